What follows belongs to an exercise in optimizing a design on an open flow for small area and a short achievable clock period; a production flow would make more cautious choices. Where RTL was checked, it was by simulation tests only, not by an equivalence proof against the original. Runs are listed by start time; runs that overlapped did not see each other's results, and the first one shown may already differ from the original design. Not every run is shown, and edits may drop behaviour that the tests do not exercise. Function not checked in runs 2 to 5, 7, 8 and 16: the RTL went through the layout flow alone. Power and IR drop assume default switching activity.

===== flow/run.sh =====
#!/bin/bash
# synth_recipe.tcl (not shown) runs the flow's synth.tcl, then flattens the netlist and writes it again
# the make line also repeats each setting of config.mk as NAME=value (left out here)
make -C /OpenROAD-flow-scripts/flow DESIGN_CONFIG=/design/flow/config.mk WORK_HOME=/design/flow/orfs CLKGATE_MAP_FILE= SYNTH_SCRIPT=/design/flow/synth_recipe.tcl finish

===== flow/config.mk =====
export PLATFORM = sky130hd
export DESIGN_NAME = CS
export DESIGN_NICKNAME = CS
export VERILOG_FILES = /design/flow/design.v
export SDC_FILE = /design/flow/constraint.sdc
export NUM_CORES = 4
export LEC_CHECK = 0
export CAP_MARGIN = 20
export CORE_MARGIN = 2
export CORE_UTILIZATION = 40
export SLEW_MARGIN = 20

===== flow/constraint.sdc =====
create_clock -name core_clock -period 16.0 [get_ports {clk}]
set_input_delay 3.2000 -clock core_clock [delete_from_list [all_inputs] [get_ports {clk}]]
set_output_delay 3.2000 -clock core_clock [all_outputs]
set_load 0.01 [all_outputs]

===== flow/design.v =====
`timescale 1ns/10ps
module CS(Y, X, reset, clk);
input clk, reset; 
input [7:0] X;
output [9:0] Y;
wire [7:0] X1, X2, X3, X4, X5, X6, X7, X8, X9;
wire [11:0] Sum_nxt, X1_9, X2_9, X3_9, X4_9, X5_9, X6_9, X7_9, X8_9, X9_9;
wire [11:0] After_Compare_to_Sum_X1_9, After_Compare_to_Sum_X2_9, After_Compare_to_Sum_X3_9, After_Compare_to_Sum_X4_9;
wire [11:0] After_Compare_to_Sum_X5_9, After_Compare_to_Sum_X6_9, After_Compare_to_Sum_X7_9, After_Compare_to_Sum_X8_9, After_Compare_to_Sum_X9_9;
wire [11:0] Compare_Reuslt_1, Compare_Reuslt_2, Compare_Reuslt_3, Compare_Reuslt_4, Compare_Reuslt_5, Compare_Reuslt_6, Compare_Reuslt_7;
wire [11:0] X_Appr_9;
wire Y_valid;
reg [11:0] Sum;
reg [7:0] X1_reg, X2_reg, X3_reg, X4_reg, X5_reg, X6_reg, X7_reg, X8_reg, X9_reg;
assign X1 = X1_reg;
assign X2 = X2_reg;
assign X3 = X3_reg;
assign X4 = X4_reg;
assign X5 = X5_reg;
assign X6 = X6_reg;
assign X7 = X7_reg;
assign X8 = X8_reg;
assign X9 = X9_reg;
assign Sum_nxt = Sum - X9 + X;
assign X1_9 = (X1<<3) + X1;
assign X2_9 = (X2<<3) + X2;
assign X3_9 = (X3<<3) + X3;
assign X4_9 = (X4<<3) + X4;
assign X5_9 = (X5<<3) + X5;
assign X6_9 = (X6<<3) + X6;
assign X7_9 = (X7<<3) + X7;
assign X8_9 = (X8<<3) + X8;
assign X9_9 = (X9<<3) + X9;
assign After_Compare_to_Sum_X1_9 = (Sum >= X1_9) ? X1_9 : 12'd0;
assign After_Compare_to_Sum_X2_9 = (Sum >= X2_9) ? X2_9 : 12'd0;
assign After_Compare_to_Sum_X3_9 = (Sum >= X3_9) ? X3_9 : 12'd0;
assign After_Compare_to_Sum_X4_9 = (Sum >= X4_9) ? X4_9 : 12'd0;
assign After_Compare_to_Sum_X5_9 = (Sum >= X5_9) ? X5_9 : 12'd0;
assign After_Compare_to_Sum_X6_9 = (Sum >= X6_9) ? X6_9 : 12'd0;
assign After_Compare_to_Sum_X7_9 = (Sum >= X7_9) ? X7_9 : 12'd0;
assign After_Compare_to_Sum_X8_9 = (Sum >= X8_9) ? X8_9 : 12'd0;
assign After_Compare_to_Sum_X9_9 = (Sum >= X9_9) ? X9_9 : 12'd0;
assign Compare_Reuslt_1 = (After_Compare_to_Sum_X1_9 >= After_Compare_to_Sum_X2_9) ? After_Compare_to_Sum_X1_9 : After_Compare_to_Sum_X2_9;
assign Compare_Reuslt_2 = (After_Compare_to_Sum_X3_9 >= After_Compare_to_Sum_X4_9) ? After_Compare_to_Sum_X3_9 : After_Compare_to_Sum_X4_9;
assign Compare_Reuslt_3 = (After_Compare_to_Sum_X5_9 >= After_Compare_to_Sum_X6_9) ? After_Compare_to_Sum_X5_9 : After_Compare_to_Sum_X6_9;
assign Compare_Reuslt_4 = (After_Compare_to_Sum_X7_9 >= After_Compare_to_Sum_X8_9) ? After_Compare_to_Sum_X7_9 : After_Compare_to_Sum_X8_9;
assign Compare_Reuslt_5 = (Compare_Reuslt_1 >= Compare_Reuslt_2) ? Compare_Reuslt_1 : Compare_Reuslt_2;
assign Compare_Reuslt_6 = (Compare_Reuslt_3 >= Compare_Reuslt_4) ? Compare_Reuslt_3 : Compare_Reuslt_4;
assign Compare_Reuslt_7 = (Compare_Reuslt_5 >= Compare_Reuslt_6) ? Compare_Reuslt_5 : Compare_Reuslt_6;
assign X_Appr_9 = (Compare_Reuslt_7 >= After_Compare_to_Sum_X9_9) ? Compare_Reuslt_7 : After_Compare_to_Sum_X9_9;
wire [12:0] Y_full;
assign Y_full = {1'b0, X_Appr_9} + {1'b0, Sum};
assign Y = Y_full[12:3];
always @(posedge clk) begin
    if (reset) begin
        Sum <= 0;
        X1_reg <= 0;
        X2_reg <= 0;
        X3_reg <= 0;
        X4_reg <= 0;
        X5_reg <= 0;
        X6_reg <= 0;
        X7_reg <= 0;
        X8_reg <= 0;
        X9_reg <= 0;
    end
    else begin
        Sum <= Sum_nxt;
        X1_reg <= X;
        X2_reg <= X1_reg;
        X3_reg <= X2_reg;
        X4_reg <= X3_reg;
        X5_reg <= X4_reg;
        X6_reg <= X5_reg;
        X7_reg <= X6_reg;
        X8_reg <= X7_reg;
        X9_reg <= X8_reg;
    end
end
endmodule

==> results of run 1 <==
## worst max-delay path: cells and delay by family (launching register included)
family,cells,cell delay [ns]
AOI/OAI and AO/OA,25,4.72
and+or+nand+nor,17,2.93
adders and majority gates,9,2.50
buffers and inverters,4,0.57
muxes,2,0.48
DFF,1,0.36
xor gates and xnor gates,1,0.22
## worst min-delay path by stage
stage	start	end	cells after the start
floorplan	X4_reg[0]	X5_reg[0]	2
global placement	X2_reg[3]	X3_reg[3]	1
detailed placement	X2_reg[3]	X3_reg[3]	1
CTS	X2_reg[3]	X3_reg[3]	1
global route	X6_reg[3]	X7_reg[3]	1
finish	X2_reg[3]	X3_reg[3]	1
## cell usage after synthesis, drive strengths merged, types with 3 or more instances
library cell	number	area [um^2]
a211o	5	43.79
a211oi	20	160.2
a21boi	4	30.03
a21o	65	488.0
a21oi	74	374.1
a221oi	3	26.28
a311oi	5	50.04
a31oi	8	50.05
and2	7	43.79
and3	5	31.28
and4	3	26.28
buf	13	56.31
clkbuf	27	102.6
dfxtp	84	1682
fa	17	340.3
ha	266	3328
inv	167	626.9
mux2	11	123.9
mux2i	29	290.3
nand2	89	334.1
nand2b	35	219.0
nand3	28	145.1
nand3b	3	22.52
nand4	17	106.4
nand4b	3	26.28
nor2	145	544.3
nor2b	58	362.9
nor3	26	130.1
nor3b	10	75.07
o2111ai	11	96.34
o211a	3	30.03
o211ai	7	52.55
o21a	23	172.7
o21ai	59	299.0
o21bai	8	60.06
o22ai	4	25.02
o31a	4	35.03
o31ai	17	127.6
or2	4	25.03
or3	10	62.56
xnor2	37	324.1
xor2	30	262.8
## timing repair
action / in CTS / in global routing
pin swaps: 2 / 20
hold buffers: 0 / 0
endpoints found under the setup margin: 6 / 10
buffers inserted: 3 / 14
gates resized for setup: 8 / 62
gates cloned: 1 / 1
## per-stage QoR
step                      TNS (ns)  instance area [um^2]  setup WS [ns]  hold slack [ns]
after floorplan                  0                 11710        0.04689           0.4530
after global placement           0                 12600         0.1230           0.5024
after detailed placement   -0.1196                 12600       -0.06693           0.5080
after CTS                        0                 12960        0.01320           0.5181
after global routing       -0.3241                 13310        -0.1126           0.5269
final                            0                 13310         0.6235           0.5099
## final cells by class
| class | instances | area share (%) |
|---|---|---|
| tap | 384 | 3.610 |
| timing repair buffer | 82 | 5.415 |
| multi-input combinational | 1182 | 71.42 |
| sequential | 84 | 12.70 |
| clock buffer | 10 | 1.796 |
| inverter | 167 | 4.710 |
| clock inverter | 6 | 0.3478 |
## placed cells by master (no fill, tap or decap), types with 8 or more instances in the layout
master and instances:
a211oi_1 14, a21o_1 65, a21oi_1 70, buf_4 54
clkbuf_16 11, clkdlybuf4s50_1 13, dfxtp_1 77, fa_1 17
ha_1 262, inv_1 167, mux2_2 11, mux2i_1 22
nand2_1 88, nand2b_1 35, nand3_1 27, nand4_1 17
nor2_1 142, nor2b_1 58, nor3_1 25, nor3b_1 9
o2111ai_1 10, o21a_1 23, o21ai_0 47, o21ai_1 9
o21bai_1 8, o31ai_1 17, or3_1 10, xnor2_1 36
xor2_1 29
## cells by family after synthesis
group | after synthesis | share of synthesized area, %
AND/OR/NAND/NOR | 451 | 19.15
flip-flops | 84 | 14.36
buffers and inverters | 207 | 6.709
adder cells (fa/ha/maj) | 284 | 31.41
multiplexers | 40 | 3.536
XOR/XNOR | 68 | 5.203
AO/OA/AOI/OAI | 339 | 19.64
## metal layers
layer / track usage, % / vias up
met4: 9.236 / 0
met2: 35.86 / 266
met3: 3.111 / 55
met5: 0 / -
met1: 29.66 / 4925
li1: - / 5314
==> results.yml, run 1 <==
run_status:
  outcome: "timing/DRC/antenna clean"
finish:
  final_util_pct: 46.24
  regArea_mm2: 0.001690
  fin_cells: 1915
  multi_input_area_mm2: 0.009505
  largest_register_ffs: 12
  fillers: 2772
  layout.nets: 1819
  antenna_cells: 0
  area_growth_pct: 13.64
  largest_register: "Sum"
  drive_above_1_share_pct: 9.798
clock_network:
  clk_path_buf_depth: 2
  clk_latency_ns: 0.37
  root_buffer: "clkbuf_16"
  cts.sinks: 84
  htree_num_levels: 3
  path_clk_slew_ns: 0.08
  cts-buffers-inserted: 9
  cts_tree: "built"
placement:
  dp.cells: 1880
  numPortBuffers: 19
  routabilityCongestion: 0.9338
  place_hpwl_mm: 26.80
yosys:
  ys_types: 72
  ys_ff_latch: 84
  async_reset_ff_share_pct: 0
  yosysSeqAreaShare_pct: 14.36
  postSynthAreaPerCell_um2: 7.951
  synth_cells: 1473
  synth_ff_type: "dfxtp_1"
  synth-edff-count: 0
  yosys_warnings: 1
  syn_area_mm2: 0.01171
  syn_nets: 1766
setup_path:
  reg2reg_slack_ns: 12.22
  setup.worst_path.start: "X5_reg[3]"
  cp-end-kind: "output port"
  critPathLaunchType: "flop"
  r2r_cells: 16
  crit_slowest_cell: "or4_1"
  crit_top_cell: "o21ai_1"
  critPathArrivalTime_ns: 12.18
  critPathKind: "flop to output port"
  cp.required_ns: 12.80
  worst_r2r_endpoint: "Sum[10]"
  worstReg2RegStart: "Sum[2]"
  critical_path.max_fanout: 8
  critPathCapture: "Y[8]"
  max_stage_delay_ns: 0.50
floorplanning:
  core_area_mm2: 0.02878
  initial_core_util_pct: 40.69
  die_w_um: 175.1
  die_height_um: 175.1
  die_area_mm2: 0.03066
  fp-row-count: 62
  num_io_pins: 20
hold_path:
  hold_class: "flop to flop"
sta:
  slew_headroom_pct: 35.34
  layout_min_cycle_time_ns: 15.38
  clock_skew_ns: 0.01555
  finalSetupViolations: 0
  final.period_utilization_pct: 96.10
  max_freq_ghz: 0.06503
  worst_slew_pin_slew_ns: 0.9699
  finalHoldViolations: 0
  maxSlewViolCount: 0
global_routing:
  grt_pass1_vias: 10130
  antenna_found_initial: 0
  grt_use_total_pct: 22.22
  grt_overflow: 0
  grt_pass1_wl_mm: 53.40
  grt_max_degree: 85
drt:
  wl_met2_mm: 15.38
  top_layer: "met4"
  wl_per_cell_um: 17.83
  vias: 10560
  drt-pass1-iter-count: 5
  drc_errors: 0
  wl_mm: 34.15
  wl_met1_mm: 15.94
  first_iter_violations: 661
  routed_via_density: 5.514
  drtAntennaViolNets: 0
  wl_met3_mm: 1.655
flow_run:
  drv_cap: 0
Power of run 1 is left out: the tool's default activity adds up to more than one toggle a clock period on the data nets, which glitch-free logic cannot reach.
==> run 2, diff against run 1 <==
==> flow/design.v (replaced) <==
`timescale 1ns/10ps
module CS(Y, X, reset, clk);
input clk, reset;
input [7:0] X;
output [9:0] Y;
reg [7:0] w [1:9];      
reg [7:0] M;            
reg [3:0] R;            
reg [35:0] g;           
function integer idx;   
    input integer i, j;
    idx = (i - 1) * 9 - (i * (i - 1)) / 2 + (j - i) - 1;
endfunction
function [8:0] divmod9;
    input [7:0] v;
    reg [4:0] q;
    reg [7:0] r;
    begin
        q = v / 9;
        r = v - q * 9;
        divmod9 = {q, r[3:0]};
    end
endfunction
wire [4:0] qx, q9;
wire [3:0] rx, r9;
assign {qx, rx} = divmod9(X);
assign {q9, r9} = divmod9(w[9]);
wire signed [5:0] t = $signed({2'b0, R}) + $signed({2'b0, rx}) - $signed({2'b0, r9});
wire t_neg = t[5];
wire t_big = !t[5] && (t >= 6'sd9);
wire [3:0] R_nxt = t_neg ? t[3:0] + 4'd9 : t_big ? t[3:0] - 4'd9 : t[3:0];
wire [7:0] M_nxt = M - {3'd0, q9} + {3'd0, qx} + {{7{t_neg}}, t_neg | t_big};
reg [35:0] G;           
reg [8:0] q, sel;
reg [7:0] A;
integer i, j;
always @* begin
    G = g;
    for (j = 2; j <= 9; j = j + 1) G[idx(1, j)] = (w[1] >= w[j]);
    for (i = 1; i <= 9; i = i + 1) q[i-1] = (w[i] <= M);
    for (i = 1; i <= 9; i = i + 1) begin
        sel[i-1] = q[i-1];
        for (j = 1; j <= 9; j = j + 1)
            if (j < i) sel[i-1] = sel[i-1] & (~q[j-1] | ~G[idx(j, i)]);
            else if (j > i) sel[i-1] = sel[i-1] & (~q[j-1] | G[idx(i, j)]);
    end
    A = 8'd0;
    for (i = 1; i <= 9; i = i + 1) A = A | (w[i] & {8{sel[i-1]}});
end
wire [11:0] S = {M, 3'd0} + {4'd0, M} + {8'd0, R};
wire [12:0] YS = {1'b0, S} + {2'b0, A, 3'd0} + {5'd0, A};
assign Y = YS[12:3];
always @(posedge clk) begin
    if (reset) begin
        M <= 8'd0;
        R <= 4'd0;
        for (i = 1; i <= 9; i = i + 1) w[i] <= 8'd0;
    end else begin
        M <= M_nxt;
        R <= R_nxt;
        w[1] <= X;
        for (i = 2; i <= 9; i = i + 1) w[i] <= w[i-1];
    end
    for (i = 1; i <= 7; i = i + 1)
        for (j = i + 1; j <= 8; j = j + 1)
            g[idx(i + 1, j + 1)] <= G[idx(i, j)];
end
endmodule
==> flow/flow/run.sh (new file) <==
#!/bin/bash
# Own layout flow: the standard ORFS flow (standard.sh), with
#  - synthesis mapped by an area-oriented ABC script (flow/abc.script) and
#    without extracting full/half-adder cells,
#  - a setup margin so that repair_timing aims below the clock period.
# Each step's full output goes to its own log file in this folder.
set -uo pipefail
SYNTH_VARS="ABC_AREA=1 ADDER_MAP_FILE= ABC_CLOCK_PERIOD_IN_PS=5000"
LAYOUT_VARS="SETUP_SLACK_MARGIN=6"
rm -rf myscripts
cp -r "$FLOW_HOME/scripts" myscripts
cp flow/abc.script myscripts/abc_area.script
bash standard.sh SCRIPTS_DIR="$PWD/myscripts" $SYNTH_VARS synth > synth.log 2>&1 || exit 1
bash standard.sh $LAYOUT_VARS finish > layout.log 2>&1 || exit 1
==> flow/flow/abc.script (new file) <==
strash
dch
map -a
topo
stime -c
buffer -c
upsize -c
dnsize -c
==> flow/standard.sh (new file) <==
#!/bin/bash
# synth_recipe.tcl (not shown) runs the flow's synth.tcl, then flattens the netlist and writes it again
# the make line also repeats each setting of config.mk as NAME=value (left out here)
make -C /OpenROAD-flow-scripts/flow DESIGN_CONFIG=/design/flow/config.mk WORK_HOME=/design/flow/orfs CLKGATE_MAP_FILE= SYNTH_SCRIPT=/design/flow/synth_recipe.tcl "${@:-finish}"
removed: flow/run.sh
==> run 2 against run 1 <==
Still clean on timing, DRC and antenna. Hold slack worse by 0.16 ns. Via count fell by 13%. Clock skew grew 0.0013 ns. Die area is 29% lower. Setup slack improved by 5.6 ns. Global-route usage grew 2.6 points. Critical path type unchanged.
==> results.yml, run 2 <==
run_status:
  outcome: "timing/DRC/antenna clean"
placement:
  post_dp_cell_area_mm2: 0.008651
  numPortBuffers: 19
  dp.cells: 1563
  place_hpwl_mm: 20.38
  routabilityCongestion: 0.9308
  dp_slack_ns: 5.025
clock_network:
  cts_tree: "built"
  htree_num_levels: 3
  clk_path_buf_depth: 2
  clk_latency_ns: 0.38
  cts-buffers-inserted: 9
  path_clk_slew_ns: 0.09
  root_buffer: "clkbuf_16"
  ctsHoldBuffers: 0
  cts.sinks: 112
finish:
  drive_above_1_share_pct: 16.86
  fin_cells: 1622
  final_util_pct: 48.83
  largest_register: "w"
  antenna_cells: 0
  final_cell_area_mm2: 0.009879
  layout.nets: 1357
  fillers: 2056
  largest_register_ffs: 72
  reg_top3: "w (72), g (28), M (8)"
  area_growth_pct: 20.09
  final_cell_mix: "nor2_1, inv_1, nand2_1, dfxtp_1, a21oi_1"
  layout_commonest_cell: "nor2_1"
setup_path:
  critPathArrivalTime_ns: 6.57
  cp.required_ns: 12.80
  cp-end-kind: "output port"
  setup.worst_path.start: "M[7]"
  critPathKind: "flop to output port"
  max_stage_delay_ns: 0.56
  crit_top_cell: "buf_4"
  r2r_cells: 60
  reg2reg_slack_ns: 8.66
  worstReg2RegStart: "w[9][7]"
  critPathLaunchType: "flop"
  critical_path.max_fanout: 12
  worst_r2r_endpoint: "M[7]"
  crit_slowest_cell: "clkdlybuf4s50_1"
  critPathCapture: "Y[4]"
sta:
  final.period_utilization_pct: 61.06
  slew_headroom_pct: 37.09
  layout_min_cycle_time_ns: 9.770
  finalWorstSetupSlack_ns: 6.230
  finalHoldViolations: 0
  maxSlewViolCount: 0
  tns_ns: 0
  worst_slew_pin_slew_ns: 0.9437
  rsz0062_at_grt: "true"
  holdWs_ns: 0.3525
  max_freq_ghz: 0.1024
  finalSetupViolations: 0
  clock_skew_ns: 0.01680
yosys:
  ys_ff_latch: 112
  syn_area_mm2: 0.008227
  synth_ff_type: "dfxtp_1"
  synthTopCellsByCount: "nor2_1, inv_1, nand2_1"
  yosysSeqAreaShare_pct: 27.25
  syn_nets: 1316
  synth_cells: 1306
  synth-edff-count: 0
  yosysTopAreaCell: "dfxtp_1"
  synthTopCellsByArea: "dfxtp_1, nor2_1, inv_1"
  ys_types: 61
  postSynthAreaPerCell_um2: 6.299
  yosys_warnings: 2
  async_reset_ff_share_pct: 0
  synth.most_common_cell: "nor2_1"
  yosys.area.top_type_share_pct: 27.25
pwr:
  ir_drop_v: 0.0001434
  p_leak_nw: 4.280
  finalPower_mw: 2.121
  power.density_mw_per_mm2: 214.6
floorplanning:
  num_io_pins: 20
  die_w_um: 147.4
  die_height_um: 147.4
  core_area_mm2: 0.02023
  fp-row-count: 52
  die_area_mm2: 0.02173
  initial_core_util_pct: 40.66
drt:
  top_layer: "met4"
  drtAntennaViolNets: 0
  wl_met2_mm: 12.39
  routed_via_density: 5.641
  wl_per_cell_um: 17.00
  wl_met1_mm: 12.27
  first_iter_violations: 1041
  drt-pass1-iter-count: 6
  drc_errors: 0
  wl_mm: 27.58
  wl_met3_mm: 1.950
  vias: 9149
flow_run:
  drv_cap: 0
global_routing:
  grt_pass1_wl_mm: 43.17
  grt_max_degree: 85
  grt_pass1_vias: 8369
  grt_overflow: 0
  grt_use_total_pct: 24.84
  antenna_found_initial: 0
hold_path:
  hold_class: "flop to flop"
## run 2: worst min path at each step
| stage | start | endpoint | slack [ns] | depth (start not counted) |
|---|---|---|---|---|
| after global placement | g[18] | g[24] | 0.33 | 0 |
| after detailed placement | g[18] | g[24] | 0.34 | 0 |
| after floorplan | g[18] | g[24] | 0.33 | 0 |
| after global routing | g[33] | g[35] | 0.37 | 0 |
| final | g[18] | g[24] | 0.35 | 0 |
| after CTS | g[18] | g[24] | 0.35 | 0 |
## run 2: metal layers
metal | track usage [%] | vias up
li1 | - | 4422
met1 | 34.99 | 4201
met2 | 38.64 | 446
met3 | 2.901 | 80
met4 | 10.29 | 0
met5 | 0 | -
## run 2: timing repair
item / 4_1_cts / 5_1_grt
hold endpoints to repair: 0 / 0
pin swaps: 5 / 39
endpoints found under the setup margin: 12 / 14
setup buffers: 19 / 24
gates resized for setup: 33 / 101
## run 2: cell type report
class,count,area (um^2),share of cell area [%]
Tap cell,270,337.8,3.419
Multi-Input combinational cell,958,5559,56.27
Inverter,197,767.0,7.763
Sequential cell,112,2262,22.90
Clock inverter,5,85.08,0.8612
Timing Repair Buffer,69,615.6,6.231
Clock buffer,11,252.7,2.558
## run 2: logic make-up (layout without fill, tap and decap cells)
kind of cell / after synthesis / in the layout / synth area share (%)
mux: 1 / 1 / 0.1217
buf+inv: 236 / 282 / 10.86
xor+xnor: 67 / 67 / 7.407
compound gates: 304 / 304 / 24.26
flops: 112 / 112 / 27.25
simple gates: 584 / 584 / 29.86
fa+ha+maj: 2 / 2 / 0.2434
## run 2: critical path: cells and delay by family, from the launching register on
| family | cells | cell delay, ns |
|---|---|---|
| buf+inv | 9 | 1.98 |
| flops | 1 | 0.32 |
| xor+xnor | 4 | 0.85 |
| compound gates | 5 | 1.07 |
| simple gates | 13 | 1.96 |
## run 2: power by group
part / internal (mW) / switching (mW) / total, mW
Clock: 0.147 / 0.113 / 0.261
Sequential: 0.308 / 0.0483 / 0.356
Combinational: 0.599 / 0.905 / 1.50
Total: 1.05 / 1.07 / 2.12
==> run 3, diff against run 2 <==
--- a/flow/design.v
+++ b/flow/design.v
@@ -5,4 +5,5 @@
 output [9:0] Y;
 reg [7:0] w [1:9];      
+reg [9:1] v;            
 reg [7:0] M;            
 reg [3:0] R;            
@@ -22,8 +23,9 @@
     end
 endfunction
+wire [7:0] x9 = v[9] ? w[9] : 8'd0;
 wire [4:0] qx, q9;
 wire [3:0] rx, r9;
 assign {qx, rx} = divmod9(X);
-assign {q9, r9} = divmod9(w[9]);
+assign {q9, r9} = divmod9(x9);
 wire signed [5:0] t = $signed({2'b0, R}) + $signed({2'b0, rx}) - $signed({2'b0, r9});
 wire t_neg = t[5];
@@ -38,5 +40,5 @@
     G = g;
     for (j = 2; j <= 9; j = j + 1) G[idx(1, j)] = (w[1] >= w[j]);
-    for (i = 1; i <= 9; i = i + 1) q[i-1] = (w[i] <= M);
+    for (i = 1; i <= 9; i = i + 1) q[i-1] = v[i] & (w[i] <= M);
     for (i = 1; i <= 9; i = i + 1) begin
         sel[i-1] = q[i-1];
@@ -48,18 +50,19 @@
     for (i = 1; i <= 9; i = i + 1) A = A | (w[i] & {8{sel[i-1]}});
 end
-wire [11:0] S = {M, 3'd0} + {4'd0, M} + {8'd0, R};
-wire [12:0] YS = {1'b0, S} + {2'b0, A, 3'd0} + {5'd0, A};
-assign Y = YS[12:3];
+wire [8:0] U = {1'b0, M} + {1'b0, A};
+wire [9:0] T = {1'b0, U} + {6'd0, R};
+assign Y = {1'b0, U} + {3'd0, T[9:3]};
 always @(posedge clk) begin
     if (reset) begin
         M <= 8'd0;
         R <= 4'd0;
-        for (i = 1; i <= 9; i = i + 1) w[i] <= 8'd0;
+        v <= 9'd0;
     end else begin
         M <= M_nxt;
         R <= R_nxt;
-        w[1] <= X;
-        for (i = 2; i <= 9; i = i + 1) w[i] <= w[i-1];
+        v <= {v[8:1], 1'b1};
     end
+    w[1] <= X;
+    for (i = 2; i <= 9; i = i + 1) w[i] <= w[i-1];
     for (i = 1; i <= 7; i = i + 1)
         for (j = i + 1; j <= 8; j = j + 1)
==> flow/flow/abc.script (replaced) <==
&get -n
&st
&dch
&nf
&st
&syn2
&if -g -K 6
&synch2
&nf
&st
&syn2
&if -g -K 6
&synch2
&nf
&st
&syn2
&if -g -K 6
&synch2
&nf
&st
&syn2
&if -g -K 6
&synch2
&nf
&st
&syn2
&if -g -K 6
&synch2
&nf
&put
buffer -c
topo
stime -c
upsize -c
dnsize -c
==> run 3 against run 2 <==
Combinational power shrank 19%. Critical path depth down 9. Die area is 20% higher. Sequential power increased by 19%. Flip-flop and latch count up 9. Utilization decreased by 0.10 points. First-iteration DRC count increased by 11%. Maximum frequency fell by 3.9%. Sequential share of layout area shrank 2.0 points. Total power down 3.4%. Largest cell class unchanged. Highest routed layer unchanged.
==> results.yml, run 3 <==
run_status:
  outcome: "timing/DRC/antenna clean"
clock_network:
  root_buffer: "clkbuf_16"
  cts-buffers-inserted: 17
  path_clk_slew_ns: 0.06
  ctsHoldBuffers: 0
  htree_num_levels: 4
  clk_latency_ns: 0.44
  cts.sinks: 121
  clk_path_buf_depth: 2
  cts_tree: "built"
yosys:
  postSynthAreaPerCell_um2: 8.222
  ys_ff_latch: 121
  yosys.area.top_type_share_pct: 24.43
  ys_types: 120
  synth-edff-count: 0
  synth_cells: 1206
  syn_area_mm2: 0.009916
  synth_ff_type: "dfxtp_1"
  syn_nets: 1216
  yosysTopAreaCell: "dfxtp_1"
  yosys_warnings: 2
  synthTopCellsByArea: "dfxtp_1, xnor2_1, nor2b_1"
  yosysSeqAreaShare_pct: 24.43
  synth.most_common_cell: "dfxtp_1"
  async_reset_ff_share_pct: 0
  synthTopCellsByCount: "dfxtp_1, nor2_1, xnor2_1"
setup_path:
  reg2reg_slack_ns: 9.30
  critPathLaunchType: "flop"
  worst_r2r_endpoint: "M[7]"
  critical_path.max_fanout: 18
  critPathArrivalTime_ns: 6.96
  r2r_cells: 21
  critPathKind: "flop to output port"
  cp.required_ns: 12.80
  cp-end-kind: "output port"
  worstReg2RegStart: "w[9][4]"
drt:
  drc_errors: 0
  vias: 10130
  wl_per_cell_um: 22.94
  drtAntennaViolNets: 0
  first_iter_violations: 1156
  drt-pass1-iter-count: 8
  wl_mm: 35.90
  routed_via_density: 6.472
hold_path:
  holdPathStages: 0
  hold_path_end: "g[31]"
  hold_class: "flop to flop"
  min_from: "g[27]"
placement:
  routabilityCongestion: 0.9652
  place_hpwl_mm: 25.24
  dp_slack_ns: 5.283
  numPortBuffers: 19
global_routing:
  grt_use_total_pct: 26.47
  grt_pass1_vias: 9323
  grt_max_degree: 27
  grt_overflow: 0
  antenna_found_initial: 0
  grt_pass1_wl_mm: 53.92
floorplanning:
  initial_core_util_pct: 40.77
  die_w_um: 161.4
  die_area_mm2: 0.02606
  die_height_um: 161.4
  num_io_pins: 20
  fp-row-count: 57
  core_area_mm2: 0.02432
sta:
  finalWorstSetupSlack_ns: 5.838
  maxSlewViolCount: 0
  rsz0062_at_grt: "true"
  tns_ns: 0
  finalSetupViolations: 0
  final.period_utilization_pct: 63.52
  worst_slew_pin_slew_ns: 1.036
  slew_headroom_pct: 30.73
  max_freq_ghz: 0.09840
  clock_skew_ns: 0.01569
  layout_min_cycle_time_ns: 10.16
  finalHoldViolations: 0
finish:
  layout_commonest_cell: "dfxtp_1"
  final_cell_mix: "dfxtp_1, nor2_1, nand2_1, xnor2_1, nor2b_1"
  largest_register_ffs: 72
  antenna_cells: 0
  layout.nets: 1238
  reg_top3: "w (72), g (28), v (9)"
  fillers: 2297
  area_growth_pct: 19.50
  largest_register: "w"
  drive_above_1_share_pct: 18.45
pwr:
  power.density_mw_per_mm2: 172.8
  p_leak_nw: 4.179
  ir_drop_v: 0.0001069
flow_run:
  drv_cap: 0
## run 3: report_power, final
part           switching (mW)  total, mW  internal, mW  leakage, nW
sequential             0.0827      0.423         0.340         1.02
combinational           0.670       1.22         0.546         2.86
clock                   0.160      0.409         0.249        0.292
## run 3: timing repair
| item | in CTS | in global routing |
|---|---|---|
| pin swaps | 14 | 29 |
| endpoints found under the setup margin | 8 | 7 |
| setup buffers | 23 | 17 |
| cloned | 1 | 1 |
| gates resized for setup | 94 | 65 |
| hold endpoints to repair | 0 | 0 |
## run 3: how the worst max path moves through the flow
stage,startpoint,endpoint,slack [ns]
2_1_floorplan,M[1],Y[7],7.22
3_3_place_gp,M[3],Y[7],5.35
3_5_place_dp,M[3],Y[7],5.28
4_1_cts,M[7],Y[7],5.93
5_1_grt,M[2],Y[7],5.71
6_report,M[2],Y[7],5.84
## run 3: per-layer routing
metal,global-route usage (%),vias up,routed length (um)
met3,4.186,120,3134
met4,10.02,0,1425
met1,35.47,4815,15070
met5,0,-,0
li1,-,4613,-
met2,42.81,581,16260
## run 3: layout make-up
cell class	instances	area [um^2]	share of cell area (%)
multi-input combinational	956	7468	63.03
timing repair buffer	66	584.3	4.931
sequential	121	2477	20.91
timing repair inverter	1	7.507	0.06336
clock buffer	18	429.2	3.622
inverter	65	289.0	2.439
clock inverter	14	187.7	1.584
tap	324	405.4	3.421
## run 3: metrics by stage
step	power [mW]	hold slack [ns]	std cells	util, %	area [um^2]
2_1_floorplan	1.210	0.3258	1206	-	9916
3_3_place_gp	1.470	0.3635	1491	42.07	10230
3_5_place_dp	1.471	0.3614	1491	42.07	10230
4_1_cts	1.959	0.3699	1547	46.92	11410
5_1_grt	2.163	0.3756	1565	48.72	11850
6_report	2.048	0.3696	1565	48.72	11850
## run 3: kinds of logic after synthesis
logic type,Yosys count,synth area share (%)
xor+xnor,93,9.047
mux,10,1.148
flops,121,24.43
buf+inv,129,5.766
fa+ha+maj,37,3.760
simple gates,409,23.09
compound gates,407,32.76
## run 3: worst max-delay path: stages (launching register included)
cell and delay (ns):
dfxtp_4 0.41, or2b_1 0.23, o2111ai_2 0.19, a2111o_1 0.48, and2_2 0.28, a221o_1 0.37, nor4_4 0.53, a222oi_1 0.16
and4bb_4 0.28, a221oi_2 0.36, a41oi_4 0.08, a31oi_4 0.43, and4b_1 0.31, nor3_4 0.08, or3_4 0.44, and2_4 0.17
o21a_1 0.23, a211oi_2 0.30, nor2_1 0.15, a211oi_1 0.24, o22ai_1 0.11, a31oi_1 0.14, clkdlybuf4s50_1 0.55
==> run 4, diff against run 3 <==
==> flow/flow/abc.script (replaced) <==
strash
dch
map -a
topo
stime -c
buffer -c
upsize -c
dnsize -c
==> run 4 against run 3 <==
Clock skew fell by 0.0077 ns. Area after synthesis fell by 25%. Wire length fell by 30%. Utilization rose by 3.9 points. Flip-flop and latch count did not move. Count of clock-buffer cells in the layout did not move. Register-to-register slack got worse by 1.2 ns. Total power rose by 3.3%. Synthesized cell count fell by 10%. Clock power fell by 7.6%. Maximum frequency rose by 2.9%. Critical path type unchanged. Largest cell class unchanged.
==> results.yml, run 4 <==
drt:
  first_iter_violations: 793
  wl_met1_mm: 10.66
  wl_met2_mm: 11.69
  wl_mm: 25.15
  drt-pass1-iter-count: 8
  routed_via_density: 5.682
  drtAntennaViolNets: 0
  vias: 7989
  top_layer: "met4"
  drc_errors: 0
  wl_per_cell_um: 17.89
  wl_met3_mm: 1.961
yosys:
  synth_cells: 1084
  ys_types: 57
  synth_adder_area_share_pct: 0.9758
  synthMuxAreaShare_pct: 0.1346
  ys_ff_latch: 121
  yosysSeqAreaShare_pct: 32.57
  synth_compound_area_share_pct: 27.25
  yosys.area_share.xor_xnor_pct: 5.855
  synthTopCellsByCount: "nor2_1, inv_1, nand2_1"
  yosys.area.top_type_share_pct: 32.57
  synth_ff_type: "dfxtp_1"
  yosys_warnings: 2
  synthTopCellsByArea: "dfxtp_1, nor2_1, inv_1"
  synth.most_common_cell: "nor2_1"
  synth_top_family_by_area: "compound AO/OA/AOI/OAI gates"
  yosys.area_share.simple_pct: 21.48
  synth-edff-count: 0
  async_reset_ff_share_pct: 0
  yosysTopAreaCell: "dfxtp_1"
  syn_area_mm2: 0.007437
  postSynthAreaPerCell_um2: 6.861
  syn_nets: 1094
sta:
  layout_min_cycle_time_ns: 9.876
  rsz0062_at_grt: "true"
  maxSlewViolCount: 0
  final.period_utilization_pct: 61.73
  slew_headroom_pct: 25.11
  clock_skew_ns: 0.007989
  finalSetupViolations: 0
  finalHoldViolations: 0
  tns_ns: 0
  finalWorstSetupSlack_ns: 6.124
  worst_slew_pin_slew_ns: 1.095
  max_freq_ghz: 0.1013
setup_path:
  max_stage_delay_ns: 0.41
  crit_slowest_cell: "dfxtp_2"
  r2r_cells: 67
  worstReg2RegStart: "w[9][7]"
  worst_r2r_endpoint: "M[7]"
  critPathKind: "flop to output port"
  cp.required_ns: 12.80
  cp-end-kind: "output port"
  reg2reg_slack_ns: 8.13
  critPathArrivalTime_ns: 6.68
  critPathLaunchType: "flop"
  critical_path.max_fanout: 9
finish:
  layout.nets: 1174
  final_cell_mix: "inv_1, nor2_1, nand2_1, dfxtp_1, a21oi_1"
  fillers: 1771
  drive_above_1_share_pct: 27.19
  antenna_cells: 0
  multi_input_area_mm2: 0.004743
  largest_register: "w"
  area_growth_pct: 28.03
  regArea_mm2: 0.002450
  layout_commonest_cell: "inv_1"
  reg_top3: "w (72), g (28), v (9)"
  largest_register_ffs: 72
pwr:
  pwr-share-comb_pct: 62.9
  power.density_mw_per_mm2: 222.2
  p_clk_share_pct: 17.9
  seq_power_share_pct: 19.2
  p_sw_share_pct: 46.88
  p_leak_nw: 4.245
  ir_drop_v: 0.0003449
  power_switching_mw: 0.9919
  p_int_mw: 1.124
clock_network:
  clk_latency_ns: 0.42
  path_clk_slew_ns: 0.06
  htree_num_levels: 4
  root_buffer: "clkbuf_16"
  cts_tree: "built"
  ctsHoldBuffers: 0
  cts.sinks: 121
  clk_path_buf_depth: 2
  cts-buffers-inserted: 17
global_routing:
  grt_use_total_pct: 24.87
  grt_max_degree: 22
  grt_overflow: 0
  antenna_found_initial: 0
  grt_pass1_wl_mm: 38.34
  grt_pass1_vias: 7245
floorplanning:
  fp-row-count: 49
  initial_core_util_pct: 41.12
  die_w_um: 140.4
  die_area_mm2: 0.01970
  num_io_pins: 20
  core_area_mm2: 0.01809
  die_height_um: 140.4
hold_path:
  hold_class: "flop to flop"
  hold_path_end: "w[5][6]"
  holdPathStages: 0
  min_from: "w[4][6]"
flow_run:
  drv_cap: 0
run_status:
  outcome: "timing/DRC/antenna clean"
placement:
  dp_slack_ns: 4.844
  routabilityCongestion: 0.9275
  numPortBuffers: 19
  place_hpwl_mm: 17.74
-- run 4: how the worst max path moves through the flow --
stage / startpoint / end / slack, ns / depth (start not counted)
floorplan: X[6] / M[7] / 6.39 / 65
global placement: X[5] / M[7] / 4.90 / 66
detailed placement: X[5] / M[7] / 4.84 / 66
CTS: w[1][1] / Y[8] / 5.92 / 45
global route: w[1][1] / Y[7] / 5.78 / 50
finish: M[5] / Y[7] / 6.12 / 37
-- run 4: cells by family after synthesis --
kind of cell    after synthesis
simple gates                375
buf+inv                     232
compound gates              300
flops                       121
mux                           1
xor+xnor                     48
fa+ha+maj                     7
-- run 4: what timing repair did --
| item | 4_1_cts | 5_1_grt |
|---|---|---|
| endpoints found under the hold margin | 0 | 0 |
| pin swaps | 22 | 58 |
| buffers inserted | 39 | 26 |
| setup endpoints to repair | 14 | 12 |
| resized for setup | 89 | 122 |
-- run 4: final cells by class --
cell class / count / share of cell area [%]
Inverter: 208 / 8.476
Clock inverter: 14 / 1.445
Sequential cell: 121 / 25.73
Multi-Input combinational cell: 731 / 49.82
Clock buffer: 18 / 4.612
Tap cell: 229 / 3.009
Timing Repair Buffer: 85 / 6.912
-- run 4: power by group through the flow --
stage / Sequential [mW] / Combinational (mW) / Clock, mW
5_1_grt: 0.410 / 1.46 / 0.394
3_5_place_dp: 0.404 / 1.09 / 0
3_3_place_gp: 0.404 / 1.09 / 0
2_1_floorplan: 0.363 / 0.850 / 0
4_1_cts: 0.402 / 1.18 / 0.381
6_report: 0.406 / 1.33 / 0.378
-- run 4: worst max-delay path: cells and delay by family, from the launching register on --
| family | cells | cell delay, ns |
|---|---|---|
| compound gates | 8 | 2.03 |
| xor+xnor | 2 | 0.34 |
| fa+ha+maj | 1 | 0.33 |
| buf+inv | 11 | 1.27 |
| flops | 1 | 0.41 |
| simple gates | 15 | 1.87 |
-- run 4: per-layer routing --
layer / up-vias / GRT usage [%]
li1: 3844 / -
met1: 3714 / 32.71
met2: 360 / 40.48
met3: 71 / 4.957
met4: 0 / 9.197
met5: - / 0
-- run 4: metrics by stage --
stage	total power, mW	std cells	area [um^2]	utilization (%)	hold WS [ns]
after floorplan	1.213	1084	7437	-	0.3290
after global placement	1.498	1309	7830	43.29	0.3356
after detailed placement	1.496	1309	7830	43.29	0.3357
after CTS	1.963	1380	8972	49.61	0.3438
after global routing	2.269	1406	9522	52.65	0.3538
final	2.116	1406	9522	52.65	0.3454
==> run 5, diff against run 4 <==
==> flow/design.v (replaced) <==
`timescale 1ns/10ps
module CS(Y, X, reset, clk);
input clk, reset;
input [7:0] X;
output [9:0] Y;
reg [7:0] w [1:9];      
reg [9:1] v;            
reg [7:0] M;            
reg [3:0] R;            
reg [9:1] q;            
reg [35:0] g;           
function integer idx;   
    input integer i, j;
    idx = (i - 1) * 9 - (i * (i - 1)) / 2 + (j - i) - 1;
endfunction
function signed [4:0] mod9t;
    input [7:0] v;
    mod9t = $signed({3'b0, v[7:6]}) - $signed({2'b0, v[5:3]}) + $signed({2'b0, v[2:0]});
endfunction
function [4:0] mod9p;
    input [7:0] v;
    mod9p = {v[7:6], 3'b0} - {3'b0, v[7:6]} + {2'b0, v[5:3]};
endfunction
wire [7:0] x9 = v[9] ? w[9] : 8'd0;
wire signed [4:0] t9 = mod9t(x9);
wire [4:0] p9 = mod9p(x9);
wire t9_neg = t9 < 0;
wire t9_big = t9 > 5'sd8;
wire [4:0] q9 = p9 - {4'd0, t9_neg} + {4'd0, t9_big};                   
wire signed [5:0] r9 = t9 + (t9_neg ? 6'sd9 : t9_big ? -6'sd9 : 6'sd0);  
wire [7:0] B = M - {3'd0, q9};
wire signed [5:0] E = $signed({2'b0, R}) - r9;                          
wire signed [4:0] tx = mod9t(X);
wire [4:0] px = mod9p(X);
wire signed [5:0] z = E + tx;                                           
wire signed [2:0] k = (z < -6'sd9) ? -3'sd2 : (z < 6'sd0) ? -3'sd1 :
                      (z < 6'sd9) ? 3'sd0 : (z < 6'sd18) ? 3'sd1 : 3'sd2;
wire [5:0] Rz = z - (k == -3'sd2 ? -6'sd18 : k == -3'sd1 ? -6'sd9 : k == 3'sd1 ? 6'sd9 : k == 3'sd2 ? 6'sd18 : 6'sd0);
wire [7:0] M_nxt = B + {3'd0, px} + {{5{k[2]}}, k};
wire [3:0] R_nxt = Rz[3:0];
wire [9:1] v_nxt = reset ? 9'd0 : {v[8:1], 1'b1};
wire [7:0] M_new = reset ? 8'd0 : M_nxt;
wire [7:0] wn [1:9];    
assign wn[1] = X;
genvar gi;
generate
    for (gi = 2; gi <= 9; gi = gi + 1) begin : shift
        assign wn[gi] = w[gi-1];
    end
endgenerate
wire [9:1] q_nxt;
wire [35:0] g_nxt;
genvar gj;
generate
    for (gi = 1; gi <= 9; gi = gi + 1) begin : qual
        assign q_nxt[gi] = v_nxt[gi] & (wn[gi] <= M_new);
    end
    for (gj = 2; gj <= 9; gj = gj + 1) begin : order_new
        assign g_nxt[idx(1, gj)] = (X >= w[gj-1]);
    end
    for (gi = 1; gi <= 7; gi = gi + 1) begin : order_old
        for (gj = gi + 1; gj <= 8; gj = gj + 1) begin : pair
            assign g_nxt[idx(gi + 1, gj + 1)] = g[idx(gi, gj)];
        end
    end
endgenerate
integer k2;
always @(posedge clk) begin
    if (reset) begin
        M <= 8'd0;
        R <= 4'd0;
    end else begin
        M <= M_nxt;
        R <= R_nxt;
    end
    v <= v_nxt;
    q <= q_nxt;
    g <= g_nxt;
    for (k2 = 1; k2 <= 9; k2 = k2 + 1) w[k2] <= wn[k2];
end
reg [9:1] sel;
integer m, n;
reg [7:0] A;
always @* begin
    for (m = 1; m <= 9; m = m + 1) begin
        sel[m] = q[m];
        for (n = 1; n <= 9; n = n + 1)
            if (n < m) sel[m] = sel[m] & (~q[n] | ~g[idx(n, m)]);
            else if (n > m) sel[m] = sel[m] & (~q[n] | g[idx(m, n)]);
    end
    A = 8'd0;
    for (m = 1; m <= 9; m = m + 1) A = A | (w[m] & {8{sel[m]}});
end
wire [11:0] S = {1'b0, M, 3'd0} + {4'd0, M} + {8'd0, R};
wire [12:0] YS = {1'b0, S} + {2'b0, A, 3'd0} + {5'd0, A};
assign Y = YS[12:3];
endmodule
--- a/flow/flow/run.sh
+++ b/flow/flow/run.sh
@@ -6,6 +6,6 @@
 # Each step's full output goes to its own log file in this folder.
 set -uo pipefail
-SYNTH_VARS="ABC_AREA=1 ADDER_MAP_FILE= ABC_CLOCK_PERIOD_IN_PS=5000"
-LAYOUT_VARS="SETUP_SLACK_MARGIN=6"
+SYNTH_VARS="ABC_AREA=1 ADDER_MAP_FILE= ABC_CLOCK_PERIOD_IN_PS=5000 SYNTH_OPERATIONS_ARGS=-noabc"
+LAYOUT_VARS="SETUP_SLACK_MARGIN=8"
 rm -rf myscripts
 cp -r "$FLOW_HOME/scripts" myscripts
==> run 5 against run 4 <==
Cell count grew 8.3%. Utilization shrank 2.7 points. Die area grew 8.8%. Final area rose by 5.1%. Flip-flop and latch count increased by 17. Non-clock buffer count down 12. Area after synthesis is 9.1% higher. Via count shrank 0.55%. Count of clock-buffer cells in the layout down 1. Critical path depth decreased by 1.
==> results.yml, run 5 <==
global_routing:
  grt_pass1_wl_mm: 37.91
  grt_max_degree: 20
  antenna_found_initial: 0
  grt_use_total_pct: 22.38
  grt_overflow: 0
  grt_pass1_vias: 7421
finish:
  largest_register: "w"
  fillers: 2016
  antenna_cells: 0
  final_cell_mix: "nor2_1, nand2_1, inv_1, dfxtp_1, a21oi_1"
  reg_top3: "w (72), g (36)"
  largest_register_ffs: 72
  layout.nets: 1250
  layout_commonest_cell: "nor2_1"
  area_growth_pct: 23.32
  drive_above_1_share_pct: 21.79
setup_path:
  crit_slowest_cell: "dfxtp_2"
  worst_r2r_endpoint: "q[2]"
  path_buf_inv: 5
  critPathKind: "flop to output port"
  critPathCapture: "Y[7]"
  worstReg2RegStart: "v[9]"
  setup.worst_path.start: "q[7]"
  cp.required_ns: 12.80
  cp.depth: 36
  critPathLaunchType: "flop"
  reg2reg_slack_ns: 9.21
  cp-end-kind: "output port"
  r2r_cells: 55
  critPathArrivalTime_ns: 5.30
  max_stage_delay_ns: 0.35
  critical_path.max_fanout: 7
  crit_family: "compound AO/OA/AOI/OAI gates"
yosys:
  yosysSeqAreaShare_pct: 34.06
  yosys.area.top_type_share_pct: 34.06
  synth.most_common_cell: "nor2_1"
  synth_ff_type: "dfxtp_1"
  yosys_warnings: 2
  synthTopCellsByArea: "dfxtp_1, nor2_1, nand2_1"
  ys_types: 63
  async_reset_ff_share_pct: 0
  syn_area_mm2: 0.008112
  synth_cells: 1166
  syn_nets: 1176
  synthTopCellsByCount: "nor2_1, nand2_1, inv_1"
  synth-edff-count: 0
  postSynthAreaPerCell_um2: 6.957
  ys_ff_latch: 138
  yosysTopAreaCell: "dfxtp_1"
sta:
  worst_slew_pin_slew_ns: 0.7755
  max_freq_ghz: 0.1177
  rsz0062_at_grt: "true"
  finalSetupViolations: 0
  finalHoldViolations: 0
  tns_ns: 0
  final.period_utilization_pct: 53.11
  layout_min_cycle_time_ns: 8.498
  slew_headroom_pct: 46.96
  maxSlewViolCount: 0
  clock_skew_ns: 0.005630
hold_path:
  hold_class: "flop to flop"
floorplanning:
  initial_core_util_pct: 40.48
  num_io_pins: 20
  die_height_um: 146.4
  die_area_mm2: 0.02143
  fp-row-count: 52
  core_area_mm2: 0.02004
  die_w_um: 146.4
drt:
  routed_via_density: 5.217
  first_iter_violations: 556
  drt-pass1-iter-count: 5
  wl_per_cell_um: 15.90
  vias: 7945
  drc_errors: 0
  wl_mm: 24.22
  drtAntennaViolNets: 0
placement:
  routabilityCongestion: 0.9105
  numPortBuffers: 19
  place_hpwl_mm: 17.88
flow_run:
  drv_cap: 0
clock_network:
  cts_tree: "built"
  ctsHoldBuffers: 0
  cts.sinks: 138
  htree_num_levels: 4
  cts-buffers-inserted: 17
  path_clk_slew_ns: 0.06
  root_buffer: "clkbuf_16"
  clk_path_buf_depth: 2
  clk_latency_ns: 0.43
run_status:
  outcome: "timing/DRC/antenna clean"
-- run 5: changes by cell type after synthesis, sizes merged, moves of 5 or more --
cell,delta
dfxtp,+17
nand3,+8
clkbuf,-9
a31oi,+6
o21a,+7
and2,+5
inv,-18
or2,+6
a2111oi,-8
nor2,+26
nand2,+49
-- run 5: area by class of cell --
| class | instances | area [um^2] | share of cell area, % |
|---|---|---|---|
| multi-input combinational | 815 | 4928 | 49.27 |
| sequential | 138 | 2784 | 27.83 |
| inverter | 194 | 783.3 | 7.830 |
| timing repair buffer | 73 | 596.8 | 5.966 |
| clock buffer | 17 | 425.4 | 4.253 |
| tap | 270 | 337.8 | 3.377 |
| clock inverter | 15 | 140.1 | 1.401 |
| timing repair inverter | 1 | 7.507 | 0.07505 |
-- run 5: kinds of logic after synthesis --
| logic type | share of synthesized area, % |
|---|---|
| buffers and inverters | 10.44 |
| adder cells (fa/ha/maj) | 0.4936 |
| AND/OR/NAND/NOR | 25.10 |
| flip-flops | 34.06 |
| XOR/XNOR | 5.599 |
| AO/OA/AOI/OAI | 24.31 |
-- run 5: metrics by stage --
step | hold WS (ns) | setup slack, ns | util, % | area, um^2 | instances
2_1_floorplan | 0.3308 | 8.003 | - | 8160 | 1166
3_3_place_gp | 0.3330 | 6.758 | 42.88 | 8593 | 1438
3_5_place_dp | 0.3349 | 6.576 | 42.88 | 8593 | 1438
4_1_cts | 0.3497 | 7.495 | 47.86 | 9592 | 1500
5_1_grt | 0.3618 | 7.188 | 49.92 | 10000 | 1523
6_report | 0.3508 | 7.502 | 49.92 | 10000 | 1523
-- run 5: worst min-delay path by stage --
stage | slack [ns] | endpoint | cells after the start | startpoint
6_report | 0.35 | w[4][4] | 0 | w[3][4]
4_1_cts | 0.35 | w[4][4] | 0 | w[3][4]
2_1_floorplan | 0.33 | g[14] | 0 | g[6]
3_5_place_dp | 0.33 | w[4][4] | 0 | w[3][4]
3_3_place_gp | 0.33 | w[4][4] | 0 | w[3][4]
5_1_grt | 0.36 | w[8][6] | 0 | w[7][6]
-- run 5: per-layer routing --
layer  part of all wire [%]  vias to the layer above  global-route usage, %
li1                       -                     4039                      -
met3                    4.6                       36                  3.750
met2                     48                      187                  37.59
met1                     46                     3683                  29.90
met4                    1.6                        0                  5.971
met5                      0                        -                      0
-- run 5: timing repair --
action / 4_1_cts / 5_1_grt
hold endpoints to repair: 0 / 0
setup buffers: 30 / 22
gates cloned: 0 / 1
pin swaps: 29 / 35
endpoints found under the setup margin: 23 / 20
resized for setup: 106 / 64
Power of run 5 is not shown: the default activity estimate is doubtful for this run.
==> run 6, diff against run 5 <==
--- a/flow/design.v
+++ b/flow/design.v
@@ -14,7 +14,7 @@
     idx = (i - 1) * 9 - (i * (i - 1)) / 2 + (j - i) - 1;
 endfunction
-function signed [4:0] mod9t;
+function [4:0] mod9t;
     input [7:0] v;
-    mod9t = $signed({3'b0, v[7:6]}) - $signed({2'b0, v[5:3]}) + $signed({2'b0, v[2:0]});
+    mod9t = {3'b0, v[7:6]} + {2'b0, v[2:0]} + {2'b0, ~v[5:3]};
 endfunction
 function [4:0] mod9p;
@@ -23,19 +23,18 @@
 endfunction
 wire [7:0] x9 = v[9] ? w[9] : 8'd0;
-wire signed [4:0] t9 = mod9t(x9);
+wire [4:0] t9 = mod9t(x9);
 wire [4:0] p9 = mod9p(x9);
-wire t9_neg = t9 < 0;
-wire t9_big = t9 > 5'sd8;
-wire [4:0] q9 = p9 - {4'd0, t9_neg} + {4'd0, t9_big};                   
-wire signed [5:0] r9 = t9 + (t9_neg ? 6'sd9 : t9_big ? -6'sd9 : 6'sd0);  
-wire [7:0] B = M - {3'd0, q9};
-wire signed [5:0] E = $signed({2'b0, R}) - r9;                          
-wire signed [4:0] tx = mod9t(X);
+wire t9_lo = t9 < 5'd7;                       
+wire t9_hi = t9 > 5'd15;                      
+wire [4:0] r9 = t9_lo ? t9 + 5'd2 : t9_hi ? t9 - 5'd16 : t9 - 5'd7;    
+wire [7:0] B = M - {3'd0, p9} - {7'd0, t9_hi} + {7'd0, t9_lo} - 8'd2;  
+wire [3:0] E = 4'd8 - r9[3:0];
+wire [4:0] tx = mod9t(X);
 wire [4:0] px = mod9p(X);
-wire signed [5:0] z = E + tx;                                           
-wire signed [2:0] k = (z < -6'sd9) ? -3'sd2 : (z < 6'sd0) ? -3'sd1 :
-                      (z < 6'sd9) ? 3'sd0 : (z < 6'sd18) ? 3'sd1 : 3'sd2;
-wire [5:0] Rz = z - (k == -3'sd2 ? -6'sd18 : k == -3'sd1 ? -6'sd9 : k == 3'sd1 ? 6'sd9 : k == 3'sd2 ? 6'sd18 : 6'sd0);
-wire [7:0] M_nxt = B + {3'd0, px} + {{5{k[2]}}, k};
+wire [5:0] z = {2'b0, R} + {2'b0, E} + {1'b0, tx};
+wire [2:0] kp = (z < 6'd6) ? 3'd0 : (z < 6'd15) ? 3'd1 : (z < 6'd24) ? 3'd2 :
+                (z < 6'd33) ? 3'd3 : 3'd4;
+wire [5:0] Rz = z + 6'd3 - {kp, 3'b0} - {3'b0, kp};
+wire [7:0] M_nxt = B + {3'd0, px} + {5'd0, kp};
 wire [3:0] R_nxt = Rz[3:0];
 wire [9:1] v_nxt = reset ? 9'd0 : {v[8:1], 1'b1};
==> flow/flow/abc.script (replaced) <==
strash
dch
map -a
topo
stime -c
==> run 6 against run 5 <==
Still clean on timing, DRC and antenna. Hold slack better by 0.0059 ns. Cell count is 2.5% lower. First-iteration DRC count is 27% higher. Wire length is 8.8% higher. Count of clock-buffer cells in the layout is 6 higher. Register-to-register slack worse by 0.62 ns. Synthesized cell count is 4.2% lower. Critical path depth is 1 higher. Maximum frequency is 5.3% higher. Clock skew is 0.0040 ns higher. Sequential share of layout area is 0.78 points lower. Area after synthesis is 5.7% lower. Largest cell class unchanged.
==> results.yml, run 6 <==
sta:
  layout_min_cycle_time_ns: 8.070
  rsz0062_at_grt: "true"
  finalHoldViolations: 0
  clock_skew_ns: 0.009650
  worst_slew_pin_slew_ns: 0.8978
  max_freq_ghz: 0.1239
  maxSlewViolCount: 0
  final.period_utilization_pct: 50.43
  tns_ns: 0
  slew_headroom_pct: 39.95
  finalSetupViolations: 0
setup_path:
  critPathArrivalTime_ns: 4.87
  critPathKind: "flop to output port"
  max_stage_delay_ns: 0.37
  cp.required_ns: 12.80
  cp-end-kind: "output port"
  crit_slowest_cell: "dfxtp_4"
  critPathLaunchType: "flop"
  critical_path.max_fanout: 6
  crit_top_cell: "nand2_1"
finish:
  multi_input_area_mm2: 0.004916
  area_growth_pct: 35.22
  drive_above_1_share_pct: 26.22
  fillers: 1766
  final_util_pct: 55.13
  largest_register: "w"
  antenna_cells: 0
  fin_cells: 1485
  layout.nets: 1248
  largest_register_ffs: 72
  regArea_mm2: 0.002799
  final_cell_mix: "nor2_1, nand2_1, clkinv_1, dfxtp_1, buf_4"
  reg_top3: "w (72), g (36)"
  layout_commonest_cell: "nor2_1"
clock_network:
  htree_num_levels: 4
  ctsHoldBuffers: 0
  clk_path_buf_depth: 2
  root_buffer: "clkbuf_16"
  path_clk_slew_ns: 0.06
  cts.sinks: 138
  cts_tree: "built"
  cts-buffers-inserted: 17
  clk_latency_ns: 0.43
floorplanning:
  num_io_pins: 20
  die_height_um: 142.3
  core_area_mm2: 0.01877
  initial_core_util_pct: 40.77
  fp-row-count: 50
  die_area_mm2: 0.02025
  die_w_um: 142.3
hold_path:
  hold_class: "flop to flop"
yosys:
  synth-edff-count: 0
  yosysSeqAreaShare_pct: 36.10
  synth_cells: 1117
  postSynthAreaPerCell_um2: 6.851
  synthTopCellsByArea: "dfxtp_1, nor2_1, clkinv_1"
  synth_ff_type: "dfxtp_1"
  synth.most_common_cell: "nor2_1"
  ys_types: 34
  async_reset_ff_share_pct: 0
  syn_area_mm2: 0.007652
  synth_top_family_by_area: "compound AO/OA/AOI/OAI gates"
  yosysTopAreaCell: "dfxtp_1"
  synth_adder_area_share_pct: 0.7848
  synthMuxAreaShare_pct: 0
  yosys_warnings: 2
  yosys.area.top_type_share_pct: 36.10
  syn_nets: 1127
  yosys.area_share.xor_xnor_pct: 5.379
  synth_compound_area_share_pct: 24.43
  yosys.area_share.simple_pct: 23.50
  ys_ff_latch: 138
  synthTopCellsByCount: "nor2_1, clkinv_1, nand2_1"
run_status:
  outcome: "timing/DRC/antenna clean"
drt:
  first_iter_violations: 705
  drt-pass1-iter-count: 6
  wl_per_cell_um: 17.74
  wl_mm: 26.34
  routed_via_density: 5.539
  drtAntennaViolNets: 0
  drc_errors: 0
  vias: 8226
global_routing:
  grt_overflow: 0
  grt_max_degree: 20
  grt_pass1_wl_mm: 40.06
  grt_use_total_pct: 25.58
  grt_pass1_vias: 7480
  antenna_found_initial: 0
pwr:
  power.density_mw_per_mm2: 226.4
  p_clk_share_pct: 17.8
  p_int_mw: 1.253
  power_switching_mw: 1.090
  p_sw_share_pct: 46.53
  seq_power_share_pct: 18.6
  ir_drop_v: 0.0001519
  p_leak_nw: 4.154
  pwr-share-comb_pct: 63.6
placement:
  routabilityCongestion: 0.9503
  numPortBuffers: 19
  place_hpwl_mm: 17.72
  dp.cells: 1376
flow_run:
  drv_cap: 0
run 6: changes by cell type after synthesis, sizes merged, moves of 6 or more:
cell    before  now
a211oi       2    8
a21oi       78   53
a221oi      17   27
buf          6    0
clkbuf      13    0
clkinv       7  200
inv        187    0
nand2      186  174
nand3       20   28
nor2       221  207
o21a         8    1
o221ai      20   38
o22ai       64   50
xnor2       13    6
run 6: logic make-up (layout without fill, tap and decap cells):
logic type                 Yosys count  count (layout)
buffers and inverters              200             332
xor gates and xnor gates            47              47
adders and majority gates            6               6
DFF                                138             138
AOI/OAI and AO/OA                  279             281
and+or+nand+nor                    447             447
run 6: layout make-up:
| type | count | area share [%] |
|---|---|---|
| Timing Repair Buffer | 98 | 8.102 |
| Clock inverter | 9 | 1.306 |
| Tap cell | 234 | 2.830 |
| Sequential cell | 138 | 27.05 |
| Clock buffer | 23 | 4.716 |
| Timing Repair inverter | 2 | 0.1572 |
| Inverter | 200 | 8.331 |
| Multi-Input combinational cell | 781 | 47.51 |
run 6: power by group through the flow:
stage | logic [mW] | clock network [mW] | registers (mW)
6_report | 1.49 | 0.418 | 0.436
5_1_grt | 1.63 | 0.435 | 0.440
4_1_cts | 1.35 | 0.418 | 0.431
3_5_place_dp | 1.15 | 0 | 0.436
3_3_place_gp | 1.14 | 0 | 0.437
2_1_floorplan | 0.833 | 0 | 0.417
run 6: path summary, 6_finish.rpt:
| path | start | endpoint | slack (ns) | depth (start not counted) |
|---|---|---|---|---|
| max | q[6] | Y[8] | 7.93 | 37 |
| min | w[7][4] | w[8][4] | 0.36 | 0 |
| max reg2reg | v[9] | q[6] | 8.59 | 57 |
| min reg2reg | w[7][4] | w[8][4] | 0.36 | 0 |
run 6: through the flow:
stage / area [um^2] / hold WS (ns) / setup WS (ns) / power [mW]
2_1_floorplan: 7656 / 0.3380 / 8.053 / 1.250
3_3_place_gp: 8184 / 0.3399 / 6.425 / 1.577
3_5_place_dp: 8184 / 0.3444 / 6.263 / 1.583
4_1_cts: 9673 / 0.3548 / 7.842 / 2.204
5_1_grt: 10350 / 0.3623 / 7.625 / 2.505
6_report: 10350 / 0.3566 / 7.930 / 2.343
run 6: metal layers:
metal | routed length [um] | GRT usage [%]
met5 | 0 | 0
met4 | 938 | 11.15
met3 | 1626 | 5.619
met2 | 12120 | 40.66
met1 | 11650 | 33.48
run 6: what timing repair did:
item | CTS | global route
endpoints found under the setup margin | 25 | 22
buffers inserted | 46 | 26
cloned | 3 | 2
pin swaps | 41 | 51
resized for setup | 178 | 141
run 6: critical path: cells and delay by family (launching register included):
family,cells,cell delay (ns)
compound gates,7,0.77
buf+inv,8,0.89
flops,1,0.37
simple gates,22,2.38
==> run 7, diff against run 6 <==
--- a/flow/design.v
+++ b/flow/design.v
@@ -8,5 +8,5 @@
 reg [7:0] M;            
 reg [3:0] R;            
-reg [9:1] q;            
+reg [9:1] sel;          
 reg [35:0] g;           
 function integer idx;   
@@ -48,6 +48,7 @@
     end
 endgenerate
-wire [9:1] q_nxt;
-wire [35:0] g_nxt;
+wire [9:1] q_nxt;       
+wire [35:0] g_nxt;      
+wire [9:1] sel_nxt;
 genvar gj;
 generate
@@ -63,4 +64,17 @@
         end
     end
+    for (gi = 1; gi <= 9; gi = gi + 1) begin : pick
+        wire [9:1] ok;
+        for (gj = 1; gj <= 9; gj = gj + 1) begin : other
+            if (gj < gi) begin : older
+                assign ok[gj] = ~q_nxt[gj] | ~g_nxt[idx(gj, gi)];
+            end else if (gj > gi) begin : newer
+                assign ok[gj] = ~q_nxt[gj] | g_nxt[idx(gi, gj)];
+            end else begin : self
+                assign ok[gj] = q_nxt[gj];
+            end
+        end
+        assign sel_nxt[gi] = &ok;
+    end
 endgenerate
 integer k2;
@@ -74,18 +88,11 @@
     end
     v <= v_nxt;
-    q <= q_nxt;
+    sel <= sel_nxt;
     g <= g_nxt;
     for (k2 = 1; k2 <= 9; k2 = k2 + 1) w[k2] <= wn[k2];
 end
-reg [9:1] sel;
-integer m, n;
 reg [7:0] A;
+integer m;
 always @* begin
-    for (m = 1; m <= 9; m = m + 1) begin
-        sel[m] = q[m];
-        for (n = 1; n <= 9; n = n + 1)
-            if (n < m) sel[m] = sel[m] & (~q[n] | ~g[idx(n, m)]);
-            else if (n > m) sel[m] = sel[m] & (~q[n] | g[idx(m, n)]);
-    end
     A = 8'd0;
     for (m = 1; m <= 9; m = m + 1) A = A | (w[m] & {8{sel[m]}});
--- a/flow/flow/run.sh
+++ b/flow/flow/run.sh
@@ -7,5 +7,5 @@
 set -uo pipefail
 SYNTH_VARS="ABC_AREA=1 ADDER_MAP_FILE= ABC_CLOCK_PERIOD_IN_PS=5000 SYNTH_OPERATIONS_ARGS=-noabc"
-LAYOUT_VARS="SETUP_SLACK_MARGIN=8"
+LAYOUT_VARS="SETUP_SLACK_MARGIN=8.5"
 rm -rf myscripts
 cp -r "$FLOW_HOME/scripts" myscripts
==> flow/flow/abc.script (replaced) <==
strash
dch
map -a
topo
stime -c
buffer -c
upsize -c
dnsize -c
==> run 7 against run 6 <==
Critical path type is now input port to flop. Highest routed layer unchanged. Cell count increased by 3.1%. Area after synthesis is 2.5% higher. Global-route usage shrank 1.2 points. Count of clock-buffer cells in the layout fell by 4. Still clean on timing, DRC and antenna.
==> results.yml, run 7 <==
clock_network:
  root_buffer: "clkbuf_16"
  ctsHoldBuffers: 0
  cts-buffers-inserted: 17
  cts.sinks: 130
  path_clk_slew_ns: 0.06
  clk_path_buf_depth: 2
  clk_latency_ns: 0.43
  cts_tree: "built"
  htree_num_levels: 4
placement:
  post_dp_cell_area_mm2: 0.008280
  dp_slack_ns: 6.606
  routabilityCongestion: 0.8981
  numPortBuffers: 19
  place_hpwl_mm: 17.18
  dp.cells: 1407
yosys:
  syn_area_mm2: 0.007844
  synth_cells: 1145
  synthTopCellsByArea: "dfxtp_1, nor2_1, nand2_1"
  ys_ff_latch: 130
  ys_types: 56
  synth-edff-count: 0
  synth_ff_type: "dfxtp_1"
  yosysSeqAreaShare_pct: 33.18
  postSynthAreaPerCell_um2: 6.850
  yosys_warnings: 2
  synth.most_common_cell: "nor2_1"
  async_reset_ff_share_pct: 0
  synthTopCellsByCount: "nor2_1, nand2_1, inv_1"
  yosysTopAreaCell: "dfxtp_1"
  yosys.area.top_type_share_pct: 33.18
  syn_nets: 1155
setup_path:
  worstReg2RegStart: "w[9][7]"
  worst_r2r_endpoint: "sel[3]"
  reg2reg_slack_ns: 8.52
  max_stage_delay_ns: 0.32
  critPathArrivalTime_ns: 8.10
  cp.required_ns: 16.31
  setup.worst_path.start: "X[0]"
  critPathCapture: "sel[3]"
  cp-end-kind: "flop"
  critPathLaunchType: "input port"
  critPathKind: "input port to flop"
  r2r_cells: 61
  critical_path.max_fanout: 6
  crit_slowest_cell: "or3_1"
floorplanning:
  initial_core_util_pct: 40.57
  die_w_um: 144.0
  core_area_mm2: 0.01933
  num_io_pins: 20
  die_area_mm2: 0.02075
  fp-row-count: 51
  die_height_um: 144.0
sta:
  layout_min_cycle_time_ns: 7.785
  maxSlewViolCount: 0
  worst_slew_pin_slew_ns: 0.6399
  slew_headroom_pct: 57.34
  max_freq_ghz: 0.1284
  tns_ns: 0
  rsz0062_at_grt: "true"
  finalHoldViolations: 0
  finalWorstSetupSlack_ns: 8.215
  clock_skew_ns: 0.008694
  final.period_utilization_pct: 48.66
  finalSetupViolations: 0
drt:
  first_iter_violations: 596
  drtAntennaViolNets: 0
  drc_errors: 0
  vias: 8324
  wl_per_cell_um: 16.85
  routed_via_density: 5.437
  wl_mm: 25.80
  drt-pass1-iter-count: 5
finish:
  layout_commonest_cell: "nor2_1"
  final_cell_area_mm2: 0.01063
  final_cell_mix: "nor2_1, inv_1, nand2_1, dfxtp_1, buf_4"
  largest_register: "w"
  antenna_cells: 0
  largest_register_ffs: 72
  reg_top3: "w (72), g (28)"
  layout.nets: 1264
  area_growth_pct: 35.54
  fin_cells: 1531
  drive_above_1_share_pct: 31.75
  fillers: 1777
hold_path:
  holdPathStages: 0
  hold_class: "flop to flop"
global_routing:
  grt_pass1_vias: 7758
  grt_use_total_pct: 24.41
  grt_overflow: 0
  antenna_found_initial: 0
  grt_pass1_wl_mm: 38.99
  grt_max_degree: 17
run_status:
  outcome: "timing/DRC/antenna clean"
flow_run:
  drv_cap: 0
-- run 7: layout make-up --
cell class              instances  area (um^2)  area share (%)
clock buffers                  19        452.9           4.260
well taps                     265        331.6           3.119
repair buffers                112        958.4           9.015
flip-flops and latches        130         2633           24.76
repair inverters                1        6.256         0.05884
clock inverters                12        132.6           1.248
multi-input cells             809         5330           50.14
inverters                     183        787.0           7.403
-- run 7: stage by stage --
stage	hold slack, ns	util (%)
2_1_floorplan	0.3308	-
3_3_place_gp	0.3329	42.83
3_5_place_dp	0.3367	42.83
4_1_cts	0.3504	51.70
5_1_grt	0.3592	54.99
6_report	0.3514	54.99
-- run 7: layer usage --
metal	vias up	GRT usage (%)	share of wire (%)
met5	-	0	0
met4	0	8.617	2.3
met3	59	3.510	5.3
met2	281	41.98	49
met1	3927	31.26	44
li1	4057	-	-
-- run 7: how the worst min path moves through the flow --
stage | from | end
detailed placement | w[2][6] | w[3][6]
CTS | w[2][6] | w[3][6]
global route | w[2][6] | w[3][6]
finish | w[2][6] | w[3][6]
global placement | w[2][6] | w[3][6]
floorplan | w[2][6] | w[3][6]
-- run 7: cell families (layout without fill, tap and decap cells) --
| logic type | Yosys count | after routing | share of synthesized area, % |
|---|---|---|---|
| flip-flops | 130 | 130 | 33.18 |
| AND/OR/NAND/NOR | 468 | 468 | 26.05 |
| AO/OA/AOI/OAI | 289 | 290 | 24.57 |
| XOR/XNOR | 47 | 47 | 5.439 |
| adder cells (fa/ha/maj) | 4 | 4 | 0.5105 |
| buffers and inverters | 207 | 327 | 10.26 |
-- run 7: repair_timing --
item	in CTS	in global routing
setup buffers	70	21
endpoints found under the setup margin	18	16
pin swaps	79	71
cloned	2	0
resized for setup	214	127
-- run 7: worst max-delay path: cells and delay by family --
family	cells	cell delay (ns)
AOI/OAI and AO/OA	8	1.27
and+or+nand+nor	24	2.63
buffers and inverters	10	0.97
Power of run 7 is not shown: the default activity estimate is doubtful for this run.
==> run 8, diff against run 7 <==
--- a/flow/flow/run.sh
+++ b/flow/flow/run.sh
@@ -7,5 +7,5 @@
 set -uo pipefail
 SYNTH_VARS="ABC_AREA=1 ADDER_MAP_FILE= ABC_CLOCK_PERIOD_IN_PS=5000 SYNTH_OPERATIONS_ARGS=-noabc"
-LAYOUT_VARS="SETUP_SLACK_MARGIN=8.5"
+LAYOUT_VARS="SETUP_SLACK_MARGIN=8.5 CTS_CLUSTER_SIZE=30 CTS_CLUSTER_DIAMETER=100"
 rm -rf myscripts
 cp -r "$FLOW_HOME/scripts" myscripts
==> run 8 against run 7 <==
Utilization did not move. Clock skew did not move. Area after synthesis did not move. Highest routed layer unchanged. Final area did not move. Global-route usage did not move. Cell count did not move. Wire length did not move.
==> results.yml, run 8 <==
run_status:
  outcome: "timing/DRC/antenna clean"
yosys:
  synth_ff_type: "dfxtp_1"
  synth.most_common_cell: "nor2_1"
  synth-edff-count: 0
  postSynthAreaPerCell_um2: 6.850
  synth_cells: 1145
  yosysTopAreaCell: "dfxtp_1"
  ys_ff_latch: 130
  ys_types: 56
  yosys.area.top_type_share_pct: 33.18
  syn_area_mm2: 0.007844
  yosys_warnings: 2
  synthTopCellsByCount: "nor2_1, nand2_1, inv_1"
  yosysSeqAreaShare_pct: 33.18
  synthTopCellsByArea: "dfxtp_1, nor2_1, nand2_1"
  syn_nets: 1155
  async_reset_ff_share_pct: 0
sta:
  final.period_utilization_pct: 48.66
  max_freq_ghz: 0.1284
  rsz0062_at_grt: "true"
  clock_skew_ns: 0.008694
  finalSetupViolations: 0
  maxSlewViolCount: 0
  tns_ns: 0
  worst_slew_pin_slew_ns: 0.6399
  finalHoldViolations: 0
  slew_headroom_pct: 57.34
  layout_min_cycle_time_ns: 7.785
finish:
  layout_commonest_cell: "nor2_1"
  antenna_cells: 0
  drive_above_1_share_pct: 31.75
  largest_register_ffs: 72
  largest_register: "w"
  reg_top3: "w (72), g (28)"
  final_cell_mix: "nor2_1, inv_1, nand2_1, dfxtp_1, buf_4"
  layout.nets: 1264
  area_growth_pct: 35.54
global_routing:
  grt-busiest-layer: "met2"
  met1_usage_pct: 31.26
  grt_use_total_pct: 24.41
  grt_pass1_vias: 7758
  grt_pass1_wl_mm: 38.99
  antenna_found_initial: 0
  grt_max_degree: 17
  grt_overflow: 0
  grtUsageMet3_pct: 3.510
  met2_usage_pct: 41.98
setup_path:
  cp.required_ns: 16.31
  critical_path.max_fanout: 6
  crit_slowest_cell: "or3_1"
  cp-end-kind: "flop"
  critPathLaunchType: "input port"
  critPathArrivalTime_ns: 8.10
  critPathKind: "input port to flop"
  max_stage_delay_ns: 0.32
clock_network:
  cts.sinks: 130
  clk_latency_ns: 0.43
  root_buffer: "clkbuf_16"
  cts_tree: "built"
  htree_num_levels: 4
  path_clk_slew_ns: 0.06
  cts-buffers-inserted: 17
  clk_path_buf_depth: 2
hold_path:
  hold_class: "flop to flop"
floorplanning:
  die_w_um: 144.0
  num_io_pins: 20
  die_height_um: 144.0
  initial_core_util_pct: 40.57
  die_area_mm2: 0.02075
  core_area_mm2: 0.01933
  fp-row-count: 51
flow_run:
  drv_cap: 0
drt:
  wl_per_cell_um: 16.85
  vias: 8324
  first_iter_violations: 596
  drt-pass1-iter-count: 5
  wl_mm: 25.80
  drc_errors: 0
  routed_via_density: 5.437
  drtAntennaViolNets: 0
placement:
  routabilityCongestion: 0.8981
  place_hpwl_mm: 17.18
  numPortBuffers: 19
==> run 8: cell counts in the layout (fill, tap and decap cells not counted) <==
No cell type changed its count.
==> run 8: worst paths after layout <==
path	from	cells past startpoint	slack [ns]	end
min	w[2][6]	0	0.35	w[3][6]
max reg2reg	w[9][7]	61	8.52	sel[3]
min reg2reg	w[2][6]	0	0.35	w[3][6]
max	X[0]	42	8.21	sel[3]
==> run 8: logic make-up after synthesis <==
logic type | share of synthesized area (%)
simple gates | 26.05
xor+xnor | 5.439
compound gates | 24.57
buf+inv | 10.26
fa+ha+maj | 0.5105
flops | 33.18
==> run 8: stage by stage <==
stage	util (%)	hold WS, ns	worst slack [ns]	area (um^2)	cells
after floorplan	-	0.3308	8.544	7861	1145
final	54.99	0.3514	8.215	10630	1531
after global placement	42.83	0.3329	6.770	8280	1407
after global routing	54.99	0.3592	7.933	10630	1531
after CTS	51.70	0.3504	8.311	9996	1510
after detailed placement	42.83	0.3367	6.606	8280	1407
==> run 8: routing by layer <==
layer / part of all wire, % / vias up
li1: - / 4057
met1: 44 / 3927
met2: 49 / 281
met3: 5.3 / 59
met4: 2.3 / 0
met5: 0 / -
==> run 8: cell type report <==
class | instances | area [um^2]
fill | 1777 | 8703
multi-input combinational | 809 | 5330
sequential | 130 | 2633
timing repair buffer | 112 | 958.4
inverter | 183 | 787.0
clock buffer | 19 | 452.9
tap | 265 | 331.6
clock inverter | 12 | 132.6
timing repair inverter | 1 | 6.256
==> run 8: what timing repair did <==
| item | CTS | global route |
|---|---|---|
| pin swaps | 79 | 71 |
| hold buffers | 0 | 0 |
| gates resized for setup | 214 | 127 |
| gates cloned | 2 | 0 |
| buffers inserted | 70 | 21 |
| setup endpoints to repair | 18 | 16 |
==> run 8: critical path, delay by kind of cell <==
| family | cells | cell delay (ns) |
|---|---|---|
| simple gates | 24 | 2.63 |
| buf+inv | 10 | 0.97 |
| compound gates | 8 | 1.27 |
Power of run 8 is not shown: the default activity estimate is doubtful for this run.
==> run 9, diff against run 8 <==
--- a/flow/design.v
+++ b/flow/design.v
@@ -98,6 +98,6 @@
     for (m = 1; m <= 9; m = m + 1) A = A | (w[m] & {8{sel[m]}});
 end
-wire [11:0] S = {1'b0, M, 3'd0} + {4'd0, M} + {8'd0, R};
-wire [12:0] YS = {1'b0, S} + {2'b0, A, 3'd0} + {5'd0, A};
-assign Y = YS[12:3];
+wire [8:0] U = {1'b0, M} + {1'b0, A};
+wire [9:0] T = {1'b0, U} + {6'd0, R};
+assign Y = {1'b0, U} + {3'd0, T[9:3]};
 endmodule
--- a/flow/flow/run.sh
+++ b/flow/flow/run.sh
@@ -7,8 +7,8 @@
 set -uo pipefail
 SYNTH_VARS="ABC_AREA=1 ADDER_MAP_FILE= ABC_CLOCK_PERIOD_IN_PS=5000 SYNTH_OPERATIONS_ARGS=-noabc"
-LAYOUT_VARS="SETUP_SLACK_MARGIN=8.5 CTS_CLUSTER_SIZE=30 CTS_CLUSTER_DIAMETER=100"
+LAYOUT_VARS=(SETUP_SLACK_MARGIN=0 "CTS_ARGS=-sink_clustering_enable -repair_clock_nets -dont_use_dummy_load -sink_clustering_size 30 -sink_clustering_max_diameter 100")
 rm -rf myscripts
 cp -r "$FLOW_HOME/scripts" myscripts
 cp flow/abc.script myscripts/abc_area.script
 bash standard.sh SCRIPTS_DIR="$PWD/myscripts" $SYNTH_VARS synth > synth.log 2>&1 || exit 1
-bash standard.sh $LAYOUT_VARS finish > layout.log 2>&1 || exit 1
+bash standard.sh "${LAYOUT_VARS[@]}" finish > layout.log 2>&1 || exit 1
==> flow/flow/abc.script (replaced) <==
strash
dc2
dch -f
map -a
topo
stime -c
buffer -c
upsize -c
dnsize -c
==> run 9 against run 8 <==
Still clean. Register-to-register slack got worse by 0.52 ns. Final area decreased by 24%. Area after synthesis decreased by 7.0%. Synthesized cell count decreased by 15%. Flip-flop and latch count unchanged. Clock skew increased by 0.015 ns. Sequential share of layout area increased by 7.5 points. First-iteration DRC count decreased by 4.5%. Cell count decreased by 21%. Wire length decreased by 23%. Critical path type unchanged. Highest routed layer unchanged.
==> results.yml, run 9 <==
sta:
  clock_skew_ns: 0.02382
  tns_ns: 0
  rsz0062_at_grt: "false"
  layout_min_cycle_time_ns: 9.391
  maxSlewViolCount: 0
  finalWorstSetupSlack_ns: 6.609
  worst_slew_pin_slew_ns: 1.038
  holdWs_ns: 0.3490
  final.period_utilization_pct: 58.70
  finalSetupViolations: 0
  finalHoldViolations: 0
  max_freq_ghz: 0.1065
  slew_headroom_pct: 29.00
global_routing:
  grt_overflow: 0
  grt_pass1_wl_mm: 31.89
  grt_pass1_vias: 6148
  grt_max_degree: 22
  antenna_found_initial: 0
  grt_use_total_pct: 20.57
yosys:
  synth-edff-count: 0
  yosysTopAreaCell: "dfxtp_1"
  yosys_warnings: 2
  synth.most_common_cell: "nand2_1"
  synth_ff_type: "dfxtp_1"
  postSynthAreaPerCell_um2: 7.502
  async_reset_ff_share_pct: 0
  yosysSeqAreaShare_pct: 35.69
  ys_ff_latch: 130
  syn_nets: 982
  synthTopCellsByCount: "nand2_1, dfxtp_1, inv_1"
  synth_cells: 972
  yosys.area.top_type_share_pct: 35.69
  synthTopCellsByArea: "dfxtp_1, nand2_1, xor2_1"
  syn_area_mm2: 0.007292
  ys_types: 60
drt:
  drc_errors: 0
  wl_per_cell_um: 16.40
  first_iter_violations: 569
  drtAntennaViolNets: 0
  vias: 6647
  drt-pass1-iter-count: 6
  routed_via_density: 5.489
  wl_mm: 19.86
setup_path:
  critical_path.max_fanout: 18
  cp-end-kind: "flop"
  critPathKind: "input port to flop"
  cp.required_ns: 16.29
  critPathArrivalTime_ns: 9.68
  crit_family: "compound AO/OA/AOI/OAI gates"
  crit_top_cell: "xor2_1"
  max_stage_delay_ns: 0.70
  crit_slowest_cell: "clkdlybuf4s50_1"
  path_buf_inv: 6
  critPathLaunchType: "input port"
placement:
  numPortBuffers: 19
  post_dp_cell_area_mm2: 0.007635
  dp.cells: 1194
  place_hpwl_mm: 15.47
  dp_slack_ns: 6.277
  routabilityCongestion: 0.9230
pwr:
  pwr-share-comb_pct: 62.3
  power.density_mw_per_mm2: 230.7
  power_switching_mw: 0.8514
  p_clk_share_pct: 16.3
  finalPower_mw: 1.860
  seq_power_share_pct: 21.4
  p_int_mw: 1.009
  ir_drop_v: 0.0002846
  p_leak_nw: 3.483
  p_sw_share_pct: 45.78
floorplanning:
  fp-row-count: 49
  num_io_pins: 20
  die_height_um: 139.0
  core_area_mm2: 0.01790
  initial_core_util_pct: 40.73
  die_w_um: 139.0
  die_area_mm2: 0.01933
clock_network:
  cts-buffers-inserted: 17
  ctsResizeCount: 0
  htree_num_levels: 4
  root_buffer: "clkbuf_16"
  post-cts-setup-buffers: 0
  cts_tree: "built"
  clk_latency_ns: 0.42
  path_clk_slew_ns: 0.05
  clk_path_buf_depth: 2
  ctsHoldBuffers: 0
  cts.sinks: 130
run_status:
  outcome: "timing/DRC/antenna clean"
finish:
  largest_register: "w"
  largest_register_ffs: 72
  final_cell_mix: "nand2_1, dfxtp_1, inv_1, nor2_1, o21ai_0"
  fin_cells: 1211
  area_growth_pct: 10.55
  antenna_cells: 0
  final_cell_area_mm2: 0.008061
  layout_commonest_cell: "nand2_1"
  reg_top3: "w (72), g (28)"
  layout.nets: 994
  drive_above_1_share_pct: 9.878
  final_util_pct: 45.03
flow_run:
  drv_cap: 0
hold_path:
  hold_class: "flop to flop"
==> run 9: path summary, 6_finish.rpt <==
path / from / end / slack [ns] / cells after the start
max: X[4] / sel[2] / 6.61 / 33
min: w[6][0] / w[7][0] / 0.35 / 0
max reg2reg: v[9] / sel[2] / 8.00 / 58
min reg2reg: w[6][0] / w[7][0] / 0.35 / 0
==> run 9: final cells by class <==
cell class                 instances  area, um^2
tap                              229       286.5
sequential                       130        2603
multi-input combinational        687        4060
fill                            1812        9841
inverter                         127       481.7
clock buffer                      17       425.4
timing repair buffer              21       205.2
==> run 9: cells by family after synthesis <==
kind of cell,Yosys count,share of synthesized area [%]
AOI/OAI and AO/OA,277,26.90
xor gates and xnor gates,63,7.567
adders and majority gates,3,0.4118
buffers and inverters,155,8.647
DFF,130,35.69
and+or+nand+nor,344,20.78
==> run 9: power by group through the flow <==
stage / Clock (mW) / Sequential [mW] / Combinational [mW]
CTS: 0.307 / 0.398 / 1.15
global placement: 0 / 0.405 / 1.14
finish: 0.303 / 0.399 / 1.16
floorplan: 0 / 0.386 / 0.875
global route: 0.319 / 0.402 / 1.29
detailed placement: 0 / 0.404 / 1.15
==> run 9: per-layer routing <==
layer	global-route usage, %	vias up	part of all wire (%)
met4	5.901	0	1.7
met1	28.77	3060	48
li1	-	3360	-
met3	3.488	27	4.8
met5	0	-	0
met2	32.72	200	45
==> run 10, diff against run 9 <==
--- a/flow/flow/run.sh
+++ b/flow/flow/run.sh
@@ -7,5 +7,5 @@
 set -uo pipefail
 SYNTH_VARS="ABC_AREA=1 ADDER_MAP_FILE= ABC_CLOCK_PERIOD_IN_PS=5000 SYNTH_OPERATIONS_ARGS=-noabc"
-LAYOUT_VARS=(SETUP_SLACK_MARGIN=0 "CTS_ARGS=-sink_clustering_enable -repair_clock_nets -dont_use_dummy_load -sink_clustering_size 30 -sink_clustering_max_diameter 100")
+LAYOUT_VARS=(SETUP_SLACK_MARGIN=0)
 rm -rf myscripts
 cp -r "$FLOW_HOME/scripts" myscripts
==> run 10 against run 9 <==
Still clean. Non-clock buffer count stayed put. Utilization is 1.3 points higher. Register-to-register slack hardly changed. Flip-flop and latch count stayed put. Sequential power hardly changed. Wire length is 0.92% higher. Global-route usage is 0.16 points higher. Hold slack hardly changed. Count of clock-buffer cells in the layout is 2 higher. Critical path type unchanged.
==> results.yml, run 10 <==
global_routing:
  grt_pass1_vias: 6174
  grt_overflow: 0
  grt_use_total_pct: 20.73
  antenna_found_initial: 0
  grt_pass1_wl_mm: 32.13
  grt_max_degree: 22
setup_path:
  critical_path.max_fanout: 18
  max_stage_delay_ns: 0.70
  worst_r2r_endpoint: "sel[2]"
  crit_family: "compound AO/OA/AOI/OAI gates"
  cp-end-kind: "flop"
  critPathArrivalTime_ns: 9.71
  crit_top_cell: "xor2_1"
  critPathKind: "input port to flop"
  worstReg2RegStart: "v[9]"
  reg2reg_slack_ns: 8.01
  path_buf_inv: 6
  critPathLaunchType: "input port"
  r2r_cells: 58
  cp.required_ns: 16.30
  crit_slowest_cell: "clkdlybuf4s50_1"
clock_network:
  root_buffer: "clkbuf_16"
  cts-buffers-inserted: 17
  post-cts-setup-buffers: 0
  htree_num_levels: 4
  cts_tree: "built"
  cts.sinks: 130
  clk_latency_ns: 0.42
  clk_path_buf_depth: 2
  path_clk_slew_ns: 0.06
  ctsHoldBuffers: 0
  ctsResizeCount: 0
placement:
  place_hpwl_mm: 15.47
  routabilityCongestion: 0.9230
  post_dp_cell_area_mm2: 0.007635
  numPortBuffers: 19
sta:
  clock_skew_ns: 0.009085
  finalHoldViolations: 0
  rsz0062_at_grt: "false"
  maxSlewViolCount: 0
  finalSetupViolations: 0
  final.period_utilization_pct: 58.80
  tns_ns: 0
  worst_slew_pin_slew_ns: 1.032
  slew_headroom_pct: 29.39
  layout_min_cycle_time_ns: 9.408
  max_freq_ghz: 0.1063
finish:
  layout_commonest_cell: "nand2_1"
  area_growth_pct: 13.81
  largest_register: "w"
  layout.nets: 994
  largest_register_ffs: 72
  reg_top3: "w (72), g (28)"
  final_cell_mix: "nand2_1, dfxtp_1, inv_1, nor2_1, o21ai_0"
  antenna_cells: 0
  drive_above_1_share_pct: 11.03
  final_cell_area_mm2: 0.008299
yosys:
  yosys.area.top_type_share_pct: 35.69
  yosys_warnings: 2
  ys_types: 60
  ys_ff_latch: 130
  synthTopCellsByCount: "nand2_1, dfxtp_1, inv_1"
  synth_ff_type: "dfxtp_1"
  syn_area_mm2: 0.007292
  yosysTopAreaCell: "dfxtp_1"
  yosysSeqAreaShare_pct: 35.69
  syn_nets: 982
  synth_cells: 972
  synth-edff-count: 0
  synthTopCellsByArea: "dfxtp_1, nand2_1, xor2_1"
  postSynthAreaPerCell_um2: 7.502
  async_reset_ff_share_pct: 0
  synth.most_common_cell: "nand2_1"
pwr:
  seq_power_share_pct: 19.9
  p_leak_nw: 3.599
  pwr-share-comb_pct: 58.2
  p_int_mw: 1.118
  p_sw_share_pct: 44.06
  power_switching_mw: 0.8804
  finalPower_mw: 1.998
  power.density_mw_per_mm2: 240.8
  ir_drop_v: 0.0002847
  p_clk_share_pct: 21.9
floorplanning:
  die_area_mm2: 0.01933
  core_area_mm2: 0.01790
  num_io_pins: 20
  die_height_um: 139.0
  die_w_um: 139.0
  fp-row-count: 49
  initial_core_util_pct: 40.73
drt:
  drtAntennaViolNets: 0
  wl_per_cell_um: 16.35
  drt-pass1-iter-count: 5
  first_iter_violations: 562
  vias: 6692
  drc_errors: 0
  routed_via_density: 5.458
  wl_mm: 20.04
hold_path:
  hold_path_end: "w[7][0]"
  min_from: "w[6][0]"
  holdPathStages: 0
  hold_class: "flop to flop"
run_status:
  outcome: "timing/DRC/antenna clean"
flow_run:
  drv_cap: 0
## run 10: cell counts after synthesis
Identical to the previous run, type by type.
## run 10: through the flow
step	utilization (%)	hold slack, ns	setup slack [ns]	std cells
6_report	46.36	0.3491	6.592	1226
5_1_grt	46.36	0.3550	5.903	1226
3_3_place_gp	42.65	0.3352	6.394	1194
3_5_place_dp	42.65	0.3397	6.277	1194
2_1_floorplan	-	0.3308	8.127	972
4_1_cts	46.35	0.3524	6.697	1226
## run 10: logic make-up after synthesis
family / Yosys count / synth area share (%)
adders and majority gates: 3 / 0.4118
AOI/OAI and AO/OA: 277 / 26.90
xor gates and xnor gates: 63 / 7.567
DFF: 130 / 35.69
and+or+nand+nor: 344 / 20.78
buffers and inverters: 155 / 8.647
## run 10: worst max-delay path by stage
stage	start	depth (start not counted)	to	slack [ns]
detailed placement	X[4]	33	sel[2]	6.28
floorplan	X[0]	41	sel[8]	8.13
CTS	X[4]	33	sel[2]	6.70
global placement	X[4]	33	sel[2]	6.39
finish	X[4]	33	sel[2]	6.59
global route	X[4]	31	sel[7]	5.90
## run 10: final cells by class
cell class              instances  area [um^2]
fillers                      1771         9603
inverters                     127        481.7
well taps                     229        286.5
multi-input cells             687         4060
repair buffers                 21        205.2
clock inverters                13        230.2
flip-flops and latches        130         2603
clock buffers                  19        432.9
## run 10: layer usage
metal / vias to the layer above / share of wire [%] / global-route usage [%]
met5: - / 0 / 0
met2: 185 / 45 / 33.00
met3: 31 / 5.3 / 4.454
met4: 0 / 1.7 / 5.688
li1: 3378 / - / -
met1: 3098 / 48 / 28.51
## run 10: power by group through the flow
stage               Sequential [mW]  Combinational (mW)  Clock [mW]
global placement              0.405                1.14           0
CTS                           0.397                1.15       0.441
detailed placement            0.404                1.15           0
global route                  0.402                1.29       0.456
floorplan                     0.386               0.875           0
finish                        0.398                1.16       0.438
==> run 11, diff against run 10 <==
--- a/flow/flow/run.sh
+++ b/flow/flow/run.sh
@@ -7,5 +7,5 @@
 set -uo pipefail
 SYNTH_VARS="ABC_AREA=1 ADDER_MAP_FILE= ABC_CLOCK_PERIOD_IN_PS=5000 SYNTH_OPERATIONS_ARGS=-noabc"
-LAYOUT_VARS=(SETUP_SLACK_MARGIN=0)
+LAYOUT_VARS=(SETUP_SLACK_MARGIN=0 "BUFFER_PORTS_ARGS=-buffer_cell sky130_fd_sc_hd__buf_2" "CTS_ARGS=-sink_clustering_enable -repair_clock_nets -dont_use_dummy_load -sink_clustering_size 30 -sink_clustering_max_diameter 100")
 rm -rf myscripts
 cp -r "$FLOW_HOME/scripts" myscripts
==> run 11 against run 10 <==
Total power shrank 9.5%. Largest cell class unchanged. Setup slack better by 0.50 ns. Area after synthesis unchanged. Global-route usage down 0.23 points. Die area is the same. Largest power group unchanged. Register-to-register slack got worse by 0.08 ns. Clock skew is 0.0056 ns higher. Utilization decreased by 1.8 points. Critical path depth did not move. Cell count shrank 1.1%. Sequential share of layout area up 1.3 points.
==> results.yml, run 11 <==
run_status:
  outcome: "timing/DRC/antenna clean"
setup_path:
  worstReg2RegStart: "v[9]"
  critPathArrivalTime_ns: 9.20
  critical_path.max_fanout: 18
  r2r_cells: 53
  cp.depth: 33
  setup.worst_path.start: "X[4]"
  max_stage_delay_ns: 0.49
  reg2reg_slack_ns: 7.93
  crit_family: "compound AO/OA/AOI/OAI gates"
  cp.required_ns: 16.29
  cp-end-kind: "flop"
  crit_slowest_cell: "clkinv_1"
  crit_top_cell: "xor2_1"
  critPathKind: "input port to flop"
  path_buf_inv: 6
  critPathLaunchType: "input port"
yosys:
  synth_cells: 972
  synth_ff_type: "dfxtp_1"
  yosys.area_share.xor_xnor_pct: 7.567
  yosys.area_share.simple_pct: 20.78
  yosys.area.top_type_share_pct: 35.69
  synthMuxAreaShare_pct: 0
  async_reset_ff_share_pct: 0
  synthTopCellsByCount: "nand2_1, dfxtp_1, inv_1"
  syn_area_mm2: 0.007292
  synthTopCellsByArea: "dfxtp_1, nand2_1, xor2_1"
  yosys_warnings: 2
  synth_top_family_by_area: "compound AO/OA/AOI/OAI gates"
  yosysTopAreaCell: "dfxtp_1"
  postSynthAreaPerCell_um2: 7.502
  synth.most_common_cell: "nand2_1"
  yosysSeqAreaShare_pct: 35.69
  ys_ff_latch: 130
  synth_adder_area_share_pct: 0.4118
  synth-edff-count: 0
  syn_nets: 982
  synth_compound_area_share_pct: 26.90
  ys_types: 60
sta:
  maxSlewViolCount: 0
  layout_min_cycle_time_ns: 8.913
  tns_ns: 0
  final.period_utilization_pct: 55.70
  clock_skew_ns: 0.01466
  max_freq_ghz: 0.1122
  finalSetupViolations: 0
  worst_slew_pin_slew_ns: 1.022
  rsz0062_at_grt: "false"
  holdWs_ns: 0.3511
  slew_headroom_pct: 30.13
  finalHoldViolations: 0
drt:
  wl_per_cell_um: 16.37
  vias: 6639
  drt-pass1-iter-count: 5
  wl_mm: 19.84
  first_iter_violations: 643
  drc_errors: 0
  drtAntennaViolNets: 0
  routed_via_density: 5.478
global_routing:
  grt_use_total_pct: 20.50
  grt_max_degree: 22
  grt_pass1_wl_mm: 31.60
  antenna_found_initial: 0
  grt_pass1_vias: 6164
  grt_overflow: 0
hold_path:
  min_from: "w[6][0]"
  holdPathStages: 0
  hold_class: "flop to flop"
finish:
  layout_commonest_cell: "nand2_1"
  layout.nets: 995
  drive_above_1_share_pct: 11.90
  antenna_cells: 0
  fillers: 1818
  final_util_pct: 44.53
  largest_register_ffs: 72
  final_cell_mix: "nand2_1, dfxtp_1, inv_1, nor2_1, o21ai_0"
  reg_top3: "w (72), g (28)"
  largest_register: "w"
  area_growth_pct: 9.334
clock_network:
  clk_path_buf_depth: 2
  htree_num_levels: 4
  ctsResizeCount: 0
  cts_tree: "built"
  clk_latency_ns: 0.42
  cts.sinks: 130
  path_clk_slew_ns: 0.05
  root_buffer: "clkbuf_16"
  ctsHoldBuffers: 0
  cts-buffers-inserted: 17
  post-cts-setup-buffers: 0
floorplanning:
  die_w_um: 139.0
  fp-row-count: 49
  num_io_pins: 20
  die_area_mm2: 0.01933
  core_area_mm2: 0.01790
  die_height_um: 139.0
  initial_core_util_pct: 40.73
pwr:
  finalPower_mw: 1.809
  p_leak_nw: 3.492
  ir_drop_v: 0.0002218
  power.density_mw_per_mm2: 226.9
placement:
  routabilityCongestion: 0.9077
  place_hpwl_mm: 15.33
  numPortBuffers: 19
flow_run:
  drv_cap: 0
run 11: changes by cell type in the layout (fill, tap and decap cells not counted), sizes merged:
cell           previous run  this run
clkinv                    8         3
clkbuf                   19        17
bufinv                    6         0
clkdlybuf4s50            19         0
buf                       2        22
inv                     126       124
run 11: logic make-up after synthesis:
| group | count (synthesis) |
|---|---|
| flip-flops | 130 |
| adder cells (fa/ha/maj) | 3 |
| AND/OR/NAND/NOR | 344 |
| XOR/XNOR | 63 |
| AO/OA/AOI/OAI | 277 |
| buffers and inverters | 155 |
run 11: per-stage QoR:
step / instance area [um^2] / setup slack [ns] / cells
2_1_floorplan: 7292 / 8.127 / 972
3_3_place_gp: 7547 / 6.929 / 1195
3_5_place_dp: 7547 / 6.816 / 1195
4_1_cts: 7973 / 7.148 / 1212
5_1_grt: 7973 / 6.565 / 1212
6_report: 7973 / 7.088 / 1212
run 11: power breakdown:
| group | internal [mW] | switching [mW] | total, mW |
|---|---|---|---|
| Clock | 0.183 | 0.122 | 0.305 |
| Sequential | 0.362 | 0.0361 | 0.398 |
| Combinational | 0.407 | 0.699 | 1.11 |
run 11: final cells by class:
class	count	area (um^2)	area share, %
repair buffers	22	117.6	1.475
clock buffers	17	425.4	5.336
flip-flops and latches	130	2603	32.64
well taps	229	286.5	3.594
inverters	127	481.7	6.042
multi-input cells	687	4059	50.91
run 11: final timing paths:
| path | end |
|---|---|
| hold / removal | w[7][0] |
| setup reg to reg | sel[4] |
| hold reg to reg | w[7][0] |
| setup / recovery | sel[4] |
run 11: metal layers:
metal  GRT usage, %  vias to the layer above  share of wire [%]
li1               -                     3363                  -
met1          28.02                     3035                 47
met2          33.11                      217                 45
met3          3.453                       24                5.7
met4          6.539                        0                1.5
met5              0                        -                  0
==> run 12, diff against run 11 <==
--- a/flow/flow/run.sh
+++ b/flow/flow/run.sh
@@ -7,5 +7,5 @@
 set -uo pipefail
 SYNTH_VARS="ABC_AREA=1 ADDER_MAP_FILE= ABC_CLOCK_PERIOD_IN_PS=5000 SYNTH_OPERATIONS_ARGS=-noabc"
-LAYOUT_VARS=(SETUP_SLACK_MARGIN=0 "BUFFER_PORTS_ARGS=-buffer_cell sky130_fd_sc_hd__buf_2" "CTS_ARGS=-sink_clustering_enable -repair_clock_nets -dont_use_dummy_load -sink_clustering_size 30 -sink_clustering_max_diameter 100")
+LAYOUT_VARS=(SETUP_SLACK_MARGIN=7.5 "BUFFER_PORTS_ARGS=-buffer_cell sky130_fd_sc_hd__buf_2" "CTS_ARGS=-sink_clustering_enable -repair_clock_nets -dont_use_dummy_load -sink_clustering_size 30 -sink_clustering_max_diameter 100")
 rm -rf myscripts
 cp -r "$FLOW_HOME/scripts" myscripts
==> run 12 against run 11 <==
Setup slack improved by 0.56 ns. Cell count increased by 2.1%. Final area increased by 5.8%. Critical endpoint is now sel[9]. Largest cell class unchanged.
==> results.yml, run 12 <==
sta:
  clock_skew_ns: 0.01577
  final.period_utilization_pct: 52.21
  slew_headroom_pct: 37.38
  worst_slew_pin_slew_ns: 0.9156
  finalWorstSetupSlack_ns: 7.646
  maxSlewViolCount: 0
  tns_ns: 0
  rsz0062_at_grt: "true"
  finalHoldViolations: 0
  layout_min_cycle_time_ns: 8.354
  finalSetupViolations: 0
  max_freq_ghz: 0.1197
floorplanning:
  die_w_um: 139.0
  initial_core_util_pct: 40.73
  die_area_mm2: 0.01933
  num_io_pins: 20
  fp-row-count: 49
  die_height_um: 139.0
  core_area_mm2: 0.01790
yosys:
  synth.most_common_cell: "nand2_1"
  syn_area_mm2: 0.007292
  synth_cells: 972
  synthMuxAreaShare_pct: 0
  yosys_warnings: 2
  synthTopCellsByCount: "nand2_1, dfxtp_1, inv_1"
  synth_ff_type: "dfxtp_1"
  yosys.area_share.simple_pct: 20.78
  yosysTopAreaCell: "dfxtp_1"
  yosys.area.top_type_share_pct: 35.69
  synth_top_family_by_area: "compound AO/OA/AOI/OAI gates"
  ys_types: 60
  synth_compound_area_share_pct: 26.90
  yosys.area_share.xor_xnor_pct: 7.567
  postSynthAreaPerCell_um2: 7.502
  yosysSeqAreaShare_pct: 35.69
  synth-edff-count: 0
  ys_ff_latch: 130
  synthTopCellsByArea: "dfxtp_1, nand2_1, xor2_1"
  syn_nets: 982
  async_reset_ff_share_pct: 0
  synth_adder_area_share_pct: 0.4118
setup_path:
  critPathLaunchType: "input port"
  critPathCapture: "sel[9]"
  worst_r2r_endpoint: "sel[9]"
  r2r_cells: 59
  crit_family: "simple AND/OR/NAND/NOR gates"
  critPathArrivalTime_ns: 8.67
  reg2reg_slack_ns: 7.98
  worstReg2RegStart: "v[9]"
  cp-end-kind: "flop"
  path_buf_inv: 9
  setup.worst_path.start: "X[1]"
  cp.depth: 41
  max_stage_delay_ns: 0.27
  critical_path.max_fanout: 6
  crit_slowest_cell: "a2111oi_2"
  cp.required_ns: 16.31
  critPathKind: "input port to flop"
drt:
  drt-pass1-iter-count: 5
  drtAntennaViolNets: 0
  drc_errors: 0
  vias: 6769
  wl_mm: 20.81
  routed_via_density: 5.468
  first_iter_violations: 713
  wl_per_cell_um: 16.81
clock_network:
  cts-buffers-inserted: 17
  cts_tree: "built"
  root_buffer: "clkbuf_16"
  clk_latency_ns: 0.42
  ctsHoldBuffers: 0
  cts.sinks: 130
  clk_path_buf_depth: 2
  path_clk_slew_ns: 0.05
  htree_num_levels: 4
finish:
  largest_register: "w"
  antenna_cells: 0
  drive_above_1_share_pct: 17.54
  largest_register_ffs: 72
  area_growth_pct: 15.70
  layout_commonest_cell: "nand2_1"
  final_cell_mix: "nand2_1, dfxtp_1, inv_1, nor2_1, o21ai_0"
  reg_top3: "w (72), g (28)"
  fillers: 1770
  layout.nets: 1021
run_status:
  outcome: "timing/DRC/antenna clean"
global_routing:
  grt_pass1_wl_mm: 31.91
  grtUsageMet3_pct: 4.144
  antenna_found_initial: 0
  met1_usage_pct: 28.15
  grt_max_degree: 22
  grt-busiest-layer: "met2"
  grt_overflow: 0
  met2_usage_pct: 33.45
  grt_pass1_vias: 6175
  grt_use_total_pct: 20.76
placement:
  numPortBuffers: 19
  routabilityCongestion: 0.9077
  dp_slack_ns: 6.816
  place_hpwl_mm: 15.33
flow_run:
  drv_cap: 0
hold_path:
  hold_class: "flop to flop"
[run 12: metrics by stage]
stage	utilization [%]	hold WS, ns	std cells	area, um^2
after floorplan	-	0.3308	972	7292
after global placement	42.16	0.3378	1195	7547
after detailed placement	42.16	0.3408	1195	7547
after CTS	44.72	0.3496	1214	8005
after global routing	47.13	0.3607	1238	8437
final	47.13	0.3483	1238	8437
[run 12: layout make-up]
| type | count | area [um^2] | share of cell area (%) |
|---|---|---|---|
| Multi-Input combinational cell | 687 | 4280 | 50.73 |
| Timing Repair Buffer | 47 | 335.3 | 3.974 |
| Clock buffer | 17 | 425.4 | 5.042 |
| Tap cell | 229 | 286.5 | 3.396 |
| Sequential cell | 130 | 2609 | 30.92 |
| Timing Repair inverter | 1 | 5.005 | 0.05932 |
| Inverter | 127 | 495.5 | 5.873 |
[run 12: worst min path at each step]
stage                  from  depth (start not counted)      end
floorplan              g[3]                          0    g[11]
global placement    w[6][0]                          0  w[7][0]
detailed placement  w[6][0]                          0  w[7][0]
CTS                 w[6][0]                          0  w[7][0]
global route           g[3]                          0    g[11]
finish              w[6][0]                          0  w[7][0]
[run 12: repair_timing]
item / CTS / global route
buffers inserted: 2 / 23
endpoints found under the setup margin: 11 / 13
pin swaps: 0 / 24
gates cloned: 0 / 1
hold endpoints to repair: 0 / 0
resized for setup: 6 / 59
[run 12: kinds of logic (layout without fill, tap and decap cells)]
group | after synthesis | after routing
buffers and inverters | 155 | 192
XOR/XNOR | 63 | 63
AO/OA/AOI/OAI | 277 | 277
adder cells (fa/ha/maj) | 3 | 3
flip-flops | 130 | 130
AND/OR/NAND/NOR | 344 | 344
[run 12: routing by layer]
layer	vias up	routed length [um]
met4	0	310
met2	205	9659
met5	-	0
met1	3123	9556
li1	3413	-
met3	28	1282
Power of run 12 is not shown: the default activity estimate is doubtful for this run.
==> run 13, diff against run 12 <==
--- a/flow/flow/run.sh
+++ b/flow/flow/run.sh
@@ -7,5 +7,5 @@
 set -uo pipefail
 SYNTH_VARS="ABC_AREA=1 ADDER_MAP_FILE= ABC_CLOCK_PERIOD_IN_PS=5000 SYNTH_OPERATIONS_ARGS=-noabc"
-LAYOUT_VARS=(SETUP_SLACK_MARGIN=7.5 "BUFFER_PORTS_ARGS=-buffer_cell sky130_fd_sc_hd__buf_2" "CTS_ARGS=-sink_clustering_enable -repair_clock_nets -dont_use_dummy_load -sink_clustering_size 30 -sink_clustering_max_diameter 100")
+LAYOUT_VARS=(SETUP_SLACK_MARGIN=7.5 "BUFFER_PORTS_ARGS=-buffer_cell sky130_fd_sc_hd__buf_2" "CTS_ARGS=-sink_clustering_enable -repair_clock_nets -dont_use_dummy_load -sink_clustering_size 30 -sink_clustering_max_diameter 100 -buf_list sky130_fd_sc_hd__clkbuf_8 -root_buf sky130_fd_sc_hd__clkbuf_16")
 rm -rf myscripts
 cp -r "$FLOW_HOME/scripts" myscripts
==> run 13 against run 12 <==
Die area unchanged. Wire length increased by 0.59%. Flip-flop and latch count unchanged. Clock skew increased by 0.0070 ns. Utilization decreased by 0.18 points. Hold slack improved by 0.0031 ns. Critical path depth increased by 2. Critical path type unchanged. Critical endpoint is now sel[2].
==> results.yml, run 13 <==
run_status:
  outcome: "timing/DRC/antenna clean"
finish:
  drive_above_1_share_pct: 18.88
  largest_register_ffs: 72
  regArea_mm2: 0.002605
  final_cell_area_mm2: 0.008404
  final_cell_mix: "nand2_1, dfxtp_1, inv_1, nor2_1, o21ai_0"
  layout.nets: 1034
  largest_register: "w"
  layout_commonest_cell: "nand2_1"
  fillers: 1772
  antenna_cells: 0
  multi_input_area_mm2: 0.004317
  reg_top3: "w (72), g (28)"
  area_growth_pct: 15.25
global_routing:
  grt_overflow: 0
  grt_pass1_wl_mm: 31.66
  antenna_found_initial: 0
  grt_max_degree: 22
  grt_pass1_vias: 6168
  grt_use_total_pct: 20.64
yosys:
  synth_cells: 972
  synth.most_common_cell: "nand2_1"
  synth_ff_type: "dfxtp_1"
  ys_types: 60
  ys_ff_latch: 130
  yosys.area.top_type_share_pct: 35.69
  synthTopCellsByCount: "nand2_1, dfxtp_1, inv_1"
  synth-edff-count: 0
  async_reset_ff_share_pct: 0
  yosysTopAreaCell: "dfxtp_1"
  yosysSeqAreaShare_pct: 35.69
  synthTopCellsByArea: "dfxtp_1, nand2_1, xor2_1"
  yosys_warnings: 2
  syn_area_mm2: 0.007292
  postSynthAreaPerCell_um2: 7.502
  syn_nets: 982
clock_network:
  root_buffer: "clkbuf_16"
  cts.sinks: 130
  clk_path_buf_depth: 2
  path_clk_slew_ns: 0.06
  cts_tree: "built"
  clk_latency_ns: 0.37
  htree_num_levels: 4
  cts-buffers-inserted: 17
setup_path:
  critPathKind: "input port to flop"
  critPathArrivalTime_ns: 8.60
  crit_family: "simple AND/OR/NAND/NOR gates"
  critical_path.max_fanout: 6
  critPathLaunchType: "input port"
  cp-end-kind: "flop"
  path_buf_inv: 10
  crit_slowest_cell: "a2111oi_2"
  cp.required_ns: 16.24
  max_stage_delay_ns: 0.29
drt:
  first_iter_violations: 659
  vias: 6824
  drt-pass1-iter-count: 5
  wl_per_cell_um: 16.73
  drc_errors: 0
  wl_mm: 20.93
  drtAntennaViolNets: 0
  routed_via_density: 5.455
hold_path:
  hold_class: "flop to flop"
floorplanning:
  die_height_um: 139.0
  initial_core_util_pct: 40.73
  core_area_mm2: 0.01790
  num_io_pins: 20
  fp-row-count: 49
  die_area_mm2: 0.01933
  die_w_um: 139.0
sta:
  rsz0062_at_grt: "true"
  worst_slew_pin_slew_ns: 0.9142
  finalHoldViolations: 0
  tns_ns: 0
  layout_min_cycle_time_ns: 8.358
  finalSetupViolations: 0
  max_freq_ghz: 0.1196
  final.period_utilization_pct: 52.24
  slew_headroom_pct: 37.48
  clock_skew_ns: 0.02281
  maxSlewViolCount: 0
placement:
  place_hpwl_mm: 15.33
  numPortBuffers: 19
  post_dp_cell_area_mm2: 0.007547
  routabilityCongestion: 0.9077
flow_run:
  drv_cap: 0
==> run 13: changes by cell type in the layout (fill, tap and decap cells not counted), moves of 3 or more <==
cell,change
clkbuf_8,+16
buf_4,+12
a22oi_1,-3
o221ai_1,-3
a22oi_2,+3
clkbuf_16,-16
o221ai_2,+3
dfxtp_1,+3
dfxtp_2,-3
==> run 13: worst paths after layout <==
check        cells past startpoint  endpoint  slack, ns  startpoint
max                             43    sel[2]       7.64        X[1]
max reg2reg                     61    sel[2]       8.02        v[9]
min reg2reg                      0   w[7][0]       0.35     w[6][0]
min                              0   w[7][0]       0.35     w[6][0]
==> run 13: kinds of logic (layout without fill, tap and decap cells) <==
family	count (synthesis)	after routing	share of synthesized area, %
xor gates and xnor gates	63	63	7.567
buffers and inverters	155	205	8.647
DFF	130	130	35.69
and+or+nand+nor	344	344	20.78
AOI/OAI and AO/OA	277	277	26.90
adders and majority gates	3	3	0.4118
==> run 13: metrics by stage <==
stage / hold slack [ns] / setup WS, ns / util (%) / cells
after floorplan: 0.3308 / 8.127 / - / 972
after global placement: 0.3378 / 6.929 / 42.16 / 1195
after detailed placement: 0.3408 / 6.816 / 42.16 / 1195
after CTS: 0.3501 / 7.504 / 43.67 / 1214
after global routing: 0.3628 / 7.305 / 46.95 / 1251
final: 0.3514 / 7.642 / 46.95 / 1251
==> run 13: worst register-to-register path, delay by kind of cell, from the launching register on <==
family	cells	cell delay [ns]
flops	1	0.43
compound gates	15	2.05
simple gates	31	3.96
buf+inv	12	0.94
xor+xnor	3	0.44
==> run 13: cell type report <==
class	count	area share (%)
multi-input cells	687	51.36
flip-flops and latches	130	31.00
inverters	127	5.925
repair buffers	60	5.300
well taps	229	3.409
clock buffers	17	2.918
repair inverters	1	0.08933
==> run 13: routing by layer <==
| layer | global-route usage, % | routed length (um) | up-vias |
|---|---|---|---|
| li1 | - | - | 3446 |
| met2 | 33.00 | 9806 | 208 |
| met1 | 28.15 | 9604 | 3140 |
| met4 | 6.114 | 288 | 0 |
| met5 | 0 | 0 | - |
| met3 | 4.316 | 1232 | 30 |
==> run 13: what timing repair did <==
action                     CTS  global route
setup buffers                2            36
resized for setup            4            67
pin swaps                    0            33
hold buffers                 0             0
setup endpoints to repair   11            14
gates cloned                 0             1
hold endpoints to repair     0             0
Power of run 13 is not shown: the default activity estimate is doubtful for this run.
==> run 14, diff against run 13 <==
==> flow/design.v (replaced) <==
`timescale 1ns/10ps
module CS(Y, X, reset, clk);
input clk, reset;
input [7:0] X;
output [9:0] Y;
reg [7:0] w [1:9];      
reg [9:1] v;            
reg [11:0] S;           
reg [9:1] sel;          
reg [35:0] g;           
function integer idx;   
    input integer i, j;
    idx = (i - 1) * 9 - (i * (i - 1)) / 2 + (j - i) - 1;
endfunction
wire [7:0] x9 = v[9] ? w[9] : 8'd0;
wire [11:0] P = S - {4'd0, x9};               
wire [11:0] S_nxt = P + {4'd0, X};
wire [9:1] v_nxt = reset ? 9'd0 : {v[8:1], 1'b1};
wire [7:0] wn [1:9];    
assign wn[1] = X;
genvar gi, gj;
generate
    for (gi = 2; gi <= 9; gi = gi + 1) begin : shift
        assign wn[gi] = w[gi-1];
    end
endgenerate
wire [9:1] q_nxt;       
wire [35:0] g_nxt;      
wire [9:1] sel_nxt;
generate
    assign q_nxt[1] = v_nxt[1] & ({1'b0, X, 3'd0} <= {1'b0, P});
    for (gi = 2; gi <= 9; gi = gi + 1) begin : qual
        wire [11:0] w9x = {1'b0, wn[gi], 3'd0} + {4'd0, wn[gi]};
        assign q_nxt[gi] = v_nxt[gi] & (w9x <= S_nxt);
    end
    for (gj = 2; gj <= 9; gj = gj + 1) begin : order_new
        assign g_nxt[idx(1, gj)] = (X >= w[gj-1]);
    end
    for (gi = 1; gi <= 7; gi = gi + 1) begin : order_old
        for (gj = gi + 1; gj <= 8; gj = gj + 1) begin : pair
            assign g_nxt[idx(gi + 1, gj + 1)] = g[idx(gi, gj)];
        end
    end
    for (gi = 1; gi <= 9; gi = gi + 1) begin : pick
        wire [9:1] ok;
        for (gj = 1; gj <= 9; gj = gj + 1) begin : other
            if (gj < gi) begin : older
                assign ok[gj] = ~q_nxt[gj] | ~g_nxt[idx(gj, gi)];
            end else if (gj > gi) begin : newer
                assign ok[gj] = ~q_nxt[gj] | g_nxt[idx(gi, gj)];
            end else begin : self
                assign ok[gj] = q_nxt[gj];
            end
        end
        assign sel_nxt[gi] = &ok;
    end
endgenerate
integer k2;
always @(posedge clk) begin
    if (reset) S <= 12'd0;
    else S <= S_nxt;
    v <= v_nxt;
    sel <= sel_nxt;
    g <= g_nxt;
    for (k2 = 1; k2 <= 9; k2 = k2 + 1) w[k2] <= wn[k2];
end
reg [7:0] A;
integer m;
always @* begin
    A = 8'd0;
    for (m = 1; m <= 9; m = m + 1) A = A | (w[m] & {8{sel[m]}});
end
wire [12:0] YS = {1'b0, S} + {2'b0, A, 3'd0} + {5'd0, A};
assign Y = YS[12:3];
endmodule
--- a/flow/flow/run.sh
+++ b/flow/flow/run.sh
@@ -6,5 +6,5 @@
 # Each step's full output goes to its own log file in this folder.
 set -uo pipefail
-SYNTH_VARS="ABC_AREA=1 ADDER_MAP_FILE= ABC_CLOCK_PERIOD_IN_PS=5000 SYNTH_OPERATIONS_ARGS=-noabc"
+SYNTH_VARS="ABC_AREA=1 ADDER_MAP_FILE= ABC_CLOCK_PERIOD_IN_PS=5000"
 LAYOUT_VARS=(SETUP_SLACK_MARGIN=7.5 "BUFFER_PORTS_ARGS=-buffer_cell sky130_fd_sc_hd__buf_2" "CTS_ARGS=-sink_clustering_enable -repair_clock_nets -dont_use_dummy_load -sink_clustering_size 30 -sink_clustering_max_diameter 100 -buf_list sky130_fd_sc_hd__clkbuf_8 -root_buf sky130_fd_sc_hd__clkbuf_16")
 rm -rf myscripts
==> run 14 against run 13 <==
Via count increased by 24%. Non-clock buffer count fell by 38. Global-route usage increased by 4.7 points. Utilization decreased by 3.5 points. Still clean on timing, DRC and antenna. Largest cell class unchanged. Critical endpoint is now Y[8]. Maximum frequency grew 9.9%. Flip-flop and latch count stayed put. Critical path depth is 21 lower. Area after synthesis rose by 13%. Hold slack gained 0.011 ns.
==> results.yml, run 14 <==
setup_path:
  max_stage_delay_ns: 0.57
  crit_chain: "a22oi_1, o21ai_0, a2111oi_0, buf_4, nand2_1, nand2_1, xor2_1, inv_1, or2_2, nand2_1, nand2_1, nand2_1, nand2_1, nand2_1, nand2_1, a21oi_1, inv_1, o21ai_0, inv_1, o41ai_1, xor2_1, buf_2"
  critPathArrivalTime_ns: 4.40
  crit_family: "compound AO/OA/AOI/OAI gates"
  path_buf_inv: 5
  cp.required_ns: 12.80
  critPathKind: "flop to output port"
  critPathLaunchType: "flop"
  cp-end-kind: "output port"
  crit_top_cell: "nand2_1"
  critical_path.max_fanout: 8
  crit_slowest_cell: "a2111oi_0"
pwr:
  ir_drop_v: 0.00007711
  power.density_mw_per_mm2: 190.1
  p_int_mw: 0.8233
  p_leak_nw: 3.938
  p_sw_share_pct: 50.60
  power_switching_mw: 0.8434
  seq_power_share_pct: 23.9
  pwr-share-comb_pct: 63.0
  p_clk_share_pct: 13.1
yosys:
  yosys.area_share.simple_pct: 23.29
  synth_compound_area_share_pct: 27.66
  synth_ff_type: "dfxtp_1"
  yosys_warnings: 2
  synth_top_family_by_area: "compound AO/OA/AOI/OAI gates"
  syn_area_mm2: 0.008209
  postSynthAreaPerCell_um2: 6.824
  synth-edff-count: 0
  synthTopCellsByCount: "nand2_1, nor2_1, inv_1"
  yosys.area.top_type_share_pct: 31.70
  yosysSeqAreaShare_pct: 31.70
  ys_ff_latch: 130
  syn_nets: 1213
  synthTopCellsByArea: "dfxtp_1, nand2_1, nor2_1"
  ys_types: 52
  synth_cells: 1203
  synth_adder_area_share_pct: 0.2439
  async_reset_ff_share_pct: 0
  synth.most_common_cell: "nand2_1"
  yosys.area_share.xor_xnor_pct: 7.438
  synthMuxAreaShare_pct: 0
  yosysTopAreaCell: "dfxtp_1"
placement:
  numPortBuffers: 19
  place_hpwl_mm: 21.22
  dp.cells: 1464
  dp_slack_ns: 8.788
  routabilityCongestion: 1.021
drt:
  drc_errors: 0
  vias: 8477
  wl_mm: 26.89
  drtAntennaViolNets: 0
  wl_per_cell_um: 18.16
  drt-pass1-iter-count: 5
  routed_via_density: 5.724
  first_iter_violations: 856
floorplanning:
  core_area_mm2: 0.02017
  die_height_um: 147.3
  die_w_um: 147.3
  num_io_pins: 20
  fp-row-count: 52
  initial_core_util_pct: 40.70
  die_area_mm2: 0.02168
global_routing:
  grt_pass1_vias: 7989
  grt_overflow: 0
  grt_max_degree: 22
  antenna_found_initial: 0
  grt_use_total_pct: 25.36
  grt_pass1_wl_mm: 42.80
sta:
  rsz0062_at_grt: "false"
  final.period_utilization_pct: 47.51
  worst_slew_pin_slew_ns: 1.042
  finalSetupViolations: 0
  finalHoldViolations: 0
  layout_min_cycle_time_ns: 7.602
  slew_headroom_pct: 30.34
  max_freq_ghz: 0.1315
  maxSlewViolCount: 0
  tns_ns: 0
  finalWorstSetupSlack_ns: 8.398
  clock_skew_ns: 0.02061
  holdWs_ns: 0.3620
finish:
  layout_commonest_cell: "nand2_1"
  largest_register: "w"
  layout.nets: 1223
  final_cell_mix: "nand2_1, nor2_1, inv_1, dfxtp_1, o22ai_1"
  area_growth_pct: 6.783
  fin_cells: 1481
  final_util_pct: 43.46
  drive_above_1_share_pct: 9.001
  antenna_cells: 0
  largest_register_ffs: 72
  reg_top3: "w (72), g (28), S (12)"
run_status:
  outcome: "timing/DRC/antenna clean"
clock_network:
  ctsResizeCount: 0
  clk_path_buf_depth: 2
  clk_latency_ns: 0.39
  cts.sinks: 130
  post-cts-setup-buffers: 0
  ctsHoldBuffers: 0
  path_clk_slew_ns: 0.07
  cts_tree: "built"
  cts-buffers-inserted: 17
  root_buffer: "clkbuf_16"
  htree_num_levels: 4
flow_run:
  drv_cap: 0
hold_path:
  hold_class: "flop to flop"
## run 14: logic make-up after synthesis
family | after synthesis
simple gates | 460
flops | 130
xor+xnor | 68
fa+ha+maj | 2
buf+inv | 203
compound gates | 340
## run 14: stage by stage
stage,cell area [um^2],total power [mW]
2_1_floorplan,8209,1.207
3_3_place_gp,8521,1.435
3_5_place_dp,8521,1.441
4_1_cts,8766,1.659
5_1_grt,8766,1.813
6_report,8766,1.667
## run 14: power by group through the flow
stage | registers, mW | logic (mW) | clock network (mW)
4_1_cts | 0.397 | 1.04 | 0.221
5_1_grt | 0.403 | 1.18 | 0.236
2_1_floorplan | 0.385 | 0.822 | 0
6_report | 0.398 | 1.05 | 0.218
3_3_place_gp | 0.405 | 1.03 | 0
3_5_place_dp | 0.405 | 1.04 | 0
## run 14: layout make-up
class | count | area [um^2]
Clock buffer | 17 | 245.2
Fill cell | 2113 | 11400
Inverter | 172 | 648.1
Multi-Input combinational cell | 870 | 4815
Tap cell | 270 | 337.8
Timing Repair Buffer | 22 | 117.6
Sequential cell | 130 | 2603
## run 14: routing by layer
metal,vias up,track usage [%],wire length (um)
met1,3984,33.74,11860
li1,4090,-,-
met4,0,8.462,619
met5,-,0,0
met3,47,4.410,1987
met2,356,41.75,12430
## run 14: worst paths after layout
kind | to | depth (start not counted) | from | slack [ns]
min | w[8][0] | 0 | w[7][0] | 0.36
max reg2reg | sel[4] | 29 | v[9] | 10.89
max | Y[8] | 22 | sel[2] | 8.40
min reg2reg | w[8][0] | 0 | w[7][0] | 0.36
==> run 15, diff against run 14 <==
--- a/flow/flow/run.sh
+++ b/flow/flow/run.sh
@@ -6,5 +6,5 @@
 # Each step's full output goes to its own log file in this folder.
 set -uo pipefail
-SYNTH_VARS="ABC_AREA=1 ADDER_MAP_FILE= ABC_CLOCK_PERIOD_IN_PS=5000"
+SYNTH_VARS="ABC_AREA=1 ADDER_MAP_FILE= ABC_CLOCK_PERIOD_IN_PS=5000 SYNTH_OPERATIONS_ARGS=-noabc"
 LAYOUT_VARS=(SETUP_SLACK_MARGIN=7.5 "BUFFER_PORTS_ARGS=-buffer_cell sky130_fd_sc_hd__buf_2" "CTS_ARGS=-sink_clustering_enable -repair_clock_nets -dont_use_dummy_load -sink_clustering_size 30 -sink_clustering_max_diameter 100 -buf_list sky130_fd_sc_hd__clkbuf_8 -root_buf sky130_fd_sc_hd__clkbuf_16")
 rm -rf myscripts
==> run 15 against run 14 <==
Still clean on timing, DRC and antenna. Sequential power is essentially flat. Setup slack worse by 0.46 ns. First-iteration DRC count fell by 21%. Combinational power fell by 14%. Global-route usage up 0.44 points. Synthesized cell count is 2.2% lower. Total power fell by 9.2%. Wire length is 0.89% higher. Hold slack got worse by 0.0045 ns. Count of clock-buffer cells in the layout unchanged. Cell count shrank 2.1%. Register-to-register slack got worse by 0.29 ns. Largest cell class unchanged.
==> results.yml, run 15 <==
finish:
  largest_register_ffs: 72
  reg_top3: "w (72), g (28), S (12)"
  final_cell_area_mm2: 0.008665
  final_cell_mix: "nand2_1, nor2_1, inv_1, dfxtp_1, o22ai_1"
  final_util_pct: 43.24
  fin_cells: 1450
  antenna_cells: 0
  largest_register: "w"
  drive_above_1_share_pct: 7.881
  layout_commonest_cell: "nand2_1"
  layout.nets: 1192
  area_growth_pct: 6.900
  fillers: 2119
placement:
  post_dp_cell_area_mm2: 0.008418
  routabilityCongestion: 0.9791
  place_hpwl_mm: 21.20
  numPortBuffers: 19
  dp.cells: 1433
yosys:
  syn_area_mm2: 0.008105
  synthTopCellsByArea: "dfxtp_1, nand2_1, nor2_1"
  yosysTopAreaCell: "dfxtp_1"
  yosysSeqAreaShare_pct: 32.11
  yosys_warnings: 2
  synth-edff-count: 0
  ys_ff_latch: 130
  ys_types: 49
  postSynthAreaPerCell_um2: 6.892
  synthTopCellsByCount: "nand2_1, nor2_1, inv_1"
  syn_nets: 1186
  async_reset_ff_share_pct: 0
  synth_ff_type: "dfxtp_1"
  synth_cells: 1176
  yosys.area.top_type_share_pct: 32.11
  synth.most_common_cell: "nand2_1"
clock_network:
  post-cts-setup-buffers: 0
  cts.sinks: 130
  path_clk_slew_ns: 0.08
  ctsHoldBuffers: 0
  clk_path_buf_depth: 2
  htree_num_levels: 4
  root_buffer: "clkbuf_16"
  cts_tree: "built"
  clk_latency_ns: 0.39
  cts-buffers-inserted: 17
  ctsResizeCount: 0
sta:
  slew_headroom_pct: 38.57
  layout_min_cycle_time_ns: 8.060
  max_freq_ghz: 0.1241
  holdWs_ns: 0.3575
  final.period_utilization_pct: 50.38
  rsz0062_at_grt: "false"
  worst_slew_pin_slew_ns: 0.9192
  maxSlewViolCount: 0
  tns_ns: 0
  finalHoldViolations: 0
  finalSetupViolations: 0
  clock_skew_ns: 0.03316
setup_path:
  cp.required_ns: 12.80
  worstReg2RegStart: "v[9]"
  r2r_cells: 33
  cp-end-kind: "output port"
  critical_path.max_fanout: 6
  critPathKind: "flop to output port"
  worst_r2r_endpoint: "sel[7]"
  critPathLaunchType: "flop"
  reg2reg_slack_ns: 10.60
  critPathArrivalTime_ns: 4.86
drt:
  wl_per_cell_um: 18.71
  routed_via_density: 5.669
  vias: 8220
  drc_errors: 0
  drt-pass1-iter-count: 5
  first_iter_violations: 676
  wl_mm: 27.13
  drtAntennaViolNets: 0
global_routing:
  antenna_found_initial: 0
  grt_overflow: 0
  grt_pass1_wl_mm: 42.59
  grt_max_degree: 22
  grt_pass1_vias: 7919
  grt_use_total_pct: 25.81
floorplanning:
  die_height_um: 146.4
  die_w_um: 146.4
  initial_core_util_pct: 40.45
  num_io_pins: 20
  core_area_mm2: 0.02004
  fp-row-count: 52
  die_area_mm2: 0.02142
hold_path:
  hold_path_end: "g[23]"
  holdPathStages: 0
  hold_class: "flop to flop"
  min_from: "g[17]"
pwr:
  power.density_mw_per_mm2: 174.7
  ir_drop_v: 0.00006529
  p_leak_nw: 3.919
flow_run:
  drv_cap: 0
run_status:
  outcome: "timing/DRC/antenna clean"
## run 15: changes by cell type after synthesis, moves of 13 or more
cell / delta
inv_1: -14
xor2_1: +13
o21ai_0: -17
nor2_1: -30
nand2_1: +23
## run 15: worst max-delay path by stage
stage	slack (ns)	cells after the start	startpoint	endpoint
floorplan	9.08	20	sel[8]	Y[9]
global placement	8.34	20	sel[6]	Y[9]
detailed placement	8.29	20	sel[1]	Y[9]
CTS	7.88	20	sel[1]	Y[9]
global route	7.56	22	sel[6]	Y[9]
finish	7.94	22	sel[6]	Y[9]
## run 15: cell type report
type	instances	area (um^2)	share of cell area (%)
clock buffers	17	245.2	2.830
inverters	160	600.6	6.931
multi-input cells	848	4738	54.69
flip-flops and latches	130	2603	30.04
well taps	270	337.8	3.899
repair buffers	25	140.1	1.617
## run 15: cell families after synthesis
logic type | Yosys count | share of synthesized area (%)
compound gates | 322 | 26.43
xor+xnor | 86 | 9.293
fa+ha+maj | 8 | 0.9880
buf+inv | 198 | 9.447
flops | 130 | 32.11
simple gates | 432 | 21.74
## run 15: stage by stage
stage / setup slack (ns) / power [mW]
final: 7.940 / 1.514
after global routing: 7.563 / 1.634
after CTS: 7.879 / 1.505
after detailed placement: 8.288 / 1.291
after global placement: 8.340 / 1.287
after floorplan: 9.081 / 1.072
## run 15: worst max-delay path: stages, from the launching register on
cell	delay, ns
dfxtp_1	0.38
inv_1	0.22
nor2_1	0.06
a21oi_1	0.21
nand4_1	0.11
a211oi_1	0.68
or2_2	0.24
nand2_1	0.07
xor2_1	0.16
maj3_1	0.37
maj3_1	0.38
maj3_1	0.38
nand2_1	0.07
o21ai_1	0.09
nand2_1	0.07
o21ai_1	0.07
and2_1	0.17
nand2_1	0.05
o21ai_1	0.09
nand2_1	0.07
nand2_1	0.07
maj3_1	0.33
buf_2	0.14
## run 15: power breakdown
group	switching (mW)	internal (mW)
clock network	0.116	0.0999
logic	0.585	0.315
registers	0.0423	0.357
total	0.743	0.771
## run 15: metal layers
layer | global-route usage (%) | wire length [um] | vias to the layer above
li1 | - | - | 3990
met1 | 34.64 | 11970 | 3827
met2 | 41.98 | 12470 | 353
met3 | 4.375 | 2061 | 50
met4 | 9.175 | 633 | 0
met5 | 0 | 0 | -
==> run 16, diff against run 15 <==
--- a/flow/design.v
+++ b/flow/design.v
@@ -65,4 +65,22 @@
     for (k2 = 1; k2 <= 9; k2 = k2 + 1) w[k2] <= wn[k2];
 end
+function [9:0] add10;
+    input [9:0] a, b;
+    reg [9:0] gg, pp, g1, p1;
+    integer l, t;
+    begin
+        gg = a & b;
+        pp = a ^ b;
+        for (l = 1; l < 10; l = l * 2) begin
+            g1 = gg;
+            p1 = pp;
+            for (t = l; t < 10; t = t + 1) begin
+                gg[t] = g1[t] | (p1[t] & g1[t-l]);
+                pp[t] = p1[t] & p1[t-l];
+            end
+        end
+        add10 = a ^ b ^ {gg[8:0], 1'b0};
+    end
+endfunction
 reg [7:0] A;
 integer m;
@@ -71,5 +89,11 @@
     for (m = 1; m <= 9; m = m + 1) A = A | (w[m] & {8{sel[m]}});
 end
-wire [12:0] YS = {1'b0, S} + {2'b0, A, 3'd0} + {5'd0, A};
-assign Y = YS[12:3];
+wire [2:0] lg = S[2:0] & A[2:0], lp = S[2:0] ^ A[2:0];
+wire c3 = lg[2] | (lp[2] & lg[1]) | (lp[2] & lp[1] & lg[0]);
+wire [9:0] ya = {1'b0, S[11:3]};
+wire [9:0] yb = {2'b0, A};
+wire [9:0] yc = {5'b0, A[7:3]};
+wire [9:0] cs_s = ya ^ yb ^ yc;
+wire [9:0] cs_c = {(ya[8:0] & yb[8:0]) | (ya[8:0] & yc[8:0]) | (yb[8:0] & yc[8:0]), c3};
+assign Y = add10(cs_s, cs_c);
 endmodule
--- a/flow/flow/run.sh
+++ b/flow/flow/run.sh
@@ -6,6 +6,6 @@
 # Each step's full output goes to its own log file in this folder.
 set -uo pipefail
-SYNTH_VARS="ABC_AREA=1 ADDER_MAP_FILE= ABC_CLOCK_PERIOD_IN_PS=5000 SYNTH_OPERATIONS_ARGS=-noabc"
-LAYOUT_VARS=(SETUP_SLACK_MARGIN=7.5 "BUFFER_PORTS_ARGS=-buffer_cell sky130_fd_sc_hd__buf_2" "CTS_ARGS=-sink_clustering_enable -repair_clock_nets -dont_use_dummy_load -sink_clustering_size 30 -sink_clustering_max_diameter 100 -buf_list sky130_fd_sc_hd__clkbuf_8 -root_buf sky130_fd_sc_hd__clkbuf_16")
+SYNTH_VARS="ABC_AREA=1 ADDER_MAP_FILE= ABC_CLOCK_PERIOD_IN_PS=5000"
+LAYOUT_VARS=(SETUP_SLACK_MARGIN=8.5 "BUFFER_PORTS_ARGS=-buffer_cell sky130_fd_sc_hd__buf_2" "CTS_ARGS=-sink_clustering_enable -repair_clock_nets -dont_use_dummy_load -sink_clustering_size 30 -sink_clustering_max_diameter 100 -buf_list sky130_fd_sc_hd__clkbuf_8 -root_buf sky130_fd_sc_hd__clkbuf_16")
 rm -rf myscripts
 cp -r "$FLOW_HOME/scripts" myscripts
==> run 16 against run 15 <==
Global-route usage fell by 0.72 points. Synthesized cell count rose by 3.4%. Non-clock buffer count fell by 4. Sequential power rose by 1%. Critical path depth fell by 2. Still clean on timing, DRC and antenna. Total power rose by 5.2%.
==> results.yml, run 16 <==
yosys:
  syn_area_mm2: 0.008237
  yosysTopAreaCell: "dfxtp_1"
  synth-edff-count: 0
  yosys.area_share.simple_pct: 23.97
  syn_nets: 1226
  synth_cells: 1216
  synth_ff_type: "dfxtp_1"
  yosys_warnings: 2
  synth_top_family_by_area: "compound AO/OA/AOI/OAI gates"
  synth_adder_area_share_pct: 0.9722
  synth.most_common_cell: "nand2_1"
  yosys.area_share.xor_xnor_pct: 8.173
  yosys.area.top_type_share_pct: 31.60
  postSynthAreaPerCell_um2: 6.774
  ys_ff_latch: 130
  async_reset_ff_share_pct: 0
  synthTopCellsByCount: "nand2_1, nor2_1, inv_1"
  synthTopCellsByArea: "dfxtp_1, nand2_1, nor2_1"
  synthMuxAreaShare_pct: 0
  ys_types: 57
  yosysSeqAreaShare_pct: 31.60
  synth_compound_area_share_pct: 25.84
hold_path:
  holdPathStages: 0
  hold_class: "flop to flop"
global_routing:
  antenna_found_initial: 0
  grt_use_total_pct: 25.09
  grt_overflow: 0
  grt_pass1_vias: 8000
  grt_max_degree: 22
  grt_pass1_wl_mm: 42.49
sta:
  slew_headroom_pct: 58.95
  rsz0062_at_grt: "true"
  maxSlewViolCount: 0
  finalWorstSetupSlack_ns: 8.747
  finalHoldViolations: 0
  final.period_utilization_pct: 45.33
  tns_ns: 0
  layout_min_cycle_time_ns: 7.253
  max_freq_ghz: 0.1379
  finalSetupViolations: 0
  clock_skew_ns: 0.02312
  worst_slew_pin_slew_ns: 0.6080
finish:
  area_growth_pct: 7.185
  reg_top3: "w (72), g (28), S (12)"
  fillers: 2168
  final_util_pct: 43.63
  antenna_cells: 0
  drive_above_1_share_pct: 8.374
  largest_register_ffs: 72
  fin_cells: 1488
  largest_register: "w"
  layout.nets: 1230
  final_cell_mix: "nand2_1, nor2_1, inv_1, dfxtp_1, o22ai_1"
  layout_commonest_cell: "nand2_1"
setup_path:
  cp-end-kind: "output port"
  critPathArrivalTime_ns: 4.05
  crit_slowest_cell: "dfxtp_1"
  r2r_cells: 26
  critPathLaunchType: "flop"
  crit_chain: "a22oi_1, nand2_1, nor3_1, inv_1, xor2_1, or3_1, nand2_1, o21ai_0, nand3_1, nand2_1, nand2_1, nand2_1, maj3_1, a21oi_1, nor2_1, inv_1, o22ai_1, nor2_1, xor2_1, buf_2"
  cp.required_ns: 12.80
  critPathKind: "flop to output port"
  max_stage_delay_ns: 0.45
  critical_path.max_fanout: 8
  crit_top_cell: "nand2_1"
  reg2reg_slack_ns: 11.05
drt:
  wl_mm: 26.94
  drc_errors: 0
  drt-pass1-iter-count: 5
  vias: 8450
  wl_per_cell_um: 18.10
  routed_via_density: 5.679
  drtAntennaViolNets: 0
  first_iter_violations: 844
clock_network:
  cts_tree: "built"
  cts.sinks: 130
  cts-buffers-inserted: 17
  htree_num_levels: 4
  path_clk_slew_ns: 0.07
  clk_path_buf_depth: 2
  ctsHoldBuffers: 0
  clk_latency_ns: 0.38
  root_buffer: "clkbuf_16"
placement:
  dp.cells: 1470
  numPortBuffers: 19
  routabilityCongestion: 0.9563
  place_hpwl_mm: 21.24
  dp_slack_ns: 8.492
pwr:
  p_leak_nw: 3.957
  ir_drop_v: 0.00008216
  power.density_mw_per_mm2: 180.5
  finalPower_mw: 1.593
floorplanning:
  core_area_mm2: 0.02023
  fp-row-count: 52
  die_area_mm2: 0.02175
  num_io_pins: 20
  initial_core_util_pct: 40.71
  die_w_um: 147.5
  die_height_um: 147.5
flow_run:
  drv_cap: 0
run_status:
  outcome: "timing/DRC/antenna clean"
## run 16: changes by cell type after synthesis, sizes merged, moves of 5 or more
| cell | previous run | this run |
|---|---|---|
| inv | 156 | 163 |
| nor2 | 164 | 201 |
| o2111ai | 2 | 10 |
| nand2 | 231 | 226 |
| a21oi | 60 | 49 |
| nand3 | 11 | 21 |
| o22ai | 70 | 75 |
| a221oi | 13 | 3 |
| a211oi | 6 | 1 |
| xnor2 | 22 | 13 |
## run 16: per-layer routing
metal / GRT usage (%) / routed length, um / up-vias
met5: 0 / 0 / -
met1: 32.71 / 11790 / 3968
met2: 42.06 / 12550 / 309
met3: 4.105 / 1845 / 56
met4: 9.038 / 747 / 0
li1: - / - / 4117
## run 16: report_power, final
| group | internal (mW) | leakage, nW | switching (mW) |
|---|---|---|---|
| combinational | 0.335 | 2.74 | 0.642 |
| sequential | 0.357 | 1.09 | 0.0474 |
| clock | 0.0999 | 0.127 | 0.112 |
## run 16: cell type report
type                    instances  area [um^2]  share of cell area [%]
flip-flops and latches        130         2604                   29.49
inverters                     167        636.9                   7.214
multi-input cells             883         4895                   55.44
repair buffers                 21        110.1                   1.247
well taps                     270        337.8                   3.827
clock buffers                  17        245.2                   2.778
## run 16: kinds of logic (layout without fill, tap and decap cells)
kind of cell | Yosys count | after routing
and+or+nand+nor | 478 | 478
buffers and inverters | 203 | 205
adders and majority gates | 8 | 8
xor gates and xnor gates | 76 | 76
DFF | 130 | 130
AOI/OAI and AO/OA | 321 | 321
## run 16: worst paths after layout
kind,endpoint,startpoint
worst min-delay path,g[15],g[8]
worst max register to register,sel[4],v[9]
worst min register to register,g[15],g[8]
worst max-delay path,Y[8],sel[2]
## run 16: worst max-delay path, delay by kind of cell, from the launching register on
family / cells / cell delay (ns)
AOI/OAI and AO/OA: 4 / 0.71
DFF: 1 / 0.45
buffers and inverters: 3 / 0.37
and+or+nand+nor: 10 / 1.44
xor gates and xnor gates: 2 / 0.35
adders and majority gates: 1 / 0.37
## run 16: what timing repair did
| item | CTS | global route |
|---|---|---|
| pin swaps | 0 | 1 |
| resized for setup | 1 | 10 |
| gates cloned | 0 | 0 |
| endpoints found under the setup margin | 1 | 11 |
| setup buffers | 0 | 1 |
## run 16: per-stage QoR
stage	hold WS [ns]	area, um^2
global route	0.3837	8828
floorplan	0.3290	8237
detailed placement	0.3694	8528
finish	0.3747	8828
CTS	0.3734	8775
global placement	0.3715	8528
==> run 17, diff against run 16 <==
--- a/flow/design.v
+++ b/flow/design.v
@@ -65,22 +65,4 @@
     for (k2 = 1; k2 <= 9; k2 = k2 + 1) w[k2] <= wn[k2];
 end
-function [9:0] add10;
-    input [9:0] a, b;
-    reg [9:0] gg, pp, g1, p1;
-    integer l, t;
-    begin
-        gg = a & b;
-        pp = a ^ b;
-        for (l = 1; l < 10; l = l * 2) begin
-            g1 = gg;
-            p1 = pp;
-            for (t = l; t < 10; t = t + 1) begin
-                gg[t] = g1[t] | (p1[t] & g1[t-l]);
-                pp[t] = p1[t] & p1[t-l];
-            end
-        end
-        add10 = a ^ b ^ {gg[8:0], 1'b0};
-    end
-endfunction
 reg [7:0] A;
 integer m;
@@ -89,11 +71,5 @@
     for (m = 1; m <= 9; m = m + 1) A = A | (w[m] & {8{sel[m]}});
 end
-wire [2:0] lg = S[2:0] & A[2:0], lp = S[2:0] ^ A[2:0];
-wire c3 = lg[2] | (lp[2] & lg[1]) | (lp[2] & lp[1] & lg[0]);
-wire [9:0] ya = {1'b0, S[11:3]};
-wire [9:0] yb = {2'b0, A};
-wire [9:0] yc = {5'b0, A[7:3]};
-wire [9:0] cs_s = ya ^ yb ^ yc;
-wire [9:0] cs_c = {(ya[8:0] & yb[8:0]) | (ya[8:0] & yc[8:0]) | (yb[8:0] & yc[8:0]), c3};
-assign Y = add10(cs_s, cs_c);
+wire [12:0] YS = {1'b0, S} + {2'b0, A, 3'd0} + {5'd0, A};
+assign Y = YS[12:3];
 endmodule
==> run 17 against run 16 <==
Still clean. Cell count shrank 0.47%. Utilization grew 0.085 points. Synthesized cell count fell by 1.1%. Setup slack gained 0.21 ns. Count of clock-buffer cells in the layout stayed put. Sequential share of layout area about the same. Flip-flop and latch count did not move. Clock skew fell by 0.0037 ns. Critical endpoint unchanged.
==> results.yml, run 17 <==
run_status:
  outcome: "timing/DRC/antenna clean"
sta:
  slew_headroom_pct: 30.11
  max_freq_ghz: 0.1420
  finalWorstSetupSlack_ns: 8.957
  worst_slew_pin_slew_ns: 1.046
  final.period_utilization_pct: 44.02
  tns_ns: 0
  finalSetupViolations: 0
  finalHoldViolations: 0
  layout_min_cycle_time_ns: 7.043
  maxSlewViolCount: 0
  clock_skew_ns: 0.01943
  rsz0062_at_grt: "false"
finish:
  layout.nets: 1223
  final_cell_area_mm2: 0.008817
  final_cell_mix: "nand2_1, nor2_1, inv_1, dfxtp_1, o22ai_1"
  layout_commonest_cell: "nand2_1"
  area_growth_pct: 7.407
  largest_register_ffs: 72
  largest_register: "w"
  drive_above_1_share_pct: 9.744
  antenna_cells: 0
  reg_top3: "w (72), g (28), S (12)"
setup_path:
  cp.depth: 21
  setup.worst_path.start: "sel[5]"
  crit_family: "simple AND/OR/NAND/NOR gates"
  cp.required_ns: 12.80
  critPathArrivalTime_ns: 3.84
  critical_path.max_fanout: 8
  max_stage_delay_ns: 0.59
  critPathKind: "flop to output port"
  path_buf_inv: 4
  cp-end-kind: "output port"
  critPathLaunchType: "flop"
  crit_top_cell: "nand2_1"
  crit_slowest_cell: "nor4_1"
  reg2reg_slack_ns: 10.91
  worstReg2RegStart: "v[9]"
  critPathCapture: "Y[8]"
  worst_r2r_endpoint: "sel[5]"
  crit_chain: "a22oi_1, o21ai_0, nor4_1, nor2_1, inv_1, nand2_1, xnor2_1, nand2_1, nand2_1, nand2_1, nand2_1, nand2_1, nand2_1, nand2_1, a21oi_1, inv_1, o21ai_1, inv_1, o41ai_2, xor2_1, buf_2"
  r2r_cells: 29
clock_network:
  ctsHoldBuffers: 0
  htree_num_levels: 4
  cts_tree: "built"
  path_clk_slew_ns: 0.07
  clk_path_buf_depth: 2
  clk_latency_ns: 0.38
  ctsResizeCount: 3
  cts.sinks: 130
  post-cts-setup-buffers: 0
  root_buffer: "clkbuf_16"
  cts-buffers-inserted: 17
yosys:
  async_reset_ff_share_pct: 0
  postSynthAreaPerCell_um2: 6.824
  yosysTopAreaCell: "dfxtp_1"
  ys_ff_latch: 130
  synthTopCellsByCount: "nand2_1, nor2_1, inv_1"
  synth_ff_type: "dfxtp_1"
  syn_nets: 1213
  ys_types: 52
  synth.most_common_cell: "nand2_1"
  yosys.area.top_type_share_pct: 31.70
  syn_area_mm2: 0.008209
  synthTopCellsByArea: "dfxtp_1, nand2_1, nor2_1"
  yosys_warnings: 2
  synth_cells: 1203
  yosysSeqAreaShare_pct: 31.70
  synth-edff-count: 0
placement:
  post_dp_cell_area_mm2: 0.008521
  dp_slack_ns: 8.788
  routabilityCongestion: 1.021
  place_hpwl_mm: 21.22
  numPortBuffers: 19
global_routing:
  antenna_found_initial: 0
  grt_use_total_pct: 25.37
  grt_overflow: 0
  grt_pass1_wl_mm: 42.81
  grt_pass1_vias: 7994
  grt_max_degree: 22
floorplanning:
  num_io_pins: 20
  core_area_mm2: 0.02017
  die_height_um: 147.3
  fp-row-count: 52
  die_area_mm2: 0.02168
  die_w_um: 147.3
  initial_core_util_pct: 40.70
drt:
  vias: 8443
  routed_via_density: 5.701
  drtAntennaViolNets: 0
  wl_per_cell_um: 18.13
  drt-pass1-iter-count: 5
  drc_errors: 0
  wl_mm: 26.85
  first_iter_violations: 916
pwr:
  power.density_mw_per_mm2: 189.7
  p_leak_nw: 3.953
  ir_drop_v: 0.00007646
hold_path:
  hold_class: "flop to flop"
  min_from: "w[7][0]"
flow_run:
  drv_cap: 0
## run 17: changes by cell type in the layout (fill, tap and decap cells not counted), moves of 5 or more
cell       before  now
o21ai_1         5   16
xor2_1         62   51
maj3_1          8    2
inv_1         144  155
nor2_2          1    6
o211ai_1       10    2
nor2_1        195  188
a221oi_2        0    9
o2111ai_1      10    4
nand2_1       214  198
## run 17: layout make-up
cell class / instances / area, um^2
Clock buffer: 17 / 245.2
Inverter: 172 / 648.1
Fill cell: 2109 / 11350
Multi-Input combinational cell: 870 / 4866
Tap cell: 270 / 337.8
Timing Repair Buffer: 22 / 117.6
Sequential cell: 130 / 2603
## run 17: stage by stage
step	utilization, %	power [mW]	cells	hold WS [ns]
6_report	43.72	1.673	1481	0.3616
5_1_grt	43.72	1.822	1481	0.3742
4_1_cts	43.48	1.660	1481	0.3622
3_5_place_dp	42.25	1.441	1464	0.3604
3_3_place_gp	42.25	1.435	1464	0.3573
2_1_floorplan	-	1.207	1203	0.3290
## run 17: metal layers
| layer | up-vias | wire (um) | GRT usage, % | share of wire, % |
|---|---|---|---|---|
| met2 | 312 | 12420 | 41.73 | 46 |
| met1 | 3996 | 11900 | 33.58 | 44 |
| met3 | 54 | 1868 | 4.720 | 7.0 |
| met5 | - | 0 | 0 | 0 |
| li1 | 4081 | - | - | - |
| met4 | 0 | 653 | 8.462 | 2.4 |
## run 17: power breakdown
group | switching, mW | total, mW | leakage [nW] | internal (mW)
combinational | 0.686 | 1.06 | 2.74 | 0.370
sequential | 0.0418 | 0.399 | 1.09 | 0.357
clock | 0.118 | 0.218 | 0.127 | 0.100
total | 0.845 | 1.67 | 3.95 | 0.827
## run 17: worst min-delay path by stage
| stage | endpoint | cells after the start |
|---|---|---|
| 2_1_floorplan | w[3][5] | 0 |
| 3_3_place_gp | w[3][0] | 0 |
| 3_5_place_dp | w[3][0] | 0 |
| 4_1_cts | w[8][0] | 0 |
| 5_1_grt | w[3][0] | 0 |
| 6_report | w[8][0] | 0 |
## run 17: worst reg2reg max path: cells and delay by family (launching register included)
| kind | cells | cell delay, ns |
|---|---|---|
| buffers and inverters | 4 | 0.85 |
| XOR/XNOR | 1 | 0.28 |
| flip-flops | 1 | 0.65 |
| AND/OR/NAND/NOR | 15 | 1.63 |
| AO/OA/AOI/OAI | 9 | 1.56 |
## run 17: logic make-up (layout without fill, tap and decap cells)
group	Yosys count	after routing	synth area share (%)
flops	130	130	31.70
compound gates	340	340	27.66
fa+ha+maj	2	2	0.2439
xor+xnor	68	68	7.438
simple gates	460	460	23.29
buf+inv	203	211	9.663
==> run 18, diff against run 17 <==
--- a/flow/flow/run.sh
+++ b/flow/flow/run.sh
@@ -7,5 +7,5 @@
 set -uo pipefail
 SYNTH_VARS="ABC_AREA=1 ADDER_MAP_FILE= ABC_CLOCK_PERIOD_IN_PS=5000"
-LAYOUT_VARS=(SETUP_SLACK_MARGIN=8.5 "BUFFER_PORTS_ARGS=-buffer_cell sky130_fd_sc_hd__buf_2" "CTS_ARGS=-sink_clustering_enable -repair_clock_nets -dont_use_dummy_load -sink_clustering_size 30 -sink_clustering_max_diameter 100 -buf_list sky130_fd_sc_hd__clkbuf_8 -root_buf sky130_fd_sc_hd__clkbuf_16")
+LAYOUT_VARS=(SETUP_SLACK_MARGIN=9.5 "BUFFER_PORTS_ARGS=-buffer_cell sky130_fd_sc_hd__buf_2" "CTS_ARGS=-sink_clustering_enable -repair_clock_nets -dont_use_dummy_load -sink_clustering_size 30 -sink_clustering_max_diameter 100 -buf_list sky130_fd_sc_hd__clkbuf_8 -root_buf sky130_fd_sc_hd__clkbuf_16")
 rm -rf myscripts
 cp -r "$FLOW_HOME/scripts" myscripts
==> run 18 against run 17 <==
Still clean on timing, DRC and antenna. Total power grew 29%. Largest cell class unchanged. Setup slack improved by 0.45 ns. Register-to-register slack improved by 0.08 ns. Utilization rose by 6.2 points. Wire length grew 10%. Highest routed layer unchanged.
==> results.yml, run 18 <==
setup_path:
  worst_r2r_endpoint: "sel[7]"
  r2r_cells: 34
  crit_slowest_cell: "dfxtp_4"
  critPathArrivalTime_ns: 3.39
  critPathLaunchType: "flop"
  max_stage_delay_ns: 0.38
  cp-end-kind: "output port"
  critPathKind: "flop to output port"
  reg2reg_slack_ns: 10.99
  crit_family: "buffers and inverters"
  crit_chain: "a22oi_2, o21ai_2, a2111oi_4, buf_4, buf_6, nor2_4, inv_2, nand2_2, xnor2_1, inv_1, or2_4, nand2_2, nand2_2, a21oi_2, inv_2, o21ai_2, buf_4, buf_6, buf_6, buf_6, xnor2_2, buf_2"
  worstReg2RegStart: "v[9]"
  critical_path.max_fanout: 6
  path_buf_inv: 10
  crit_top_cell: "buf_6"
  cp.required_ns: 12.80
drt:
  wl_mm: 29.57
  first_iter_violations: 766
  routed_via_density: 5.744
  vias: 8990
  drtAntennaViolNets: 0
  drc_errors: 0
  wl_per_cell_um: 18.89
  drt-pass1-iter-count: 5
sta:
  holdWs_ns: 0.3595
  rsz0062_at_grt: "true"
  max_freq_ghz: 0.1518
  worst_slew_pin_slew_ns: 0.5993
  maxSlewViolCount: 0
  tns_ns: 0
  final.period_utilization_pct: 41.18
  slew_headroom_pct: 60.05
  finalHoldViolations: 0
  layout_min_cycle_time_ns: 6.588
  finalSetupViolations: 0
  clock_skew_ns: 0.03376
finish:
  layout.nets: 1307
  fin_cells: 1565
  area_growth_pct: 22.60
  reg_top3: "w (72), g (28), S (12)"
  drive_above_1_share_pct: 24.17
  largest_register: "w"
  antenna_cells: 0
  multi_input_area_mm2: 0.005348
  regArea_mm2: 0.002635
  layout_commonest_cell: "nor2_1"
  final_cell_mix: "nor2_1, nand2_1, inv_1, dfxtp_1, o22ai_1"
  largest_register_ffs: 72
  fillers: 2006
clock_network:
  root_buffer: "clkbuf_16"
  cts-buffers-inserted: 17
  cts.sinks: 130
  cts_tree: "built"
  clk_path_buf_depth: 2
  clk_latency_ns: 0.39
  path_clk_slew_ns: 0.06
  htree_num_levels: 4
floorplanning:
  die_height_um: 147.3
  core_area_mm2: 0.02017
  die_area_mm2: 0.02168
  num_io_pins: 20
  initial_core_util_pct: 40.70
  die_w_um: 147.3
  fp-row-count: 52
hold_path:
  holdPathStages: 0
  min_from: "w[8][0]"
  hold_path_end: "w[9][0]"
  hold_class: "flop to flop"
pwr:
  ir_drop_v: 0.0001005
  power.density_mw_per_mm2: 214.4
  p_leak_nw: 4.453
yosys:
  yosysSeqAreaShare_pct: 31.70
  yosysTopAreaCell: "dfxtp_1"
  syn_area_mm2: 0.008209
  yosys_warnings: 2
  yosys.area.top_type_share_pct: 31.70
  synthTopCellsByArea: "dfxtp_1, nand2_1, nor2_1"
  synth_cells: 1203
  postSynthAreaPerCell_um2: 6.824
  synth-edff-count: 0
  async_reset_ff_share_pct: 0
  syn_nets: 1213
  ys_ff_latch: 130
  synth.most_common_cell: "nand2_1"
  synthTopCellsByCount: "nand2_1, nor2_1, inv_1"
  synth_ff_type: "dfxtp_1"
  ys_types: 52
placement:
  dp.cells: 1463
  place_hpwl_mm: 21.63
  numPortBuffers: 19
  routabilityCongestion: 0.9772
global_routing:
  grt_pass1_wl_mm: 43.78
  grt_use_total_pct: 26.05
  grt_pass1_vias: 8254
  antenna_found_initial: 0
  grt_max_degree: 22
  grt_overflow: 0
flow_run:
  drv_cap: 0
run_status:
  outcome: "timing/DRC/antenna clean"
-- run 18: cell counts after synthesis --
No cell type changed its count.
-- run 18: cells by family (layout without fill, tap and decap cells) --
group / count (synthesis) / count (layout) / synth area share (%)
DFF: 130 / 130 / 31.70
xor gates and xnor gates: 68 / 68 / 7.438
and+or+nand+nor: 460 / 462 / 23.29
buffers and inverters: 203 / 293 / 9.663
AOI/OAI and AO/OA: 340 / 340 / 27.66
adders and majority gates: 2 / 2 / 0.2439
-- run 18: worst register-to-register path, delay by kind of cell (launching register included) --
family	cells	cell delay, ns
compound gates	8	1.15
simple gates	19	2.17
flops	1	0.65
buf+inv	7	0.92
-- run 18: what timing repair did --
| item | CTS | global route |
|---|---|---|
| setup endpoints to repair | 14 | 14 |
| resized for setup | 50 | 137 |
| cloned | 0 | 4 |
| hold buffers | 0 | 0 |
| pin swaps | 16 | 59 |
| setup buffers | 23 | 58 |
-- run 18: worst max-delay path by stage --
stage / start / endpoint / slack, ns / depth (start not counted)
6_report: sel[2] / Y[6] / 9.41 / 22
5_1_grt: sel[9] / Y[6] / 9.21 / 22
4_1_cts: sel[2] / Y[8] / 9.15 / 23
3_5_place_dp: X[1] / sel[5] / 8.84 / 30
3_3_place_gp: sel[2] / Y[8] / 8.65 / 21
2_1_floorplan: X[1] / sel[9] / 9.51 / 33
-- run 18: cell type report --
class | count | area share, %
Inverter | 172 | 6.813
Multi-Input combinational cell | 872 | 53.13
Tap cell | 270 | 3.357
Timing Repair Buffer | 102 | 7.931
Timing Repair inverter | 2 | 0.1492
Clock buffer | 17 | 2.437
Sequential cell | 130 | 26.18
-- run 18: power breakdown --
part | internal (mW) | switching, mW
registers | 0.359 | 0.0445
clock network | 0.0999 | 0.114
logic | 0.653 | 0.887
total | 1.11 | 1.05
-- run 18: layer usage --
metal	track usage [%]	vias up	wire, um
met4	9.760	0	757
li1	-	4264	-
met2	43.57	412	14040
met3	5.776	62	2320
met1	32.89	4252	12450
met5	0	-	0
-- run 18: per-stage QoR --
stage | instance area, um^2 | power [mW] | utilization [%] | worst slack (ns)
6_report | 10060 | 2.158 | 49.90 | 9.412
3_3_place_gp | 8521 | 1.438 | 42.25 | 8.653
5_1_grt | 10060 | 2.311 | 49.90 | 9.214
2_1_floorplan | 8217 | 1.208 | - | 9.508
3_5_place_dp | 8526 | 1.445 | 42.27 | 8.839
4_1_cts | 9129 | 1.774 | 45.26 | 9.152
==> run 19, diff against run 18 <==
--- a/flow/flow/run.sh
+++ b/flow/flow/run.sh
@@ -7,5 +7,5 @@
 set -uo pipefail
 SYNTH_VARS="ABC_AREA=1 ADDER_MAP_FILE= ABC_CLOCK_PERIOD_IN_PS=5000"
-LAYOUT_VARS=(SETUP_SLACK_MARGIN=9.5 "BUFFER_PORTS_ARGS=-buffer_cell sky130_fd_sc_hd__buf_2" "CTS_ARGS=-sink_clustering_enable -repair_clock_nets -dont_use_dummy_load -sink_clustering_size 30 -sink_clustering_max_diameter 100 -buf_list sky130_fd_sc_hd__clkbuf_8 -root_buf sky130_fd_sc_hd__clkbuf_16")
+LAYOUT_VARS=(SETUP_SLACK_MARGIN=8.5 CORE_UTILIZATION=65 PLACE_DENSITY=0.75 GPL_TIMING_DRIVEN=1 "BUFFER_PORTS_ARGS=-buffer_cell sky130_fd_sc_hd__buf_2" "CTS_ARGS=-sink_clustering_enable -repair_clock_nets -dont_use_dummy_load -sink_clustering_size 30 -sink_clustering_max_diameter 100 -buf_list sky130_fd_sc_hd__clkbuf_8 -root_buf sky130_fd_sc_hd__clkbuf_16")
 rm -rf myscripts
 cp -r "$FLOW_HOME/scripts" myscripts
==> run 19 against run 18 <==
Largest power group unchanged. Sequential power shrank 1%. Final area shrank 13%. Critical path depth decreased by 1. Clock skew is 0.015 ns lower. Via count decreased by 4.0%. Global-route usage is 13 points higher. Highest routed layer is now met5.
==> results.yml, run 19 <==
yosys:
  synth_ff_type: "dfxtp_1"
  yosysTopAreaCell: "dfxtp_1"
  ys_ff_latch: 130
  synth.most_common_cell: "nand2_1"
  synthTopCellsByCount: "nand2_1, nor2_1, inv_1"
  syn_area_mm2: 0.008209
  postSynthAreaPerCell_um2: 6.824
  ys_types: 52
  synthTopCellsByArea: "dfxtp_1, nand2_1, nor2_1"
  async_reset_ff_share_pct: 0
  synth-edff-count: 0
  syn_nets: 1213
  yosys.area.top_type_share_pct: 31.70
  yosysSeqAreaShare_pct: 31.70
  synth_cells: 1203
  yosys_warnings: 2
drt:
  routed_via_density: 6.236
  wl_mm: 25.72
  vias: 8631
  drc_errors: 0
  first_iter_violations: 1123
  drt-pass1-iter-count: 8
  wl_per_cell_um: 18.58
  drtAntennaViolNets: 0
clock_network:
  cts_tree: "built"
  ctsHoldBuffers: 0
  root_buffer: "clkbuf_16"
  path_clk_slew_ns: 0.07
  clk_latency_ns: 0.38
  clk_path_buf_depth: 2
  htree_num_levels: 4
  cts-buffers-inserted: 17
  cts.sinks: 130
finish:
  drive_above_1_share_pct: 9.818
  largest_register: "w"
  antenna_cells: 0
  layout.nets: 1224
  area_growth_pct: 6.173
  reg_top3: "w (72), g (28), S (12)"
  final_cell_mix: "nand2_1, nor2_1, inv_1, dfxtp_1, o22ai_1"
  largest_register_ffs: 72
  layout_commonest_cell: "nand2_1"
  fin_cells: 1384
global_routing:
  antenna_found_initial: 1
  grt_pass1_vias: 8146
  grt_max_degree: 22
  grt_overflow: 0
  grt_use_total_pct: 39.38
  grt_pass1_wl_mm: 40.56
placement:
  dp_slack_ns: 8.852
  numPortBuffers: 19
  routabilityCongestion: 0.9931
  dp.cells: 1366
  place_hpwl_mm: 19.96
sta:
  finalWorstSetupSlack_ns: 8.899
  maxSlewViolCount: 0
  layout_min_cycle_time_ns: 7.101
  holdWs_ns: 0.3669
  finalSetupViolations: 0
  tns_ns: 0
  worst_slew_pin_slew_ns: 0.6997
  max_freq_ghz: 0.1408
  slew_headroom_pct: 53.00
  final.period_utilization_pct: 44.38
  clock_skew_ns: 0.01876
  finalHoldViolations: 0
  rsz0062_at_grt: "false"
floorplanning:
  fp-row-count: 41
  num_io_pins: 20
  core_area_mm2: 0.01247
  die_area_mm2: 0.01354
  initial_core_util_pct: 65.85
  die_height_um: 116.4
  die_w_um: 116.4
setup_path:
  critPathLaunchType: "flop"
  cp-end-kind: "output port"
  cp.required_ns: 12.80
  critPathArrivalTime_ns: 3.90
  critical_path.max_fanout: 8
  critPathKind: "flop to output port"
pwr:
  ir_drop_v: 0.00008815
  p_leak_nw: 3.967
  finalPower_mw: 1.685
  power.density_mw_per_mm2: 193.4
flow_run:
  drv_cap: 0
run_status:
  outcome: "timing/DRC/antenna clean"
hold_path:
  hold_class: "flop to flop"
[run 19: final cells by class]
class	instances	area [um^2]
multi-input combinational	870	4880
fill	1134	3750
sequential	130	2603
inverter	172	648.1
clock buffer	17	245.2
tap	172	215.2
timing repair buffer	23	125.1
[run 19: timing repair]
item	4_1_cts	5_1_grt
endpoints found under the setup margin	1	5
resized for setup	1	10
pin swaps	0	2
cloned	0	0
setup buffers	0	1
endpoints found under the hold margin	0	0
[run 19: per-stage QoR]
stage               util [%]  cell area (um^2)
CTS                    69.40              8651
floorplan                  -              8209
detailed placement     67.42              8404
global placement       67.37              8398
global route           69.92              8716
finish                 69.92              8716
[run 19: path summary, 6_finish.rpt]
| check | endpoint | from | slack, ns | cells past startpoint |
|---|---|---|---|---|
| max reg2reg | sel[7] | v[9] | 10.84 | 25 |
| min | w[5][0] | w[4][0] | 0.37 | 0 |
| min reg2reg | w[5][0] | w[4][0] | 0.37 | 0 |
| max | Y[8] | sel[2] | 8.90 | 21 |
[run 19: routing by layer]
metal  routed length, um  GRT usage [%]  vias to the layer above
met4                 993          17.46                        2
li1                    -              -                     4092
met2               11750          64.22                      491
met1               10220          49.82                     3955
met5                  15              0                        -
met3                2743          9.289                       91
[run 19: report_power, final]
part	switching, mW	leakage [nW]	internal, mW	total [mW]
combinational	0.698	2.75	0.375	1.07
clock	0.113	0.127	0.0998	0.213
sequential	0.0414	1.09	0.357	0.399
[run 19: kinds of logic after synthesis]
| group | synth area share (%) |
|---|---|
| flip-flops | 31.70 |
| AND/OR/NAND/NOR | 23.29 |
| adder cells (fa/ha/maj) | 0.2439 |
| AO/OA/AOI/OAI | 27.66 |
| XOR/XNOR | 7.438 |
| buffers and inverters | 9.663 |
[run 19: worst max-delay path, stage by stage (launching register included)]
cell       delay (ns)
dfxtp_1          0.42
a22oi_2          0.28
o21ai_0          0.19
a2111oi_4        0.50
nand2_1          0.13
nand2_1          0.10
xor2_1           0.14
inv_1            0.06
or2_2            0.28
nand2_1          0.06
nand2_1          0.08
nand2_1          0.07
nand2_1          0.07
nand2_1          0.06
nand2_1          0.07
a21oi_1          0.13
inv_1            0.08
o21ai_2          0.15
inv_1            0.09
o41ai_2          0.23
xor2_1           0.17
buf_2            0.15
==> run 20, diff against run 19 <==
--- a/flow/flow/run.sh
+++ b/flow/flow/run.sh
@@ -7,5 +7,5 @@
 set -uo pipefail
 SYNTH_VARS="ABC_AREA=1 ADDER_MAP_FILE= ABC_CLOCK_PERIOD_IN_PS=5000"
-LAYOUT_VARS=(SETUP_SLACK_MARGIN=8.5 CORE_UTILIZATION=65 PLACE_DENSITY=0.75 GPL_TIMING_DRIVEN=1 "BUFFER_PORTS_ARGS=-buffer_cell sky130_fd_sc_hd__buf_2" "CTS_ARGS=-sink_clustering_enable -repair_clock_nets -dont_use_dummy_load -sink_clustering_size 30 -sink_clustering_max_diameter 100 -buf_list sky130_fd_sc_hd__clkbuf_8 -root_buf sky130_fd_sc_hd__clkbuf_16")
+LAYOUT_VARS=(SETUP_SLACK_MARGIN=8.5 CORE_UTILIZATION=65 PLACE_DENSITY=0.75 "BUFFER_PORTS_ARGS=-buffer_cell sky130_fd_sc_hd__buf_2" "CTS_ARGS=-sink_clustering_enable -repair_clock_nets -dont_use_dummy_load -sink_clustering_size 30 -sink_clustering_max_diameter 100 -buf_list sky130_fd_sc_hd__clkbuf_8 -root_buf sky130_fd_sc_hd__clkbuf_16")
 rm -rf myscripts
 cp -r "$FLOW_HOME/scripts" myscripts
==> run 20 against run 19 <==
Utilization did not move. Synthesized cell count did not move. Register-to-register slack barely moved. First-iteration DRC count did not move. Flip-flop and latch count did not move. Hold slack did not move. Maximum frequency did not move. Critical path type unchanged. Largest cell class unchanged.
==> results.yml, run 20 <==
run_status:
  outcome: "timing/DRC/antenna clean"
sta:
  rsz0062_at_grt: "false"
  finalSetupViolations: 0
  finalHoldViolations: 0
  worst_slew_pin_slew_ns: 0.6997
  max_freq_ghz: 0.1408
  clock_skew_ns: 0.01876
  layout_min_cycle_time_ns: 7.101
  slew_headroom_pct: 53.00
  tns_ns: 0
  final.period_utilization_pct: 44.38
  finalWorstSetupSlack_ns: 8.899
  maxSlewViolCount: 0
floorplanning:
  die_w_um: 116.4
  initial_core_util_pct: 65.85
  fp-row-count: 41
  die_height_um: 116.4
  num_io_pins: 20
  core_area_mm2: 0.01247
  die_area_mm2: 0.01354
global_routing:
  antenna_found_initial: 1
  grt_pass1_vias: 8146
  met1_usage_pct: 49.82
  grt-busiest-layer: "met2"
  grtUsageMet3_pct: 9.289
  grt_use_total_pct: 39.38
  grt_overflow: 0
  met2_usage_pct: 64.22
  grt_pass1_wl_mm: 40.56
  grt_max_degree: 22
pwr:
  p_sw_share_pct: 50.60
  p_leak_nw: 3.967
  ir_drop_v: 0.00008815
  p_clk_share_pct: 12.6
  seq_power_share_pct: 23.7
  pwr-share-comb_pct: 63.7
  power_switching_mw: 0.8528
  p_int_mw: 0.8325
  power.density_mw_per_mm2: 193.4
yosys:
  async_reset_ff_share_pct: 0
  yosys_warnings: 2
  syn_area_mm2: 0.008209
  ys_types: 52
  synth-edff-count: 0
  synthTopCellsByArea: "dfxtp_1, nand2_1, nor2_1"
  yosys.area.top_type_share_pct: 31.70
  ys_ff_latch: 130
  synth_ff_type: "dfxtp_1"
  yosysTopAreaCell: "dfxtp_1"
  synth_cells: 1203
  synthTopCellsByCount: "nand2_1, nor2_1, inv_1"
  yosysSeqAreaShare_pct: 31.70
  syn_nets: 1213
  synth.most_common_cell: "nand2_1"
  postSynthAreaPerCell_um2: 6.824
setup_path:
  max_stage_delay_ns: 0.50
  critical_path.max_fanout: 8
  critPathArrivalTime_ns: 3.90
  crit_chain: "a22oi_2, o21ai_0, a2111oi_4, nand2_1, nand2_1, xor2_1, inv_1, or2_2, nand2_1, nand2_1, nand2_1, nand2_1, nand2_1, nand2_1, a21oi_1, inv_1, o21ai_2, inv_1, o41ai_2, xor2_1, buf_2"
  crit_top_cell: "nand2_1"
  critPathKind: "flop to output port"
  crit_slowest_cell: "a2111oi_4"
  critPathLaunchType: "flop"
  cp.required_ns: 12.80
  cp-end-kind: "output port"
finish:
  largest_register: "w"
  layout.nets: 1224
  area_growth_pct: 6.173
  layout_commonest_cell: "nand2_1"
  largest_register_ffs: 72
  reg_top3: "w (72), g (28), S (12)"
  final_cell_mix: "nand2_1, nor2_1, inv_1, dfxtp_1, o22ai_1"
  drive_above_1_share_pct: 9.818
  antenna_cells: 0
placement:
  dp_slack_ns: 8.852
  place_hpwl_mm: 19.96
  numPortBuffers: 19
  routabilityCongestion: 0.9931
drt:
  wl_mm: 25.72
  drc_errors: 0
  drtAntennaViolNets: 0
  drt-pass1-iter-count: 8
  vias: 8631
  first_iter_violations: 1123
  routed_via_density: 6.236
  wl_per_cell_um: 18.58
clock_network:
  cts.sinks: 130
  cts-buffers-inserted: 17
  htree_num_levels: 4
  path_clk_slew_ns: 0.07
  cts_tree: "built"
  root_buffer: "clkbuf_16"
  clk_latency_ns: 0.38
  ctsHoldBuffers: 0
  clk_path_buf_depth: 2
flow_run:
  drv_cap: 0
hold_path:
  hold_class: "flop to flop"
run 20: cell counts in the layout (fill, tap and decap cells not counted):
No cell type changed its count.
run 20: cell type report:
class / count / area, um^2
inverter: 172 / 648.1
clock buffer: 17 / 245.2
sequential: 130 / 2603
tap: 172 / 215.2
fill: 1134 / 3750
multi-input combinational: 870 / 4880
timing repair buffer: 23 / 125.1
run 20: worst paths after layout:
| path | startpoint | to | slack [ns] | depth (start not counted) |
|---|---|---|---|---|
| hold reg to reg | w[4][0] | w[5][0] | 0.37 | 0 |
| setup reg to reg | v[9] | sel[7] | 10.84 | 25 |
| setup / recovery | sel[2] | Y[8] | 8.90 | 21 |
| hold / removal | w[4][0] | w[5][0] | 0.37 | 0 |
run 20: logic make-up after synthesis:
kind of cell             synth area share, %
flip-flops                             31.70
buffers and inverters                  9.663
adder cells (fa/ha/maj)               0.2439
AND/OR/NAND/NOR                        23.29
XOR/XNOR                               7.438
AO/OA/AOI/OAI                          27.66
run 20: power by group through the flow:
stage	combinational (mW)	clock, mW	sequential [mW]
after floorplan	0.822	0	0.385
after global placement	1.01	0	0.403
after detailed placement	1.03	0	0.402
after CTS	1.04	0.213	0.395
after global routing	1.20	0.224	0.401
final	1.07	0.213	0.399
run 20: critical path: cells and delay by family, from the launching register on:
family          cells  cell delay (ns)
compound gates      6             1.48
buf+inv             4             0.38
flops               1             0.42
xor+xnor            2             0.31
simple gates        9             0.92
run 20: timing repair:
item / in CTS / in global routing
gates resized for setup: 1 / 10
pin swaps: 0 / 2
setup buffers: 0 / 1
gates cloned: 0 / 0
endpoints found under the setup margin: 1 / 5
run 20: layer usage:
metal | share of wire, % | vias to the layer above
li1 | - | 4092
met1 | 40 | 3955
met2 | 46 | 491
met3 | 11 | 91
met4 | 3.9 | 2
met5 | 0.058 | -
run 20: stage by stage:
step | util (%) | power (mW) | cells | cell area (um^2) | hold slack (ns)
after global routing | 69.92 | 1.826 | 1384 | 8716 | 0.3706
after CTS | 69.40 | 1.645 | 1383 | 8651 | 0.3657
after global placement | 67.37 | 1.417 | 1366 | 8398 | 0.3551
after detailed placement | 67.42 | 1.432 | 1366 | 8404 | 0.3569
final | 69.92 | 1.685 | 1384 | 8716 | 0.3669
after floorplan | - | 1.207 | 1203 | 8209 | 0.3290
==> run 21, diff against run 20 <==
--- a/flow/flow/run.sh
+++ b/flow/flow/run.sh
@@ -7,5 +7,5 @@
 set -uo pipefail
 SYNTH_VARS="ABC_AREA=1 ADDER_MAP_FILE= ABC_CLOCK_PERIOD_IN_PS=5000"
-LAYOUT_VARS=(SETUP_SLACK_MARGIN=8.5 CORE_UTILIZATION=65 PLACE_DENSITY=0.75 "BUFFER_PORTS_ARGS=-buffer_cell sky130_fd_sc_hd__buf_2" "CTS_ARGS=-sink_clustering_enable -repair_clock_nets -dont_use_dummy_load -sink_clustering_size 30 -sink_clustering_max_diameter 100 -buf_list sky130_fd_sc_hd__clkbuf_8 -root_buf sky130_fd_sc_hd__clkbuf_16")
+LAYOUT_VARS=(SETUP_SLACK_MARGIN=8.5 "BUFFER_PORTS_ARGS=-buffer_cell sky130_fd_sc_hd__buf_2" "CTS_ARGS=-sink_clustering_enable -repair_clock_nets -dont_use_dummy_load -sink_clustering_size 30 -sink_clustering_max_diameter 100 -buf_list sky130_fd_sc_hd__clkbuf_8 -root_buf sky130_fd_sc_hd__clkbuf_16")
 rm -rf myscripts
 cp -r "$FLOW_HOME/scripts" myscripts
==> flow/flow/abc.script (replaced) <==
strash
dc2
dch -f
map -a
topo
stime -c
buffer -c
upsize -c
dnsize -c
strash
dch -f
map -a
topo
stime -c
buffer -c
upsize -c
dnsize -c
==> run 21 against run 20 <==
Count of clock-buffer cells in the layout unchanged. Final area about the same. Die area increased by 58%. Setup slack improved by 0.0031 ns. Critical path type is now input port to flop. Via count decreased by 5.2%. Sequential power about the same. Utilization decreased by 26 points. Clock power about the same.
==> results.yml, run 21 <==
setup_path:
  critical_path.max_fanout: 12
  reg2reg_slack_ns: 10.93
  r2r_cells: 31
  critPathArrivalTime_ns: 7.36
  critPathLaunchType: "input port"
  worstReg2RegStart: "v[9]"
  worst_r2r_endpoint: "sel[2]"
  critPathKind: "input port to flop"
  cp.required_ns: 16.26
  cp-end-kind: "flop"
finish:
  largest_register: "w"
  drive_above_1_share_pct: 8.593
  area_growth_pct: 7.470
  largest_register_ffs: 72
  final_cell_mix: "nor2_1, nand2_1, inv_1, dfxtp_1"
  layout.nets: 1199
  reg_top3: "w (72), g (28), S (12)"
floorplanning:
  die_w_um: 146.4
  die_area_mm2: 0.02142
  die_height_um: 146.4
  num_io_pins: 20
  core_area_mm2: 0.02004
  fp-row-count: 52
  initial_core_util_pct: 40.45
yosys:
  syn_area_mm2: 0.008107
  ys_types: 54
  async_reset_ff_share_pct: 0
  ys_ff_latch: 130
  synth_ff_type: "dfxtp_1"
  synth-edff-count: 0
  yosysTopAreaCell: "dfxtp_1"
  postSynthAreaPerCell_um2: 6.911
  yosys_warnings: 2
  synth.most_common_cell: "nand2_1"
  yosys.area.top_type_share_pct: 32.10
  yosysSeqAreaShare_pct: 32.10
  synth_cells: 1173
  synthTopCellsByCount: "nand2_1, nor2_1, inv_1"
  synthTopCellsByArea: "dfxtp_1, nand2_1, nor2_1"
  syn_nets: 1183
drt:
  drt-pass1-iter-count: 6
  vias: 8181
  wl_mm: 27.13
  drtAntennaViolNets: 0
  routed_via_density: 5.611
  drc_errors: 0
  first_iter_violations: 812
  wl_per_cell_um: 18.61
pwr:
  p_int_mw: 0.7874
  p_sw_share_pct: 48.97
  ir_drop_v: 0.00007138
  p_leak_nw: 3.839
  pwr-share-comb_pct: 60.3
  power.density_mw_per_mm2: 177.1
  seq_power_share_pct: 25.7
  power_switching_mw: 0.7555
  p_clk_share_pct: 14.0
clock_network:
  ctsResizeCount: 0
  clk_latency_ns: 0.38
  cts_tree: "built"
  root_buffer: "clkbuf_16"
  post-cts-setup-buffers: 0
  cts-buffers-inserted: 17
  clk_path_buf_depth: 2
  htree_num_levels: 4
  cts.sinks: 130
  path_clk_slew_ns: 0.08
  ctsHoldBuffers: 0
sta:
  clock_skew_ns: 0.03189
  final.period_utilization_pct: 44.36
  worst_slew_pin_slew_ns: 0.7930
  finalHoldViolations: 0
  slew_headroom_pct: 46.65
  layout_min_cycle_time_ns: 7.097
  finalSetupViolations: 0
  max_freq_ghz: 0.1409
  tns_ns: 0
  maxSlewViolCount: 0
  holdWs_ns: 0.3371
  rsz0062_at_grt: "false"
global_routing:
  grt_max_degree: 22
  grt_pass1_vias: 7777
  grt_use_total_pct: 25.30
  grt_overflow: 0
  grt_pass1_wl_mm: 41.90
  antenna_found_initial: 3
hold_path:
  min_from: "g[5]"
  hold_class: "flop to flop"
  hold_path_end: "g[13]"
  holdPathStages: 0
placement:
  numPortBuffers: 19
  routabilityCongestion: 0.9353
  place_hpwl_mm: 21.47
run_status:
  outcome: "timing/DRC/antenna clean"
flow_run:
  drv_cap: 0
==> run 21: cell count changes after synthesis, moves of 7 or more <==
cell	change
inv_1	-10
clkbuf_1	-9
nor3_1	+7
nand2_1	-10
xor2_1	+8
o21ai_1	-12
a22oi_1	-12
o21ai_0	+9
==> run 21: kinds of logic after synthesis <==
| logic type | Yosys count | synth area share [%] |
|---|---|---|
| compound gates | 318 | 25.59 |
| xor+xnor | 81 | 9.029 |
| fa+ha+maj | 8 | 1.034 |
| buf+inv | 183 | 8.906 |
| flops | 130 | 32.10 |
| simple gates | 453 | 23.34 |
==> run 21: cell type report <==
class / instances / area, um^2
diodes: 1 / 2.502
clock buffers: 17 / 245.2
inverters: 160 / 609.3
repair buffers: 20 / 100.1
multi-input cells: 860 / 4815
fillers: 2171 / 11330
flip-flops and latches: 130 / 2603
well taps: 270 / 337.8
==> run 21: through the flow <==
step           util, %  cells  instance area (um^2)  setup WS [ns]  power [mW]
2_1_floorplan        -   1173                  8107          9.589       1.103
3_3_place_gp     42.02   1439                  8421          8.662       1.305
3_5_place_dp     42.02   1439                  8421          8.533       1.312
4_1_cts          43.24   1456                  8666          8.516       1.524
5_1_grt          43.46   1457                  8710          8.524       1.668
6_report         43.48   1458                  8712          8.903       1.543
==> run 21: worst max path at each step <==
stage	from	endpoint	slack [ns]
after floorplan	X[1]	sel[8]	9.59
after global placement	X[1]	sel[7]	8.66
after detailed placement	X[1]	sel[8]	8.53
after CTS	sel[9]	Y[7]	8.52
after global routing	X[1]	sel[8]	8.52
final	X[1]	sel[8]	8.90
==> run 21: routing by layer <==
metal | vias up | global-route usage, % | wire, um | part of all wire (%)
met5 | - | 0 | 0 | 0
met4 | 0 | 8.981 | 618 | 2.3
met3 | 40 | 4.938 | 2071 | 7.6
met2 | 345 | 41.63 | 12420 | 46
met1 | 3793 | 33.17 | 12020 | 44
li1 | 4003 | - | - | -
==> run 21: worst max-delay path, cell delays in order <==
cell	delay, ns
buf_2	0.23
clkinv_1	0.33
nand2_1	0.19
nand3_1	0.10
nand2_1	0.37
clkinvlp_4	0.33
a211oi_1	0.25
a21oi_1	0.06
a21oi_1	0.13
a21oi_1	0.05
a221oi_1	0.29
o22ai_1	0.15
maj3_1	0.37
o21ai_1	0.09
a21oi_1	0.08
a211oi_2	0.15
o221ai_1	0.20
nand2_1	0.22
nor2_1	0.06
a21oi_1	0.12
o2111ai_1	0.13
a2111oi_2	0.24
==> run 21: power by group through the flow <==
stage / clock (mW) / combinational [mW] / sequential, mW
2_1_floorplan: 0 / 0.718 / 0.385
3_3_place_gp: 0 / 0.901 / 0.403
3_5_place_dp: 0 / 0.909 / 0.402
4_1_cts: 0.217 / 0.913 / 0.395
5_1_grt: 0.229 / 1.04 / 0.399
6_report: 0.216 / 0.931 / 0.397
==> run 22, diff against run 21 <==
==> flow/flow/abc.script (replaced) <==
strash
dc2
dch -f
map -a
topo
==> run 22 against run 21 <==
Highest routed layer unchanged. Flip-flop and latch count unchanged. Still clean on timing, DRC and antenna. Combinational power is 21% higher. Critical path type unchanged. Non-clock buffer count is 24 higher. Clock power about the same. Count of clock-buffer cells in the layout stayed put. Setup slack worse by 0.087 ns. Hold slack better by 0.022 ns. Area after synthesis fell by 2.8%. Critical path depth up 10. Wire length shrank 0.53%. Via count up 4.5%.
==> results.yml, run 22 <==
finish:
  drive_above_1_share_pct: 9.887
  final_cell_mix: "nand2_1, nor2_1, clkinv_1, dfxtp_1, o21ai_0"
  multi_input_area_mm2: 0.004765
  area_growth_pct: 13.18
  final_util_pct: 45.96
  regArea_mm2: 0.002605
  fillers: 2061
  largest_register: "w"
  fin_cells: 1499
  layout.nets: 1246
  largest_register_ffs: 72
  layout_commonest_cell: "nand2_1"
  antenna_cells: 0
  reg_top3: "w (72), g (28), S (12)"
  final_cell_area_mm2: 0.008916
global_routing:
  grt_use_total_pct: 26.55
  grtUsageMet3_pct: 4.305
  grt_overflow: 0
  grt_pass1_wl_mm: 41.97
  grt_pass1_vias: 7958
  grt_max_degree: 22
  antenna_found_initial: 0
  met1_usage_pct: 35.04
  met2_usage_pct: 44.38
  grt-busiest-layer: "met2"
floorplanning:
  die_height_um: 144.3
  fp-row-count: 51
  core_area_mm2: 0.01940
  num_io_pins: 20
  die_w_um: 144.3
  die_area_mm2: 0.02083
  initial_core_util_pct: 40.61
setup_path:
  cp.required_ns: 16.25
  crit_top_cell: "nor2_1"
  critPathKind: "input port to flop"
  critPathLaunchType: "input port"
  max_stage_delay_ns: 0.40
  cp-end-kind: "flop"
  critPathArrivalTime_ns: 7.43
  crit_slowest_cell: "a2111oi_1"
  critical_path.max_fanout: 10
yosys:
  ys_types: 32
  synthMuxAreaShare_pct: 0
  yosys.area.top_type_share_pct: 33.04
  synth_ff_type: "dfxtp_1"
  synth-edff-count: 0
  yosysSeqAreaShare_pct: 33.04
  yosys.area_share.xor_xnor_pct: 7.560
  synth.most_common_cell: "nand2_1"
  synth_cells: 1172
  yosys_warnings: 2
  syn_area_mm2: 0.007878
  synth_adder_area_share_pct: 0.2541
  synthTopCellsByArea: "dfxtp_1, nand2_1, nor2_1"
  syn_nets: 1182
  yosys.area_share.simple_pct: 23.05
  synth_top_family_by_area: "compound AO/OA/AOI/OAI gates"
  synth_compound_area_share_pct: 27.91
  async_reset_ff_share_pct: 0
  ys_ff_latch: 130
  synthTopCellsByCount: "nand2_1, nor2_1, clkinv_1"
  yosysTopAreaCell: "dfxtp_1"
  postSynthAreaPerCell_um2: 6.721
sta:
  final.period_utilization_pct: 44.91
  slew_headroom_pct: 26.99
  tns_ns: 0
  finalSetupViolations: 0
  finalHoldViolations: 0
  rsz0062_at_grt: "true"
  holdWs_ns: 0.3596
  maxSlewViolCount: 0
  layout_min_cycle_time_ns: 7.185
  worst_slew_pin_slew_ns: 1.092
  finalWorstSetupSlack_ns: 8.815
  max_freq_ghz: 0.1392
  clock_skew_ns: 0.03001
clock_network:
  cts.sinks: 130
  path_clk_slew_ns: 0.09
  ctsHoldBuffers: 0
  cts-buffers-inserted: 17
  root_buffer: "clkbuf_16"
  clk_path_buf_depth: 2
  cts_tree: "built"
  clk_latency_ns: 0.38
  htree_num_levels: 4
drt:
  routed_via_density: 5.706
  drc_errors: 0
  first_iter_violations: 779
  wl_mm: 26.99
  vias: 8553
  wl_per_cell_um: 18.00
  drt-pass1-iter-count: 7
  drtAntennaViolNets: 0
pwr:
  power.density_mw_per_mm2: 196.1
  p_int_mw: 0.8963
  p_leak_nw: 3.520
  ir_drop_v: 0.00008576
  power_switching_mw: 0.8519
  seq_power_share_pct: 23.0
  finalPower_mw: 1.748
  p_sw_share_pct: 48.73
  pwr-share-comb_pct: 64.7
  p_clk_share_pct: 12.4
hold_path:
  hold_class: "flop to flop"
placement:
  routabilityCongestion: 0.9566
  post_dp_cell_area_mm2: 0.008322
  place_hpwl_mm: 20.91
  numPortBuffers: 19
  dp_slack_ns: 7.738
  dp.cells: 1458
flow_run:
  drv_cap: 0
run_status:
  outcome: "timing/DRC/antenna clean"
==> run 22: changes by cell type after synthesis, moves of 8 or more <==
| cell | before | now |
|---|---|---|
| clkinv_1 | 5 | 172 |
| clkbuf_1 | 14 | 0 |
| inv_1 | 145 | 0 |
| nand2_2 | 11 | 0 |
| nor2_2 | 8 | 0 |
| a221oi_1 | 4 | 13 |
| nor2_1 | 187 | 196 |
| nand2_1 | 188 | 215 |
| a22oi_1 | 35 | 47 |
| inv_2 | 9 | 0 |
==> run 22: final cells by class <==
cell class              count  area share [%]
clock buffers              17           2.750
inverters                 172           7.592
flip-flops and latches    130           29.22
multi-input cells         870           53.44
well taps                 265           3.719
repair buffers             44           3.228
repair inverters            1         0.05613
==> run 22: power groups by stage <==
stage	clock [mW]	combinational (mW)	sequential, mW
after floorplan	0	0.704	0.389
after global placement	0	0.949	0.406
after detailed placement	0	0.952	0.405
after CTS	0.217	0.964	0.398
after global routing	0.230	1.27	0.405
final	0.216	1.13	0.401
==> run 22: worst paths after layout <==
check,from,end,slack (ns),cells after the start
hold / removal,g[30],g[33],0.36,0
hold reg to reg,g[30],g[33],0.36,0
setup reg to reg,v[9],sel[5],10.25,33
setup / recovery,X[0],sel[5],8.82,32
==> run 22: routing by layer <==
metal	share of wire, %	vias to the layer above
li1	-	4167
met1	44	3990
met2	47	347
met3	7.1	49
met4	2.1	0
met5	0	-
==> run 22: worst max-delay path, delay by kind of cell <==
family                 cells  cell delay (ns)
buffers and inverters     10             1.12
AND/OR/NAND/NOR           16             1.84
AO/OA/AOI/OAI              6             1.26
==> run 22: what timing repair did <==
item | in CTS | in global routing
cloned | 0 | 1
gates resized for setup | 12 | 42
endpoints found under the hold margin | 0 | 0
setup endpoints to repair | 13 | 14
pin swaps | 0 | 9
buffers inserted | 0 | 23
==> run 22: logic make-up after synthesis <==
| logic type | count (synthesis) |
|---|---|
| simple gates | 460 |
| flops | 130 |
| xor+xnor | 68 |
| buf+inv | 172 |
| fa+ha+maj | 2 |
| compound gates | 340 |
==> run 23, diff against run 22 <==
--- a/flow/design.v
+++ b/flow/design.v
@@ -5,5 +5,5 @@
 output [9:0] Y;
 reg [7:0] w [1:9];      
-reg [9:1] v;            
+reg [3:0] n;            
 reg [11:0] S;           
 reg [9:1] sel;          
@@ -13,8 +13,15 @@
     idx = (i - 1) * 9 - (i * (i - 1)) / 2 + (j - i) - 1;
 endfunction
-wire [7:0] x9 = v[9] ? w[9] : 8'd0;
+wire [3:0] n_nxt = reset ? 4'd0 : (n == 4'd9) ? 4'd9 : n + 4'd1;
+wire [9:1] v_nxt;       
+genvar gv;
+generate
+    for (gv = 1; gv <= 9; gv = gv + 1) begin : valid
+        assign v_nxt[gv] = n_nxt >= gv;
+    end
+endgenerate
+wire [7:0] x9 = (n == 4'd9) ? w[9] : 8'd0;
 wire [11:0] P = S - {4'd0, x9};               
 wire [11:0] S_nxt = P + {4'd0, X};
-wire [9:1] v_nxt = reset ? 9'd0 : {v[8:1], 1'b1};
 wire [7:0] wn [1:9];    
 assign wn[1] = X;
@@ -60,5 +67,5 @@
     if (reset) S <= 12'd0;
     else S <= S_nxt;
-    v <= v_nxt;
+    n <= n_nxt;
     sel <= sel_nxt;
     g <= g_nxt;
==> flow/flow/abc.script (replaced) <==
strash
dc2
dch -f
map -a
topo
stime -c
buffer -c
upsize -c
dnsize -c
==> run 23 against run 22 <==
Total power shrank 14%. Flip-flop and latch count shrank 5. Setup slack lost 0.063 ns.
==> results.yml, run 23 <==
sta:
  finalHoldViolations: 0
  final.period_utilization_pct: 45.30
  rsz0062_at_grt: "true"
  worst_slew_pin_slew_ns: 0.9567
  finalWorstSetupSlack_ns: 8.752
  holdWs_ns: 0.3592
  clock_skew_ns: 0.02446
  finalSetupViolations: 0
  maxSlewViolCount: 0
  slew_headroom_pct: 36.22
  layout_min_cycle_time_ns: 7.248
  tns_ns: 0
  max_freq_ghz: 0.1380
drt:
  vias: 8580
  routed_via_density: 5.766
  wl_mm: 27.25
  drtAntennaViolNets: 0
  first_iter_violations: 851
  wl_per_cell_um: 18.31
  drc_errors: 0
  drt-pass1-iter-count: 6
clock_network:
  cts.sinks: 125
  htree_num_levels: 4
  cts-buffers-inserted: 17
  root_buffer: "clkbuf_16"
  cts_tree: "built"
  clk_latency_ns: 0.37
  ctsHoldBuffers: 0
  clk_path_buf_depth: 2
  path_clk_slew_ns: 0.07
finish:
  layout.nets: 1235
  largest_register_ffs: 72
  fin_cells: 1488
  reg_top3: "w (72), g (28), S (12)"
  multi_input_area_mm2: 0.004915
  final_util_pct: 45.15
  final_cell_mix: "nor2_1, nand2_1, inv_1, dfxtp_1, o22ai_1"
  antenna_cells: 0
  largest_register: "w"
  regArea_mm2: 0.002515
  fillers: 2097
  area_growth_pct: 10.00
  layout_commonest_cell: "nor2_1"
  drive_above_1_share_pct: 10.47
setup_path:
  crit_slowest_cell: "dfxtp_1"
  crit_top_cell: "nand2_1"
  critPathArrivalTime_ns: 4.05
  path_buf_inv: 1
  cp-end-kind: "output port"
  critPathLaunchType: "flop"
  crit_family: "simple AND/OR/NAND/NOR gates"
  critPathKind: "flop to output port"
  critical_path.max_fanout: 6
  cp.required_ns: 12.80
  crit_chain: "a22oi_1, nand2_1, nor3_4, or2_4, nand2_1, xor2_1, or2_2, and2_1, nand2_1, nand2_1, nand2_1, nand2_1, maj3_1, nand2_1, nand2_1, maj3_1, nand2_1, a21oi_1, nor2_2, xnor2_1, buf_2"
  max_stage_delay_ns: 0.39
placement:
  routabilityCongestion: 0.9642
  place_hpwl_mm: 21.15
  numPortBuffers: 19
  dp_slack_ns: 8.172
  dp.cells: 1461
floorplanning:
  die_height_um: 146.0
  die_area_mm2: 0.02132
  fp-row-count: 51
  core_area_mm2: 0.01965
  initial_core_util_pct: 41.04
  die_w_um: 146.0
  num_io_pins: 20
yosys:
  ys_types: 62
  yosys.area.top_type_share_pct: 31.02
  yosys.area_share.simple_pct: 24.71
  synth_top_family_by_area: "compound AO/OA/AOI/OAI gates"
  synth_cells: 1200
  synthTopCellsByCount: "nor2_1, nand2_1, inv_1"
  synth-edff-count: 0
  synth_ff_type: "dfxtp_1"
  syn_area_mm2: 0.008066
  async_reset_ff_share_pct: 0
  synthTopCellsByArea: "dfxtp_1, nor2_1, nand2_1"
  yosysTopAreaCell: "dfxtp_1"
  syn_nets: 1210
  synth_adder_area_share_pct: 0.7445
  synthMuxAreaShare_pct: 0
  yosys.area_share.xor_xnor_pct: 6.933
  synth.most_common_cell: "nor2_1"
  postSynthAreaPerCell_um2: 6.722
  ys_ff_latch: 125
  yosysSeqAreaShare_pct: 31.02
  synth_compound_area_share_pct: 27.00
  yosys_warnings: 2
pwr:
  p_leak_nw: 4.001
  power.density_mw_per_mm2: 170.4
  ir_drop_v: 0.00006226
global_routing:
  grt_overflow: 0
  grt_use_total_pct: 25.14
  grt_max_degree: 21
  grt_pass1_wl_mm: 42.21
  antenna_found_initial: 0
  grt_pass1_vias: 7945
run_status:
  outcome: "timing/DRC/antenna clean"
flow_run:
  drv_cap: 0
hold_path:
  hold_class: "flop to flop"
==> run 23: worst paths after layout <==
kind,depth (start not counted),slack [ns],end,startpoint
worst max-delay path,21,8.75,Y[8],w[2][1]
worst min-delay path,0,0.36,w[6][0],w[5][0]
worst max register to register,38,10.68,sel[2],n[0]
worst min register to register,0,0.36,w[6][0],w[5][0]
==> run 23: routing by layer <==
metal  GRT usage (%)  wire (um)
met1           33.26      11570
met5               0          0
met3           4.357       2212
met4           7.621        638
met2           41.96      12830
==> run 23: area by class of cell <==
cell class	instances	area share [%]
inverter	175	7.572
timing repair buffer	32	2.200
clock buffer	17	2.764
sequential	125	28.34
multi-input combinational	874	55.39
tap	265	3.737
==> run 23: through the flow <==
| stage | power, mW | instance area, um^2 |
|---|---|---|
| floorplan | 1.034 | 8066 |
| global placement | 1.243 | 8402 |
| detailed placement | 1.251 | 8402 |
| CTS | 1.464 | 8673 |
| global route | 1.639 | 8874 |
| finish | 1.512 | 8874 |
==> run 23: power by group <==
part,internal (mW),switching [mW],total (mW)
Clock,0.100,0.112,0.212
Combinational,0.329,0.587,0.916
Sequential,0.345,0.0391,0.384
Total,0.774,0.738,1.51
==> run 23: timing repair <==
item                       CTS  global route
setup buffers                0            10
setup endpoints to repair    3            12
pin swaps                    0             7
resized for setup            4            45
==> run 23: cells by family (layout without fill, tap and decap cells) <==
family	count (synthesis)	in the layout
AOI/OAI and AO/OA	322	322
xor gates and xnor gates	63	63
adders and majority gates	6	6
buffers and inverters	201	224
DFF	125	125
and+or+nand+nor	483	483
==> run 24, diff against run 23 <==
==> flow/flow/abc.script (replaced) <==
strash
dc2
dch -f
map -a
topo
stime -c
buffer -c
upsize -c
dnsize -c
strash
dch -f
map -a
topo
stime -c
buffer -c
upsize -c
dnsize -c
==> run 24 against run 23 <==
Still clean. Utilization fell by 1.7 points. Hold slack improved by 0.0066 ns. Sequential share of layout area rose by 0.44 points. Die area rose by 0.21%. Clock power barely moved. Final area fell by 2.0%. First-iteration DRC count rose by 15%.
==> results.yml, run 24 <==
run_status:
  outcome: "timing/DRC/antenna clean"
drt:
  wl_per_cell_um: 19.19
  drc_errors: 0
  wl_mm: 28.78
  first_iter_violations: 978
  drt-pass1-iter-count: 5
  routed_via_density: 5.767
  drtAntennaViolNets: 0
  vias: 8650
yosys:
  postSynthAreaPerCell_um2: 6.664
  syn_area_mm2: 0.008084
  synth_ff_type: "dfxtp_1"
  yosys.area.top_type_share_pct: 30.95
  synthTopCellsByArea: "dfxtp_1, nand2_1, nor2_1"
  syn_nets: 1223
  synth.most_common_cell: "nand2_1"
  yosysTopAreaCell: "dfxtp_1"
  synth-edff-count: 0
  yosysSeqAreaShare_pct: 30.95
  async_reset_ff_share_pct: 0
  ys_ff_latch: 125
  yosys_warnings: 2
  synth_cells: 1213
  ys_types: 58
  synthTopCellsByCount: "nand2_1, nor2_1, inv_1"
clock_network:
  path_clk_slew_ns: 0.08
  clk_path_buf_depth: 2
  htree_num_levels: 4
  cts.sinks: 125
  ctsHoldBuffers: 0
  clk_latency_ns: 0.38
  root_buffer: "clkbuf_16"
  cts-buffers-inserted: 17
  cts_tree: "built"
global_routing:
  grt_use_total_pct: 26.76
  grt_pass1_wl_mm: 44.39
  antenna_found_initial: 0
  grt_pass1_vias: 8227
  grt_max_degree: 19
  grt_overflow: 0
setup_path:
  reg2reg_slack_ns: 10.33
  worstReg2RegStart: "n[0]"
  worst_r2r_endpoint: "sel[3]"
  cp.required_ns: 12.80
  critPathKind: "flop to output port"
  cp-end-kind: "output port"
  critPathArrivalTime_ns: 3.89
  critPathLaunchType: "flop"
  critical_path.max_fanout: 6
  r2r_cells: 30
hold_path:
  holdPathStages: 0
  hold_class: "flop to flop"
  min_from: "g[0]"
  hold_path_end: "g[8]"
sta:
  maxSlewViolCount: 0
  finalWorstSetupSlack_ns: 8.909
  slew_headroom_pct: 37.75
  clock_skew_ns: 0.02398
  final.period_utilization_pct: 44.32
  rsz0062_at_grt: "false"
  finalHoldViolations: 0
  tns_ns: 0
  max_freq_ghz: 0.1410
  layout_min_cycle_time_ns: 7.091
  finalSetupViolations: 0
  worst_slew_pin_slew_ns: 0.9337
placement:
  dp_slack_ns: 8.449
  place_hpwl_mm: 22.40
  post_dp_cell_area_mm2: 0.008404
  routabilityCongestion: 1.013
  numPortBuffers: 19
  dp.cells: 1481
pwr:
  p_leak_nw: 3.879
  finalPower_mw: 1.465
  ir_drop_v: 0.00006512
  power.density_mw_per_mm2: 168.4
floorplanning:
  initial_core_util_pct: 40.34
  die_w_um: 146.2
  num_io_pins: 20
  fp-row-count: 52
  core_area_mm2: 0.02004
  die_height_um: 146.2
  die_area_mm2: 0.02136
flow_run:
  drv_cap: 0
finish:
  largest_register: "w"
  fin_cells: 1500
  layout.nets: 1242
  final_cell_area_mm2: 0.008698
  largest_register_ffs: 72
  reg_top3: "w (72), g (28), S (12)"
  drive_above_1_share_pct: 8.130
  area_growth_pct: 7.599
  layout_commonest_cell: "nand2_1"
  final_cell_mix: "nand2_1, nor2_1, inv_1, dfxtp_1, o22ai_1"
  antenna_cells: 0
-- run 24: cell types whose count changed after synthesis, moves of 6 or more --
cell,before,now
o221ai_1,39,23
xnor2_1,12,18
nand2_1,180,208
xor2_1,50,41
nor3_1,10,16
o211ai_1,8,14
o21ai_0,58,76
clkbuf_1,20,12
a22oi_1,45,34
nor2_1,235,203
-- run 24: layer usage --
metal | track usage, % | share of wire, % | up-vias
li1 | - | - | 4134
met1 | 34.62 | 43 | 4093
met2 | 44.46 | 47 | 371
met3 | 5.188 | 7.7 | 52
met4 | 9.806 | 2.8 | 0
met5 | 0 | 0 | -
-- run 24: how the worst max path moves through the flow --
stage                 start      to  slack, ns  depth (start not counted)
finish               sel[6]    Y[8]       8.91                         22
global route        w[4][4]    Y[9]       8.49                         26
CTS                 w[4][4]    Y[9]       8.50                         25
detailed placement     X[2]  sel[4]       8.45                         29
global placement       X[2]  sel[4]       8.61                         29
floorplan              X[0]  sel[4]       9.41                         34
-- run 24: logic make-up after synthesis --
family / count (synthesis) / share of synthesized area, %
AOI/OAI and AO/OA: 334 / 26.71
xor gates and xnor gates: 62 / 6.996
adders and majority gates: 6 / 0.7739
and+or+nand+nor: 483 / 24.56
buffers and inverters: 203 / 9.999
DFF: 125 / 30.95
-- run 24: cell type report --
cell class | count | area [um^2]
fillers | 2187 | 11340
multi-input cells | 885 | 4807
flip-flops and latches | 125 | 2504
inverters | 179 | 671.9
well taps | 270 | 337.8
clock buffers | 17 | 245.2
repair buffers | 24 | 132.6
-- run 24: repair_timing --
item                                    4_1_cts  5_1_grt
gates resized for setup                       1       10
endpoints found under the hold margin         0        0
endpoints found under the setup margin        1        7
pin swaps                                     0        2
buffers inserted                              0        2
-- run 24: stage by stage --
stage,util [%],hold WS (ns)
3_5_place_dp,41.94,0.3601
2_1_floorplan,-,0.3472
3_3_place_gp,41.94,0.3679
5_1_grt,43.41,0.3768
6_report,43.41,0.3658
4_1_cts,43.17,0.3590
-- run 24: power by group --
part | total, mW | switching, mW | leakage (nW) | internal (mW)
Clock | 0.215 | 0.115 | 0.127 | 0.0999
Combinational | 0.866 | 0.561 | 2.70 | 0.304
Sequential | 0.384 | 0.0411 | 1.05 | 0.343
-- run 24: critical path: stages, from the launching register on --
cell and delay [ns]:
dfxtp_1 0.39, inv_1 0.25, o21ai_0 0.20, a2111oi_1 0.52, buf_4 0.24, o22ai_1 0.07, o21ai_0 0.17, inv_1 0.08
nand2_1 0.11, o21ai_1 0.09, nand3_1 0.09, nand2_1 0.09, nand2_1 0.06, nand2_1 0.07, nand2_1 0.07, nand2_1 0.06
nor2_1 0.12, inv_1 0.06, a21oi_2 0.17, o21ai_1 0.11, a21oi_1 0.19, xor2_1 0.15, buf_2 0.14
==> run 25, diff against run 24 <==
--- a/flow/flow/run.sh
+++ b/flow/flow/run.sh
@@ -7,5 +7,5 @@
 set -uo pipefail
 SYNTH_VARS="ABC_AREA=1 ADDER_MAP_FILE= ABC_CLOCK_PERIOD_IN_PS=5000"
-LAYOUT_VARS=(SETUP_SLACK_MARGIN=8.5 "BUFFER_PORTS_ARGS=-buffer_cell sky130_fd_sc_hd__buf_2" "CTS_ARGS=-sink_clustering_enable -repair_clock_nets -dont_use_dummy_load -sink_clustering_size 30 -sink_clustering_max_diameter 100 -buf_list sky130_fd_sc_hd__clkbuf_8 -root_buf sky130_fd_sc_hd__clkbuf_16")
+LAYOUT_VARS=(SETUP_SLACK_MARGIN=9.0 "BUFFER_PORTS_ARGS=-buffer_cell sky130_fd_sc_hd__buf_2" "CTS_ARGS=-sink_clustering_enable -repair_clock_nets -dont_use_dummy_load -sink_clustering_size 30 -sink_clustering_max_diameter 100 -buf_list sky130_fd_sc_hd__clkbuf_8 -root_buf sky130_fd_sc_hd__clkbuf_16")
 rm -rf myscripts
 cp -r "$FLOW_HOME/scripts" myscripts
==> run 25 against run 24 <==
Area after synthesis unchanged. Total power is 4.7% higher. Non-clock buffer count up 13.
==> results.yml, run 25 <==
placement:
  routabilityCongestion: 1.013
  numPortBuffers: 19
  place_hpwl_mm: 22.40
  post_dp_cell_area_mm2: 0.008404
drt:
  drc_errors: 0
  drt-pass1-iter-count: 12
  wl_per_cell_um: 19.05
  drtAntennaViolNets: 0
  vias: 8627
  first_iter_violations: 918
  routed_via_density: 5.702
  wl_mm: 28.83
sta:
  clock_skew_ns: 0.02379
  worst_slew_pin_slew_ns: 0.9146
  finalHoldViolations: 0
  slew_headroom_pct: 39.03
  final.period_utilization_pct: 42.57
  maxSlewViolCount: 0
  finalSetupViolations: 0
  max_freq_ghz: 0.1468
  rsz0062_at_grt: "true"
  layout_min_cycle_time_ns: 6.812
  tns_ns: 0
yosys:
  yosysSeqAreaShare_pct: 30.95
  synthTopCellsByArea: "dfxtp_1, nand2_1, nor2_1"
  ys_types: 58
  synthTopCellsByCount: "nand2_1, nor2_1, inv_1"
  yosys.area.top_type_share_pct: 30.95
  async_reset_ff_share_pct: 0
  ys_ff_latch: 125
  yosys_warnings: 2
  yosysTopAreaCell: "dfxtp_1"
  synth-edff-count: 0
  synth.most_common_cell: "nand2_1"
  synth_ff_type: "dfxtp_1"
  postSynthAreaPerCell_um2: 6.664
  synth_cells: 1213
  syn_area_mm2: 0.008084
  syn_nets: 1223
floorplanning:
  die_area_mm2: 0.02136
  initial_core_util_pct: 40.34
  die_w_um: 146.2
  die_height_um: 146.2
  fp-row-count: 52
  num_io_pins: 20
  core_area_mm2: 0.02004
clock_network:
  clk_latency_ns: 0.38
  cts_tree: "built"
  cts.sinks: 125
  ctsHoldBuffers: 0
  cts-buffers-inserted: 17
  path_clk_slew_ns: 0.08
  htree_num_levels: 4
  clk_path_buf_depth: 2
  root_buffer: "clkbuf_16"
setup_path:
  cp.required_ns: 12.80
  reg2reg_slack_ns: 10.54
  critPathLaunchType: "flop"
  r2r_cells: 28
  cp-end-kind: "output port"
  critPathKind: "flop to output port"
  critical_path.max_fanout: 6
  critPathArrivalTime_ns: 3.61
  worst_r2r_endpoint: "sel[1]"
  worstReg2RegStart: "n[0]"
finish:
  drive_above_1_share_pct: 12.47
  largest_register: "w"
  antenna_cells: 0
  largest_register_ffs: 72
  final_cell_mix: "nor2_1, nand2_1, inv_1, dfxtp_1, o22ai_1"
  final_cell_area_mm2: 0.008955
  fillers: 2159
  regArea_mm2: 0.002516
  area_growth_pct: 10.77
  multi_input_area_mm2: 0.004932
  layout.nets: 1255
  layout_commonest_cell: "nor2_1"
  reg_top3: "w (72), g (28), S (12)"
pwr:
  seq_power_share_pct: 25.1
  p_int_mw: 0.7851
  p_clk_share_pct: 14.1
  finalPower_mw: 1.534
  power_switching_mw: 0.7492
  p_sw_share_pct: 48.83
  p_leak_nw: 3.964
  ir_drop_v: 0.00007019
  power.density_mw_per_mm2: 171.3
  pwr-share-comb_pct: 60.8
global_routing:
  grt_use_total_pct: 26.77
  antenna_found_initial: 0
  grt_pass1_vias: 8293
  grt_overflow: 0
  grt_pass1_wl_mm: 44.51
  grt_max_degree: 19
run_status:
  outcome: "timing/DRC/antenna clean"
hold_path:
  hold_class: "flop to flop"
  holdPathStages: 0
  hold_path_end: "w[7][0]"
  min_from: "w[6][0]"
flow_run:
  drv_cap: 0
==> run 25: cell counts after synthesis <==
No cell type changed its count.
==> run 25: kinds of logic (layout without fill, tap and decap cells) <==
logic type,count (synthesis),count (layout),synth area share [%]
compound gates,334,334,26.71
xor+xnor,62,62,6.996
fa+ha+maj,6,6,0.7739
buf+inv,203,233,9.999
flops,125,125,30.95
simple gates,483,483,24.56
==> run 25: what timing repair did <==
action | in CTS | in global routing
hold endpoints to repair | 0 | 0
setup buffers | 5 | 10
setup endpoints to repair | 11 | 14
pin swaps | 4 | 16
gates resized for setup | 19 | 54
==> run 25: how the worst max path moves through the flow <==
stage	start	to	cells past startpoint
6_report	sel[6]	Y[8]	24
4_1_cts	w[4][4]	Y[8]	28
2_1_floorplan	X[0]	sel[4]	34
3_5_place_dp	X[2]	sel[4]	29
3_3_place_gp	X[2]	sel[4]	29
5_1_grt	sel[4]	Y[8]	26
==> run 25: layer usage <==
metal	vias up	track usage (%)	share of wire, %
met2	343	44.46	47
met1	4051	34.65	43
met4	0	10.10	3.2
met5	-	0	0
met3	68	5.000	6.9
li1	4165	-	-
==> run 25: cell type report <==
cell class / count / share of cell area (%)
well taps: 270 / 3.773
repair buffers: 37 / 2.641
flip-flops and latches: 125 / 28.10
multi-input cells: 885 / 55.08
clock buffers: 17 / 2.739
inverters: 179 / 7.671
==> run 25: worst max-delay path, cell delays in order (launching register included) <==
cell and delay, ns:
dfxtp_1 0.40, inv_2 0.17, o22ai_1 0.11, a221o_1 0.30, a2111oi_4 0.28, buf_4 0.21
nand2_1 0.06, nand2_1 0.08, xor2_1 0.14, inv_1 0.06, nor2_1 0.08, inv_1 0.08
nand3_2 0.09, nand2_2 0.06, nand2_2 0.06, nand2_2 0.06, nand2_2 0.06, nand2_2 0.06
nor2_2 0.09, inv_1 0.06, a21oi_2 0.18, o21ai_2 0.09, a21oi_2 0.17, xor2_1 0.14
buf_2 0.14
==> run 25: through the flow <==
step | setup WS, ns | cells | util (%) | hold WS [ns]
floorplan | 9.405 | 1213 | - | 0.3472
detailed placement | 8.449 | 1481 | 41.94 | 0.3601
global placement | 8.605 | 1481 | 41.94 | 0.3679
global route | 8.921 | 1513 | 44.69 | 0.3780
CTS | 8.972 | 1503 | 43.62 | 0.3590
finish | 9.188 | 1513 | 44.69 | 0.3710
==> run 25: power by group through the flow <==
stage	registers (mW)	clock network (mW)	logic, mW
after floorplan	0.371	0	0.648
after global placement	0.391	0	0.832
after detailed placement	0.389	0	0.840
after CTS	0.383	0.217	0.861
after global routing	0.388	0.228	1.03
final	0.385	0.216	0.933

-- port drivers added, routing unchanged --
Ports are ideal in the flow. The routed layouts listed here were re-timed in OpenROAD. Step 1, drivers: a clkbuf_16 drives clk and a buf_2 each remaining input, both assumed. Step 2 moves the port delays by t, midway between the first and last clock arrival at a register: inputs arrive t later, outputs are due t later. That takes back most of the time a late clock gives input paths. a / b / c = no drivers / after step 1 / after step 2; a / b = the first two.
| run | t (ns) | slack for setup (ns) | worst setup path at the end | worst slew at a driven data input, ns | cell pins on the clock port's net |
|---|---|---|---|---|---|
| run 1 | 0.414 | 0.624 / 0.572 / 0.986 | register to output | 0.05 | 1 |
| run 2 | 0.413 | 6.230 / 6.185 / 6.161 | input to register | 0.03 | 1 |
| run 3 | 0.475 | 5.838 / 5.793 / 6.005 | input to register | 0.04 | 1 |
| run 4 | 0.463 | 6.124 / 6.081 / 5.964 | input to register | 0.03 | 1 |
| run 5 | 0.471 | 7.502 / 7.455 / 7.886 | input to register | 0.03 | 1 |
| run 6 | 0.475 | 7.930 / 7.884 / 7.815 | input to register | 0.03 | 1 |
| run 7 | 0.469 | 8.215 / 8.194 / 7.725 | input to register | 0.06 | 1 |
| run 8 | 0.469 | 8.215 / 8.194 / 7.725 | input to register | 0.06 | 1 |
| run 9 | 0.444 | 6.609 / 6.628 / 6.184 | input to register | 0.03 | 1 |
| run 10 | 0.454 | 6.592 / 6.612 / 6.159 | input to register | 0.03 | 1 |
| run 11 | 0.452 | 7.088 / 7.112 / 6.660 | input to register | 0.03 | 1 |
| run 12 | 0.454 | 7.646 / 7.624 / 7.170 | input to register | 0.06 | 1 |
| run 13 | 0.403 | 7.642 / 7.621 / 7.218 | input to register | 0.06 | 1 |
| run 14 | 0.421 | 8.398 / 8.354 / 8.676 | input to register | 0.03 | 1 |
| run 15 | 0.420 | 7.940 / 7.891 / 8.311 | register to output | 0.03 | 1 |
| run 16 | 0.415 | 8.747 / 8.699 / 8.501 | input to register | 0.03 | 1 |
| run 17 | 0.418 | 8.957 / 8.914 / 8.704 | input to register | 0.03 | 1 |
| run 18 | 0.418 | 9.412 / 9.364 / 8.997 | input to register | 0.06 | 1 |
| run 19 | 0.414 | 8.899 / 8.857 / 8.660 | input to register | 0.03 | 1 |
| run 20 | 0.414 | 8.899 / 8.857 / 8.660 | input to register | 0.03 | 1 |
| run 21 | 0.415 | 8.903 / 8.867 / 8.511 | input to register | 0.03 | 1 |
| run 22 | 0.413 | 8.815 / 8.796 / 8.424 | input to register | 0.05 | 1 |
| run 23 | 0.411 | 8.752 / 8.704 / 8.521 | input to register | 0.03 | 1 |
| run 24 | 0.408 | 8.909 / 8.868 / 8.603 | input to register | 0.03 | 1 |
| run 25 | 0.413 | 9.188 / 9.146 / 8.957 | input to register | 0.03 | 1 |
After both steps every run listed still meets setup and hold.
